This is an optimization exercise on Yosys and OpenROAD, whose aim is small area, a short achievable clock period and few clock cycles, not a production implementation.
Only simulation tests tie the RTL to the original design; equivalence was not proved.
The runs stand in the order in which they began. Some may have run side by side, so a run need not build on the results above it, and the first need not be the original design.
Some runs may be left out. An edit can pass the tests and still lose a function that they never use.
No activity file was given, so power comes from the tool's default toggle rates.

$ cat flow/run.sh
#!/bin/bash
# synth_recipe.tcl (not shown) runs the flow's synth.tcl, then flattens the netlist and writes it again
# the make line also repeats each setting of config.mk as NAME=value (left out here)
make -C /OpenROAD-flow-scripts/flow DESIGN_CONFIG=/design/flow/config.mk WORK_HOME=/design/flow/orfs CLKGATE_MAP_FILE= SYNTH_SCRIPT=/design/flow/synth_recipe.tcl finish
$ cat flow/config.mk
export PLATFORM = sky130hd
export DESIGN_NAME = ysyx_23060203
export DESIGN_NICKNAME = ysyx_23060203
export VERILOG_FILES = /design/flow/design.v
export SDC_FILE = /design/flow/constraint.sdc
export NUM_CORES = 4
export LEC_CHECK = 0
export CAP_MARGIN = 20
export CORE_MARGIN = 2
export CORE_UTILIZATION = 40
export SLEW_MARGIN = 20
$ cat flow/constraint.sdc
create_clock -name core_clock -period 12.0 [get_ports {clock}]
set_input_delay 2.4000 -clock core_clock [delete_from_list [all_inputs] [get_ports {clock}]]
set_output_delay 2.4000 -clock core_clock [all_outputs]
set_load 0.01 [all_outputs]
$ cat flow/design.v
localparam ALU_ADD = 3'b000;
localparam ALU_SHL = 3'b001;
localparam ALU_LTS = 3'b010;
localparam ALU_LTU = 3'b011;
localparam ALU_XOR = 3'b100;
localparam ALU_SHR = 3'b101;
localparam ALU_OR  = 3'b110;
localparam ALU_AND = 3'b111;
localparam BR_BEQ  = 3'b000;
localparam BR_BNE  = 3'b001;
localparam BR_BLT  = 3'b100;
localparam BR_BGE  = 3'b101;
localparam BR_BLTU = 3'b110;
localparam BR_BGEU = 3'b111;
localparam OP_LUI    = 5'b01101;
localparam OP_AUIPC  = 5'b00101;
localparam OP_JAL    = 5'b11011;
localparam OP_JALR   = 5'b11001;
localparam OP_BRANCH = 5'b11000;
localparam OP_LOAD   = 5'b00000;
localparam OP_STORE  = 5'b01000;
localparam OP_RI     = 5'b00100;
localparam OP_RR     = 5'b01100;
localparam OP_SYS    = 5'b11100;
localparam OP_FENCEI = 5'b00011;
localparam logic [11:0] CSR_MSTATUS  = 12'h300;
localparam logic [11:0] CSR_MTVEC    = 12'h305;
localparam logic [11:0] CSR_MEPC     = 12'h341;
localparam logic [11:0] CSR_MCAUSE   = 12'h342;
localparam logic [11:0] CSR_SATP     = 12'h180;
localparam logic [11:0] CSR_MSCRATCH = 12'h340;
localparam logic [11:0] CSR_MVENDORID = 12'hf11;
localparam logic [11:0] CSR_MARCHID   = 12'hf12;
localparam logic [2:0] CSRF_RW  = 3'b001;
localparam logic [2:0] CSRF_RS  = 3'b010;
localparam logic [2:0] CSRF_RC  = 3'b011;
localparam logic [2:0] CSRF_RWI = 3'b101;
localparam logic [2:0] CSRF_RSI = 3'b110;
localparam logic [2:0] CSRF_RCI = 3'b111;
module ysyx_23060203_CLINT (
  input clock, reset,
  output reg mtip,
  input mtip_clear,
  output logic read_arready,
  input [31:0] read_araddr,
  output logic read_rvalid,
  output logic [1:0] read_rresp,
  output logic [31:0] read_rdata,
  output logic read_rlast,
  output logic [3:0] read_rid
);
  reg [63:0] mtime;
  always @(posedge clock)
  if (reset) begin
    mtime <= 0;
    mtip <= 0;
  end else begin
    mtime <= mtime + 1;
    if (&mtime[15:0]) begin
      mtip <= 1;
    end else if (mtip_clear) begin
      mtip <= 0;
    end
  end
  assign read_arready = 1;
  assign read_rvalid = 1;
  assign read_rresp = 0;
  assign read_rdata = read_araddr[2] ? mtime[63:32] : mtime[31:0];
  assign read_rlast = 1;
  assign read_rid = 0;
endmodule
module ysyx_23060203_MemArb (
  input clock, reset,
  output logic ifu_r_arready,
  input ifu_r_arvalid,
  input [31:0] ifu_r_araddr,
  input [3:0] ifu_r_arid,
  input [7:0] ifu_r_arlen,
  input [2:0] ifu_r_arsize,
  input [1:0] ifu_r_arburst,
  input ifu_r_rready,
  output logic ifu_r_rvalid,
  output logic [1:0] ifu_r_rresp,
  output logic [31:0] ifu_r_rdata,
  output logic ifu_r_rlast,
  output logic [3:0] ifu_r_rid,
  output logic lsu_r_arready,
  input lsu_r_arvalid,
  input [31:0] lsu_r_araddr,
  input [3:0] lsu_r_arid,
  input [7:0] lsu_r_arlen,
  input [2:0] lsu_r_arsize,
  input [1:0] lsu_r_arburst,
  input lsu_r_rready,
  output logic lsu_r_rvalid,
  output logic [1:0] lsu_r_rresp,
  output logic [31:0] lsu_r_rdata,
  output logic lsu_r_rlast,
  output logic [3:0] lsu_r_rid,
  output logic mmu_r_arready,
  input mmu_r_arvalid,
  input [31:0] mmu_r_araddr,
  input [3:0] mmu_r_arid,
  input [7:0] mmu_r_arlen,
  input [2:0] mmu_r_arsize,
  input [1:0] mmu_r_arburst,
  input mmu_r_rready,
  output logic mmu_r_rvalid,
  output logic [1:0] mmu_r_rresp,
  output logic [31:0] mmu_r_rdata,
  output logic mmu_r_rlast,
  output logic [3:0] mmu_r_rid,
  input ram_r_arready,
  output logic ram_r_arvalid,
  output logic [31:0] ram_r_araddr,
  output logic [3:0] ram_r_arid,
  output logic [7:0] ram_r_arlen,
  output logic [2:0] ram_r_arsize,
  output logic [1:0] ram_r_arburst,
  output logic ram_r_rready,
  input ram_r_rvalid,
  input [1:0] ram_r_rresp,
  input [31:0] ram_r_rdata,
  input ram_r_rlast,
  input [3:0] ram_r_rid
);
  typedef enum logic [1:0] {
    ST_IDLE,
    ST_IFU,
    ST_LSU,
    ST_MMU
  } state_t;
  wire st_idle = state == ST_IDLE;
  wire st_ifu = state == ST_IFU;
  wire st_lsu = state == ST_LSU;
  wire st_mmu = state == ST_MMU;
  state_t state, state_next;
  always @(posedge clock) begin
    if (reset) begin
      state <= ST_IDLE;
    end else begin
      state <= state_next;
    end
  end
  wire rhs = ram_r_rready & ram_r_rvalid & ram_r_rlast;
  always_comb begin
    state_next = state;
    if (st_idle) begin
      if (mmu_r_arvalid) begin
        state_next = ST_MMU;
      end else if (ifu_r_arvalid) begin
        state_next = ST_IFU;
      end else if (lsu_r_arvalid) begin
        state_next = ST_LSU;
      end
    end else begin
      if (rhs) begin
        state_next = ST_IDLE;
      end
    end
  end
  always_comb begin
    if (st_ifu) begin
      ram_r_arvalid = ifu_r_arvalid;
      ram_r_araddr = ifu_r_araddr;
      ram_r_arid = ifu_r_arid;
      ram_r_arlen = ifu_r_arlen;
      ram_r_arsize = ifu_r_arsize;
      ram_r_arburst = ifu_r_arburst;
      ram_r_rready = ifu_r_rready;
    end else if (st_lsu) begin
      ram_r_arvalid = lsu_r_arvalid;
      ram_r_araddr = lsu_r_araddr;
      ram_r_arid = lsu_r_arid;
      ram_r_arlen = lsu_r_arlen;
      ram_r_arsize = lsu_r_arsize;
      ram_r_arburst = lsu_r_arburst;
      ram_r_rready = lsu_r_rready;
    end else if (st_mmu) begin
      ram_r_arvalid = mmu_r_arvalid;
      ram_r_araddr = mmu_r_araddr;
      ram_r_arid = mmu_r_arid;
      ram_r_arlen = mmu_r_arlen;
      ram_r_arsize = mmu_r_arsize;
      ram_r_arburst = mmu_r_arburst;
      ram_r_rready = mmu_r_rready;
    end else begin
      ram_r_arvalid = 0;
      ram_r_araddr = 0;
      ram_r_arid = 0;
      ram_r_arlen = 0;
      ram_r_arsize = 0;
      ram_r_arburst = 0;
      ram_r_rready = 0;
    end
  end
  always_comb begin
    if (st_ifu) begin
      ifu_r_arready = ram_r_arready;
      ifu_r_rvalid = ram_r_rvalid;
      ifu_r_rresp = ram_r_rresp;
      ifu_r_rdata = ram_r_rdata;
      ifu_r_rlast = ram_r_rlast;
      ifu_r_rid = ram_r_rid;
    end else begin
      ifu_r_arready = 0;
      ifu_r_rvalid = 0;
      ifu_r_rresp = 0;
      ifu_r_rdata = 0;
      ifu_r_rlast = 0;
      ifu_r_rid = 0;
    end
    if (st_lsu) begin
      lsu_r_arready = ram_r_arready;
      lsu_r_rvalid = ram_r_rvalid;
      lsu_r_rresp = ram_r_rresp;
      lsu_r_rdata = ram_r_rdata;
      lsu_r_rlast = ram_r_rlast;
      lsu_r_rid = ram_r_rid;
    end else begin
      lsu_r_arready = 0;
      lsu_r_rvalid = 0;
      lsu_r_rresp = 0;
      lsu_r_rdata = 0;
      lsu_r_rlast = 0;
      lsu_r_rid = 0;
    end
    if (st_mmu) begin
      mmu_r_arready = ram_r_arready;
      mmu_r_rvalid = ram_r_rvalid;
      mmu_r_rresp = ram_r_rresp;
      mmu_r_rdata = ram_r_rdata;
      mmu_r_rlast = ram_r_rlast;
      mmu_r_rid = ram_r_rid;
    end else begin
      mmu_r_arready = 0;
      mmu_r_rvalid = 0;
      mmu_r_rresp = 0;
      mmu_r_rdata = 0;
      mmu_r_rlast = 0;
      mmu_r_rid = 0;
    end
  end
endmodule
module ysyx_23060203_XBar (
  input clock, reset,
  output logic read_arready,
  input read_arvalid,
  input [31:0] read_araddr,
  input [3:0] read_arid,
  input [7:0] read_arlen,
  input [2:0] read_arsize,
  input [1:0] read_arburst,
  input read_rready,
  output logic read_rvalid,
  output logic [1:0] read_rresp,
  output logic [31:0] read_rdata,
  output logic read_rlast,
  output logic [3:0] read_rid,
  input soc_r_arready,
  output logic soc_r_arvalid,
  output logic [31:0] soc_r_araddr,
  output logic [3:0] soc_r_arid,
  output logic [7:0] soc_r_arlen,
  output logic [2:0] soc_r_arsize,
  output logic [1:0] soc_r_arburst,
  output logic soc_r_rready,
  input soc_r_rvalid,
  input [1:0] soc_r_rresp,
  input [31:0] soc_r_rdata,
  input soc_r_rlast,
  input [3:0] soc_r_rid,
  input clint_r_arready,
  output logic clint_r_arvalid,
  output logic [31:0] clint_r_araddr,
  output logic [3:0] clint_r_arid,
  output logic [7:0] clint_r_arlen,
  output logic [2:0] clint_r_arsize,
  output logic [1:0] clint_r_arburst,
  output logic clint_r_rready,
  input clint_r_rvalid,
  input [1:0] clint_r_rresp,
  input [31:0] clint_r_rdata,
  input clint_r_rlast,
  input [3:0] clint_r_rid
);
  typedef enum logic [2:0] {
    ST_IDLE  = 3'b001,
    ST_SOC   = 3'b010,
    ST_CLINT = 3'b100
  } state_t;
  wire st_idle  = state[0];
  wire st_soc   = state[1];
  wire st_clint = state[2];
  state_t state, state_next;
  always @(posedge clock) begin
    if (reset) begin
      state <= ST_IDLE;
    end else begin
      state <= state_next;
    end
  end
  wire req_clint;
    assign req_clint = (read_araddr[31:16] == 16'h0200);
  always_comb begin
    state_next = state;
    if (st_idle) begin
      if (read_arready & read_arvalid) begin
        if (req_clint) begin
          state_next = ST_CLINT;
        end else begin
          state_next = ST_SOC;
        end
      end
    end else begin
      if (read_rready & read_rvalid & read_rlast) begin
        state_next = ST_IDLE;
      end
    end
  end
  assign read_arready = st_idle & (req_clint ? clint_r_arready : soc_r_arready);
  assign clint_r_arvalid = st_idle & req_clint & read_arvalid;
  assign clint_r_araddr = read_araddr;
  assign clint_r_arid = read_arid;
  assign clint_r_arlen = read_arlen;
  assign clint_r_arsize = read_arsize;
  assign clint_r_arburst = read_arburst;
  assign soc_r_arvalid = st_idle & ~req_clint & read_arvalid;
  assign soc_r_araddr = read_araddr;
  assign soc_r_arid = read_arid;
  assign soc_r_arlen = read_arlen;
  assign soc_r_arsize = read_arsize;
  assign soc_r_arburst = read_arburst;
  assign clint_r_rready = st_clint & read_rready;
  assign soc_r_rready = st_soc & read_rready;
  assign read_rvalid = (st_clint & clint_r_rvalid) | (st_soc & soc_r_rvalid);
  always_comb begin
    if (st_clint) begin
      read_rresp = clint_r_rresp;
      read_rdata = clint_r_rdata;
      read_rlast = clint_r_rlast;
      read_rid = clint_r_rid;
    end else begin
      read_rresp = soc_r_rresp;
      read_rdata = soc_r_rdata;
      read_rlast = soc_r_rlast;
      read_rid = soc_r_rid;
    end
  end
endmodule
module ysyx_23060203_ALU (
  input [31:0] alu_a,
  input [31:0] alu_b,
  input [2:0] funct,
  input sw,
  output reg [31:0] val
);
localparam ALU_ADD = 3'b000;
localparam ALU_SHL = 3'b001;
localparam ALU_LTS = 3'b010;
localparam ALU_LTU = 3'b011;
localparam ALU_XOR = 3'b100;
localparam ALU_SHR = 3'b101;
localparam ALU_OR  = 3'b110;
localparam ALU_AND = 3'b111;
localparam BR_BEQ  = 3'b000;
localparam BR_BNE  = 3'b001;
localparam BR_BLT  = 3'b100;
localparam BR_BGE  = 3'b101;
localparam BR_BLTU = 3'b110;
localparam BR_BGEU = 3'b111;
localparam OP_LUI    = 5'b01101;
localparam OP_AUIPC  = 5'b00101;
localparam OP_JAL    = 5'b11011;
localparam OP_JALR   = 5'b11001;
localparam OP_BRANCH = 5'b11000;
localparam OP_LOAD   = 5'b00000;
localparam OP_STORE  = 5'b01000;
localparam OP_RI     = 5'b00100;
localparam OP_RR     = 5'b01100;
localparam OP_SYS    = 5'b11100;
localparam OP_FENCEI = 5'b00011;
localparam logic [11:0] CSR_MSTATUS  = 12'h300;
localparam logic [11:0] CSR_MTVEC    = 12'h305;
localparam logic [11:0] CSR_MEPC     = 12'h341;
localparam logic [11:0] CSR_MCAUSE   = 12'h342;
localparam logic [11:0] CSR_SATP     = 12'h180;
localparam logic [11:0] CSR_MSCRATCH = 12'h340;
localparam logic [11:0] CSR_MVENDORID = 12'hf11;
localparam logic [11:0] CSR_MARCHID   = 12'hf12;
localparam logic [2:0] CSRF_RW  = 3'b001;
localparam logic [2:0] CSRF_RS  = 3'b010;
localparam logic [2:0] CSRF_RC  = 3'b011;
localparam logic [2:0] CSRF_RWI = 3'b101;
localparam logic [2:0] CSRF_RSI = 3'b110;
localparam logic [2:0] CSRF_RCI = 3'b111;
  wire sub = sw | (funct == ALU_LTS) | (funct == ALU_LTU);
  wire [31:0] a = alu_a;
  wire [31:0] b = alu_b ^ {32{sub}};
  reg [31:0] e;
  reg cf;  
  wire sf = e[31];  
  wire of = (a[31] == b[31]) & (sf ^ a[31]);  
  wire [4:0] shift = alu_b[4:0];
  wire signed [31:0] sra = $signed(a) >>> $signed(shift);
  wire [31:0] srl = a >> shift;
  wire [31:0] shr = sw ? sra : srl;
  always_comb begin
    cf = 0;
    case (funct)
      ALU_ADD, ALU_LTS, ALU_LTU:
        {cf, e} = a + b + {31'b0, sub};  
      ALU_SHL: e = a << shift;
      ALU_XOR: e = a ^ b;
      ALU_SHR: e = shr;
      ALU_OR : e = a | b;
      ALU_AND: e = a & b;
      default: e = 32'b0;
    endcase
  end
  always_comb begin
    case (funct)
      ALU_LTS: val = {31'b0, sf ^ of};
      ALU_LTU: val = {31'b0, ~cf};
      default: val = e;
    endcase
  end
endmodule
module ysyx_23060203_DIV (
  input clock, reset,
  input flush,
  output in_ready,
  input in_valid,
  input in_sign,
  input [31:0] in_a, in_b,
  input out_ready,
  output out_valid,
  output [31:0] out_quot,
  output [31:0] out_rem
);
  parameter ST_HOLD = 6'b111111;
  parameter ST_IDLE = 6'd32;
  reg [5:0] state, state_next;
  wire st_hold = state == ST_HOLD;
  wire st_idle = state == ST_IDLE;
  reg [63:0] a, a_next;
  reg [31:0] b, b_next;
  reg qs, qs_next;
  reg rs, rs_next;
  reg [31:0] q, q_next;
  wire [32:0] rem = a[63:31] - {1'b0, b};
  always @(posedge clock) begin
    if (reset) begin
      state <= ST_IDLE;
    end else begin
      state <= state_next;
      a <= a_next;
      b <= b_next;
      qs <= qs_next;
      rs <= rs_next;
      q <= q_next;
    end
  end
  wire in_as = in_a[31] & in_sign;
  wire in_bs = in_b[31] & in_sign;
  always_comb begin
    state_next = state;
    a_next = a;
    b_next = b;
    qs_next = qs;
    rs_next = rs;
    q_next = q;
    if (in_ready & in_valid) begin
      state_next = 6'd31;
      a_next = {32'b0, ({32{in_as}} ^ in_a) + {31'b0, in_as}};
      b_next = ({32{in_bs}} ^ in_b) + {31'b0, in_bs};
      qs_next = (in_a[31] ^ in_b[31]) & in_sign & (|in_b);
      rs_next = in_a[31] & in_sign;
    end
    if (st_idle) begin
      if (in_valid) ;
    end else if (st_hold) begin
      if (flush | out_ready) begin
        if (in_valid) begin
          ;
        end else begin
          state_next = ST_IDLE;
        end
      end
    end else begin
      if (flush) begin
        if (in_valid) begin
          ;
        end else begin
          state_next = ST_IDLE;
        end
      end else begin
        state_next = state - 1;
        a_next = rem[32] ? {a[62:0], 1'b0} : {rem[31:0], a[30:0], 1'b0};
        q_next = {q[30:0], ~rem[32]};
      end
    end
  end
  assign in_ready = st_idle | flush | (out_ready & st_hold);
  assign out_valid = st_hold & ~flush;
  assign out_quot = ({32{qs}} ^ q) + {31'b0, qs};
  assign out_rem  = ({32{rs}} ^ a[63:32]) + {31'b0, rs};
endmodule
module ysyx_23060203_MUL_radix_4 (
  input clock, reset,
  input flush,
  output in_ready,
  input in_valid,
  input [1:0] in_sign,
  input [31:0] in_a, in_b,
  input out_ready,
  output out_valid,
  output [63:0] out_prod
);
  reg [5:0] state, state_next;
  wire st_idle = state == 0;
  wire st_hold = state == 6'd34;
  reg [33:0] a, a_next;
  reg [33:0] b, b_next;
  wire [67:0] s = {a, 34'b0};
  wire [67:0] ds = {s[66:0], 1'b0};
  wire [67:0] ms = {~a + 1, 34'b0};
  wire [67:0] mds = {ms[66:0], 1'b0};
  reg [67:0] prod, prod_next;
  reg [67:0] prod_next_add;
  always_comb begin
    case ({b[state+1], b[state], b[state-1]})
      3'b001, 3'b010 : prod_next_add = s;
      3'b011         : prod_next_add = ds;
      3'b100         : prod_next_add = mds;
      3'b101, 3'b110 : prod_next_add = ms;
      default        : prod_next_add = 0;
    endcase
  end
  wire [67:0] prod_next_uns = prod + prod_next_add;
  always @(posedge clock) begin
    if (reset) begin
      state <= 0;
    end else begin
      state <= state_next;
      prod <= prod_next;
      a <= a_next;
      b <= b_next;
    end
  end
  wire [33:0] in_sa = {{2{in_sign[1] & in_a[31]}}, in_a};
  wire [67:0] in_s = {in_sa, 34'b0};
  wire [67:0] in_ms = {~in_sa + 1, 34'b0};
  always_comb begin
    state_next = state;
    prod_next = prod;
    a_next = a;
    b_next = b;
    if (in_ready & in_valid) begin
      state_next = 6'd2;
      case (in_b[1:0])
        2'b01: prod_next = {{2{in_s[67]}}, in_s[67:2]};
        2'b10: prod_next = {in_ms[67], in_ms[67:1]};
        2'b11: prod_next = {{2{in_ms[67]}}, in_ms[67:2]};
        default: prod_next = 0;
      endcase
      a_next = in_sa;
      b_next = {{2{in_sign[0] & in_b[31]}}, in_b};
    end
    if (st_idle) begin
      if (in_valid) ;
    end else if (st_hold) begin
      if (flush | out_ready) begin
        if (in_valid) begin
          ;  
        end else begin
          state_next = 0;
        end
      end
    end else begin
      if (flush) begin
        if (in_valid) begin
          ;  
        end else begin
          state_next = 0;
        end
      end else begin
        state_next = state + 6'd2;
        prod_next = {{2{prod_next_uns[67]}}, prod_next_uns[67:2]};
      end
    end
  end
  assign in_ready = st_idle | flush | (out_ready & st_hold);
  assign out_valid = st_hold & ~flush;
  assign out_prod = prod[63:0];
endmodule
module ysyx_23060203_LSU (
  input clock, reset,
  input mem_r_arready,
  output logic mem_r_arvalid,
  output logic [31:0] mem_r_araddr,
  output logic [3:0] mem_r_arid,
  output logic [7:0] mem_r_arlen,
  output logic [2:0] mem_r_arsize,
  output logic [1:0] mem_r_arburst,
  output logic mem_r_rready,
  input mem_r_rvalid,
  input [31:0] mem_r_rdata,
  output logic mem_w_awvalid,
  input mem_w_awready,
  output logic [31:0] mem_w_awaddr,
  output logic [3:0] mem_w_awid,
  output logic [7:0] mem_w_awlen,
  output logic [2:0] mem_w_awsize,
  output logic [1:0] mem_w_awburst,
  input mem_w_wready,
  output logic mem_w_wvalid,
  output logic [31:0] mem_w_wdata,
  output logic [3:0] mem_w_wstrb,
  output logic mem_w_wlast,
  output logic mem_w_bready,
  input mem_w_bvalid,
  output mmu_valid,
  output [31:0] mmu_vaddr,
  input mmu_hit,
  input [31:0] mmu_paddr,
  output in_ready,
  input in_valid,
  input [3:0] ls,
  input [31:0] alu_val,
  input [31:0] val_c,
  input out_ready,
  output out_valid,
  output [31:0] out_rdata
);
  typedef enum logic [3:0] {
    ST_IDLE,
    ST_HOLD,
    ST_MMU,
    ST_LOAD_REQ,
    ST_LOAD_RESP,
    ST_STORE_REQ,
    ST_STORE_ADDR,
    ST_STORE_DATA,
    ST_STORE_RESP
  } state_t;
  state_t state, state_next;
  wire st_idle = state == ST_IDLE;
  wire st_hold = state == ST_HOLD;
  wire st_mmu  = state == ST_MMU;
  reg [31:0] addr, addr_next;
  reg [31:0] load_val, load_val_next;
  always @(posedge clock) begin
    if (reset) begin
      state <= ST_IDLE;
    end else begin
      state <= state_next;
      addr <= addr_next;
      load_val <= load_val_next;
    end
  end
  assign in_ready = st_idle | (st_hold & out_ready);
  always_comb begin
    state_next = state;
    addr_next = addr;
    load_val_next = load_val;
    if (in_valid & in_ready) begin
      addr_next = alu_val;
      state_next = ST_MMU;
    end
    case (state)
      ST_IDLE: begin
        if (in_valid) ;  
      end
      ST_HOLD: begin
        if (out_ready) begin
          if (in_valid) begin
            ;  
          end else begin
            state_next = ST_IDLE;
          end
        end
      end
      ST_MMU: begin
        if (mmu_hit) begin
          addr_next = mmu_paddr;
          if (ls[3]) begin
            state_next = ST_LOAD_REQ;
          end else begin
            state_next = ST_STORE_REQ;
          end
        end
      end
      ST_LOAD_REQ: begin
        if (mem_r_arready) begin
          state_next = ST_LOAD_RESP;
        end
      end
      ST_LOAD_RESP: begin
        if (mem_r_rvalid) begin
          load_val_next = mem_rdata;
          state_next = ST_HOLD;
        end
      end
      ST_STORE_REQ: begin
        if (mem_w_awready & mem_w_wready) begin
          state_next = ST_STORE_RESP;
        end else if (mem_w_awready) begin
          state_next = ST_STORE_DATA;
        end else if (mem_w_wready) begin
          state_next = ST_STORE_ADDR;
        end
      end
      ST_STORE_ADDR: begin
        if (mem_w_awready) begin
          state_next = ST_STORE_RESP;
        end
      end
      ST_STORE_DATA: begin
        if (mem_w_wready) begin
          state_next = ST_STORE_RESP;
        end
      end
      ST_STORE_RESP: begin
        if (mem_w_bvalid) begin
          state_next = ST_HOLD;
        end
      end
      default: ;
    endcase
  end
  assign mmu_valid = st_mmu;
  assign mmu_vaddr = addr;
  assign out_valid = st_hold;
  assign mem_r_arvalid = state == ST_LOAD_REQ;
  assign mem_r_araddr = addr;
  assign mem_r_arid = 4'b0;
  assign mem_r_arlen = 8'b0;
  assign mem_r_arsize = {1'b0, ls[1:0]};
  assign mem_r_arburst = 2'b0;
  assign mem_r_rready = state == ST_LOAD_RESP;
  wire [31:0] mem_rdata_raw = mem_r_rdata >> {addr[1:0], 3'b0};
  reg [31:0] mem_rdata;
  always_comb begin
    case (ls[1:0])
      2'b00: mem_rdata = {{24{mem_rdata_raw[7]  & ls[2]}}, mem_rdata_raw[7:0] };
      2'b01: mem_rdata = {{16{mem_rdata_raw[15] & ls[2]}}, mem_rdata_raw[15:0]};
      default: mem_rdata = mem_rdata_raw[31:0];
    endcase
  end
  assign out_rdata = load_val;
  wire st_store_req = state == ST_STORE_REQ;
  wire st_store_addr = state == ST_STORE_ADDR;
  wire st_store_data = state == ST_STORE_DATA;
  assign mem_w_awvalid = st_store_req | st_store_addr;
  assign mem_w_awaddr = addr;
  assign mem_w_awid = 4'b0;
  assign mem_w_awlen = 8'b0;
  assign mem_w_awsize = {1'b0, ls[1:0]};
  assign mem_w_awburst = 2'b0;
  wire [31:0] mem_wdata = val_c << {addr[1:0], 3'b0};
  reg [3:0] mem_wstrb_raw;
  always_comb begin
    case (ls[1:0])
      2'b00: mem_wstrb_raw = 4'b0001;
      2'b01: mem_wstrb_raw = 4'b0011;
      2'b10: mem_wstrb_raw = 4'b1111;
      default: mem_wstrb_raw = 4'b0000;
    endcase
  end
  wire [3:0] mem_wstrb = mem_wstrb_raw << addr[1:0];
  assign mem_w_wvalid = st_store_req | st_store_data;
  assign mem_w_wdata = mem_wdata;
  assign mem_w_wstrb = mem_wstrb;
  assign mem_w_wlast = 1'b1;
  assign mem_w_bready = state == ST_STORE_RESP;
endmodule
module ysyx_23060203_EXU (
  input clock, reset,
  input flush,
  output [4:0] exu_rd,
  output [31:0] exu_rd_val,
  output mmu_valid,
  output [31:0] mmu_vaddr,
  input mmu_hit,
  input [31:0] mmu_paddr,
  input mem_r_arready,
  output logic mem_r_arvalid,
  output logic [31:0] mem_r_araddr,
  output logic [3:0] mem_r_arid,
  output logic [7:0] mem_r_arlen,
  output logic [2:0] mem_r_arsize,
  output logic [1:0] mem_r_arburst,
  output logic mem_r_rready,
  input mem_r_rvalid,
  input [31:0] mem_r_rdata,
  output logic mem_w_awvalid,
  input mem_w_awready,
  output logic [31:0] mem_w_awaddr,
  output logic [3:0] mem_w_awid,
  output logic [7:0] mem_w_awlen,
  output logic [2:0] mem_w_awsize,
  output logic [1:0] mem_w_awburst,
  input mem_w_wready,
  output logic mem_w_wvalid,
  output logic [31:0] mem_w_wdata,
  output logic [3:0] mem_w_wstrb,
  output logic mem_w_wlast,
  output logic mem_w_bready,
  input mem_w_bvalid,
  output in_ready,
  input in_valid,
  input [31:0] in_pc,
  input [31:0] in_dnpc,
  input [31:0] in_val_a,
  input [31:0] in_val_b,
  input [31:0] in_val_c,
  input [ 2:0] in_alu_funct,
  input        in_alu_sw,
  input        in_mul,
  input [ 4:0] in_rd,
  input        in_rd_src,
  input [ 3:0] in_ls,
  input        in_zicsr,
  input        in_csr_src,
  input        in_exc,
  input        in_ret,
  input        in_fencei,
  input out_ready,
  output out_valid,
  output [31:0] out_pc,
  output [31:0] out_dnpc,
  output [4:0] out_gpr_waddr,
  output [31:0] out_gpr_wdata,
  output out_zicsr,
  output [11:0] out_csr_waddr,
  output [31:0] out_csr_wdata,
  output out_exc,
  output out_ret,
  output out_fencei
);
  reg valid;
  reg [31:0] pc;
  reg [31:0] dnpc;
  reg [31:0] val_a, val_b, val_c;
  reg [ 2:0] alu_funct;
  reg        alu_sw;
  reg        mul;
  reg [ 4:0] rd;
  reg        rd_src;
  reg [ 3:0] ls;
  reg        zicsr;
  reg        csr_src;
  reg        exc;
  reg        ret;
  reg        fencei;
  always @(posedge clock)
  if (reset) begin
    valid <= 0;
  end else begin
    if (flush) begin
      valid <= 0;
    end if (in_ready & in_valid) begin
      valid <= 1;
      pc <= in_pc;
      dnpc <= in_dnpc;
      val_a <= in_val_a;
      val_b <= in_val_b;
      val_c <= in_val_c;
      alu_funct <= in_alu_funct;
      alu_sw <= in_alu_sw;
      mul <= in_mul;
      rd <= in_rd;
      rd_src <= in_rd_src;
      ls <= in_ls;
      zicsr <= in_zicsr;
      csr_src <= in_csr_src;
      exc <= in_exc;
      ret <= in_ret;
      fencei <= in_fencei;
    end else if (out_ready & out_valid) begin
      valid <= 0;
    end
  end
  assign in_ready = ~valid | (out_ready & out_valid);
  assign out_valid = ~flush & valid & exec_out_valid;
  assign out_pc = pc;
  assign out_dnpc = dnpc;
  reg exec_en_r, exec_en_r_next;
  always @(posedge clock)
  if (reset) begin
    exec_en_r <= 0;
  end else begin
    exec_en_r <= exec_en_r_next;
  end
  always_comb begin
    exec_en_r_next = exec_en_r;
    if (flush) exec_en_r_next = 0;
    else if (in_ready & in_valid) exec_en_r_next = 1;
    else if (exec_en_r) begin
      if (lsu_en) begin
        if (lsu_in_ready) exec_en_r_next = 0;
      end else if (mul_en) begin
        if (mul_in_ready) exec_en_r_next = 0;
      end else if (div_en) begin
        if (div_in_ready) exec_en_r_next = 0;
      end
    end
  end
  wire exec_en = ~flush & exec_en_r;
  reg exec_out_valid;
  always_comb begin
    if (exec_en_r) begin
      exec_out_valid = ~(|ls | mul);
    end else begin
      exec_out_valid =
        (lsu_en & lsu_out_valid) |
        (mul_en & mul_out_valid) |
        (div_en & div_out_valid) ;
    end
  end
  wire [31:0] alu_val;
  ysyx_23060203_ALU ALU (
    .alu_a(val_a), .alu_b(val_b),
    .funct(alu_funct), .sw(alu_sw),
    .val(alu_val)
  );
  wire lsu_en = |ls;
  wire lsu_in_ready, lsu_out_valid;
  wire [31:0] lsu_val;
  ysyx_23060203_LSU LSU (
    .clock(clock), .reset(reset),
    .mem_r_arready(mem_r_arready), .mem_r_arvalid(mem_r_arvalid), .mem_r_araddr(mem_r_araddr), .mem_r_arid(mem_r_arid), .mem_r_arlen(mem_r_arlen), .mem_r_arsize(mem_r_arsize), .mem_r_arburst(mem_r_arburst), .mem_r_rready(mem_r_rready), .mem_r_rvalid(mem_r_rvalid), .mem_r_rdata(mem_r_rdata), .mem_w_awvalid(mem_w_awvalid), .mem_w_awready(mem_w_awready), .mem_w_awaddr(mem_w_awaddr), .mem_w_awid(mem_w_awid), .mem_w_awlen(mem_w_awlen), .mem_w_awsize(mem_w_awsize), .mem_w_awburst(mem_w_awburst), .mem_w_wready(mem_w_wready), .mem_w_wvalid(mem_w_wvalid), .mem_w_wdata(mem_w_wdata), .mem_w_wstrb(mem_w_wstrb), .mem_w_wlast(mem_w_wlast), .mem_w_bready(mem_w_bready), .mem_w_bvalid(mem_w_bvalid),
    .mmu_valid(mmu_valid), .mmu_vaddr(mmu_vaddr),
    .mmu_hit(mmu_hit), .mmu_paddr(mmu_paddr),
    .in_ready(lsu_in_ready), .in_valid(exec_en & lsu_en),
    .ls(ls), .alu_val(alu_val), .val_c(val_c),
    .out_ready(out_ready), .out_valid(lsu_out_valid),
    .out_rdata(lsu_val)
  );
  wire mul_en = mul & ~alu_funct[2];
  wire [1:0] mul_sign = {^alu_funct[1:0], ~alu_funct[1] & alu_funct[0]};
  wire mul_in_ready, mul_out_valid;
  wire [63:0] mul_prod;
  wire [31:0] mul_val = (|alu_funct[1:0]) ? mul_prod[63:32] : mul_prod[31:0];
  ysyx_23060203_MUL_radix_4 MUL (
    .clock(clock), .reset(reset), .flush(0),
    .in_ready(mul_in_ready), .in_valid(exec_en & mul_en),
    .in_sign(mul_sign), .in_a(val_a), .in_b(val_b),
    .out_ready(out_ready), .out_valid(mul_out_valid),
    .out_prod(mul_prod)
  );
  wire div_en = mul & alu_funct[2];
  wire div_sign = ~alu_funct[0];
  wire div_in_ready, div_out_valid;
  wire [31:0] div_quot, div_rem;
  wire [31:0] div_val = alu_funct[1] ? div_rem : div_quot;
  ysyx_23060203_DIV DIV (
    .clock(clock), .reset(reset), .flush(0),
    .in_ready(div_in_ready), .in_valid(exec_en & div_en),
    .in_sign(div_sign), .in_a(val_a), .in_b(val_b),
    .out_ready(out_ready), .out_valid(div_out_valid),
    .out_quot(div_quot), .out_rem(div_rem)
  );
  assign out_gpr_waddr = rd;
  assign out_gpr_wdata =
    ls[3] ? lsu_val :
    rd_src ? val_a :
    mul ? (alu_funct[2] ? div_val : mul_val) :
    alu_val;
  assign exu_rd = rd & {5{valid}};
  assign exu_rd_val =
    ls[3] ? lsu_val :
    mul ? (alu_funct[2] ? div_val : mul_val) :
    alu_val;
  assign out_zicsr = zicsr;
  assign out_csr_waddr = val_c[11:0];
  assign out_csr_wdata = csr_src ? val_b : alu_val;
  assign out_exc = exc;
  assign out_ret = ret;
  assign out_fencei = fencei;
endmodule
module ysyx_23060203_BRU (
  input [31:0] src1, src2,
  input [2:0] funct,
  output jump_en
);
  wire [31:0] a = src1;
  wire [31:0] b = ~src2;
  wire cf;
  wire [31:0] e;
  assign {cf, e} = a + b + 1;
  wire sf = e[31];
  wire of = (a[31] == b[31]) & (sf ^ a[31]);
  wire lts = sf ^ of;
  wire ltu = ~cf;
  wire eq = ~(|(src1 ^ src2));
  wire t = funct[2] ? (
    funct[1] ? ltu : lts
  ) : eq;
  assign jump_en = t ^ funct[0];
endmodule
module ysyx_23060203_IDU (
  input clock, reset,
  input flush,
  output [4:0] rs1,
  input [31:0] src1,
  output [4:0] rs2,
  input [31:0] src2,
  output [11:0] csr_raddr,
  input [31:0] csr_rdata,
  input [4:0] exu_rd,
  input [31:0] exu_rd_val,
  output jump_flush,
  output [31:0] jump_dnpc,
  output in_ready,
  input in_valid,
  input [31:0] in_pc,
  input [31:0] in_inst,
  input out_ready,
  output out_valid,
  output     [31:0] out_pc,
  output     [31:0] out_dnpc,
  output reg [31:0] out_val_a,
  output reg [31:0] out_val_b,
  output reg [31:0] out_val_c,
  output reg [ 2:0] out_alu_funct,
  output reg        out_alu_sw,
  output            out_mul,
  output reg [ 4:0] out_rd,
  output            out_rd_src,
  output reg [ 3:0] out_ls,
  output            out_zicsr,
  output            out_csr_src,
  output            out_exc,
  output            out_ret,
  output            out_fencei
);
localparam ALU_ADD = 3'b000;
localparam ALU_SHL = 3'b001;
localparam ALU_LTS = 3'b010;
localparam ALU_LTU = 3'b011;
localparam ALU_XOR = 3'b100;
localparam ALU_SHR = 3'b101;
localparam ALU_OR  = 3'b110;
localparam ALU_AND = 3'b111;
localparam BR_BEQ  = 3'b000;
localparam BR_BNE  = 3'b001;
localparam BR_BLT  = 3'b100;
localparam BR_BGE  = 3'b101;
localparam BR_BLTU = 3'b110;
localparam BR_BGEU = 3'b111;
localparam OP_LUI    = 5'b01101;
localparam OP_AUIPC  = 5'b00101;
localparam OP_JAL    = 5'b11011;
localparam OP_JALR   = 5'b11001;
localparam OP_BRANCH = 5'b11000;
localparam OP_LOAD   = 5'b00000;
localparam OP_STORE  = 5'b01000;
localparam OP_RI     = 5'b00100;
localparam OP_RR     = 5'b01100;
localparam OP_SYS    = 5'b11100;
localparam OP_FENCEI = 5'b00011;
localparam logic [11:0] CSR_MSTATUS  = 12'h300;
localparam logic [11:0] CSR_MTVEC    = 12'h305;
localparam logic [11:0] CSR_MEPC     = 12'h341;
localparam logic [11:0] CSR_MCAUSE   = 12'h342;
localparam logic [11:0] CSR_SATP     = 12'h180;
localparam logic [11:0] CSR_MSCRATCH = 12'h340;
localparam logic [11:0] CSR_MVENDORID = 12'hf11;
localparam logic [11:0] CSR_MARCHID   = 12'hf12;
localparam logic [2:0] CSRF_RW  = 3'b001;
localparam logic [2:0] CSRF_RS  = 3'b010;
localparam logic [2:0] CSRF_RC  = 3'b011;
localparam logic [2:0] CSRF_RWI = 3'b101;
localparam logic [2:0] CSRF_RSI = 3'b110;
localparam logic [2:0] CSRF_RCI = 3'b111;
  reg valid;
  reg [31:0] pc, inst;
  reg jump_flush_en;
  always @(posedge clock)
  if (reset) begin
    valid <= 0;
  end else begin
    if (flush) begin
      valid <= 0;
    end else if (in_valid & in_ready) begin
      valid <= 1;
      pc <= in_pc;
      inst <= in_inst;
      jump_flush_en <= 1;
    end else begin
      if (out_valid & out_ready) begin
        valid <= 0;
      end else if (jump_flush) begin
        jump_flush_en <= 0;
      end
    end
  end
  assign in_ready = ~valid | (out_ready & ~gpr_raw);
  assign out_valid = valid & ~flush & ~gpr_raw;
  assign out_pc = pc;
  wire [4:0] opcode = inst[6:2];
  wire [2:0] funct3 = inst[14:12];
  wire [6:0] funct7 = inst[31:25];
  wire [11:0] funct12 = inst[31:20];
  wire [31:0] imm_i, imm_s, imm_b, imm_u, imm_j, imm_z;
  assign imm_i = {{20{inst[31]}}, inst[31:20]};
  assign imm_s = {{20{inst[31]}}, inst[31:25], inst[11:7]};
  assign imm_b = {{20{inst[31]}}, inst[7], inst[30:25], inst[11:8], 1'b0};
  assign imm_u = {inst[31:12], 12'b0};
  assign imm_j = {{12{inst[31]}}, inst[19:12], inst[20], inst[30:21], 1'b0};
  assign imm_z = {27'b0, inst[19:15]};
  assign rs1 = inst[19:15];
  assign rs2 = inst[24:20];
  wire [4:0] rd = inst[11:7];
  wire rs1_raw = (|rs1) & (rs1 == exu_rd);
  wire rs2_raw = (|rs2) & (rs2 == exu_rd);
  wire gpr_raw = (opcode[4:1] == 4'b1100) & (rs1_raw | (rs2_raw & ~opcode[0]));
  wire [31:0] src1_fw = ((exu_rd == rs1) & (|rs1)) ? exu_rd_val : src1;
  wire [31:0] src2_fw = ((exu_rd == rs2) & (|rs2)) ? exu_rd_val : src2;
  wire sys = opcode == OP_SYS;
  wire zicsr = |funct3;
  wire ecall  = funct12[1:0] == 2'b00;
  wire ebreak = funct12[1:0] == 2'b01;
  wire mret   = funct12[1:0] == 2'b10;
  wire [11:0] csr = inst[31:20];
  assign csr_raddr = csr;
  reg [2:0] sys_alu_funct;
  always_comb begin
    case (funct3)
      CSRF_RS, CSRF_RSI: sys_alu_funct = ALU_OR;
      CSRF_RC, CSRF_RCI: sys_alu_funct = ALU_AND;
      default          : sys_alu_funct = ALU_ADD;
    endcase
  end
  wire br_jump_en;
  ysyx_23060203_BRU BRU (
    .src1(src1), .src2(src2), .funct(funct3),
    .jump_en(br_jump_en)
  );
  wire jump_pred_fail = (opcode[4:1] == 4'b1100) & (opcode[0] | (br_jump_en ^ inst[31]));
  assign jump_flush = valid & ~gpr_raw & jump_pred_fail & jump_flush_en;
  wire [31:0] dnpc_a = (opcode == OP_JALR) ? src1 : pc;
  reg [31:0] jump_dnpc_b;
  always_comb begin
    case (opcode)
      OP_JALR: jump_dnpc_b = imm_i;
      default: jump_dnpc_b = inst[31] ? 32'h4 : imm_b;
    endcase
  end
  wire [31:0] jump_dnpc_c = dnpc_a + jump_dnpc_b;
  assign jump_dnpc = {jump_dnpc_c[31:1], 1'b0};
  reg [31:0] out_dnpc_b;
  always_comb begin
    case (opcode)
      OP_JAL    : out_dnpc_b = imm_j;
      OP_JALR   : out_dnpc_b = imm_i;
      OP_BRANCH : out_dnpc_b = br_jump_en ? imm_b : 32'h4;
      default   : out_dnpc_b = 32'h4;
    endcase
  end
  wire [31:0] out_dnpc_c = dnpc_a + out_dnpc_b;
  assign out_dnpc = {out_dnpc_c[31:1], 1'b0};
  always_comb begin
    case (opcode)
      OP_LUI                    : out_val_a = 0;
      OP_AUIPC, OP_JAL, OP_JALR : out_val_a = pc;
      OP_SYS                    : out_val_a = csr_rdata;
      default                   : out_val_a = src1_fw;
    endcase
    case (opcode)
      OP_LUI, OP_AUIPC : out_val_b = imm_u;
      OP_LOAD, OP_RI   : out_val_b = imm_i;
      OP_STORE         : out_val_b = imm_s;
      OP_RR            : out_val_b = src2_fw;
      OP_SYS           : out_val_b = funct3[2] ? imm_z : src1_fw;
      default          : out_val_b = 32'h4;
    endcase
    case (opcode)
      OP_SYS   : out_val_c = {20'h0, csr};
      default  : out_val_c = src2_fw;
    endcase
  end
  always_comb begin
    case (opcode)
      OP_RI, OP_RR : out_alu_funct = funct3;
      OP_SYS       : out_alu_funct = sys_alu_funct;
      default      : out_alu_funct = ALU_ADD;
    endcase
  end
  always_comb begin
    case (opcode)
      OP_RR   : out_alu_sw = funct7[5];
      OP_RI   : out_alu_sw = (funct3 == ALU_SHR) & funct7[5];
      OP_SYS  : out_alu_sw = &funct3[1:0];
      default : out_alu_sw = 1'b0;
    endcase
  end
  assign out_mul = (opcode == OP_RR) & funct7[0];
  always_comb begin
    case (opcode)
      OP_BRANCH, OP_STORE : out_rd = 5'b0;
      default             : out_rd = rd;
    endcase
  end
  assign out_rd_src = sys;
  always_comb begin
    case (opcode)
      OP_LOAD  : out_ls = {1'b1, ~funct3[2], funct3[1:0]};
      OP_STORE : out_ls = {2'b01, funct3[1:0]};
      default  : out_ls = 4'b0;
    endcase
  end
  assign out_zicsr = sys & zicsr;
  assign out_csr_src = (funct3[1:0] == 2'b01);
  assign out_exc = sys & ~zicsr & (ecall | ebreak);
  assign out_ret = sys & ~zicsr & (mret | ebreak);
  assign out_fencei = opcode == OP_FENCEI;
endmodule
module ysyx_23060203_ICache (
  input clock, reset,
  input flush_icache,
  input [31:0] addr,
  output hit,
  output [31:0] inst,
  output mmu_valid,
  output [31:0] mmu_vaddr,
  input mmu_hit,
  input [31:0] mmu_paddr,
  input mem_r_arready,
  output logic mem_r_arvalid,
  output logic [31:0] mem_r_araddr,
  output logic [3:0] mem_r_arid,
  output logic [7:0] mem_r_arlen,
  output logic [2:0] mem_r_arsize,
  output logic [1:0] mem_r_arburst,
  output logic mem_r_rready,
  input mem_r_rvalid,
  input [31:0] mem_r_rdata,
  input mem_r_rlast
);
  parameter OFFSET_W = 4;  
  parameter INDEX_W  = 2;  
  parameter TAG_W    = 32 - OFFSET_W - INDEX_W;  
  parameter SET_N = 1 << INDEX_W;  
  parameter BLOCK_W = (1 << OFFSET_W) << 3;  
  parameter BLOCK_SZ = (1 << OFFSET_W) >> 2;  
  reg line_valid [SET_N];
  reg [TAG_W-1:0] line_tag [SET_N];
  reg [31:0] line_data [SET_N][BLOCK_SZ];
  wire [TAG_W-1:0] tag = addr[31:OFFSET_W+INDEX_W];
  wire [INDEX_W-1:0] index = addr[OFFSET_W+INDEX_W-1:OFFSET_W];
  wire [(OFFSET_W-2)-1:0] off = addr[OFFSET_W-1:2];
  wire [(OFFSET_W-2)-1:0] off_next = off + 1;
  assign hit = line_valid[index] & (line_tag[index] == tag);
  assign inst = line_data[index][off];
  typedef enum logic [1:0] {
    ST_IDLE,
    ST_MMU,
    ST_REQ,
    ST_RESP
  } state_t;
  wire st_idle = state == ST_IDLE;
  wire st_mmu  = state == ST_MMU;
  wire st_req  = state == ST_REQ;
  wire st_resp = state == ST_RESP;
  state_t state, state_next;
  reg [31:0] paddr, paddr_next;
  always @(posedge clock) begin
    if (reset) begin
      state <= ST_IDLE;
    end else begin
      state <= state_next;
      paddr <= paddr_next;
    end
  end
  always_comb begin
    state_next = state;
    paddr_next = paddr;
    case (state)
      ST_IDLE: begin
        if (~hit) begin
          state_next = ST_MMU;
        end
      end
      ST_MMU: begin
        if (mmu_hit) begin
          state_next = ST_REQ;
          paddr_next = mmu_paddr;
        end
      end
      ST_REQ: begin
        if (mem_r_arready) begin
          state_next = ST_RESP;
        end
      end
      ST_RESP: begin
        if (mem_r_rready & mem_r_rvalid & mem_r_rlast) begin
          state_next = ST_IDLE;
        end
      end
      default: ;
    endcase
  end
  assign mmu_valid = st_mmu;
  assign mmu_vaddr = {tag, index, off_next, 2'b00};
  assign mem_r_arvalid = st_req;
  assign mem_r_araddr = paddr;
  assign mem_r_arid = 0;
  assign mem_r_arlen = BLOCK_SZ - 1;
  assign mem_r_arsize = 3'b010;
  assign mem_r_arburst = (BLOCK_SZ == 1) ? 2'b00 : 2'b10;
  assign mem_r_rready = st_resp;
  reg [(OFFSET_W-2)-1:0] off_r, off_r_next;
  always @(posedge clock) begin
    if (reset) begin
      off_r <= 0;
    end else begin
      off_r <= off_r_next;
    end
  end
  always_comb begin
    off_r_next = off_r;
    if (mem_r_arready & mem_r_arvalid) begin
      off_r_next = off_next;
    end
    if (mem_r_rready & mem_r_rvalid) begin
      off_r_next = off_r + 1;
    end
  end
  integer i;
  always @(posedge clock) if (reset) begin
    for (i = 0; i < SET_N; i = i + 1) begin
      line_valid[i] <= 0;
    end
  end else begin
    if (flush_icache) begin
      for (i = 0; i < SET_N; i = i + 1) begin
        if (mem_r_rready & mem_r_rvalid & mem_r_rlast & (i[INDEX_W-1:0] == index)) ;
        else line_valid[i] <= 0;
      end
    end
    if (mem_r_rready & mem_r_rvalid) begin
      line_data[index][off_r] <= mem_r_rdata;
      if (mem_r_rlast) begin
        line_valid[index] <= 1;
        line_tag[index] <= tag;
      end
    end
  end
endmodule
module ysyx_23060203_IFU (
  input clock, reset,
  input mem_r_arready,
  output logic mem_r_arvalid,
  output logic [31:0] mem_r_araddr,
  output logic [3:0] mem_r_arid,
  output logic [7:0] mem_r_arlen,
  output logic [2:0] mem_r_arsize,
  output logic [1:0] mem_r_arburst,
  output logic mem_r_rready,
  input mem_r_rvalid,
  input [31:0] mem_r_rdata,
  input mem_r_rlast,
  input jump_flush,
  input [31:0] jump_dnpc,
  input cs_flush,
  input [31:0] cs_dnpc,
  input flush_icache,
  output mmu_valid,
  output [31:0] mmu_vaddr,
  input mmu_hit,
  input [31:0] mmu_paddr,
  input out_ready,
  output out_valid,
  output reg [31:0] out_pc,
  output reg [31:0] out_inst
);
  reg [31:0] fetch_pc;
  wire hit;
  wire [31:0] cache_inst;
  ysyx_23060203_ICache ICache (
    .clock(clock), .reset(reset),
    .flush_icache(flush_icache),
    .addr(fetch_pc), .hit(hit), .inst(cache_inst),
    .mmu_valid(mmu_valid), .mmu_vaddr(mmu_vaddr),
    .mmu_hit(mmu_hit), .mmu_paddr(mmu_paddr),
    .mem_r_arready(mem_r_arready), .mem_r_arvalid(mem_r_arvalid), .mem_r_araddr(mem_r_araddr), .mem_r_arid(mem_r_arid), .mem_r_arlen(mem_r_arlen), .mem_r_arsize(mem_r_arsize), .mem_r_arburst(mem_r_arburst), .mem_r_rready(mem_r_rready), .mem_r_rvalid(mem_r_rvalid), .mem_r_rdata(mem_r_rdata), .mem_r_rlast(mem_r_rlast)
  );
  wire [31:0] imm_b =
    {{20{cache_inst[31]}}, cache_inst[7], cache_inst[30:25], cache_inst[11:8], 1'b0};
  wire [31:0] imm_j =
    {{12{cache_inst[31]}}, cache_inst[19:12], cache_inst[20], cache_inst[30:21], 1'b0};
  reg [31:0] pc_incr;
  always_comb begin
    case (cache_inst[6:2])
      5'b11000: pc_incr = cache_inst[31] ? imm_b : 32'h4;
      5'b11011: pc_incr = imm_j;
      5'b11100: pc_incr = 0;  
      default : pc_incr = 32'h4;
    endcase
  end
  wire [31:0] fetch_pc_pred = fetch_pc + pc_incr;
  wire flush = jump_flush | cs_flush;
  wire [31:0] dnpc = cs_flush ? cs_dnpc : jump_dnpc;
  reg flush_r;
  wire flush_w = flush | flush_r;
  wire flush_r_next = flush_w & ~hit;
  reg [31:0] dnpc_r;
  wire [31:0] dnpc_r_next = (flush & ~hit) ? dnpc : dnpc_r;
  assign out_valid = out_valid_r & ~flush;
  reg out_valid_r, out_valid_r_next;
  wire out_step_en = ~out_valid_r | out_ready;
  wire [31:0] out_pc_next   = (~flush_w & hit & out_step_en) ? fetch_pc   : out_pc;
  wire [31:0] out_inst_next = (~flush_w & hit & out_step_en) ? cache_inst : out_inst;
  always_comb begin
    out_valid_r_next = out_valid_r;
    if (flush) begin
      out_valid_r_next = 0;
    end else if (~flush_r) begin
      if (out_valid_r) begin
        if (out_ready) begin
          if (hit) out_valid_r_next = 1;
          else out_valid_r_next = 0;
        end
      end else begin
        if (hit) out_valid_r_next = 1;
      end
    end
  end
  reg [31:0] fetch_pc_next;
  always_comb begin  
    fetch_pc_next = fetch_pc;
    if (flush_r) begin
      if (hit) begin
        fetch_pc_next = dnpc_r;
      end
    end else if (out_valid_r) begin
      if (out_ready) begin
        if (hit) begin
          fetch_pc_next = fetch_pc_pred;
        end
      end
    end else begin
      if (hit) begin
        fetch_pc_next = fetch_pc_pred;
      end
    end
    if (flush) begin
      if (hit) begin
        fetch_pc_next = dnpc;
      end
    end
  end
  always @(posedge clock) begin
    if (reset) begin
      out_valid_r <= 0;
      flush_r <= 0;
        fetch_pc <= 32'h30000000;
    end else begin
      out_valid_r <= out_valid_r_next;
      out_pc <= out_pc_next;
      out_inst <= out_inst_next;
      fetch_pc <= fetch_pc_next;
      flush_r <= flush_r_next;
      dnpc_r <= dnpc_r_next;
    end
  end
endmodule
module ysyx_23060203_GPR (
  input clock, reset,
  input wen,  
  input [4:0] waddr,  
  input [31:0] wdata,  
  input [4:0] raddr1,  
  output [31:0] rdata1,  
  input [4:0] raddr2,  
  output [31:0] rdata2  
);
  parameter NR_REG = 32;
  reg [31:0] r [1:NR_REG-1];
  always @(posedge clock) begin
    if (wen & (|waddr)) begin
      r[waddr] <= wdata;
    end
  end
  assign rdata1 = (|raddr1) ? r[raddr1] : 0;
  assign rdata2 = (|raddr2) ? r[raddr2] : 0;
endmodule
module ysyx_23060203_MMU (
  input clock, reset,
  input flush,
  input [31:0] csr_satp,
  input mem_r_arready,
  output logic mem_r_arvalid,
  output logic [31:0] mem_r_araddr,
  output logic [3:0] mem_r_arid,
  output logic [7:0] mem_r_arlen,
  output logic [2:0] mem_r_arsize,
  output logic [1:0] mem_r_arburst,
  output logic mem_r_rready,
  input mem_r_rvalid,
  input [31:0] mem_r_rdata,
  input ifu_valid,
  input [31:0] ifu_vaddr,
  output reg ifu_hit,
  output [31:0] ifu_paddr,
  input lsu_valid,
  input [31:0] lsu_vaddr,
  output reg lsu_hit,
  output [31:0] lsu_paddr
);
  wire [19:0] ifu_vpn = ifu_vaddr[31:12];
  reg [19:0] ifu_ppn;
  assign ifu_paddr = {ifu_ppn, ifu_vaddr[11:0]};
  wire [19:0] lsu_vpn = lsu_vaddr[31:12];
  reg [19:0] lsu_ppn;
  assign lsu_paddr = {lsu_ppn, lsu_vaddr[11:0]};
  parameter integer LINE_W = 4;
  localparam integer LINE_N = 1 << LINE_W;
  reg line_valid [LINE_N];
  reg [19:0] line_vpn [LINE_N];
  reg [19:0] line_ppn [LINE_N];
  reg [LINE_W-1:0] line_rand;  
  reg [LINE_W-1:0] line_evit;
  always @(posedge clock) begin
    line_rand <= line_rand + 1;
  end
  always_comb begin
    line_evit = line_rand;
    for (integer i = 0; i < LINE_N; i = i + 1) begin
      if (~line_valid[i]) begin
        line_evit = i[LINE_W-1:0];
      end
    end
  end
  always_comb begin
    if (csr_satp[31]) begin  
      ifu_hit = 0;
      ifu_ppn = 0;
      lsu_hit = 0;
      lsu_ppn = 0;
      for (integer i = 0; i < LINE_N; i = i + 1) begin
        if (line_valid[i]) begin
          if (line_vpn[i] == ifu_vpn) begin
            ifu_hit = 1;
            ifu_ppn = line_ppn[i];
          end
          if (line_vpn[i] == lsu_vpn) begin
            lsu_hit = 1;
            lsu_ppn = line_ppn[i];
          end
        end
      end
    end else begin  
      ifu_hit = 1;
      ifu_ppn = ifu_vpn;
      lsu_hit = 1;
      lsu_ppn = lsu_vpn;
    end
  end
  always @(posedge clock) if (reset) begin
    for (integer i = 0; i < LINE_N; i = i + 1) begin
      line_valid[i] <= 0;
    end
  end else begin
    if (st_resp & mem_r_rvalid & ~ptw_lv) begin
      line_valid[line_evit] <= 1;
      line_vpn[line_evit] <= ptw_dev ? lsu_vpn : ifu_vpn;
      line_ppn[line_evit] <= mem_r_rdata[29:10];
    end
    if (flush) begin
      for (integer i = 0; i < LINE_N; i = i + 1) begin
        line_valid[i] <= 0;
      end
    end
  end
  typedef enum logic [2:0] {
    ST_IDLE = 3'b001,
    ST_REQ  = 3'b010,
    ST_RESP = 3'b100
  } state_t;
  wire st_idle = state[0];
  wire st_req  = state[1];
  wire st_resp = state[2];
  state_t state, state_next;
  reg ptw_dev, ptw_dev_next;
  reg ptw_lv, ptw_lv_next;
  reg [31:0] ptw_raddr, ptw_raddr_next;
  always @(posedge clock)
  if (reset) begin
    state <= ST_IDLE;
  end else begin
    state <= state_next;
    ptw_dev <= ptw_dev_next;
    ptw_lv <= ptw_lv_next;
    ptw_raddr <= ptw_raddr_next;
  end
  always_comb begin
    state_next = state;
    ptw_dev_next = ptw_dev;
    ptw_lv_next = ptw_lv;
    ptw_raddr_next = ptw_raddr;
    case (1'b1)
      state[0]: begin  
        if (lsu_valid & ~lsu_hit) begin
          state_next = ST_REQ;
          ptw_dev_next = 1;  
          ptw_lv_next = 1;
          ptw_raddr_next = {csr_satp[19:0], lsu_vpn[19:10], 2'b0};
        end else if (ifu_valid & ~ifu_hit) begin
          state_next = ST_REQ;
          ptw_dev_next = 0;  
          ptw_lv_next = 1;
          ptw_raddr_next = {csr_satp[19:0], ifu_vpn[19:10], 2'b0};
        end
      end
      state[1]: begin  
        if (mem_r_arready) begin
          state_next = ST_RESP;
        end
      end
      state[2]: begin  
        if (mem_r_rvalid) begin
          if (ptw_lv) begin
            state_next = ST_REQ;
            ptw_lv_next = 0;
            ptw_raddr_next = {mem_r_rdata[29:10], ptw_dev ? lsu_vpn[9:0] : ifu_vpn[9:0], 2'b0};
          end else begin
            state_next = ST_IDLE;
          end
        end
      end
      default: ;
    endcase
  end
  assign mem_r_arvalid = st_req;
  assign mem_r_araddr = ptw_raddr;
  assign mem_r_arid = 0;
  assign mem_r_arlen = 0;  
  assign mem_r_arsize = 3'b010;
  assign mem_r_arburst = 0;
  assign mem_r_rready = st_resp;
endmodule
module ysyx_23060203_WBU (
  input clock, reset,
  output gpr_wen,  
  output [4:0] gpr_waddr,  
  output [31:0] gpr_wdata,  
  input [11:0] csr_raddr,  
  output reg [31:0] csr_rdata,  
  output cs_flush,
  output reg [31:0] cs_dnpc,
  output flush_icache,
  output [31:0] csr_satp,
  output flush_tlb,
  input clint_mtip,
  output clint_mtip_clear,
  output in_ready,
  input in_valid,
  input [31:0] in_pc,
  input [31:0] in_dnpc,
  input [4:0] in_gpr_waddr,
  input [31:0] in_gpr_wdata,
  input in_zicsr,
  input [11:0] in_csr_waddr,
  input [31:0] in_csr_wdata,
  input in_exc,
  input in_ret,
  input in_fencei
);
localparam ALU_ADD = 3'b000;
localparam ALU_SHL = 3'b001;
localparam ALU_LTS = 3'b010;
localparam ALU_LTU = 3'b011;
localparam ALU_XOR = 3'b100;
localparam ALU_SHR = 3'b101;
localparam ALU_OR  = 3'b110;
localparam ALU_AND = 3'b111;
localparam BR_BEQ  = 3'b000;
localparam BR_BNE  = 3'b001;
localparam BR_BLT  = 3'b100;
localparam BR_BGE  = 3'b101;
localparam BR_BLTU = 3'b110;
localparam BR_BGEU = 3'b111;
localparam OP_LUI    = 5'b01101;
localparam OP_AUIPC  = 5'b00101;
localparam OP_JAL    = 5'b11011;
localparam OP_JALR   = 5'b11001;
localparam OP_BRANCH = 5'b11000;
localparam OP_LOAD   = 5'b00000;
localparam OP_STORE  = 5'b01000;
localparam OP_RI     = 5'b00100;
localparam OP_RR     = 5'b01100;
localparam OP_SYS    = 5'b11100;
localparam OP_FENCEI = 5'b00011;
localparam logic [11:0] CSR_MSTATUS  = 12'h300;
localparam logic [11:0] CSR_MTVEC    = 12'h305;
localparam logic [11:0] CSR_MEPC     = 12'h341;
localparam logic [11:0] CSR_MCAUSE   = 12'h342;
localparam logic [11:0] CSR_SATP     = 12'h180;
localparam logic [11:0] CSR_MSCRATCH = 12'h340;
localparam logic [11:0] CSR_MVENDORID = 12'hf11;
localparam logic [11:0] CSR_MARCHID   = 12'hf12;
localparam logic [2:0] CSRF_RW  = 3'b001;
localparam logic [2:0] CSRF_RS  = 3'b010;
localparam logic [2:0] CSRF_RC  = 3'b011;
localparam logic [2:0] CSRF_RWI = 3'b101;
localparam logic [2:0] CSRF_RSI = 3'b110;
localparam logic [2:0] CSRF_RCI = 3'b111;
  assign in_ready = 1;
  assign gpr_wen = in_valid;
  assign gpr_waddr = in_gpr_waddr;
  assign gpr_wdata = in_gpr_wdata;
  wire mstatus_mie = mstatus[3];
  wire timer_intr_pending = mstatus_mie & clint_mtip;
  reg valid;
  reg [31:0] pc;
  reg zicsr, exc, ret, fencei, intr;
  reg vmas_sw;
  always @(posedge clock)
  if (reset) begin
    valid <= 0;
  end else begin
    if (in_valid) begin
      valid <= 1;
      pc <= in_pc;
      zicsr <= in_zicsr;
      exc <= in_exc;
      ret <= in_ret;
      fencei <= in_fencei;
      vmas_sw <= in_csr_waddr == CSR_SATP;
    end else begin
      valid <= 0;
    end
  end
  assign cs_flush = valid & (zicsr | exc | ret | fencei | intr);
  assign flush_icache = valid & (fencei | vmas_sw);
  assign flush_tlb = valid & vmas_sw;
  assign clint_mtip_clear = valid & intr;
  always_comb begin
    case (1'b1)
      exc, intr : cs_dnpc = mtvec;
      ret       : cs_dnpc = mepc;
      default   : cs_dnpc = pc + 4;
    endcase
  end
  reg [31:0] mstatus, mtvec, mepc, mcause, satp, mscratch;
  assign csr_satp = satp;
  wire [31:0] exc_mstatus = {mstatus[31:8], mstatus[3], mstatus[6:4], 1'b0, mstatus[2:0]};
  wire [31:0] ret_mstatus = {mstatus[31:8], 1'b1, mstatus[6:4], mstatus[7], mstatus[2:0]};
  always @(posedge clock)
  if (reset) begin
    mstatus <= 32'h1800;
    satp <= 0;
    intr <= 0;
  end else begin
    if (in_valid) begin
      if (in_exc) begin
        mepc <= in_pc;
        mcause <= 32'd11;
        mstatus <= exc_mstatus;
        intr <= 0;
      end else if (in_ret) begin
        mstatus <= ret_mstatus;
        intr <= 0;
      end else if (in_zicsr) begin
        case (in_csr_waddr)
          CSR_MSTATUS  : mstatus  <= in_csr_wdata;
          CSR_MTVEC    : mtvec    <= in_csr_wdata;
          CSR_MEPC     : mepc     <= in_csr_wdata;
          CSR_MCAUSE   : mcause   <= in_csr_wdata;
          CSR_SATP     : satp     <= in_csr_wdata;
          CSR_MSCRATCH : mscratch <= in_csr_wdata;
          default: ;
        endcase
        intr <= 0;
      end else if (timer_intr_pending) begin
        mepc <= in_dnpc;
        mcause <= 32'h80000007;
        mstatus <= exc_mstatus;
        intr <= 1;
      end else begin
        intr <= 0;
      end
    end
  end
  always_comb begin
    case (csr_raddr)
      CSR_MSTATUS  : csr_rdata = mstatus;
      CSR_MTVEC    : csr_rdata = mtvec;
      CSR_MEPC     : csr_rdata = mepc;
      CSR_MCAUSE   : csr_rdata = mcause;
      CSR_SATP     : csr_rdata = satp;
      CSR_MSCRATCH : csr_rdata = mscratch;
      CSR_MVENDORID : csr_rdata = 32'h79737978;
      CSR_MARCHID   : csr_rdata = 32'h015fdeeb;
      default: csr_rdata = 32'b0;
    endcase
  end
endmodule
module ysyx_23060203_CPU (
  input clock, reset,
  input io_out_arready,
  output logic io_out_arvalid,
  output logic [31:0] io_out_araddr,
  output logic [3:0] io_out_arid,
  output logic [7:0] io_out_arlen,
  output logic [2:0] io_out_arsize,
  output logic [1:0] io_out_arburst,
  output logic io_out_rready,
  input io_out_rvalid,
  input [1:0] io_out_rresp,
  input [31:0] io_out_rdata,
  input io_out_rlast,
  input [3:0] io_out_rid,
  output logic io_out_awvalid,
  input io_out_awready,
  output logic [31:0] io_out_awaddr,
  output logic [3:0] io_out_awid,
  output logic [7:0] io_out_awlen,
  output logic [2:0] io_out_awsize,
  output logic [1:0] io_out_awburst,
  input io_out_wready,
  output logic io_out_wvalid,
  output logic [31:0] io_out_wdata,
  output logic [3:0] io_out_wstrb,
  output logic io_out_wlast,
  output logic io_out_bready,
  input io_out_bvalid,
  input [1:0] io_out_bresp
);
  wire [31:0] gpr_rdata1, gpr_rdata2;
  ysyx_23060203_GPR GPR (
    .clock(clock), .reset(reset),
    .raddr1(gpr_raddr1), .rdata1(gpr_rdata1),
    .raddr2(gpr_raddr2), .rdata2(gpr_rdata2),
    .wen(gpr_wen), .waddr(gpr_waddr), .wdata(gpr_wdata)
  );
  wire ifu_out_valid;
  wire [31:0] ifu_out_pc;
  wire [31:0] ifu_out_inst;
  wire ifu_mem_r_arready;
  wire ifu_mem_r_arvalid;
  wire [31:0] ifu_mem_r_araddr;
  wire [3:0] ifu_mem_r_arid;
  wire [7:0] ifu_mem_r_arlen;
  wire [2:0] ifu_mem_r_arsize;
  wire [1:0] ifu_mem_r_arburst;
  wire ifu_mem_r_rready;
  wire ifu_mem_r_rvalid;
  wire [1:0] ifu_mem_r_rresp;
  wire [31:0] ifu_mem_r_rdata;
  wire ifu_mem_r_rlast;
  wire [3:0] ifu_mem_r_rid;
  wire ifu_mem_r_awvalid;
  wire ifu_mem_r_awready;
  wire [31:0] ifu_mem_r_awaddr;
  wire [3:0] ifu_mem_r_awid;
  wire [7:0] ifu_mem_r_awlen;
  wire [2:0] ifu_mem_r_awsize;
  wire [1:0] ifu_mem_r_awburst;
  wire ifu_mem_r_wready;
  wire ifu_mem_r_wvalid;
  wire [31:0] ifu_mem_r_wdata;
  wire [3:0] ifu_mem_r_wstrb;
  wire ifu_mem_r_wlast;
  wire ifu_mem_r_bready;
  wire ifu_mem_r_bvalid;
  wire [1:0] ifu_mem_r_bresp;
  wire [3:0] ifu_mem_r_bid;
  wire ifu_mmu_valid;
  wire [31:0] ifu_mmu_vaddr;
  ysyx_23060203_IFU IFU (
    .clock(clock), .reset(reset),
    .mem_r_arready(ifu_mem_r_arready), .mem_r_arvalid(ifu_mem_r_arvalid), .mem_r_araddr(ifu_mem_r_araddr), .mem_r_arid(ifu_mem_r_arid), .mem_r_arlen(ifu_mem_r_arlen), .mem_r_arsize(ifu_mem_r_arsize), .mem_r_arburst(ifu_mem_r_arburst), .mem_r_rready(ifu_mem_r_rready), .mem_r_rvalid(ifu_mem_r_rvalid), .mem_r_rdata(ifu_mem_r_rdata), .mem_r_rlast(ifu_mem_r_rlast),
    .jump_flush(jump_flush), .jump_dnpc(jump_dnpc),
    .cs_flush(cs_flush), .cs_dnpc(cs_dnpc),
    .flush_icache(flush_icache),
    .mmu_valid(ifu_mmu_valid), .mmu_vaddr(ifu_mmu_vaddr),
    .mmu_hit(ifu_mmu_hit), .mmu_paddr(ifu_mmu_paddr),
    .out_ready(idu_in_ready),
    .out_valid(ifu_out_valid),
    .out_pc(ifu_out_pc),
    .out_inst(ifu_out_inst)
  );
  wire [4:0] gpr_raddr1, gpr_raddr2;
  wire [11:0] csr_raddr;
  wire jump_flush;
  wire [31:0] jump_dnpc;
  wire idu_in_ready;
  wire idu_out_valid;
  wire [31:0] idu_out_pc;
  wire [31:0] idu_out_dnpc;
  wire [31:0] idu_out_val_a;
  wire [31:0] idu_out_val_b;
  wire [31:0] idu_out_val_c;
  wire        idu_out_alu_src;
  wire [2:0]  idu_out_alu_funct;
  wire        idu_out_alu_sw;
  wire        idu_out_mul;
  wire [4:0]  idu_out_rd;
  wire        idu_out_rd_src;
  wire [3:0]  idu_out_ls;
  wire idu_out_zicsr;
  wire idu_out_csr_src;
  wire idu_out_exc;
  wire idu_out_ret;
  wire idu_out_fencei;
  ysyx_23060203_IDU IDU (
    .clock(clock), .reset(reset),
    .flush(cs_flush),
    .rs1(gpr_raddr1), .src1(gpr_rdata1),
    .rs2(gpr_raddr2), .src2(gpr_rdata2),
    .csr_raddr(csr_raddr), .csr_rdata(csr_rdata),
    .exu_rd(exu_rd), .exu_rd_val(exu_rd_val),
    .jump_flush(jump_flush), .jump_dnpc(jump_dnpc),
    .in_ready(idu_in_ready),
    .in_valid(ifu_out_valid),
    .in_pc(ifu_out_pc),
    .in_inst(ifu_out_inst),
    .out_ready(exu_in_ready),
    .out_valid(idu_out_valid),
    .out_pc(idu_out_pc),
    .out_dnpc(idu_out_dnpc),
    .out_val_a(idu_out_val_a),
    .out_val_b(idu_out_val_b),
    .out_val_c(idu_out_val_c),
    .out_alu_funct(idu_out_alu_funct),
    .out_alu_sw(idu_out_alu_sw),
    .out_mul(idu_out_mul),
    .out_rd(idu_out_rd),
    .out_rd_src(idu_out_rd_src),
    .out_ls(idu_out_ls),
    .out_zicsr(idu_out_zicsr),
    .out_csr_src(idu_out_csr_src),
    .out_exc(idu_out_exc),
    .out_ret(idu_out_ret),
    .out_fencei(idu_out_fencei)
  );
  wire [4:0] exu_rd;
  wire [31:0] exu_rd_val;
  wire lsu_mmu_valid;
  wire [31:0] lsu_mmu_vaddr;
  wire lsu_mem_r_arready;
  wire lsu_mem_r_arvalid;
  wire [31:0] lsu_mem_r_araddr;
  wire [3:0] lsu_mem_r_arid;
  wire [7:0] lsu_mem_r_arlen;
  wire [2:0] lsu_mem_r_arsize;
  wire [1:0] lsu_mem_r_arburst;
  wire lsu_mem_r_rready;
  wire lsu_mem_r_rvalid;
  wire [1:0] lsu_mem_r_rresp;
  wire [31:0] lsu_mem_r_rdata;
  wire lsu_mem_r_rlast;
  wire [3:0] lsu_mem_r_rid;
  wire lsu_mem_r_awvalid;
  wire lsu_mem_r_awready;
  wire [31:0] lsu_mem_r_awaddr;
  wire [3:0] lsu_mem_r_awid;
  wire [7:0] lsu_mem_r_awlen;
  wire [2:0] lsu_mem_r_awsize;
  wire [1:0] lsu_mem_r_awburst;
  wire lsu_mem_r_wready;
  wire lsu_mem_r_wvalid;
  wire [31:0] lsu_mem_r_wdata;
  wire [3:0] lsu_mem_r_wstrb;
  wire lsu_mem_r_wlast;
  wire lsu_mem_r_bready;
  wire lsu_mem_r_bvalid;
  wire [1:0] lsu_mem_r_bresp;
  wire [3:0] lsu_mem_r_bid;
  wire exu_in_ready;
  wire exu_out_valid;
  wire [31:0] exu_out_pc;
  wire [31:0] exu_out_dnpc;
  wire [4:0] exu_out_gpr_waddr;
  wire [31:0] exu_out_gpr_wdata;
  wire exu_out_zicsr;
  wire [11:0] exu_out_csr_waddr;
  wire [31:0] exu_out_csr_wdata;
  wire exu_out_exc;
  wire exu_out_ret;
  wire exu_out_fencei;
  ysyx_23060203_EXU EXU (
    .clock(clock), .reset(reset),
    .flush(cs_flush),
    .exu_rd(exu_rd), .exu_rd_val(exu_rd_val),
    .mmu_valid(lsu_mmu_valid), .mmu_vaddr(lsu_mmu_vaddr),
    .mmu_hit(lsu_mmu_hit), .mmu_paddr(lsu_mmu_paddr),
    .mem_r_arready(lsu_mem_r_arready), .mem_r_arvalid(lsu_mem_r_arvalid), .mem_r_araddr(lsu_mem_r_araddr), .mem_r_arid(lsu_mem_r_arid), .mem_r_arlen(lsu_mem_r_arlen), .mem_r_arsize(lsu_mem_r_arsize), .mem_r_arburst(lsu_mem_r_arburst), .mem_r_rready(lsu_mem_r_rready), .mem_r_rvalid(lsu_mem_r_rvalid), .mem_r_rdata(lsu_mem_r_rdata),
    .mem_w_awvalid(io_out_awvalid), .mem_w_awready(io_out_awready), .mem_w_awaddr(io_out_awaddr), .mem_w_awid(io_out_awid), .mem_w_awlen(io_out_awlen), .mem_w_awsize(io_out_awsize), .mem_w_awburst(io_out_awburst), .mem_w_wready(io_out_wready), .mem_w_wvalid(io_out_wvalid), .mem_w_wdata(io_out_wdata), .mem_w_wstrb(io_out_wstrb), .mem_w_wlast(io_out_wlast), .mem_w_bready(io_out_bready), .mem_w_bvalid(io_out_bvalid),
    .in_ready(exu_in_ready),
    .in_valid(idu_out_valid),
    .in_pc(idu_out_pc),
    .in_dnpc(idu_out_dnpc),
    .in_val_a(idu_out_val_a),
    .in_val_b(idu_out_val_b),
    .in_val_c(idu_out_val_c),
    .in_alu_funct(idu_out_alu_funct),
    .in_alu_sw(idu_out_alu_sw),
    .in_mul(idu_out_mul),
    .in_rd(idu_out_rd),
    .in_rd_src(idu_out_rd_src),
    .in_ls(idu_out_ls),
    .in_zicsr(idu_out_zicsr),
    .in_csr_src(idu_out_csr_src),
    .in_exc(idu_out_exc),
    .in_ret(idu_out_ret),
    .in_fencei(idu_out_fencei),
    .out_ready(wbu_in_ready),
    .out_valid(exu_out_valid),
    .out_pc(exu_out_pc),
    .out_dnpc(exu_out_dnpc),
    .out_gpr_waddr(exu_out_gpr_waddr),
    .out_gpr_wdata(exu_out_gpr_wdata),
    .out_zicsr(exu_out_zicsr),
    .out_csr_waddr(exu_out_csr_waddr),
    .out_csr_wdata(exu_out_csr_wdata),
    .out_exc(exu_out_exc),
    .out_ret(exu_out_ret),
    .out_fencei(exu_out_fencei)
  );
  wire gpr_wen;
  wire [4:0] gpr_waddr;
  wire [31:0] gpr_wdata;
  wire [31:0] csr_rdata;
  wire cs_flush;
  wire [31:0] cs_dnpc;
  wire flush_icache;
  wire [31:0] csr_satp;
  wire flush_tlb;
  wire clint_mtip_clear;
  wire wbu_in_ready;
  ysyx_23060203_WBU WBU(
    .clock(clock), .reset(reset),
    .gpr_wen(gpr_wen), .gpr_waddr(gpr_waddr), .gpr_wdata(gpr_wdata),
    .csr_raddr(csr_raddr), .csr_rdata(csr_rdata),
    .cs_flush(cs_flush), .cs_dnpc(cs_dnpc),
    .flush_icache(flush_icache),
    .csr_satp(csr_satp), .flush_tlb(flush_tlb),
    .clint_mtip(clint_mtip), .clint_mtip_clear(clint_mtip_clear),
    .in_ready(wbu_in_ready),
    .in_valid(exu_out_valid),
    .in_pc(exu_out_pc),
    .in_dnpc(exu_out_dnpc),
    .in_gpr_waddr(exu_out_gpr_waddr),
    .in_gpr_wdata(exu_out_gpr_wdata),
    .in_zicsr(exu_out_zicsr),
    .in_csr_waddr(exu_out_csr_waddr),
    .in_csr_wdata(exu_out_csr_wdata),
    .in_exc(exu_out_exc),
    .in_ret(exu_out_ret),
    .in_fencei(exu_out_fencei)
  );
  wire mmu_mem_r_arready;
  wire mmu_mem_r_arvalid;
  wire [31:0] mmu_mem_r_araddr;
  wire [3:0] mmu_mem_r_arid;
  wire [7:0] mmu_mem_r_arlen;
  wire [2:0] mmu_mem_r_arsize;
  wire [1:0] mmu_mem_r_arburst;
  wire mmu_mem_r_rready;
  wire mmu_mem_r_rvalid;
  wire [1:0] mmu_mem_r_rresp;
  wire [31:0] mmu_mem_r_rdata;
  wire mmu_mem_r_rlast;
  wire [3:0] mmu_mem_r_rid;
  wire mmu_mem_r_awvalid;
  wire mmu_mem_r_awready;
  wire [31:0] mmu_mem_r_awaddr;
  wire [3:0] mmu_mem_r_awid;
  wire [7:0] mmu_mem_r_awlen;
  wire [2:0] mmu_mem_r_awsize;
  wire [1:0] mmu_mem_r_awburst;
  wire mmu_mem_r_wready;
  wire mmu_mem_r_wvalid;
  wire [31:0] mmu_mem_r_wdata;
  wire [3:0] mmu_mem_r_wstrb;
  wire mmu_mem_r_wlast;
  wire mmu_mem_r_bready;
  wire mmu_mem_r_bvalid;
  wire [1:0] mmu_mem_r_bresp;
  wire [3:0] mmu_mem_r_bid;
  wire ifu_mmu_hit;
  wire [31:0] ifu_mmu_paddr;
  wire lsu_mmu_hit;
  wire [31:0] lsu_mmu_paddr;
  ysyx_23060203_MMU MMU(
    .clock(clock), .reset(reset),
    .flush(flush_tlb),
    .csr_satp(csr_satp),
    .mem_r_arready(mmu_mem_r_arready), .mem_r_arvalid(mmu_mem_r_arvalid), .mem_r_araddr(mmu_mem_r_araddr), .mem_r_arid(mmu_mem_r_arid), .mem_r_arlen(mmu_mem_r_arlen), .mem_r_arsize(mmu_mem_r_arsize), .mem_r_arburst(mmu_mem_r_arburst), .mem_r_rready(mmu_mem_r_rready), .mem_r_rvalid(mmu_mem_r_rvalid), .mem_r_rdata(mmu_mem_r_rdata),
    .ifu_valid(ifu_mmu_valid), .ifu_vaddr(ifu_mmu_vaddr),
    .ifu_hit(ifu_mmu_hit), .ifu_paddr(ifu_mmu_paddr),
    .lsu_valid(lsu_mmu_valid), .lsu_vaddr(lsu_mmu_vaddr),
    .lsu_hit(lsu_mmu_hit), .lsu_paddr(lsu_mmu_paddr)
  );
  wire mem_r_arready;
  wire mem_r_arvalid;
  wire [31:0] mem_r_araddr;
  wire [3:0] mem_r_arid;
  wire [7:0] mem_r_arlen;
  wire [2:0] mem_r_arsize;
  wire [1:0] mem_r_arburst;
  wire mem_r_rready;
  wire mem_r_rvalid;
  wire [1:0] mem_r_rresp;
  wire [31:0] mem_r_rdata;
  wire mem_r_rlast;
  wire [3:0] mem_r_rid;
  wire mem_r_awvalid;
  wire mem_r_awready;
  wire [31:0] mem_r_awaddr;
  wire [3:0] mem_r_awid;
  wire [7:0] mem_r_awlen;
  wire [2:0] mem_r_awsize;
  wire [1:0] mem_r_awburst;
  wire mem_r_wready;
  wire mem_r_wvalid;
  wire [31:0] mem_r_wdata;
  wire [3:0] mem_r_wstrb;
  wire mem_r_wlast;
  wire mem_r_bready;
  wire mem_r_bvalid;
  wire [1:0] mem_r_bresp;
  wire [3:0] mem_r_bid;
  ysyx_23060203_MemArb MemArb (
    .clock(clock), .reset(reset),
    .ifu_r_arready(ifu_mem_r_arready), .ifu_r_arvalid(ifu_mem_r_arvalid), .ifu_r_araddr(ifu_mem_r_araddr), .ifu_r_arid(ifu_mem_r_arid), .ifu_r_arlen(ifu_mem_r_arlen), .ifu_r_arsize(ifu_mem_r_arsize), .ifu_r_arburst(ifu_mem_r_arburst), .ifu_r_rready(ifu_mem_r_rready), .ifu_r_rvalid(ifu_mem_r_rvalid), .ifu_r_rresp(ifu_mem_r_rresp), .ifu_r_rdata(ifu_mem_r_rdata), .ifu_r_rlast(ifu_mem_r_rlast), .ifu_r_rid(ifu_mem_r_rid), .lsu_r_arready(lsu_mem_r_arready), .lsu_r_arvalid(lsu_mem_r_arvalid), .lsu_r_araddr(lsu_mem_r_araddr), .lsu_r_arid(lsu_mem_r_arid), .lsu_r_arlen(lsu_mem_r_arlen), .lsu_r_arsize(lsu_mem_r_arsize), .lsu_r_arburst(lsu_mem_r_arburst), .lsu_r_rready(lsu_mem_r_rready), .lsu_r_rvalid(lsu_mem_r_rvalid), .lsu_r_rresp(lsu_mem_r_rresp), .lsu_r_rdata(lsu_mem_r_rdata), .lsu_r_rlast(lsu_mem_r_rlast), .lsu_r_rid(lsu_mem_r_rid), .mmu_r_arready(mmu_mem_r_arready), .mmu_r_arvalid(mmu_mem_r_arvalid), .mmu_r_araddr(mmu_mem_r_araddr), .mmu_r_arid(mmu_mem_r_arid), .mmu_r_arlen(mmu_mem_r_arlen), .mmu_r_arsize(mmu_mem_r_arsize), .mmu_r_arburst(mmu_mem_r_arburst), .mmu_r_rready(mmu_mem_r_rready), .mmu_r_rvalid(mmu_mem_r_rvalid), .mmu_r_rresp(mmu_mem_r_rresp), .mmu_r_rdata(mmu_mem_r_rdata), .mmu_r_rlast(mmu_mem_r_rlast), .mmu_r_rid(mmu_mem_r_rid),
    .ram_r_arready(mem_r_arready), .ram_r_arvalid(mem_r_arvalid), .ram_r_araddr(mem_r_araddr), .ram_r_arid(mem_r_arid), .ram_r_arlen(mem_r_arlen), .ram_r_arsize(mem_r_arsize), .ram_r_arburst(mem_r_arburst), .ram_r_rready(mem_r_rready), .ram_r_rvalid(mem_r_rvalid), .ram_r_rresp(mem_r_rresp), .ram_r_rdata(mem_r_rdata), .ram_r_rlast(mem_r_rlast), .ram_r_rid(mem_r_rid)
  );
  wire clint_r_arready;
  wire clint_r_arvalid;
  wire [31:0] clint_r_araddr;
  wire [3:0] clint_r_arid;
  wire [7:0] clint_r_arlen;
  wire [2:0] clint_r_arsize;
  wire [1:0] clint_r_arburst;
  wire clint_r_rready;
  wire clint_r_rvalid;
  wire [1:0] clint_r_rresp;
  wire [31:0] clint_r_rdata;
  wire clint_r_rlast;
  wire [3:0] clint_r_rid;
  wire clint_r_awvalid;
  wire clint_r_awready;
  wire [31:0] clint_r_awaddr;
  wire [3:0] clint_r_awid;
  wire [7:0] clint_r_awlen;
  wire [2:0] clint_r_awsize;
  wire [1:0] clint_r_awburst;
  wire clint_r_wready;
  wire clint_r_wvalid;
  wire [31:0] clint_r_wdata;
  wire [3:0] clint_r_wstrb;
  wire clint_r_wlast;
  wire clint_r_bready;
  wire clint_r_bvalid;
  wire [1:0] clint_r_bresp;
  wire [3:0] clint_r_bid;
  ysyx_23060203_XBar Xbar (
    .clock(clock), .reset(reset),
    .read_arready(mem_r_arready), .read_arvalid(mem_r_arvalid), .read_araddr(mem_r_araddr), .read_arid(mem_r_arid), .read_arlen(mem_r_arlen), .read_arsize(mem_r_arsize), .read_arburst(mem_r_arburst), .read_rready(mem_r_rready), .read_rvalid(mem_r_rvalid), .read_rresp(mem_r_rresp), .read_rdata(mem_r_rdata), .read_rlast(mem_r_rlast), .read_rid(mem_r_rid),
    .soc_r_arready(io_out_arready), .soc_r_arvalid(io_out_arvalid), .soc_r_araddr(io_out_araddr), .soc_r_arid(io_out_arid), .soc_r_arlen(io_out_arlen), .soc_r_arsize(io_out_arsize), .soc_r_arburst(io_out_arburst), .soc_r_rready(io_out_rready), .soc_r_rvalid(io_out_rvalid), .soc_r_rresp(io_out_rresp), .soc_r_rdata(io_out_rdata), .soc_r_rlast(io_out_rlast), .soc_r_rid(io_out_rid), .clint_r_arready(clint_r_arready), .clint_r_arvalid(clint_r_arvalid), .clint_r_araddr(clint_r_araddr), .clint_r_arid(clint_r_arid), .clint_r_arlen(clint_r_arlen), .clint_r_arsize(clint_r_arsize), .clint_r_arburst(clint_r_arburst), .clint_r_rready(clint_r_rready), .clint_r_rvalid(clint_r_rvalid), .clint_r_rresp(clint_r_rresp), .clint_r_rdata(clint_r_rdata), .clint_r_rlast(clint_r_rlast), .clint_r_rid(clint_r_rid)
  );
  wire clint_mtip;
  ysyx_23060203_CLINT CLINT (
    .clock(clock), .reset(reset),
    .mtip(clint_mtip), .mtip_clear(clint_mtip_clear),
    .read_arready(clint_r_arready), .read_araddr(clint_r_araddr), .read_rvalid(clint_r_rvalid), .read_rresp(clint_r_rresp), .read_rdata(clint_r_rdata), .read_rlast(clint_r_rlast), .read_rid(clint_r_rid)
  );
endmodule
module ysyx_23060203 (
  input clock, reset,
  input io_interrupt,
  input         io_master_awready,
  output        io_master_awvalid,
  output [31:0] io_master_awaddr,
  output [3:0]  io_master_awid,
  output [7:0]  io_master_awlen,
  output [2:0]  io_master_awsize,
  output [1:0]  io_master_awburst,
  input         io_master_wready,
  output        io_master_wvalid,
  output [31:0] io_master_wdata,
  output [3:0]  io_master_wstrb,
  output        io_master_wlast,
  output        io_master_bready,
  input         io_master_bvalid,
  input  [1:0]  io_master_bresp,
  input  [3:0]  io_master_bid,
  input         io_master_arready,
  output        io_master_arvalid,
  output [31:0] io_master_araddr,
  output [3:0]  io_master_arid,
  output [7:0]  io_master_arlen,
  output [2:0]  io_master_arsize,
  output [1:0]  io_master_arburst,
  output        io_master_rready,
  input         io_master_rvalid,
  input  [1:0]  io_master_rresp,
  input  [31:0] io_master_rdata,
  input         io_master_rlast,
  input  [3:0]  io_master_rid,
  output        io_slave_awready,
  input         io_slave_awvalid,
  input  [31:0] io_slave_awaddr,
  input  [3:0]  io_slave_awid,
  input  [7:0]  io_slave_awlen,
  input  [2:0]  io_slave_awsize,
  input  [1:0]  io_slave_awburst,
  output        io_slave_wready,
  input         io_slave_wvalid,
  input  [31:0] io_slave_wdata,
  input  [3:0]  io_slave_wstrb,
  input         io_slave_wlast,
  input         io_slave_bready,
  output        io_slave_bvalid,
  output [1:0]  io_slave_bresp,
  output [3:0]  io_slave_bid,
  output        io_slave_arready,
  input         io_slave_arvalid,
  input  [31:0] io_slave_araddr,
  input  [3:0]  io_slave_arid,
  input  [7:0]  io_slave_arlen,
  input  [2:0]  io_slave_arsize,
  input  [1:0]  io_slave_arburst,
  input         io_slave_rready,
  output        io_slave_rvalid,
  output [1:0]  io_slave_rresp,
  output [31:0] io_slave_rdata,
  output        io_slave_rlast,
  output [3:0]  io_slave_rid
);
  assign io_slave_awready = 0;
  assign io_slave_wready  = 0;
  assign io_slave_bvalid  = 0;
  assign io_slave_bresp   = 0;
  assign io_slave_bid     = 0;
  assign io_slave_arready = 0;
  assign io_slave_rvalid  = 0;
  assign io_slave_rresp   = 0;
  assign io_slave_rdata   = 0;
  assign io_slave_rlast   = 0;
  assign io_slave_rid     = 0;
  ysyx_23060203_CPU NPC_CPU (
    .clock(clock), .reset(reset),
    .io_out_arready(io_master_arready),
    .io_out_arvalid(io_master_arvalid),
    .io_out_araddr(io_master_araddr),
    .io_out_arid(io_master_arid),
    .io_out_arlen(io_master_arlen),
    .io_out_arsize(io_master_arsize),
    .io_out_arburst(io_master_arburst),
    .io_out_rready(io_master_rready),
    .io_out_rvalid(io_master_rvalid),
    .io_out_rresp(io_master_rresp),
    .io_out_rdata(io_master_rdata),
    .io_out_rlast(io_master_rlast),
    .io_out_rid(io_master_rid),
    .io_out_awvalid(io_master_awvalid),
    .io_out_awready(io_master_awready),
    .io_out_awaddr(io_master_awaddr),
    .io_out_awid(io_master_awid),
    .io_out_awlen(io_master_awlen),
    .io_out_awsize(io_master_awsize),
    .io_out_awburst(io_master_awburst),
    .io_out_wready(io_master_wready),
    .io_out_wvalid(io_master_wvalid),
    .io_out_wdata(io_master_wdata),
    .io_out_wstrb(io_master_wstrb),
    .io_out_wlast(io_master_wlast),
    .io_out_bready(io_master_bready),
    .io_out_bvalid(io_master_bvalid),
    .io_out_bresp(io_master_bresp)
  );
endmodule
==> impl_metrics.ini, run 1 <==
[route]
routed_via_density = 6.35
detail-route-antenna-nets = 0
wirelength_um = 683000
wire_per_inst_um = 32.8
drc = 0
dr_total_vias = 132000
detail_route.iter0.violations = 19300
first_pass_iters = 8

[placement]
globalplace.congestion = 0.974
post-dp-hpwl_um = 461000
numPortBuffers = 151
dp_cells = 20100

[die]
rows = 246
pin_count = 383
initial_core_util = 0.402
die_h_um = 676
dieWidth_um = 676
core_sq_um = 449000
dieArea_sq_um = 457000

[cts]
cts_setup_buffers = 0
cts.clk_slew.worst_paths_ps = 60
ctsHtreeMaxLevel = 5
hold_buffers = 0
clock-root-buffer = clkbuf_16
clock-sinks = 3337
insertion_delay_ps = 1010
clk_path_buf_depth = 4
cts_tree = yes
cts_made_buffers = 367
ctsResizeCount = 0

[synthesis]
syn_avg_cell_area_sq_um = 12.4
synth_edf_count = 3107
synthFlopType = edfxtp_1
synth_cell_types = 107
syn-cell-area_sq_um = 181000
yosysWarnings = 16
netlist_instances = 14500
yosysSeqAreaShare = 0.542
synth-seq-cells = 3337
async_reset_ff_frac = 0

[sta]
fmax_ghz = 0.100
drv_slew = 0
fin_crit_sh = 0.831
fin_skew_ps = 108
hold_viol = 0
min_period_ps = 9970
rsz0062_at_grt = no
worstMarginPinSlew_ps = 1360
setup_violations = 0
tns_ps = 0
slew_headroom = 0.0808

[setup_path]
critPathRequiredTime_ps = 12710
worst-setup-path-type = flop to flop
start_kind = flop
cpMaxStageDelayCell = dfxtp_4
worstPathArrival_ps = 10680
rrSetupSlack_ps = 2030
cp_max_fo = 35
end_kind = flop
critPathMaxStageDelay_ps = 930
cp_common_cell = o21ai_0
r2r_cells = 32

[cells_and_area]
drive_above_1_share = 0.162
nets = 15000
finalNonFillerCells = 20800
syn2layout_area_growth_pct = 12.3

[outcome]
status = finished clean

[pwr]
ir_worst_vdd_uv = 116
power_density_nw_per_um2 = 139
leakage_nw = 67.2

[global_routing]
antenna_found_initial = 29
grt_pass1_wl_um = 945000
grt_max_degree = 160
gr-total-overflow = 0
grt_pass1_vias = 123000
grt_usage = 0.290

[flow_run]
drv_cap = 0

[min_path]
holdPathStages = 0
min_path_type = flop to flop
## critical path, delay by kind of cell, from the launching register on
kind            cells  cell delay (ps)
simple gates        3              500
fa+ha+maj           2              820
flops               1              930
compound gates     20             4610
buf+inv             2              710
xor+xnor            1              140
mux                 4             1890
## layout by cell type (no fill, tap or decap), types with 310 or more instances in the layout
| master | n |
|---|---|
| nor2_1 | 1143 |
| o21ai_0 | 685 |
| nand3_1 | 335 |
| buf_4 | 508 |
| clkbuf_16 | 373 |
| xor2_1 | 449 |
| mux4_2 | 842 |
| inv_1 | 310 |
| a21oi_1 | 769 |
| nand2_1 | 980 |
| edfxtp_1 | 3107 |
| xnor2_1 | 769 |
| mux2i_1 | 368 |
## flip-flops by register name, indices dropped and copies added (netlist names), 33 cells and up, named ones only
register and flops:
NPC_CPU.CLINT.mtime 64, NPC_CPU.EXU.DIV.a 64, NPC_CPU.EXU.MUL.a 33, NPC_CPU.EXU.MUL.b 33, NPC_CPU.EXU.MUL.prod 68, NPC_CPU.GPR.r 992
NPC_CPU.IFU.ICache.line_data 480, NPC_CPU.IFU.ICache.line_tag 104, NPC_CPU.MMU.line_ppn 320, NPC_CPU.MMU.line_vpn 320
## metal layers
| metal | routed length [um] | vias up | track usage |
|---|---|---|---|
| met5 | 13 | - | 0 |
| met3 | 75400 | 1488 | 0.0616 |
| met2 | 295000 | 7925 | 0.428 |
| li1 | - | 55800 | - |
| met1 | 269000 | 66800 | 0.401 |
| met4 | 44000 | 2 | 0.156 |
## through the flow
stage / area [sq um] / hold WS (ps) / worst slack (ps) / power [mW] / utilization
floorplan: 181000 / 380 / 1090 / 15.6 / -
global placement: 190000 / 394 / 2270 / 16.6 / 0.423
detailed placement: 190000 / 405 / 2380 / 16.6 / 0.423
CTS: 203000 / 390 / 2270 / 28.3 / 0.451
global route: 203000 / 408 / 1610 / 29.1 / 0.451
finish: 203000 / 377 / 2030 / 28.3 / 0.451
## cells in the mapped netlist, drive strengths merged, types with 29 or more instances
cell type,count,share of area
edfxtp,3107,0.52
nor2,1223,0.025
nand2,982,0.020
mux4,842,0.10
a21oi,778,0.022
xnor2,769,0.037
o21ai,756,0.021
clkbuf,670,0.014
xor2,450,0.022
buf,445,0.012
mux2i,369,0.020
nand3,338,0.0094
inv,313,0.0065
ha,296,0.021
nor3,233,0.0065
dfxtp,230,0.025
nand4,216,0.0075
nor4,162,0.0060
a21o,161,0.0067
a22oi,146,0.0061
mux2,144,0.0090
a211oi,140,0.0058
a31oi,121,0.0042
o211ai,109,0.0045
a221oi,102,0.0050
nand2b,99,0.0034
nor2b,93,0.0032
and3,91,0.0032
o31ai,91,0.0038
or3,87,0.0030
and2,74,0.0026
o21a,65,0.0027
o22ai,61,0.0021
a221o,60,0.0033
o311ai,51,0.0025
a22o,48,0.0023
o221ai,43,0.0021
a211o,33,0.0016
nand3b,32,0.0013
or2,31,0.0011
and4,29,0.0014
nor3b,29,0.0012
## area by class of cell
cell class / count / area [sq um]
clock inverters: 230 / 2720
diodes: 11 / 27.5
fillers: 40200 / 247000
clock buffers: 450 / 9720
inverters: 330 / 1240
well taps: 5952 / 7450
repair buffers: 675 / 5650
flip-flops and latches: 3337 / 98000
multi-input cells: 9819 / 78000
## path summary, 6_finish.rpt
check                              start                    to
setup / recovery                    flop  NPC_CPU.EXU.dnpc[30]
hold / removal    NPC_CPU.IFU.out_pc[22]    NPC_CPU.IDU.pc[22]
setup reg to reg                    flop  NPC_CPU.EXU.dnpc[30]
hold reg to reg   NPC_CPU.IFU.out_pc[22]    NPC_CPU.IDU.pc[22]
## where the power goes
part	internal [mW]	switching (mW)	total [mW]
sequential	13.0	0.331	13.4
combinational	1.13	1.93	3.07
clock	6.84	4.99	11.8
## cell families (layout without fill, tap and decap cells)
| family | count (synthesis) | after routing | share of synthesized area |
|---|---|---|---|
| AND/OR/NAND/NOR | 3834 | 3834 | 0.101 |
| flip-flops | 3337 | 3337 | 0.542 |
| AO/OA/AOI/OAI | 3031 | 3031 | 0.109 |
| buffers and inverters | 1445 | 1685 | 0.0331 |
| multiplexers | 1355 | 1355 | 0.134 |
| XOR/XNOR | 1219 | 1219 | 0.0591 |
| adder cells (fa/ha/maj) | 302 | 302 | 0.0212 |
| other | 2 | 89 | 0.0000416 |
Testbench counts, summed over its fixed seeds: cycles 62,571.
--- run 2: outline of the changes from run 1 ---
flow/design.v: 2280 -> 2380 lines; modules unchanged: 3
  ysyx_23060203_MemArb: edited, 173 -> 184 lines
  ysyx_23060203_XBar: edited, 106 -> 107 lines
  ysyx_23060203_ALU: edited, 78 -> 78 lines
  ysyx_23060203_DIV: edited, 80 -> 99 lines
  ysyx_23060203_MUL_radix_4: edited, 88 -> 69 lines
  ysyx_23060203_LSU: edited, 181 -> 230 lines
  ysyx_23060203_EXU: edited, 205 -> 243 lines, not shown
  ysyx_23060203_IDU: edited, 218 -> 202 lines
  ysyx_23060203_ICache: edited, 132 -> 167 lines
  ysyx_23060203_IFU: edited, 118 -> 84 lines
  ysyx_23060203_GPR: edited, 20 -> 20 lines
  ysyx_23060203_MMU: edited, 155 -> 157 lines
  ysyx_23060203_WBU: edited, 157 -> 157 lines
  ysyx_23060203_CPU: edited, 373 -> 387 lines, shown in part
==> module ysyx_23060203_MemArb, changes in run 2 <==
@@ -1,4 +1,9 @@
 module ysyx_23060203_MemArb (
   input clock, reset,
+  input wbuf_busy,
+  input wbuf_busy_next,
+  input ifu_r_arvalid_next,
+  input lsu_r_arvalid_next,
+  input mmu_r_arvalid_next,
   output logic ifu_r_arready,
   input ifu_r_arvalid,
@@ -28,5 +33,5 @@
   output logic [3:0] lsu_r_rid,
   output logic mmu_r_arready,
-  input mmu_r_arvalid,
+  input mmu_r_arvalid_raw,
   input [31:0] mmu_r_araddr,
   input [3:0] mmu_r_arid,
@@ -41,4 +46,5 @@
   output logic [3:0] mmu_r_rid,
   input ram_r_arready,
+  output ram_r_clint,
   output logic ram_r_arvalid,
   output logic [31:0] ram_r_araddr,
@@ -72,17 +78,22 @@
     end
   end
+  wire mmu_r_arvalid = mmu_r_arvalid_raw;
+  wire g_mmu = st_mmu;
+  wire g_lsu = st_lsu;
+  wire g_ifu = st_ifu;
+  assign ram_r_clint = (g_ifu & (ifu_r_araddr[31:16] == 16'h0200)) |
+                       (g_lsu & (lsu_r_araddr[31:16] == 16'h0200)) |
+                       (g_mmu & (mmu_r_araddr[31:16] == 16'h0200));
   wire rhs = ram_r_rready & ram_r_rvalid & ram_r_rlast;
   always_comb begin
     state_next = state;
-    if (st_idle) begin
-      if (mmu_r_arvalid) begin
+    if (st_idle | rhs) begin
+      if (mmu_r_arvalid_next & ~wbuf_busy_next) begin
         state_next = ST_MMU;
-      end else if (ifu_r_arvalid) begin
+      end else if (lsu_r_arvalid_next) begin
+        state_next = ST_LSU;
+      end else if (ifu_r_arvalid_next) begin
         state_next = ST_IFU;
-      end else if (lsu_r_arvalid) begin
-        state_next = ST_LSU;
-      end
-    end else begin
-      if (rhs) begin
+      end else begin
         state_next = ST_IDLE;
       end
@@ -90,5 +101,5 @@
   end
   always_comb begin
-    if (st_ifu) begin
+    if (g_ifu) begin
       ram_r_arvalid = ifu_r_arvalid;
       ram_r_araddr = ifu_r_araddr;
@@ -98,5 +109,5 @@
       ram_r_arburst = ifu_r_arburst;
       ram_r_rready = ifu_r_rready;
-    end else if (st_lsu) begin
+    end else if (g_lsu) begin
       ram_r_arvalid = lsu_r_arvalid;
       ram_r_araddr = lsu_r_araddr;
@@ -106,5 +117,5 @@
       ram_r_arburst = lsu_r_arburst;
       ram_r_rready = lsu_r_rready;
-    end else if (st_mmu) begin
+    end else if (g_mmu) begin
       ram_r_arvalid = mmu_r_arvalid;
       ram_r_araddr = mmu_r_araddr;
@@ -125,5 +136,5 @@
   end
   always_comb begin
-    if (st_ifu) begin
+    if (g_ifu) begin
       ifu_r_arready = ram_r_arready;
       ifu_r_rvalid = ram_r_rvalid;
@@ -140,5 +151,5 @@
       ifu_r_rid = 0;
     end
-    if (st_lsu) begin
+    if (g_lsu) begin
       lsu_r_arready = ram_r_arready;
       lsu_r_rvalid = ram_r_rvalid;
@@ -155,5 +166,5 @@
       lsu_r_rid = 0;
     end
-    if (st_mmu) begin
+    if (g_mmu) begin
       mmu_r_arready = ram_r_arready;
       mmu_r_rvalid = ram_r_rvalid;
==> module ysyx_23060203_XBar, changes in run 2 <==
@@ -3,4 +3,5 @@
   output logic read_arready,
   input read_arvalid,
+  input read_clint,
   input [31:0] read_araddr,
   input [3:0] read_arid,
@@ -58,5 +59,5 @@
   end
   wire req_clint;
-    assign req_clint = (read_araddr[31:16] == 16'h0200);
+  assign req_clint = read_clint;
   always_comb begin
     state_next = state;
==> module ysyx_23060203_ALU, changes in run 2 <==
@@ -4,4 +4,5 @@
   input [2:0] funct,
   input sw,
+  input sub,    
   output reg [31:0] val
 );
@@ -45,5 +46,4 @@
 localparam logic [2:0] CSRF_RSI = 3'b110;
 localparam logic [2:0] CSRF_RCI = 3'b111;
-  wire sub = sw | (funct == ALU_LTS) | (funct == ALU_LTU);
   wire [31:0] a = alu_a;
   wire [31:0] b = alu_b ^ {32{sub}};
@@ -60,5 +60,5 @@
     case (funct)
       ALU_ADD, ALU_LTS, ALU_LTU:
-        {cf, e} = a + b + {31'b0, sub};  
+        {cf, e} = a + b + {31'b0, sub}; 
       ALU_SHL: e = a << shift;
       ALU_XOR: e = a ^ b;
==> module ysyx_23060203_DIV as of run 2 <==
module ysyx_23060203_DIV (
  input clock, reset,
  input flush,
  output in_ready,
  input in_valid,
  input in_sign,
  input in_rem,      
  input [31:0] in_a, in_b,
  input out_ready,
  output out_valid,
  output [31:0] out_val
);
  parameter ST_HOLD = 6'b111111;
  parameter ST_IDLE = 6'd32;
  parameter ST_NORM = 6'd33;
  parameter ST_SHIFT = 6'd34;
  reg [5:0] state, state_next;
  wire st_hold = state == ST_HOLD;
  wire st_idle = state == ST_IDLE;
  wire st_norm = state == ST_NORM;
  wire st_shift = state == ST_SHIFT;
  reg [5:0] sh_r;
  reg [63:0] a, a_next;
  reg [31:0] b, b_next;
  reg qs, qs_next;
  reg rs, rs_next;
  reg sel_rem, sel_rem_next;
  wire [32:0] rem = a[63:31] - {1'b0, b};
  function automatic [5:0] clz32(input [31:0] v);
    integer i;
    reg found;
    clz32 = 6'd32;
    found = 0;
    for (i = 31; i >= 0; i = i - 1) begin
      if (v[i] & ~found) begin
        clz32 = 6'(31 - i);
        found = 1;
      end
    end
  endfunction
  wire [5:0] clz_a = clz32(a[31:0]);
  wire [5:0] clz_b = clz32(b);
  wire       b_zero = ~(|b);
  wire [5:0] sh_b = 6'd31 - clz_b;
  wire [5:0] sh = b_zero ? 6'd0 : ((clz_a > sh_b) ? clz_a : sh_b);
  wire [63:0] a_norm = {32'b0, a[31:0]} << sh_r;
  always @(posedge clock) if (st_norm) sh_r <= sh;
  always @(posedge clock) begin
    if (reset) begin
      state <= ST_IDLE;
    end else begin
      state <= state_next;
      a <= a_next;
      b <= b_next;
      qs <= qs_next;
      rs <= rs_next;
      sel_rem <= sel_rem_next;
    end
  end
  wire in_as = in_a[31] & in_sign;
  wire in_bs = in_b[31] & in_sign;
  always_comb begin
    state_next = state;
    a_next = a;
    b_next = b;
    qs_next = qs;
    rs_next = rs;
    sel_rem_next = sel_rem;
    if (in_ready & in_valid) begin
      state_next = ST_NORM;
      a_next = {32'b0, ({32{in_as}} ^ in_a) + {31'b0, in_as}};
      b_next = ({32{in_bs}} ^ in_b) + {31'b0, in_bs};
      qs_next = (in_a[31] ^ in_b[31]) & in_sign & (|in_b);
      rs_next = in_a[31] & in_sign;
      sel_rem_next = in_rem;
    end else if (st_idle) begin
      ;
    end else if (st_hold) begin
      if (flush | out_ready) begin
        state_next = ST_IDLE;
      end
    end else if (flush) begin
      state_next = ST_IDLE;
    end else if (st_norm) begin
      state_next = ST_SHIFT;
    end else if (st_shift) begin
      a_next = a_norm;
      state_next = 6'd31 - sh_r;  
    end else begin
      state_next = state - 1;
      a_next = rem[32] ? {a[62:0], 1'b0} : {rem[31:0], a[30:0], 1'b1};
    end
  end
  assign in_ready = st_idle | flush | (out_ready & st_hold);
  assign out_valid = st_hold & ~flush;
  wire [31:0] res = sel_rem ? a[63:32] : a[31:0];
  wire neg = sel_rem ? rs : qs;
  assign out_val = ({32{neg}} ^ res) + {31'b0, neg};
endmodule
==> module ysyx_23060203_MUL_radix_4 as of run 2 <==
module ysyx_23060203_MUL_radix_4 (
  input clock, reset,
  input flush,
  output in_ready,
  input in_valid,
  input [1:0] in_sign,
  input [31:0] in_a, in_b,
  input out_ready,
  output out_valid,
  output [63:0] out_prod
);
  localparam [3:0] ST_IDLE = 4'd0;
  localparam [3:0] ST_HOLD = 4'd10;
  reg [3:0] state;
  wire st_idle = state == ST_IDLE;
  wire st_hold = state == ST_HOLD;
  wire st_busy = ~st_idle & ~st_hold;
  reg [33:0] a;       
  reg [37:0] hi;      
  reg [35:0] lb;      
  reg        prev;    
  function automatic [37:0] booth(input [2:0] bits, input [33:0] m);
    reg [37:0] m1;
    reg [37:0] sel;
    begin
      m1 = {{4{m[33]}}, m};
      case (bits)
        3'b001, 3'b010, 3'b101, 3'b110: sel = m1;
        3'b011, 3'b100:                 sel = m1 << 1;
        default:                        sel = 38'b0;
      endcase
      booth = (bits[2] & ~(&bits)) ? ~sel : sel;
    end
  endfunction
  wire [2:0] d0 = {lb[1], lb[0], prev};
  wire [2:0] d1 = {lb[3], lb[2], lb[1]};
  wire neg0 = d0[2] & ~(&d0);
  wire neg1 = d1[2] & ~(&d1);
  wire [37:0] pp0 = booth(d0, a);
  wire [37:0] pp1 = booth(d1, a);
  wire [37:0] sum = hi + pp0 + {pp1[35:0], 2'b00} + {35'b0, neg1, 1'b0, neg0};
  always @(posedge clock) begin
    if (reset) begin
      state <= ST_IDLE;
    end else if (in_ready & in_valid) begin
      state <= 4'd1;
    end else if (st_hold) begin
      if (flush | out_ready) state <= ST_IDLE;
    end else if (st_busy) begin
      if (flush) state <= ST_IDLE;
      else state <= state + 4'd1;
    end
  end
  always @(posedge clock) begin
    if (in_ready & in_valid) begin
      a <= {{2{in_sign[1] & in_a[31]}}, in_a};
      lb <= {{4{in_sign[0] & in_b[31]}}, in_b};
      hi <= 38'b0;
      prev <= 1'b0;
    end else if (st_busy) begin
      hi <= {{4{sum[37]}}, sum[37:4]};
      lb <= {sum[3:0], lb[35:4]};
      prev <= lb[3];
    end
  end
  assign in_ready = st_idle | flush | (out_ready & st_hold);
  assign out_valid = st_hold & ~flush;
  assign out_prod = {hi[27:0], lb};
endmodule
==> module ysyx_23060203_LSU as of run 2 <==
module ysyx_23060203_LSU (
  input clock, reset,
  input mem_r_arready,
  output logic mem_r_arvalid,
  output mem_r_arvalid_next,
  output logic [31:0] mem_r_araddr,
  output logic [3:0] mem_r_arid,
  output logic [7:0] mem_r_arlen,
  output logic [2:0] mem_r_arsize,
  output logic [1:0] mem_r_arburst,
  output logic mem_r_rready,
  input mem_r_rvalid,
  input [31:0] mem_r_rdata,
  output logic mem_w_awvalid,
  input mem_w_awready,
  output logic [31:0] mem_w_awaddr,
  output logic [3:0] mem_w_awid,
  output logic [7:0] mem_w_awlen,
  output logic [2:0] mem_w_awsize,
  output logic [1:0] mem_w_awburst,
  input mem_w_wready,
  output logic mem_w_wvalid,
  output logic [31:0] mem_w_wdata,
  output logic [3:0] mem_w_wstrb,
  output logic mem_w_wlast,
  output logic mem_w_bready,
  input mem_w_bvalid,
  output mmu_valid,
  output [31:0] mmu_vaddr,
  input mmu_hit,
  input [31:0] mmu_paddr,
  input vm_on,
  output wbuf_busy,
  output wbuf_busy_next,
  output store_fast,
  output in_ready,
  input in_valid,
  input [3:0] ls,
  input [31:0] alu_val,
  input [31:0] val_c,
  input out_ready,
  output out_valid,
  output [31:0] out_rdata
);
  typedef enum logic [2:0] {
    ST_IDLE,
    ST_HOLD,
    ST_MMU,
    ST_LOAD_REQ,
    ST_LOAD_RESP,
    ST_STORE_WAIT
  } state_t;
  state_t state, state_next;
  wire st_idle = state == ST_IDLE;
  wire st_hold = state == ST_HOLD;
  wire st_mmu  = state == ST_MMU;
  reg [31:0] addr, addr_next;
  reg [31:0] load_val, load_val_next;
  parameter WB_W = 2;
  localparam WB_N = 1 << WB_W;
  reg             wb_v    [WB_N];
  reg [31:0]      wb_a    [WB_N];
  reg [31:0]      wb_d    [WB_N];
  reg [3:0]       wb_s    [WB_N];
  reg [1:0]       wb_z    [WB_N];
  reg             wb_aw_done, wb_w_done;
  wire wb_valid = wb_v[0];
  wire wb_full  = wb_v[WB_N-1];
  wire aw_hs = mem_w_awvalid & mem_w_awready;
  wire w_hs  = mem_w_wvalid & mem_w_wready;
  wire wb_done = wb_valid & (wb_aw_done | aw_hs) & (wb_w_done | w_hs);
  assign wbuf_busy = wb_valid;
  assign store_fast = st_idle & ~vm_on & ~wb_full;
  wire is_store = ~ls[3];
  function automatic [31:0] st_data(input [31:0] d, input [1:0] a);
    st_data = d << {a, 3'b0};
  endfunction
  function automatic [3:0] st_strb(input [1:0] sz, input [1:0] a);
    reg [3:0] raw;
    case (sz)
      2'b00: raw = 4'b0001;
      2'b01: raw = 4'b0011;
      2'b10: raw = 4'b1111;
      default: raw = 4'b0000;
    endcase
    st_strb = raw << a;
  endfunction
  wire accept = in_valid & in_ready;
  wire wb_push_fast = accept & is_store & store_fast;
  wire wb_push_slow = (state == ST_STORE_WAIT) & ~wb_full;
  wire wb_push = wb_push_fast | wb_push_slow;
  wire [31:0] wb_src_addr = wb_push_fast ? alu_val : addr;
  reg ld_conflict;
  reg ld_conflict_next;
  always_comb begin
    ld_conflict_next = 0;
    for (integer i = 0; i < WB_N; i = i + 1) begin
      if (wb_v[i] & ~(wb_done & (i == 0)) & (wb_a[i][11:2] == addr_next[11:2]))
        ld_conflict_next = 1;
    end
  end
  always @(posedge clock) ld_conflict <= ld_conflict_next;
  reg [WB_N-1:0] wb_v_sh, wb_push_at;
  always_comb begin
    for (integer i = 0; i < WB_N; i = i + 1) begin
      wb_v_sh[i] = wb_done ? ((i == WB_N-1) ? 1'b0 : wb_v[(i == WB_N-1) ? i : i+1]) : wb_v[i];
    end
    for (integer i = 0; i < WB_N; i = i + 1) begin
      wb_push_at[i] = wb_push & ~wb_v_sh[i] & ((i == 0) ? 1'b1 : wb_v_sh[(i == 0) ? 0 : i-1]);
    end
  end
  assign wbuf_busy_next = |(wb_v_sh | wb_push_at);
  wire [31:0] wb_new_d = st_data(val_c, wb_src_addr[1:0]);
  wire [3:0]  wb_new_s = st_strb(ls[1:0], wb_src_addr[1:0]);
  always @(posedge clock) begin
    if (reset) begin
      for (integer i = 0; i < WB_N; i = i + 1) wb_v[i] <= 0;
      wb_aw_done <= 0;
      wb_w_done <= 0;
    end else begin
      for (integer i = 0; i < WB_N; i = i + 1) wb_v[i] <= wb_v_sh[i] | wb_push_at[i];
      if (wb_done) begin
        wb_aw_done <= 0;
        wb_w_done <= 0;
      end else begin
        if (aw_hs) wb_aw_done <= 1;
        if (w_hs) wb_w_done <= 1;
      end
    end
  end
  always @(posedge clock) begin
    for (integer i = 0; i < WB_N; i = i + 1) begin
      if (wb_push_at[i]) begin
        wb_a[i] <= wb_src_addr;
        wb_d[i] <= wb_new_d;
        wb_s[i] <= wb_new_s;
        wb_z[i] <= ls[1:0];
      end else if (wb_done & (i != WB_N-1)) begin
        wb_a[i] <= wb_a[(i == WB_N-1) ? i : i+1];
        wb_d[i] <= wb_d[(i == WB_N-1) ? i : i+1];
        wb_s[i] <= wb_s[(i == WB_N-1) ? i : i+1];
        wb_z[i] <= wb_z[(i == WB_N-1) ? i : i+1];
      end
    end
  end
  always @(posedge clock) begin
    if (reset) begin
      state <= ST_IDLE;
    end else begin
      state <= state_next;
      addr <= addr_next;
      load_val <= load_val_next;
    end
  end
  assign in_ready = st_idle | (st_hold & out_ready);
  always_comb begin
    state_next = state;
    addr_next = addr;
    load_val_next = load_val;
    case (state)
      ST_HOLD: begin
        if (out_ready) state_next = ST_IDLE;
      end
      ST_MMU: begin
        if (mmu_hit) begin
          addr_next = mmu_paddr;
          if (ls[3]) begin
            state_next = ST_LOAD_REQ;
          end else begin
            state_next = ST_STORE_WAIT;
          end
        end
      end
      ST_LOAD_REQ: begin
        if (mem_r_arvalid & mem_r_arready) begin
          state_next = ST_LOAD_RESP;
        end
      end
      ST_LOAD_RESP: begin
        if (mem_r_rvalid) begin
          load_val_next = mem_rdata;
          state_next = ST_HOLD;
        end
      end
      ST_STORE_WAIT: begin
        if (~wb_full) state_next = ST_HOLD;
      end
      default: ;
    endcase
    if (accept) begin
      addr_next = alu_val;
      if (vm_on) state_next = ST_MMU;
      else if (ls[3]) state_next = ST_LOAD_REQ;
      else if (wb_full) state_next = ST_STORE_WAIT;
      else state_next = ST_IDLE;
    end
  end
  assign mmu_valid = st_mmu;
  assign mmu_vaddr = addr;
  assign out_valid = st_hold;
  assign mem_r_arvalid = (state == ST_LOAD_REQ) & ~ld_conflict;
  assign mem_r_arvalid_next = (state_next == ST_LOAD_REQ) & ~ld_conflict_next;
  assign mem_r_araddr = addr;
  assign mem_r_arid = 4'b0;
  assign mem_r_arlen = 8'b0;
  assign mem_r_arsize = {1'b0, ls[1:0]};
  assign mem_r_arburst = 2'b0;
  assign mem_r_rready = state == ST_LOAD_RESP;
  wire [31:0] mem_rdata_raw = mem_r_rdata >> {addr[1:0], 3'b0};
  reg [31:0] mem_rdata;
  always_comb begin
    case (ls[1:0])
      2'b00: mem_rdata = {{24{mem_rdata_raw[7]  & ls[2]}}, mem_rdata_raw[7:0] };
      2'b01: mem_rdata = {{16{mem_rdata_raw[15] & ls[2]}}, mem_rdata_raw[15:0]};
      default: mem_rdata = mem_rdata_raw[31:0];
    endcase
  end
  assign out_rdata = load_val;
  assign mem_w_awvalid = wb_valid & ~wb_aw_done;
  assign mem_w_awaddr = wb_a[0];
  assign mem_w_awid = 4'b0;
  assign mem_w_awlen = 8'b0;
  assign mem_w_awsize = {1'b0, wb_z[0]};
  assign mem_w_awburst = 2'b0;
  assign mem_w_wvalid = wb_valid & ~wb_w_done;
  assign mem_w_wdata = wb_d[0];
  assign mem_w_wstrb = wb_s[0];
  assign mem_w_wlast = 1'b1;
  assign mem_w_bready = 1'b1;
endmodule
==> module ysyx_23060203_IDU, changes in run 2 <==
@@ -10,6 +10,4 @@
   input [4:0] exu_rd,
   input [31:0] exu_rd_val,
-  output jump_flush,
-  output [31:0] jump_dnpc,
   output in_ready,
   input in_valid,
@@ -20,4 +18,8 @@
   output     [31:0] out_pc,
   output     [31:0] out_dnpc,
+  output     [31:0] out_alt,
+  output            out_br,
+  output            out_jalr,
+  output            out_pred,
   output reg [31:0] out_val_a,
   output reg [31:0] out_val_b,
@@ -25,4 +27,5 @@
   output reg [ 2:0] out_alu_funct,
   output reg        out_alu_sw,
+  output            out_alu_sub,
   output            out_mul,
   output reg [ 4:0] out_rd,
@@ -76,5 +79,4 @@
   reg valid;
   reg [31:0] pc, inst;
-  reg jump_flush_en;
   always @(posedge clock)
   if (reset) begin
@@ -85,17 +87,18 @@
     end else if (in_valid & in_ready) begin
       valid <= 1;
-      pc <= in_pc;
-      inst <= in_inst;
-      jump_flush_en <= 1;
     end else begin
       if (out_valid & out_ready) begin
         valid <= 0;
-      end else if (jump_flush) begin
-        jump_flush_en <= 0;
       end
     end
   end
-  assign in_ready = ~valid | (out_ready & ~gpr_raw);
-  assign out_valid = valid & ~flush & ~gpr_raw;
+  assign in_ready = ~valid | out_ready;
+  always @(posedge clock) begin
+    if (in_ready) begin
+      pc <= in_pc;
+      inst <= in_inst;
+    end
+  end
+  assign out_valid = valid & ~flush;
   assign out_pc = pc;
   wire [4:0] opcode = inst[6:2];
@@ -113,7 +116,4 @@
   assign rs2 = inst[24:20];
   wire [4:0] rd = inst[11:7];
-  wire rs1_raw = (|rs1) & (rs1 == exu_rd);
-  wire rs2_raw = (|rs2) & (rs2 == exu_rd);
-  wire gpr_raw = (opcode[4:1] == 4'b1100) & (rs1_raw | (rs2_raw & ~opcode[0]));
   wire [31:0] src1_fw = ((exu_rd == rs1) & (|rs1)) ? exu_rd_val : src1;
   wire [31:0] src2_fw = ((exu_rd == rs2) & (|rs2)) ? exu_rd_val : src2;
@@ -133,36 +133,18 @@
     endcase
   end
-  wire br_jump_en;
-  ysyx_23060203_BRU BRU (
-    .src1(src1), .src2(src2), .funct(funct3),
-    .jump_en(br_jump_en)
-  );
-  wire jump_pred_fail = (opcode[4:1] == 4'b1100) & (opcode[0] | (br_jump_en ^ inst[31]));
-  assign jump_flush = valid & ~gpr_raw & jump_pred_fail & jump_flush_en;
-  wire [31:0] dnpc_a = (opcode == OP_JALR) ? src1 : pc;
-  reg [31:0] jump_dnpc_b;
-  always_comb begin
-    case (opcode)
-      OP_JALR: jump_dnpc_b = imm_i;
-      default: jump_dnpc_b = inst[31] ? 32'h4 : imm_b;
-    endcase
-  end
-  wire [31:0] jump_dnpc_c = dnpc_a + jump_dnpc_b;
-  assign jump_dnpc = {jump_dnpc_c[31:1], 1'b0};
-  reg [31:0] out_dnpc_b;
-  always_comb begin
-    case (opcode)
-      OP_JAL    : out_dnpc_b = imm_j;
-      OP_JALR   : out_dnpc_b = imm_i;
-      OP_BRANCH : out_dnpc_b = br_jump_en ? imm_b : 32'h4;
-      default   : out_dnpc_b = 32'h4;
-    endcase
-  end
-  wire [31:0] out_dnpc_c = dnpc_a + out_dnpc_b;
-  assign out_dnpc = {out_dnpc_c[31:1], 1'b0};
+  wire is_jal = opcode == OP_JAL;
+  wire is_br = opcode == OP_BRANCH;
+  wire [31:0] tgt_j = pc + imm_j;
+  wire [31:0] tgt_b = pc + imm_b;
+  wire [31:0] pc_plus4 = pc + 32'h4;
+  assign out_dnpc = is_jal ? tgt_j : ((is_br & inst[31]) ? tgt_b : pc_plus4);
+  assign out_alt = inst[31] ? pc_plus4 : tgt_b;
+  assign out_br = is_br;
+  assign out_jalr = opcode == OP_JALR;
+  assign out_pred = inst[31];
   always_comb begin
     case (opcode)
       OP_LUI                    : out_val_a = 0;
-      OP_AUIPC, OP_JAL, OP_JALR : out_val_a = pc;
+      OP_AUIPC, OP_JAL          : out_val_a = pc;
       OP_SYS                    : out_val_a = csr_rdata;
       default                   : out_val_a = src1_fw;
@@ -170,5 +152,5 @@
     case (opcode)
       OP_LUI, OP_AUIPC : out_val_b = imm_u;
-      OP_LOAD, OP_RI   : out_val_b = imm_i;
+      OP_LOAD, OP_RI, OP_JALR : out_val_b = imm_i;
       OP_STORE         : out_val_b = imm_s;
       OP_RR            : out_val_b = src2_fw;
@@ -185,4 +167,5 @@
       OP_RI, OP_RR : out_alu_funct = funct3;
       OP_SYS       : out_alu_funct = sys_alu_funct;
+      OP_BRANCH    : out_alu_funct = funct3;  
       default      : out_alu_funct = ALU_ADD;
     endcase
@@ -196,4 +179,5 @@
     endcase
   end
+  assign out_alu_sub = out_alu_sw | (out_alu_funct == ALU_LTS) | (out_alu_funct == ALU_LTU);
   assign out_mul = (opcode == OP_RR) & funct7[0];
   always_comb begin
==> module ysyx_23060203_ICache as of run 2 <==
module ysyx_23060203_ICache (
  input clock, reset,
  input flush_icache,
  input vm_on,
  input [31:0] addr,
  output hit,
  output [31:0] inst,
  output mmu_valid,
  output [31:0] mmu_vaddr,
  input mmu_hit,
  input [31:0] mmu_paddr,
  input mem_r_arready,
  output logic mem_r_arvalid,
  output mem_r_arvalid_next,
  output logic [31:0] mem_r_araddr,
  output logic [3:0] mem_r_arid,
  output logic [7:0] mem_r_arlen,
  output logic [2:0] mem_r_arsize,
  output logic [1:0] mem_r_arburst,
  output logic mem_r_rready,
  input mem_r_rvalid,
  input [31:0] mem_r_rdata,
  input mem_r_rlast
);
  parameter OFFSET_W = 4;  
  parameter INDEX_W  = 2;  
  parameter TAG_W    = 32 - OFFSET_W - INDEX_W; 
  parameter SET_N = 1 << INDEX_W; 
  parameter BLOCK_SZ = (1 << OFFSET_W) >> 2;  
  reg line_valid [SET_N];
  reg [BLOCK_SZ-1:0] line_wvalid [SET_N];  
  reg [TAG_W-1:0] line_tag [SET_N];
  reg [31:0] line_data [SET_N][BLOCK_SZ];
  wire [TAG_W-1:0] tag = addr[31:OFFSET_W+INDEX_W];
  wire [INDEX_W-1:0] index = addr[OFFSET_W+INDEX_W-1:OFFSET_W];
  wire [(OFFSET_W-2)-1:0] off = addr[OFFSET_W-1:2];
  wire tag_hit = line_valid[index] & (line_tag[index] == tag);
  assign hit = tag_hit & line_wvalid[index][off];
  assign inst = line_data[index][off];
  wire [31-OFFSET_W:0] pf_line = addr[31:OFFSET_W] + 1'b1;
  wire [TAG_W-1:0] pf_tag = pf_line[31-OFFSET_W:INDEX_W];
  wire [INDEX_W-1:0] pf_index = pf_line[INDEX_W-1:0];
  wire pf_present = line_valid[pf_index] & (line_tag[pf_index] == pf_tag);
  wire pf_want = hit & ~pf_present & ~(&addr[11:OFFSET_W]);
  typedef enum logic [1:0] {
    ST_IDLE,
    ST_MMU,
    ST_REQ,
    ST_RESP
  } state_t;
  wire st_idle = state == ST_IDLE;
  wire st_mmu  = state == ST_MMU;
  wire st_req  = state == ST_REQ;
  wire st_resp = state == ST_RESP;
  state_t state, state_next;
  reg [31:0] paddr, paddr_next;            
  reg [TAG_W-1:0] rf_tag, rf_tag_next;     
  reg [INDEX_W-1:0] rf_index, rf_index_next;
  reg [(OFFSET_W-2)-1:0] rf_off, rf_off_next;  
  wire beat = mem_r_rready & mem_r_rvalid;
  wire last_beat = beat & mem_r_rlast;
  always @(posedge clock) begin
    if (reset) begin
      state <= ST_IDLE;
    end else begin
      state <= state_next;
      paddr <= paddr_next;
      rf_tag <= rf_tag_next;
      rf_index <= rf_index_next;
      rf_off <= rf_off_next;
    end
  end
  always_comb begin
    state_next = state;
    paddr_next = paddr;
    rf_tag_next = rf_tag;
    rf_index_next = rf_index;
    rf_off_next = rf_off;
    case (state)
      ST_IDLE: begin
        if (~hit) begin
          rf_tag_next = tag;
          rf_index_next = index;
          rf_off_next = off;
          if (vm_on) begin
            state_next = ST_MMU;
          end else begin
            state_next = ST_REQ;
            paddr_next = {addr[31:2], 2'b00};
          end
        end else if (pf_want) begin
          rf_tag_next = pf_tag;
          rf_index_next = pf_index;
          rf_off_next = 0;
          if (vm_on) begin
            state_next = ST_MMU;
          end else begin
            state_next = ST_REQ;
            paddr_next = {pf_line, {OFFSET_W{1'b0}}};
          end
        end
      end
      ST_MMU: begin
        if (mmu_hit) begin
          state_next = ST_REQ;
          paddr_next = {mmu_paddr[31:2], 2'b00};
        end
      end
      ST_REQ: begin
        if (mem_r_arready) begin
          state_next = ST_RESP;
        end
      end
      ST_RESP: begin
        if (last_beat) begin
          state_next = ST_IDLE;
        end
      end
      default: ;
    endcase
  end
  assign mmu_valid = st_mmu;
  assign mmu_vaddr = {rf_tag, rf_index, rf_off, 2'b00};
  assign mem_r_arvalid = st_req;
  assign mem_r_arvalid_next = state_next == ST_REQ;
  assign mem_r_araddr = paddr;
  assign mem_r_arid = 0;
  assign mem_r_arlen = BLOCK_SZ - 1;
  assign mem_r_arsize = 3'b010;
  assign mem_r_arburst = 2'b10;  
  assign mem_r_rready = st_resp;
  reg [(OFFSET_W-2)-1:0] off_r;
  always @(posedge clock) begin
    if (reset) begin
      off_r <= 0;
    end else if (st_req) begin
      off_r <= paddr[OFFSET_W-1:2];
    end else if (beat) begin
      off_r <= off_r + 1;
    end
  end
  always @(posedge clock) begin
    if (beat) begin
      line_data[rf_index][off_r] <= mem_r_rdata;
    end
  end
  integer i;
  always @(posedge clock) if (reset) begin
    for (i = 0; i < SET_N; i = i + 1) begin
      line_valid[i] <= 0;
    end
  end else begin
    if (st_req & mem_r_arready) begin
      line_valid[rf_index] <= 1;
      line_tag[rf_index] <= rf_tag;
      line_wvalid[rf_index] <= 0;
    end
    if (beat) begin
      line_wvalid[rf_index][off_r] <= 1;
    end
    if (flush_icache) begin
      for (i = 0; i < SET_N; i = i + 1) begin
        line_valid[i] <= 0;
      end
    end
  end
endmodule
==> module ysyx_23060203_IFU as of run 2 <==
module ysyx_23060203_IFU (
  input clock, reset,
  input mem_r_arready,
  output logic mem_r_arvalid,
  output mem_r_arvalid_next,
  output logic [31:0] mem_r_araddr,
  output logic [3:0] mem_r_arid,
  output logic [7:0] mem_r_arlen,
  output logic [2:0] mem_r_arsize,
  output logic [1:0] mem_r_arburst,
  output logic mem_r_rready,
  input mem_r_rvalid,
  input [31:0] mem_r_rdata,
  input mem_r_rlast,
  input jump_flush,
  input [31:0] jump_dnpc,
  input cs_flush,
  input [31:0] cs_dnpc,
  input flush_icache,
  input vm_on,
  output mmu_valid,
  output [31:0] mmu_vaddr,
  input mmu_hit,
  input [31:0] mmu_paddr,
  input out_ready,
  output out_valid,
  output reg [31:0] out_pc,
  output reg [31:0] out_inst
);
  reg [31:0] fetch_pc;
  wire hit;
  wire [31:0] cache_inst;
  ysyx_23060203_ICache ICache (
    .clock(clock), .reset(reset),
    .flush_icache(flush_icache), .vm_on(vm_on),
    .addr(fetch_pc), .hit(hit), .inst(cache_inst),
    .mmu_valid(mmu_valid), .mmu_vaddr(mmu_vaddr),
    .mmu_hit(mmu_hit), .mmu_paddr(mmu_paddr),
    .mem_r_arready(mem_r_arready), .mem_r_arvalid(mem_r_arvalid), .mem_r_arvalid_next(mem_r_arvalid_next), .mem_r_araddr(mem_r_araddr), .mem_r_arid(mem_r_arid), .mem_r_arlen(mem_r_arlen), .mem_r_arsize(mem_r_arsize), .mem_r_arburst(mem_r_arburst), .mem_r_rready(mem_r_rready), .mem_r_rvalid(mem_r_rvalid), .mem_r_rdata(mem_r_rdata), .mem_r_rlast(mem_r_rlast)
  );
  wire [31:0] o_imm_b =
    {{20{out_inst[31]}}, out_inst[7], out_inst[30:25], out_inst[11:8], 1'b0};
  wire [31:0] o_imm_j =
    {{12{out_inst[31]}}, out_inst[19:12], out_inst[20], out_inst[30:21], 1'b0};
  wire o_jal = out_inst[6:2] == 5'b11011;
  wire o_br  = out_inst[6:2] == 5'b11000;
  wire o_sys = out_inst[6:2] == 5'b11100;
  wire o_taken = o_jal | (o_br & out_inst[31]);
  wire [31:0] pred_tgt = out_pc + (o_jal ? o_imm_j : o_imm_b);
  reg out_new;    
  reg sys_hold;
  wire redirect = out_new & o_taken;
  wire block = (out_new & o_sys) | sys_hold;
  wire flush = jump_flush | cs_flush;
  wire [31:0] dnpc = cs_flush ? cs_dnpc : jump_dnpc;
  assign out_valid = out_valid_r & ~flush;
  reg out_valid_r;
  wire out_step_en = ~out_valid_r | out_ready;
  wire fetch_ok = hit & ~redirect & ~block;
  wire step = fetch_ok & out_step_en;
  wire out_valid_r_next = flush ? 1'b0 : (out_step_en ? fetch_ok : out_valid_r);
  wire [31:0] fetch_pc_next = flush ? dnpc :
                              redirect ? pred_tgt :
                              step ? {fetch_pc[31:2] + 1'b1, fetch_pc[1:0]} : fetch_pc;
  always @(posedge clock) begin
    if (reset) begin
      out_valid_r <= 0;
      out_new <= 0;
      sys_hold <= 0;
      fetch_pc <= 32'h30000000;
    end else begin
      out_valid_r <= out_valid_r_next;
      out_new <= ~flush & step;
      sys_hold <= ~flush & (sys_hold | (out_new & o_sys));
      fetch_pc <= fetch_pc_next;
    end
  end
  always @(posedge clock) begin
    if (~flush & step) begin
      out_pc <= fetch_pc;
      out_inst <= cache_inst;
    end
  end
endmodule
==> module ysyx_23060203_GPR as of run 2 <==
module ysyx_23060203_GPR (
  input clock, reset,
  input wen, 
  input [4:0] waddr, 
  input [31:0] wdata, 
  input [4:0] raddr1, 
  output [31:0] rdata1, 
  input [4:0] raddr2, 
  output [31:0] rdata2 
);
  parameter NR_REG = 32;
  reg [31:0] r [1:NR_REG-1];
  always @(posedge clock) begin
    if (wen & (|waddr)) begin
      r[waddr] <= wdata;
    end
  end
  assign rdata1 = (|raddr1) ? r[raddr1] : 0;
  assign rdata2 = (|raddr2) ? r[raddr2] : 0;
endmodule
==> module ysyx_23060203_MMU, changes in run 2 <==
@@ -5,4 +5,5 @@
   input mem_r_arready,
   output logic mem_r_arvalid,
+  output mem_r_arvalid_next,
   output logic [31:0] mem_r_araddr,
   output logic [3:0] mem_r_arid,
@@ -28,10 +29,10 @@
   reg [19:0] lsu_ppn;
   assign lsu_paddr = {lsu_ppn, lsu_vaddr[11:0]};
-  parameter integer LINE_W = 4;
+  parameter integer LINE_W = 1;
   localparam integer LINE_N = 1 << LINE_W;
   reg line_valid [LINE_N];
   reg [19:0] line_vpn [LINE_N];
   reg [19:0] line_ppn [LINE_N];
-  reg [LINE_W-1:0] line_rand;  
+  reg [LINE_W-1:0] line_rand; 
   reg [LINE_W-1:0] line_evit;
   always @(posedge clock) begin
@@ -147,4 +148,5 @@
   end
   assign mem_r_arvalid = st_req;
+  assign mem_r_arvalid_next = state_next[1];
   assign mem_r_araddr = ptw_raddr;
   assign mem_r_arid = 0;
==> module ysyx_23060203_WBU, changes in run 2 <==
@@ -1,9 +1,9 @@
 module ysyx_23060203_WBU (
   input clock, reset,
-  output gpr_wen,  
-  output [4:0] gpr_waddr,  
-  output [31:0] gpr_wdata,  
-  input [11:0] csr_raddr,  
-  output reg [31:0] csr_rdata,  
+  output gpr_wen, 
+  output [4:0] gpr_waddr, 
+  output [31:0] gpr_wdata, 
+  input [11:0] csr_raddr, 
+  output reg [31:0] csr_rdata, 
   output cs_flush,
   output reg [31:0] cs_dnpc,
==> module ysyx_23060203_CPU, changes in run 2, first 32 of 109 lines <==
@@ -73,8 +73,9 @@
   ysyx_23060203_IFU IFU (
     .clock(clock), .reset(reset),
-    .mem_r_arready(ifu_mem_r_arready), .mem_r_arvalid(ifu_mem_r_arvalid), .mem_r_araddr(ifu_mem_r_araddr), .mem_r_arid(ifu_mem_r_arid), .mem_r_arlen(ifu_mem_r_arlen), .mem_r_arsize(ifu_mem_r_arsize), .mem_r_arburst(ifu_mem_r_arburst), .mem_r_rready(ifu_mem_r_rready), .mem_r_rvalid(ifu_mem_r_rvalid), .mem_r_rdata(ifu_mem_r_rdata), .mem_r_rlast(ifu_mem_r_rlast),
+    .mem_r_arready(ifu_mem_r_arready), .mem_r_arvalid(ifu_mem_r_arvalid), .mem_r_arvalid_next(ifu_mem_r_arvalid_next), .mem_r_araddr(ifu_mem_r_araddr), .mem_r_arid(ifu_mem_r_arid), .mem_r_arlen(ifu_mem_r_arlen), .mem_r_arsize(ifu_mem_r_arsize), .mem_r_arburst(ifu_mem_r_arburst), .mem_r_rready(ifu_mem_r_rready), .mem_r_rvalid(ifu_mem_r_rvalid), .mem_r_rdata(ifu_mem_r_rdata), .mem_r_rlast(ifu_mem_r_rlast),
     .jump_flush(jump_flush), .jump_dnpc(jump_dnpc),
     .cs_flush(cs_flush), .cs_dnpc(cs_dnpc),
     .flush_icache(flush_icache),
+    .vm_on(csr_satp[31]),
     .mmu_valid(ifu_mmu_valid), .mmu_vaddr(ifu_mmu_vaddr),
     .mmu_hit(ifu_mmu_hit), .mmu_paddr(ifu_mmu_paddr),
@@ -92,4 +93,6 @@
   wire [31:0] idu_out_pc;
   wire [31:0] idu_out_dnpc;
+  wire [31:0] idu_out_alt;
+  wire idu_out_br, idu_out_jalr, idu_out_pred;
   wire [31:0] idu_out_val_a;
   wire [31:0] idu_out_val_b;
@@ -98,4 +101,5 @@
   wire [2:0]  idu_out_alu_funct;
   wire        idu_out_alu_sw;
+  wire        idu_out_alu_sub;
   wire        idu_out_mul;
   wire [4:0]  idu_out_rd;
@@ -109,10 +113,9 @@
   ysyx_23060203_IDU IDU (
     .clock(clock), .reset(reset),
-    .flush(cs_flush),
+    .flush(cs_flush | jump_flush),
     .rs1(gpr_raddr1), .src1(gpr_rdata1),
     .rs2(gpr_raddr2), .src2(gpr_rdata2),
     .csr_raddr(csr_raddr), .csr_rdata(csr_rdata),
--- a/flow/config.mk
+++ b/flow/config.mk
@@ -9,3 +9,4 @@
 export CORE_MARGIN = 2
 export CORE_UTILIZATION = 40
+export SETUP_SLACK_MARGIN = 5
 export SLEW_MARGIN = 20
==> run 2 against run 1 <==
Critical path depth down 21. Via count fell by 5.7%. Global-route usage increased by 0.89 points. Design area down 7.6%. Sequential share of layout area fell by 0.92 points.
==> impl_metrics.ini, run 2 <==
[sta]
fin_crit_sh = 0.542
drv_slew = 0
slew_headroom = 0.145
setup_violations = 0
fin_skew_ps = 64.5
hold_viol = 0
fmax_ghz = 0.154
rsz0062_at_grt = no
timing.final.ws_setup_ps = 5490
min_period_ps = 6510
tns_ps = 0
worstMarginPinSlew_ps = 1270

[global_routing]
grt_max_degree = 143
grt_use_met3 = 0.0754
grt_pass1_vias = 116000
grt_pass1_wl_um = 907000
grt_busiest_layer = met2
gr-total-overflow = 0
grt_use_met2 = 0.441
gr-usage-met1 = 0.403
grt_usage = 0.299
antenna_found_initial = 42

[die]
rows = 238
die_h_um = 652
dieWidth_um = 652
dieArea_sq_um = 426000
initial_core_util = 0.401
pin_count = 383
core_sq_um = 419000

[cts]
cts.clk_slew.worst_paths_ps = 60
cts_made_buffers = 338
ctsResizeCount = 0
hold_buffers = 0
clock-root-buffer = clkbuf_16
clk_path_buf_depth = 4
insertion_delay_ps = 1030
cts_tree = yes
clock-sinks = 3040
ctsHtreeMaxLevel = 5
cts_setup_buffers = 0

[setup_path]
worstPathArrival_ps = 7220
start_kind = flop
critPathRequiredTime_ps = 12720
r2r_cells = 11
crit_path_end = NPC_CPU.GPR.r[25][15]
worst-setup-path-type = flop to flop
reg2reg_from = NPC_CPU.EXU.val_b[1]
worstSetupStartpoint = NPC_CPU.EXU.val_b[1]
end_kind = flop
rr_endpoint = NPC_CPU.GPR.r[25][15]
cp_max_fo = 56
rrSetupSlack_ps = 5490

[cells_and_area]
largest_reg_flops = 992
syn2layout_area_growth_pct = 11.5
top_regs = NPC_CPU.GPR.r: 992 flops, NPC_CPU.IFU.ICache.line_data: 480 flops
n_fill_cell = 38100
final_common_cell = edfxtp_1
top_register = NPC_CPU.GPR.r
drive_above_1_share = 0.156
nets = 14200
final_cell_mix = edfxtp_1, nand2_1, nor2_1
finalInstanceArea_sq_um = 187000
finalNonFillerCells = 19400

[placement]
dpl-instance-area_sq_um = 176000
numPortBuffers = 149
post-dp-hpwl_um = 450000
dp_cells = 18800
globalplace.congestion = 1.04
place_ws_ps = 5810

[pwr]
power_density_nw_per_um2 = 157
ir_worst_vdd_uv = 362
leakage_nw = 64.0
total_power_mw = 29.4

[route]
wirelength_um = 656000
detail-route-antenna-nets = 0
routed_via_density = 6.40
wire_per_inst_um = 33.8
dr_total_vias = 124000
drc = 0
detail_route.iter0.violations = 18100
first_pass_iters = 12

[synthesis]
synth_area_leaders = edfxtp_1, mux4_2, dfxtp_1
syn-cell-area_sq_um = 168000
yosysWarnings = 21
netlist.area_leader.share = 0.497
synth-seq-cells = 3040
synth_cell_types = 112
async_reset_ff_frac = 0
synth.most_common_cell = edfxtp_1
synth_edf_count = 2785
syn_avg_cell_area_sq_um = 12.2
synthFlopType = edfxtp_1
synth.cells.most_frequent = edfxtp_1, nor2_1, nand2_1, mux4_2, a21oi_1
yosysSeqAreaShare = 0.528
synth.largest_area_cell = edfxtp_1
netlist_instances = 13700

[min_path]
holdPathStages = 1
min_path_type = flop to flop

[outcome]
status = finished clean

[flow_run]
drv_cap = 0
run 2: cell types whose count changed after synthesis, sizes merged, moves of 85 or more:
cell,before,now
xor2,450,277
buf,445,348
nor2,1223,1133
nand4,216,119
inv,313,398
nand2,982,1108
xnor2,769,505
edfxtp,3107,2785
a211oi,140,241
nand3,338,237
run 2: worst min-delay path by stage:
stage                                        to             startpoint  slack [ps]
after floorplan           NPC_CPU.MMU.line_rand  NPC_CPU.MMU.line_rand         350
after global placement    NPC_CPU.MMU.line_rand  NPC_CPU.MMU.line_rand         360
after detailed placement  NPC_CPU.MMU.line_rand  NPC_CPU.MMU.line_rand         360
after CTS                 NPC_CPU.MMU.line_rand  NPC_CPU.MMU.line_rand         380
after global routing      NPC_CPU.MMU.line_rand  NPC_CPU.MMU.line_rand         400
final                     NPC_CPU.MMU.line_rand  NPC_CPU.MMU.line_rand         380
run 2: logic make-up (layout without fill, tap and decap cells):
group | after synthesis | after routing | synth area share
buffers and inverters | 1489 | 1573 | 0.0366
xor gates and xnor gates | 785 | 785 | 0.0411
DFF | 3040 | 3040 | 0.528
muxes | 1447 | 1447 | 0.150
adders and majority gates | 387 | 387 | 0.0306
other | 2 | 101 | 0.0000447
and+or+nand+nor | 3421 | 3421 | 0.0926
AOI/OAI and AO/OA | 3164 | 3164 | 0.121
run 2: layout make-up:
cell class | count | area, sq um | area share
diodes | 22 | 55.1 | 0.000294
clock buffers | 422 | 9010 | 0.0481
clock inverters | 197 | 1940 | 0.0103
inverters | 401 | 1510 | 0.00803
multi-input cells | 9283 | 74500 | 0.398
flip-flops and latches | 3040 | 88800 | 0.474
well taps | 5520 | 6910 | 0.0369
repair buffers | 553 | 4680 | 0.0250
run 2: stage by stage:
stage / utilization / hold WS, ps
2_1_floorplan: - / 353
3_3_place_gp: 0.420 / 363
3_5_place_dp: 0.420 / 365
4_1_cts: 0.446 / 380
5_1_grt: 0.447 / 396
6_report: 0.447 / 378
run 2: per-layer routing:
layer  share of wire  vias up
li1                -    52400
met1            0.39    63000
met2            0.43     7532
met3            0.11     1525
met4           0.065       24
met5         0.00025        -
run 2: worst max-delay path: stages (launching register included):
cell       delay (ps)
edfxtp_1          620
buf_4             580
buf_4             800
mux4_2            630
mux2_2            330
a221oi_1          640
nand3_1           160
nor2_1           1000
a2111oi_2         430
a211oi_1          570
o31ai_4           210
buf_6             230
run 2: power breakdown:
part	leakage, nW	switching, mW	internal, mW	total [mW]
clock network	5.32	4.56	5.89	10.4
logic	30.9	3.87	2.76	6.63
registers	27.8	0.455	11.9	12.3
Testbench counts for the RTL of run 2, summed over its fixed seeds: cycles 33,230.
==> run 3, diff against run 2 <==
--- a/flow/design.v
+++ b/flow/design.v
@@ -77,4 +77,7 @@
   input lsu_r_arvalid_next,
   input mmu_r_arvalid_next,
+  input [31:0] ifu_r_araddr_next,
+  input [31:0] lsu_r_araddr_next,
+  input [31:0] mmu_r_araddr_next,
   output logic ifu_r_arready,
   input ifu_r_arvalid,
@@ -153,8 +156,29 @@
   wire g_lsu = st_lsu;
   wire g_ifu = st_ifu;
-  assign ram_r_clint = (g_ifu & (ifu_r_araddr[31:16] == 16'h0200)) |
-                       (g_lsu & (lsu_r_araddr[31:16] == 16'h0200)) |
-                       (g_mmu & (mmu_r_araddr[31:16] == 16'h0200));
   wire rhs = ram_r_rready & ram_r_rvalid & ram_r_rlast;
+  reg [31:0] ar_addr;
+  reg [7:0]  ar_len;
+  reg [2:0]  ar_size;
+  reg [1:0]  ar_burst;
+  reg        ar_clint;
+  assign ram_r_clint = ar_clint;
+  always @(posedge clock) begin
+    if (st_idle | rhs) begin
+      case (state_next)
+        ST_MMU: begin
+          ar_addr <= mmu_r_araddr_next; ar_len <= mmu_r_arlen; ar_size <= mmu_r_arsize; ar_burst <= mmu_r_arburst;
+          ar_clint <= mmu_r_araddr_next[31:16] == 16'h0200;
+        end
+        ST_LSU: begin
+          ar_addr <= lsu_r_araddr_next; ar_len <= lsu_r_arlen; ar_size <= lsu_r_arsize; ar_burst <= lsu_r_arburst;
+          ar_clint <= lsu_r_araddr_next[31:16] == 16'h0200;
+        end
+        default: begin
+          ar_addr <= ifu_r_araddr_next; ar_len <= ifu_r_arlen; ar_size <= ifu_r_arsize; ar_burst <= ifu_r_arburst;
+          ar_clint <= ifu_r_araddr_next[31:16] == 16'h0200;
+        end
+      endcase
+    end
+  end
   always_comb begin
     state_next = state;
@@ -171,36 +195,21 @@
     end
   end
+  assign ram_r_araddr = ar_addr;
+  assign ram_r_arid = 4'b0;
+  assign ram_r_arlen = ar_len;
+  assign ram_r_arsize = ar_size;
+  assign ram_r_arburst = ar_burst;
   always_comb begin
     if (g_ifu) begin
       ram_r_arvalid = ifu_r_arvalid;
-      ram_r_araddr = ifu_r_araddr;
-      ram_r_arid = ifu_r_arid;
-      ram_r_arlen = ifu_r_arlen;
-      ram_r_arsize = ifu_r_arsize;
-      ram_r_arburst = ifu_r_arburst;
       ram_r_rready = ifu_r_rready;
     end else if (g_lsu) begin
       ram_r_arvalid = lsu_r_arvalid;
-      ram_r_araddr = lsu_r_araddr;
-      ram_r_arid = lsu_r_arid;
-      ram_r_arlen = lsu_r_arlen;
-      ram_r_arsize = lsu_r_arsize;
-      ram_r_arburst = lsu_r_arburst;
       ram_r_rready = lsu_r_rready;
     end else if (g_mmu) begin
       ram_r_arvalid = mmu_r_arvalid;
-      ram_r_araddr = mmu_r_araddr;
-      ram_r_arid = mmu_r_arid;
-      ram_r_arlen = mmu_r_arlen;
-      ram_r_arsize = mmu_r_arsize;
-      ram_r_arburst = mmu_r_arburst;
       ram_r_rready = mmu_r_rready;
     end else begin
       ram_r_arvalid = 0;
-      ram_r_araddr = 0;
-      ram_r_arid = 0;
-      ram_r_arlen = 0;
-      ram_r_arsize = 0;
-      ram_r_arburst = 0;
       ram_r_rready = 0;
     end
@@ -466,5 +475,10 @@
   reg rs, rs_next;
   reg sel_rem, sel_rem_next;
-  wire [32:0] rem = a[63:31] - {1'b0, b};
+  reg [33:0] b3;    
+  wire [33:0] r = a[63:30];
+  wire [34:0] d1 = {1'b0, r} - {3'b0, b};
+  wire [34:0] d2 = {1'b0, r} - {2'b0, b, 1'b0};
+  wire [34:0] d3 = {1'b0, r} - {1'b0, b3};
+  always @(posedge clock) if (st_norm) b3 <= {2'b0, b} + {1'b0, b, 1'b0};
   function automatic [5:0] clz32(input [31:0] v);
     integer i;
@@ -485,5 +499,5 @@
   wire [5:0] sh = b_zero ? 6'd0 : ((clz_a > sh_b) ? clz_a : sh_b);
   wire [63:0] a_norm = {32'b0, a[31:0]} << sh_r;
-  always @(posedge clock) if (st_norm) sh_r <= sh;
+  always @(posedge clock) if (st_norm) sh_r <= {sh[5:1], 1'b0};  
   always @(posedge clock) begin
     if (reset) begin
@@ -526,8 +540,11 @@
     end else if (st_shift) begin
       a_next = a_norm;
-      state_next = 6'd31 - sh_r;  
+      state_next = 6'd15 - {1'b0, sh_r[5:1]};  
     end else begin
       state_next = state - 1;
-      a_next = rem[32] ? {a[62:0], 1'b0} : {rem[31:0], a[30:0], 1'b1};
+      if (~d3[34])      a_next = {d3[31:0], a[29:0], 2'b11};
+      else if (~d2[34]) a_next = {d2[31:0], a[29:0], 2'b10};
+      else if (~d1[34]) a_next = {d1[31:0], a[29:0], 2'b01};
+      else              a_next = {r[31:0],  a[29:0], 2'b00};
     end
   end
@@ -558,25 +575,26 @@
   reg [37:0] hi;      
   reg [35:0] lb;      
-  reg        prev;    
-  function automatic [37:0] booth(input [2:0] bits, input [33:0] m);
+  function automatic [2:0] bdec(input [2:0] bits);
+    reg one, two, neg;
+    begin
+      one = bits[1] ^ bits[0];
+      two = (bits == 3'b011) | (bits == 3'b100);
+      neg = bits[2] & ~(&bits);
+      bdec = {neg, two, one};
+    end
+  endfunction
+  function automatic [37:0] bsel(input [2:0] d, input [33:0] m);
     reg [37:0] m1;
     reg [37:0] sel;
     begin
       m1 = {{4{m[33]}}, m};
-      case (bits)
-        3'b001, 3'b010, 3'b101, 3'b110: sel = m1;
-        3'b011, 3'b100:                 sel = m1 << 1;
-        default:                        sel = 38'b0;
-      endcase
-      booth = (bits[2] & ~(&bits)) ? ~sel : sel;
+      sel = ({38{d[0]}} & m1) | ({38{d[1]}} & (m1 << 1));
+      bsel = d[2] ? ~sel : sel;
     end
   endfunction
-  wire [2:0] d0 = {lb[1], lb[0], prev};
-  wire [2:0] d1 = {lb[3], lb[2], lb[1]};
-  wire neg0 = d0[2] & ~(&d0);
-  wire neg1 = d1[2] & ~(&d1);
-  wire [37:0] pp0 = booth(d0, a);
-  wire [37:0] pp1 = booth(d1, a);
-  wire [37:0] sum = hi + pp0 + {pp1[35:0], 2'b00} + {35'b0, neg1, 1'b0, neg0};
+  reg [2:0] dd0, dd1;
+  wire [37:0] pp0 = bsel(dd0, a);
+  wire [37:0] pp1 = bsel(dd1, a);
+  wire [37:0] sum = hi + pp0 + {pp1[35:0], 2'b00} + {35'b0, dd1[2], 1'b0, dd0[2]};
   always @(posedge clock) begin
     if (reset) begin
@@ -596,9 +614,11 @@
       lb <= {{4{in_sign[0] & in_b[31]}}, in_b};
       hi <= 38'b0;
-      prev <= 1'b0;
+      dd0 <= bdec({in_b[1:0], 1'b0});
+      dd1 <= bdec(in_b[3:1]);
     end else if (st_busy) begin
       hi <= {{4{sum[37]}}, sum[37:4]};
       lb <= {sum[3:0], lb[35:4]};
-      prev <= lb[3];
+      dd0 <= bdec(lb[5:3]);
+      dd1 <= bdec(lb[7:5]);
     end
   end
@@ -612,4 +632,5 @@
   output logic mem_r_arvalid,
   output mem_r_arvalid_next,
+  output [31:0] mem_r_araddr_next,
   output logic [31:0] mem_r_araddr,
   output logic [3:0] mem_r_arid,
@@ -809,4 +830,5 @@
   assign mem_r_arvalid = (state == ST_LOAD_REQ) & ~ld_conflict;
   assign mem_r_arvalid_next = (state_next == ST_LOAD_REQ) & ~ld_conflict_next;
+  assign mem_r_araddr_next = addr_next;
   assign mem_r_araddr = addr;
   assign mem_r_arid = 4'b0;
@@ -854,4 +876,5 @@
   output logic mem_r_arvalid,
   output mem_r_arvalid_next,
+  output [31:0] mem_r_araddr_next,
   output logic [31:0] mem_r_araddr,
   output logic [3:0] mem_r_arid,
@@ -1028,5 +1051,5 @@
   ysyx_23060203_LSU LSU (
     .clock(clock), .reset(reset),
-    .mem_r_arready(mem_r_arready), .mem_r_arvalid(mem_r_arvalid), .mem_r_arvalid_next(mem_r_arvalid_next), .mem_r_araddr(mem_r_araddr), .mem_r_arid(mem_r_arid), .mem_r_arlen(mem_r_arlen), .mem_r_arsize(mem_r_arsize), .mem_r_arburst(mem_r_arburst), .mem_r_rready(mem_r_rready), .mem_r_rvalid(mem_r_rvalid), .mem_r_rdata(mem_r_rdata), .mem_w_awvalid(mem_w_awvalid), .mem_w_awready(mem_w_awready), .mem_w_awaddr(mem_w_awaddr), .mem_w_awid(mem_w_awid), .mem_w_awlen(mem_w_awlen), .mem_w_awsize(mem_w_awsize), .mem_w_awburst(mem_w_awburst), .mem_w_wready(mem_w_wready), .mem_w_wvalid(mem_w_wvalid), .mem_w_wdata(mem_w_wdata), .mem_w_wstrb(mem_w_wstrb), .mem_w_wlast(mem_w_wlast), .mem_w_bready(mem_w_bready), .mem_w_bvalid(mem_w_bvalid),
+    .mem_r_arready(mem_r_arready), .mem_r_arvalid(mem_r_arvalid), .mem_r_arvalid_next(mem_r_arvalid_next), .mem_r_araddr_next(mem_r_araddr_next), .mem_r_araddr(mem_r_araddr), .mem_r_arid(mem_r_arid), .mem_r_arlen(mem_r_arlen), .mem_r_arsize(mem_r_arsize), .mem_r_arburst(mem_r_arburst), .mem_r_rready(mem_r_rready), .mem_r_rvalid(mem_r_rvalid), .mem_r_rdata(mem_r_rdata), .mem_w_awvalid(mem_w_awvalid), .mem_w_awready(mem_w_awready), .mem_w_awaddr(mem_w_awaddr), .mem_w_awid(mem_w_awid), .mem_w_awlen(mem_w_awlen), .mem_w_awsize(mem_w_awsize), .mem_w_awburst(mem_w_awburst), .mem_w_wready(mem_w_wready), .mem_w_wvalid(mem_w_wvalid), .mem_w_wdata(mem_w_wdata), .mem_w_wstrb(mem_w_wstrb), .mem_w_wlast(mem_w_wlast), .mem_w_bready(mem_w_bready), .mem_w_bvalid(mem_w_bvalid),
     .mmu_valid(mmu_valid), .mmu_vaddr(mmu_vaddr),
     .mmu_hit(mmu_hit), .mmu_paddr(mmu_paddr),
@@ -1061,16 +1084,18 @@
   );
   assign out_gpr_waddr = rd;
-  assign out_gpr_wdata =
+  wire use_alu = ~ls[3] & ~rd_src & ~jalr & ~mul;
+  wire [31:0] other_val =
     ls[3] ? lsu_val :
     rd_src ? val_a :
     jalr ? dnpc :
-    mul ? (alu_funct[2] ? div_val : mul_val) :
-    alu_val;
+    (alu_funct[2] ? div_val : mul_val);
+  assign out_gpr_wdata = use_alu ? alu_val : other_val;
   assign exu_rd = rd & {5{valid}};
-  assign exu_rd_val =
+  wire use_alu_fw = ~ls[3] & ~jalr & ~mul;
+  wire [31:0] other_fw =
     ls[3] ? lsu_val :
     jalr ? dnpc :
-    mul ? (alu_funct[2] ? div_val : mul_val) :
-    alu_val;
+    (alu_funct[2] ? div_val : mul_val);
+  assign exu_rd_val = use_alu_fw ? alu_val : other_fw;
   assign out_zicsr = zicsr;
   assign out_csr_waddr = val_c[11:0];
@@ -1217,6 +1242,4 @@
   assign rs2 = inst[24:20];
   wire [4:0] rd = inst[11:7];
-  wire [31:0] src1_fw = ((exu_rd == rs1) & (|rs1)) ? exu_rd_val : src1;
-  wire [31:0] src2_fw = ((exu_rd == rs2) & (|rs2)) ? exu_rd_val : src2;
   wire sys = opcode == OP_SYS;
   wire zicsr = |funct3;
@@ -1244,23 +1267,33 @@
   assign out_jalr = opcode == OP_JALR;
   assign out_pred = inst[31];
+  wire fw1 = (exu_rd == rs1) & (|rs1);
+  wire fw2 = (exu_rd == rs2) & (|rs2);
+  reg [31:0] val_a_rf, val_b_rf, val_c_rf;
+  reg sel_a_fw, sel_b_fw, sel_c_fw;
   always_comb begin
+    sel_a_fw = 0;
     case (opcode)
-      OP_LUI                    : out_val_a = 0;
-      OP_AUIPC, OP_JAL          : out_val_a = pc;
-      OP_SYS                    : out_val_a = csr_rdata;
-      default                   : out_val_a = src1_fw;
+      OP_LUI                    : val_a_rf = 0;
+      OP_AUIPC, OP_JAL          : val_a_rf = pc;
+      OP_SYS                    : val_a_rf = csr_rdata;
+      default                   : begin val_a_rf = src1; sel_a_fw = fw1; end
     endcase
+    sel_b_fw = 0;
     case (opcode)
-      OP_LUI, OP_AUIPC : out_val_b = imm_u;
-      OP_LOAD, OP_RI, OP_JALR : out_val_b = imm_i;
-      OP_STORE         : out_val_b = imm_s;
-      OP_RR            : out_val_b = src2_fw;
-      OP_SYS           : out_val_b = funct3[2] ? imm_z : src1_fw;
-      default          : out_val_b = 32'h4;
+      OP_LUI, OP_AUIPC : val_b_rf = imm_u;
+      OP_LOAD, OP_RI, OP_JALR : val_b_rf = imm_i;
+      OP_STORE         : val_b_rf = imm_s;
+      OP_RR            : begin val_b_rf = src2; sel_b_fw = fw2; end
+      OP_SYS           : begin val_b_rf = funct3[2] ? imm_z : src1; sel_b_fw = ~funct3[2] & fw1; end
+      default          : val_b_rf = 32'h4;
     endcase
+    sel_c_fw = 0;
     case (opcode)
-      OP_SYS   : out_val_c = {20'h0, csr};
-      default  : out_val_c = src2_fw;
+      OP_SYS   : val_c_rf = {20'h0, csr};
+      default  : begin val_c_rf = src2; sel_c_fw = fw2; end
     endcase
+    out_val_a = sel_a_fw ? exu_rd_val : val_a_rf;
+    out_val_b = sel_b_fw ? exu_rd_val : val_b_rf;
+    out_val_c = sel_c_fw ? exu_rd_val : val_c_rf;
   end
   always_comb begin
@@ -1316,4 +1349,5 @@
   output logic mem_r_arvalid,
   output mem_r_arvalid_next,
+  output [31:0] mem_r_araddr_next,
   output logic [31:0] mem_r_araddr,
   output logic [3:0] mem_r_arid,
@@ -1427,4 +1461,5 @@
   assign mem_r_arvalid = st_req;
   assign mem_r_arvalid_next = state_next == ST_REQ;
+  assign mem_r_araddr_next = paddr_next;
   assign mem_r_araddr = paddr;
   assign mem_r_arid = 0;
@@ -1474,4 +1509,5 @@
   output logic mem_r_arvalid,
   output mem_r_arvalid_next,
+  output [31:0] mem_r_araddr_next,
   output logic [31:0] mem_r_araddr,
   output logic [3:0] mem_r_arid,
@@ -1507,5 +1543,5 @@
     .mmu_valid(mmu_valid), .mmu_vaddr(mmu_vaddr),
     .mmu_hit(mmu_hit), .mmu_paddr(mmu_paddr),
-    .mem_r_arready(mem_r_arready), .mem_r_arvalid(mem_r_arvalid), .mem_r_arvalid_next(mem_r_arvalid_next), .mem_r_araddr(mem_r_araddr), .mem_r_arid(mem_r_arid), .mem_r_arlen(mem_r_arlen), .mem_r_arsize(mem_r_arsize), .mem_r_arburst(mem_r_arburst), .mem_r_rready(mem_r_rready), .mem_r_rvalid(mem_r_rvalid), .mem_r_rdata(mem_r_rdata), .mem_r_rlast(mem_r_rlast)
+    .mem_r_arready(mem_r_arready), .mem_r_arvalid(mem_r_arvalid), .mem_r_arvalid_next(mem_r_arvalid_next), .mem_r_araddr_next(mem_r_araddr_next), .mem_r_araddr(mem_r_araddr), .mem_r_arid(mem_r_arid), .mem_r_arlen(mem_r_arlen), .mem_r_arsize(mem_r_arsize), .mem_r_arburst(mem_r_arburst), .mem_r_rready(mem_r_rready), .mem_r_rvalid(mem_r_rvalid), .mem_r_rdata(mem_r_rdata), .mem_r_rlast(mem_r_rlast)
   );
   wire [31:0] o_imm_b =
@@ -1580,4 +1616,5 @@
   output logic mem_r_arvalid,
   output mem_r_arvalid_next,
+  output [31:0] mem_r_araddr_next,
   output logic [31:0] mem_r_araddr,
   output logic [3:0] mem_r_arid,
@@ -1723,4 +1760,5 @@
   assign mem_r_arvalid = st_req;
   assign mem_r_arvalid_next = state_next[1];
+  assign mem_r_araddr_next = ptw_raddr_next;
   assign mem_r_araddr = ptw_raddr;
   assign mem_r_arid = 0;
@@ -1961,5 +1999,5 @@
   ysyx_23060203_IFU IFU (
     .clock(clock), .reset(reset),
-    .mem_r_arready(ifu_mem_r_arready), .mem_r_arvalid(ifu_mem_r_arvalid), .mem_r_arvalid_next(ifu_mem_r_arvalid_next), .mem_r_araddr(ifu_mem_r_araddr), .mem_r_arid(ifu_mem_r_arid), .mem_r_arlen(ifu_mem_r_arlen), .mem_r_arsize(ifu_mem_r_arsize), .mem_r_arburst(ifu_mem_r_arburst), .mem_r_rready(ifu_mem_r_rready), .mem_r_rvalid(ifu_mem_r_rvalid), .mem_r_rdata(ifu_mem_r_rdata), .mem_r_rlast(ifu_mem_r_rlast),
+    .mem_r_arready(ifu_mem_r_arready), .mem_r_arvalid(ifu_mem_r_arvalid), .mem_r_arvalid_next(ifu_mem_r_arvalid_next), .mem_r_araddr_next(ifu_mem_r_araddr_next), .mem_r_araddr(ifu_mem_r_araddr), .mem_r_arid(ifu_mem_r_arid), .mem_r_arlen(ifu_mem_r_arlen), .mem_r_arsize(ifu_mem_r_arsize), .mem_r_arburst(ifu_mem_r_arburst), .mem_r_rready(ifu_mem_r_rready), .mem_r_rvalid(ifu_mem_r_rvalid), .mem_r_rdata(ifu_mem_r_rdata), .mem_r_rlast(ifu_mem_r_rlast),
     .jump_flush(jump_flush), .jump_dnpc(jump_dnpc),
     .cs_flush(cs_flush), .cs_dnpc(cs_dnpc),
@@ -2033,4 +2071,5 @@
   wire wbuf_busy, wbuf_busy_next;
   wire ifu_mem_r_arvalid_next, lsu_mem_r_arvalid_next, mmu_mem_r_arvalid_next;
+  wire [31:0] ifu_mem_r_araddr_next, lsu_mem_r_araddr_next, mmu_mem_r_araddr_next;
   wire [4:0] exu_rd;
   wire [31:0] exu_rd_val;
@@ -2086,5 +2125,5 @@
     .mmu_hit(lsu_mmu_hit), .mmu_paddr(lsu_mmu_paddr),
     .vm_on(csr_satp[31]), .wbuf_busy(wbuf_busy), .wbuf_busy_next(wbuf_busy_next),
-    .mem_r_arready(lsu_mem_r_arready), .mem_r_arvalid(lsu_mem_r_arvalid), .mem_r_arvalid_next(lsu_mem_r_arvalid_next), .mem_r_araddr(lsu_mem_r_araddr), .mem_r_arid(lsu_mem_r_arid), .mem_r_arlen(lsu_mem_r_arlen), .mem_r_arsize(lsu_mem_r_arsize), .mem_r_arburst(lsu_mem_r_arburst), .mem_r_rready(lsu_mem_r_rready), .mem_r_rvalid(lsu_mem_r_rvalid), .mem_r_rdata(lsu_mem_r_rdata),
+    .mem_r_arready(lsu_mem_r_arready), .mem_r_arvalid(lsu_mem_r_arvalid), .mem_r_arvalid_next(lsu_mem_r_arvalid_next), .mem_r_araddr_next(lsu_mem_r_araddr_next), .mem_r_araddr(lsu_mem_r_araddr), .mem_r_arid(lsu_mem_r_arid), .mem_r_arlen(lsu_mem_r_arlen), .mem_r_arsize(lsu_mem_r_arsize), .mem_r_arburst(lsu_mem_r_arburst), .mem_r_rready(lsu_mem_r_rready), .mem_r_rvalid(lsu_mem_r_rvalid), .mem_r_rdata(lsu_mem_r_rdata),
     .mem_w_awvalid(io_out_awvalid), .mem_w_awready(io_out_awready), .mem_w_awaddr(io_out_awaddr), .mem_w_awid(io_out_awid), .mem_w_awlen(io_out_awlen), .mem_w_awsize(io_out_awsize), .mem_w_awburst(io_out_awburst), .mem_w_wready(io_out_wready), .mem_w_wvalid(io_out_wvalid), .mem_w_wdata(io_out_wdata), .mem_w_wstrb(io_out_wstrb), .mem_w_wlast(io_out_wlast), .mem_w_bready(io_out_bready), .mem_w_bvalid(io_out_bvalid),
     .in_ready(exu_in_ready),
@@ -2190,5 +2229,5 @@
     .flush(flush_tlb),
     .csr_satp(csr_satp),
-    .mem_r_arready(mmu_mem_r_arready), .mem_r_arvalid(mmu_mem_r_arvalid), .mem_r_arvalid_next(mmu_mem_r_arvalid_next), .mem_r_araddr(mmu_mem_r_araddr), .mem_r_arid(mmu_mem_r_arid), .mem_r_arlen(mmu_mem_r_arlen), .mem_r_arsize(mmu_mem_r_arsize), .mem_r_arburst(mmu_mem_r_arburst), .mem_r_rready(mmu_mem_r_rready), .mem_r_rvalid(mmu_mem_r_rvalid), .mem_r_rdata(mmu_mem_r_rdata),
+    .mem_r_arready(mmu_mem_r_arready), .mem_r_arvalid(mmu_mem_r_arvalid), .mem_r_arvalid_next(mmu_mem_r_arvalid_next), .mem_r_araddr_next(mmu_mem_r_araddr_next), .mem_r_araddr(mmu_mem_r_araddr), .mem_r_arid(mmu_mem_r_arid), .mem_r_arlen(mmu_mem_r_arlen), .mem_r_arsize(mmu_mem_r_arsize), .mem_r_arburst(mmu_mem_r_arburst), .mem_r_rready(mmu_mem_r_rready), .mem_r_rvalid(mmu_mem_r_rvalid), .mem_r_rdata(mmu_mem_r_rdata),
     .ifu_valid(ifu_mmu_valid), .ifu_vaddr(ifu_mmu_vaddr),
     .ifu_hit(ifu_mmu_hit), .ifu_paddr(ifu_mmu_paddr),
@@ -2230,4 +2269,5 @@
     .wbuf_busy(wbuf_busy), .wbuf_busy_next(wbuf_busy_next),
     .ifu_r_arvalid_next(ifu_mem_r_arvalid_next), .lsu_r_arvalid_next(lsu_mem_r_arvalid_next), .mmu_r_arvalid_next(mmu_mem_r_arvalid_next),
+    .ifu_r_araddr_next(ifu_mem_r_araddr_next), .lsu_r_araddr_next(lsu_mem_r_araddr_next), .mmu_r_araddr_next(mmu_mem_r_araddr_next),
     .ifu_r_arready(ifu_mem_r_arready), .ifu_r_arvalid(ifu_mem_r_arvalid), .ifu_r_araddr(ifu_mem_r_araddr), .ifu_r_arid(ifu_mem_r_arid), .ifu_r_arlen(ifu_mem_r_arlen), .ifu_r_arsize(ifu_mem_r_arsize), .ifu_r_arburst(ifu_mem_r_arburst), .ifu_r_rready(ifu_mem_r_rready), .ifu_r_rvalid(ifu_mem_r_rvalid), .ifu_r_rresp(ifu_mem_r_rresp), .ifu_r_rdata(ifu_mem_r_rdata), .ifu_r_rlast(ifu_mem_r_rlast), .ifu_r_rid(ifu_mem_r_rid), .lsu_r_arready(lsu_mem_r_arready), .lsu_r_arvalid(lsu_mem_r_arvalid), .lsu_r_araddr(lsu_mem_r_araddr), .lsu_r_arid(lsu_mem_r_arid), .lsu_r_arlen(lsu_mem_r_arlen), .lsu_r_arsize(lsu_mem_r_arsize), .lsu_r_arburst(lsu_mem_r_arburst), .lsu_r_rready(lsu_mem_r_rready), .lsu_r_rvalid(lsu_mem_r_rvalid), .lsu_r_rresp(lsu_mem_r_rresp), .lsu_r_rdata(lsu_mem_r_rdata), .lsu_r_rlast(lsu_mem_r_rlast), .lsu_r_rid(lsu_mem_r_rid), .mmu_r_arready(mmu_mem_r_arready), .mmu_r_arvalid_raw(mmu_mem_r_arvalid), .mmu_r_araddr(mmu_mem_r_araddr), .mmu_r_arid(mmu_mem_r_arid), .mmu_r_arlen(mmu_mem_r_arlen), .mmu_r_arsize(mmu_mem_r_arsize), .mmu_r_arburst(mmu_mem_r_arburst), .mmu_r_rready(mmu_mem_r_rready), .mmu_r_rvalid(mmu_mem_r_rvalid), .mmu_r_rresp(mmu_mem_r_rresp), .mmu_r_rdata(mmu_mem_r_rdata), .mmu_r_rlast(mmu_mem_r_rlast), .mmu_r_rid(mmu_mem_r_rid),
     .ram_r_arready(mem_r_arready), .ram_r_clint(mem_r_clint), .ram_r_arvalid(mem_r_arvalid), .ram_r_araddr(mem_r_araddr), .ram_r_arid(mem_r_arid), .ram_r_arlen(mem_r_arlen), .ram_r_arsize(mem_r_arsize), .ram_r_arburst(mem_r_arburst), .ram_r_rready(mem_r_rready), .ram_r_rvalid(mem_r_rvalid), .ram_r_rresp(mem_r_rresp), .ram_r_rdata(mem_r_rdata), .ram_r_rlast(mem_r_rlast), .ram_r_rid(mem_r_rid)
==> flow/flow/run.sh (new file) <==
#!/bin/bash
set -euo pipefail
bash standard.sh SETUP_SLACK_MARGIN=7 CORE_UTILIZATION=50 finish > flow_make.log 2>&1
==> flow/standard.sh (new file) <==
#!/bin/bash
# synth_recipe.tcl (not shown) runs the flow's synth.tcl, then flattens the netlist and writes it again
# the make line also repeats each setting of config.mk as NAME=value (left out here)
make -C /OpenROAD-flow-scripts/flow DESIGN_CONFIG=/design/flow/config.mk WORK_HOME=/design/flow/orfs CLKGATE_MAP_FILE= SYNTH_SCRIPT=/design/flow/synth_recipe.tcl "${@:-finish}"
--- a/flow/config.mk
+++ b/flow/config.mk
@@ -9,4 +9,3 @@
 export CORE_MARGIN = 2
 export CORE_UTILIZATION = 40
-export SETUP_SLACK_MARGIN = 5
 export SLEW_MARGIN = 20
removed: flow/run.sh
==> run 3 against run 2 <==
Wire length is 6.8% higher. Clock-buffer cell count is 22 higher. Non-clock buffer count rose by 267. Final cell count up 1.6%. Sequential share of layout area fell by 1.5 points. Critical path type is now primary input to flop. Critical endpoint is now NPC_CPU.MemArb.ar_clint.
==> impl_metrics.ini, run 3 <==
[outcome]
status = finished clean

[sta]
hold_viol = 0
drv_slew = 0
slew_headroom = 0.149
rsz0062_at_grt = yes
min_period_ps = 5440
fmax_ghz = 0.184
fin_crit_sh = 0.453
tns_ps = 0
worstMarginPinSlew_ps = 1260
timing.final.ws_setup_ps = 6560
fin_skew_ps = 61.3
setup_violations = 0

[pwr]
sw_frac_of_total = 0.311
combinationalPowerShare = 0.257
seq_power_share = 0.402
power_density_nw_per_um2 = 160
ir_worst_vdd_uv = 224
power_frac_clock = 0.341
p_sw_mw = 9.89
p_int_mw = 21.9
total_power_mw = 31.7
leakage_nw = 70.2

[setup_path]
end_kind = flop
worst-setup-path-type = primary input to flop
start_kind = primary input
worstPathArrival_ps = 6270
cp_max_fo = 34
crit_path_end = NPC_CPU.MemArb.ar_clint
crit_buf_inv = 2
worstSetupStartpoint = io_master_rvalid
reg2reg_from = NPC_CPU.IFU.fetch_pc[12]
critPathRequiredTime_ps = 12830
path_cells = clkdlybuf4s50_1, a21oi_2, nand2b_4, o21a_1, o21ai_0, nand2_1, a21oi_2, nand3b_1, o41a_1, buf_6, a22o_1, a21o_1, nor4_2, nand4_1, nor4_2, and4b_1
critPathMaxStageDelay_ps = 630
rrSetupSlack_ps = 6590
path_delay_family = compound AO/OA/AOI/OAI gates
r2r_cells = 16
rr_endpoint = NPC_CPU.MemArb.ar_clint
worst-path-stages = 16
cpMaxStageDelayCell = clkdlybuf4s50_1

[cts]
clock-root-buffer = clkbuf_16
cts.clk_slew.worst_paths_ps = 60
insertion_delay_ps = 980
ctsHtreeMaxLevel = 5
cts_made_buffers = 346
cts_tree = yes
clock-sinks = 3118
clk_path_buf_depth = 4

[synthesis]
yosysSeqAreaShare = 0.522
async_reset_ff_frac = 0
synth.cells.most_frequent = edfxtp_1, nor2_1, nand2_1, o21ai_0, a21oi_1
netlist.area_leader.share = 0.493
netlist_instances = 14700
synth-seq-cells = 3118
synth_area_leaders = edfxtp_1, mux4_2, ha_1
yosysWarnings = 21
synth_edf_count = 2864
synth.most_common_cell = edfxtp_1
synth.largest_area_cell = edfxtp_1
synth_cell_types = 102
synthFlopType = edfxtp_1
syn-cell-area_sq_um = 174000
syn_avg_cell_area_sq_um = 11.9

[placement]
place_ws_ps = 4960
globalplace.congestion = 1.03
post-dp-hpwl_um = 477000
dpl-instance-area_sq_um = 182000
numPortBuffers = 149

[route]
wire_per_inst_um = 35.5
detail_route.iter0.violations = 19300
detail-route-antenna-nets = 0
wirelength_um = 701000
first_pass_iters = 9
routed_via_density = 6.77
drc = 0
dr_total_vias = 134000

[global_routing]
grt_max_degree = 139
grt_pass1_vias = 125000
antenna_found_initial = 67
gr-total-overflow = 0
grt_pass1_wl_um = 966000
grt_usage = 0.385

[cells_and_area]
post-route-util = 0.573
top_regs = NPC_CPU.GPR.r: 992 flops, NPC_CPU.IFU.ICache.line_data: 480 flops
largest_reg_flops = 992
final_cell_mix = edfxtp_1, nand2_1, nor2_1
n_fill_cell = 28400
syn2layout_area_growth_pct = 13.9
nets = 15500
top_register = NPC_CPU.GPR.r
final_common_cell = edfxtp_1
finalInstanceArea_sq_um = 199000
drive_above_1_share = 0.177

[die]
die_h_um = 595
rows = 216
dieArea_sq_um = 354000
pin_count = 383
dieWidth_um = 595
initial_core_util = 0.503
core_sq_um = 347000

[min_path]
min_path_type = flop to flop

[flow_run]
drv_cap = 0
-- run 3: cell count changes after synthesis, moves of 89 or more --
| cell | delta |
|---|---|
| nor2_1 | +190 |
| o21ai_0 | +337 |
| buf_2 | -89 |
| a21oi_1 | +95 |
| o21ai_1 | -112 |
| ha_1 | +118 |
| nand2_1 | +182 |
-- run 3: area by class of cell --
class | count | area (sq um) | area share
Timing Repair Buffer | 820 | 7720 | 0.0389
Sequential cell | 3118 | 91200 | 0.459
Clock buffer | 444 | 9160 | 0.0461
Clock inverter | 187 | 2170 | 0.0109
Tap cell | 4578 | 5730 | 0.0288
Inverter | 464 | 1780 | 0.00895
Antenna cell | 46 | 115 | 0.000580
Multi-Input combinational cell | 10100 | 80800 | 0.407
Timing Repair inverter | 1 | 5.00 | 0.0000252
-- run 3: worst min-delay path by stage --
stage | from | endpoint | cells past startpoint
final | NPC_CPU.MMU.line_rand | NPC_CPU.MMU.line_rand | 1
after global routing | NPC_CPU.MMU.line_rand | NPC_CPU.MMU.line_rand | 1
after CTS | NPC_CPU.MMU.line_rand | NPC_CPU.MMU.line_rand | 1
after detailed placement | NPC_CPU.MMU.line_rand | NPC_CPU.MMU.line_rand | 1
after global placement | NPC_CPU.MMU.line_rand | NPC_CPU.MMU.line_rand | 1
after floorplan | NPC_CPU.MMU.line_rand | NPC_CPU.MMU.line_rand | 1
-- run 3: metal layers --
| layer | vias up | track usage | routed length, um |
|---|---|---|---|
| met5 | - | 0 | 474 |
| met4 | 50 | 0.202 | 43100 |
| met3 | 1629 | 0.110 | 87000 |
| met2 | 8652 | 0.556 | 299000 |
| met1 | 67300 | 0.526 | 271000 |
| li1 | 56100 | - | - |
-- run 3: logic make-up (layout without fill, tap and decap cells) --
| group | count (synthesis) | after routing | synth area share |
|---|---|---|---|
| simple gates | 3831 | 3831 | 0.0980 |
| compound gates | 3406 | 3412 | 0.122 |
| flops | 3118 | 3118 | 0.522 |
| buf+inv | 1518 | 1916 | 0.0349 |
| mux | 1422 | 1422 | 0.141 |
| xor+xnor | 844 | 844 | 0.0426 |
| fa+ha+maj | 509 | 509 | 0.0384 |
| other cells | 2 | 125 | 0.0000431 |
-- run 3: worst reg2reg max path, delay by kind of cell (launching register included) --
kind	cells	cell delay [ps]
flops	1	320
simple gates	11	3370
buf+inv	1	310
compound gates	4	1280
-- run 3: power by group through the flow --
stage	combinational (mW)	clock, mW	sequential (mW)
3_5_place_dp	6.83	0	13.0
5_1_grt	8.86	11.3	12.8
6_report	8.14	10.8	12.8
3_3_place_gp	6.74	0	13.0
4_1_cts	7.48	10.9	12.8
2_1_floorplan	5.10	0	12.7
-- run 3: repair_timing --
action                      CTS  global route
gates cloned                 15             7
gates resized for setup     363           258
pin swaps                    77           131
setup endpoints to repair  1562           803
setup buffers               110           108
hold buffers                  0             0
-- run 3: metrics by stage --
step / std cells / hold slack, ps
2_1_floorplan: 14700 / 353
3_3_place_gp: 18800 / 362
3_5_place_dp: 18800 / 365
4_1_cts: 19600 / 380
5_1_grt: 19700 / 394
6_report: 19800 / 380
Testbench counts for the RTL of run 3, summed over its fixed seeds: cycles 31,743.
==> run 4, diff against run 3 <==
--- a/flow/design.v
+++ b/flow/design.v
@@ -77,7 +77,4 @@
   input lsu_r_arvalid_next,
   input mmu_r_arvalid_next,
-  input [31:0] ifu_r_araddr_next,
-  input [31:0] lsu_r_araddr_next,
-  input [31:0] mmu_r_araddr_next,
   output logic ifu_r_arready,
   input ifu_r_arvalid,
@@ -156,29 +153,8 @@
   wire g_lsu = st_lsu;
   wire g_ifu = st_ifu;
+  assign ram_r_clint = (g_ifu & (ifu_r_araddr[31:16] == 16'h0200)) |
+                       (g_lsu & (lsu_r_araddr[31:16] == 16'h0200)) |
+                       (g_mmu & (mmu_r_araddr[31:16] == 16'h0200));
   wire rhs = ram_r_rready & ram_r_rvalid & ram_r_rlast;
-  reg [31:0] ar_addr;
-  reg [7:0]  ar_len;
-  reg [2:0]  ar_size;
-  reg [1:0]  ar_burst;
-  reg        ar_clint;
-  assign ram_r_clint = ar_clint;
-  always @(posedge clock) begin
-    if (st_idle | rhs) begin
-      case (state_next)
-        ST_MMU: begin
-          ar_addr <= mmu_r_araddr_next; ar_len <= mmu_r_arlen; ar_size <= mmu_r_arsize; ar_burst <= mmu_r_arburst;
-          ar_clint <= mmu_r_araddr_next[31:16] == 16'h0200;
-        end
-        ST_LSU: begin
-          ar_addr <= lsu_r_araddr_next; ar_len <= lsu_r_arlen; ar_size <= lsu_r_arsize; ar_burst <= lsu_r_arburst;
-          ar_clint <= lsu_r_araddr_next[31:16] == 16'h0200;
-        end
-        default: begin
-          ar_addr <= ifu_r_araddr_next; ar_len <= ifu_r_arlen; ar_size <= ifu_r_arsize; ar_burst <= ifu_r_arburst;
-          ar_clint <= ifu_r_araddr_next[31:16] == 16'h0200;
-        end
-      endcase
-    end
-  end
   always_comb begin
     state_next = state;
@@ -195,21 +171,36 @@
     end
   end
-  assign ram_r_araddr = ar_addr;
-  assign ram_r_arid = 4'b0;
-  assign ram_r_arlen = ar_len;
-  assign ram_r_arsize = ar_size;
-  assign ram_r_arburst = ar_burst;
   always_comb begin
     if (g_ifu) begin
       ram_r_arvalid = ifu_r_arvalid;
+      ram_r_araddr = ifu_r_araddr;
+      ram_r_arid = ifu_r_arid;
+      ram_r_arlen = ifu_r_arlen;
+      ram_r_arsize = ifu_r_arsize;
+      ram_r_arburst = ifu_r_arburst;
       ram_r_rready = ifu_r_rready;
     end else if (g_lsu) begin
       ram_r_arvalid = lsu_r_arvalid;
+      ram_r_araddr = lsu_r_araddr;
+      ram_r_arid = lsu_r_arid;
+      ram_r_arlen = lsu_r_arlen;
+      ram_r_arsize = lsu_r_arsize;
+      ram_r_arburst = lsu_r_arburst;
       ram_r_rready = lsu_r_rready;
     end else if (g_mmu) begin
       ram_r_arvalid = mmu_r_arvalid;
+      ram_r_araddr = mmu_r_araddr;
+      ram_r_arid = mmu_r_arid;
+      ram_r_arlen = mmu_r_arlen;
+      ram_r_arsize = mmu_r_arsize;
+      ram_r_arburst = mmu_r_arburst;
       ram_r_rready = mmu_r_rready;
     end else begin
       ram_r_arvalid = 0;
+      ram_r_araddr = 0;
+      ram_r_arid = 0;
+      ram_r_arlen = 0;
+      ram_r_arsize = 0;
+      ram_r_arburst = 0;
       ram_r_rready = 0;
     end
@@ -632,5 +623,4 @@
   output logic mem_r_arvalid,
   output mem_r_arvalid_next,
-  output [31:0] mem_r_araddr_next,
   output logic [31:0] mem_r_araddr,
   output logic [3:0] mem_r_arid,
@@ -830,5 +820,4 @@
   assign mem_r_arvalid = (state == ST_LOAD_REQ) & ~ld_conflict;
   assign mem_r_arvalid_next = (state_next == ST_LOAD_REQ) & ~ld_conflict_next;
-  assign mem_r_araddr_next = addr_next;
   assign mem_r_araddr = addr;
   assign mem_r_arid = 4'b0;
@@ -876,5 +865,4 @@
   output logic mem_r_arvalid,
   output mem_r_arvalid_next,
-  output [31:0] mem_r_araddr_next,
   output logic [31:0] mem_r_araddr,
   output logic [3:0] mem_r_arid,
@@ -1051,5 +1039,5 @@
   ysyx_23060203_LSU LSU (
     .clock(clock), .reset(reset),
-    .mem_r_arready(mem_r_arready), .mem_r_arvalid(mem_r_arvalid), .mem_r_arvalid_next(mem_r_arvalid_next), .mem_r_araddr_next(mem_r_araddr_next), .mem_r_araddr(mem_r_araddr), .mem_r_arid(mem_r_arid), .mem_r_arlen(mem_r_arlen), .mem_r_arsize(mem_r_arsize), .mem_r_arburst(mem_r_arburst), .mem_r_rready(mem_r_rready), .mem_r_rvalid(mem_r_rvalid), .mem_r_rdata(mem_r_rdata), .mem_w_awvalid(mem_w_awvalid), .mem_w_awready(mem_w_awready), .mem_w_awaddr(mem_w_awaddr), .mem_w_awid(mem_w_awid), .mem_w_awlen(mem_w_awlen), .mem_w_awsize(mem_w_awsize), .mem_w_awburst(mem_w_awburst), .mem_w_wready(mem_w_wready), .mem_w_wvalid(mem_w_wvalid), .mem_w_wdata(mem_w_wdata), .mem_w_wstrb(mem_w_wstrb), .mem_w_wlast(mem_w_wlast), .mem_w_bready(mem_w_bready), .mem_w_bvalid(mem_w_bvalid),
+    .mem_r_arready(mem_r_arready), .mem_r_arvalid(mem_r_arvalid), .mem_r_arvalid_next(mem_r_arvalid_next), .mem_r_araddr(mem_r_araddr), .mem_r_arid(mem_r_arid), .mem_r_arlen(mem_r_arlen), .mem_r_arsize(mem_r_arsize), .mem_r_arburst(mem_r_arburst), .mem_r_rready(mem_r_rready), .mem_r_rvalid(mem_r_rvalid), .mem_r_rdata(mem_r_rdata), .mem_w_awvalid(mem_w_awvalid), .mem_w_awready(mem_w_awready), .mem_w_awaddr(mem_w_awaddr), .mem_w_awid(mem_w_awid), .mem_w_awlen(mem_w_awlen), .mem_w_awsize(mem_w_awsize), .mem_w_awburst(mem_w_awburst), .mem_w_wready(mem_w_wready), .mem_w_wvalid(mem_w_wvalid), .mem_w_wdata(mem_w_wdata), .mem_w_wstrb(mem_w_wstrb), .mem_w_wlast(mem_w_wlast), .mem_w_bready(mem_w_bready), .mem_w_bvalid(mem_w_bvalid),
     .mmu_valid(mmu_valid), .mmu_vaddr(mmu_vaddr),
     .mmu_hit(mmu_hit), .mmu_paddr(mmu_paddr),
@@ -1349,5 +1337,4 @@
   output logic mem_r_arvalid,
   output mem_r_arvalid_next,
-  output [31:0] mem_r_araddr_next,
   output logic [31:0] mem_r_araddr,
   output logic [3:0] mem_r_arid,
@@ -1461,5 +1448,4 @@
   assign mem_r_arvalid = st_req;
   assign mem_r_arvalid_next = state_next == ST_REQ;
-  assign mem_r_araddr_next = paddr_next;
   assign mem_r_araddr = paddr;
   assign mem_r_arid = 0;
@@ -1509,5 +1495,4 @@
   output logic mem_r_arvalid,
   output mem_r_arvalid_next,
-  output [31:0] mem_r_araddr_next,
   output logic [31:0] mem_r_araddr,
   output logic [3:0] mem_r_arid,
@@ -1543,5 +1528,5 @@
     .mmu_valid(mmu_valid), .mmu_vaddr(mmu_vaddr),
     .mmu_hit(mmu_hit), .mmu_paddr(mmu_paddr),
-    .mem_r_arready(mem_r_arready), .mem_r_arvalid(mem_r_arvalid), .mem_r_arvalid_next(mem_r_arvalid_next), .mem_r_araddr_next(mem_r_araddr_next), .mem_r_araddr(mem_r_araddr), .mem_r_arid(mem_r_arid), .mem_r_arlen(mem_r_arlen), .mem_r_arsize(mem_r_arsize), .mem_r_arburst(mem_r_arburst), .mem_r_rready(mem_r_rready), .mem_r_rvalid(mem_r_rvalid), .mem_r_rdata(mem_r_rdata), .mem_r_rlast(mem_r_rlast)
+    .mem_r_arready(mem_r_arready), .mem_r_arvalid(mem_r_arvalid), .mem_r_arvalid_next(mem_r_arvalid_next), .mem_r_araddr(mem_r_araddr), .mem_r_arid(mem_r_arid), .mem_r_arlen(mem_r_arlen), .mem_r_arsize(mem_r_arsize), .mem_r_arburst(mem_r_arburst), .mem_r_rready(mem_r_rready), .mem_r_rvalid(mem_r_rvalid), .mem_r_rdata(mem_r_rdata), .mem_r_rlast(mem_r_rlast)
   );
   wire [31:0] o_imm_b =
@@ -1616,5 +1601,4 @@
   output logic mem_r_arvalid,
   output mem_r_arvalid_next,
-  output [31:0] mem_r_araddr_next,
   output logic [31:0] mem_r_araddr,
   output logic [3:0] mem_r_arid,
@@ -1760,5 +1744,4 @@
   assign mem_r_arvalid = st_req;
   assign mem_r_arvalid_next = state_next[1];
-  assign mem_r_araddr_next = ptw_raddr_next;
   assign mem_r_araddr = ptw_raddr;
   assign mem_r_arid = 0;
@@ -1999,5 +1982,5 @@
   ysyx_23060203_IFU IFU (
     .clock(clock), .reset(reset),
-    .mem_r_arready(ifu_mem_r_arready), .mem_r_arvalid(ifu_mem_r_arvalid), .mem_r_arvalid_next(ifu_mem_r_arvalid_next), .mem_r_araddr_next(ifu_mem_r_araddr_next), .mem_r_araddr(ifu_mem_r_araddr), .mem_r_arid(ifu_mem_r_arid), .mem_r_arlen(ifu_mem_r_arlen), .mem_r_arsize(ifu_mem_r_arsize), .mem_r_arburst(ifu_mem_r_arburst), .mem_r_rready(ifu_mem_r_rready), .mem_r_rvalid(ifu_mem_r_rvalid), .mem_r_rdata(ifu_mem_r_rdata), .mem_r_rlast(ifu_mem_r_rlast),
+    .mem_r_arready(ifu_mem_r_arready), .mem_r_arvalid(ifu_mem_r_arvalid), .mem_r_arvalid_next(ifu_mem_r_arvalid_next), .mem_r_araddr(ifu_mem_r_araddr), .mem_r_arid(ifu_mem_r_arid), .mem_r_arlen(ifu_mem_r_arlen), .mem_r_arsize(ifu_mem_r_arsize), .mem_r_arburst(ifu_mem_r_arburst), .mem_r_rready(ifu_mem_r_rready), .mem_r_rvalid(ifu_mem_r_rvalid), .mem_r_rdata(ifu_mem_r_rdata), .mem_r_rlast(ifu_mem_r_rlast),
     .jump_flush(jump_flush), .jump_dnpc(jump_dnpc),
     .cs_flush(cs_flush), .cs_dnpc(cs_dnpc),
@@ -2071,5 +2054,4 @@
   wire wbuf_busy, wbuf_busy_next;
   wire ifu_mem_r_arvalid_next, lsu_mem_r_arvalid_next, mmu_mem_r_arvalid_next;
-  wire [31:0] ifu_mem_r_araddr_next, lsu_mem_r_araddr_next, mmu_mem_r_araddr_next;
   wire [4:0] exu_rd;
   wire [31:0] exu_rd_val;
@@ -2125,5 +2107,5 @@
     .mmu_hit(lsu_mmu_hit), .mmu_paddr(lsu_mmu_paddr),
     .vm_on(csr_satp[31]), .wbuf_busy(wbuf_busy), .wbuf_busy_next(wbuf_busy_next),
-    .mem_r_arready(lsu_mem_r_arready), .mem_r_arvalid(lsu_mem_r_arvalid), .mem_r_arvalid_next(lsu_mem_r_arvalid_next), .mem_r_araddr_next(lsu_mem_r_araddr_next), .mem_r_araddr(lsu_mem_r_araddr), .mem_r_arid(lsu_mem_r_arid), .mem_r_arlen(lsu_mem_r_arlen), .mem_r_arsize(lsu_mem_r_arsize), .mem_r_arburst(lsu_mem_r_arburst), .mem_r_rready(lsu_mem_r_rready), .mem_r_rvalid(lsu_mem_r_rvalid), .mem_r_rdata(lsu_mem_r_rdata),
+    .mem_r_arready(lsu_mem_r_arready), .mem_r_arvalid(lsu_mem_r_arvalid), .mem_r_arvalid_next(lsu_mem_r_arvalid_next), .mem_r_araddr(lsu_mem_r_araddr), .mem_r_arid(lsu_mem_r_arid), .mem_r_arlen(lsu_mem_r_arlen), .mem_r_arsize(lsu_mem_r_arsize), .mem_r_arburst(lsu_mem_r_arburst), .mem_r_rready(lsu_mem_r_rready), .mem_r_rvalid(lsu_mem_r_rvalid), .mem_r_rdata(lsu_mem_r_rdata),
     .mem_w_awvalid(io_out_awvalid), .mem_w_awready(io_out_awready), .mem_w_awaddr(io_out_awaddr), .mem_w_awid(io_out_awid), .mem_w_awlen(io_out_awlen), .mem_w_awsize(io_out_awsize), .mem_w_awburst(io_out_awburst), .mem_w_wready(io_out_wready), .mem_w_wvalid(io_out_wvalid), .mem_w_wdata(io_out_wdata), .mem_w_wstrb(io_out_wstrb), .mem_w_wlast(io_out_wlast), .mem_w_bready(io_out_bready), .mem_w_bvalid(io_out_bvalid),
     .in_ready(exu_in_ready),
@@ -2229,5 +2211,5 @@
     .flush(flush_tlb),
     .csr_satp(csr_satp),
-    .mem_r_arready(mmu_mem_r_arready), .mem_r_arvalid(mmu_mem_r_arvalid), .mem_r_arvalid_next(mmu_mem_r_arvalid_next), .mem_r_araddr_next(mmu_mem_r_araddr_next), .mem_r_araddr(mmu_mem_r_araddr), .mem_r_arid(mmu_mem_r_arid), .mem_r_arlen(mmu_mem_r_arlen), .mem_r_arsize(mmu_mem_r_arsize), .mem_r_arburst(mmu_mem_r_arburst), .mem_r_rready(mmu_mem_r_rready), .mem_r_rvalid(mmu_mem_r_rvalid), .mem_r_rdata(mmu_mem_r_rdata),
+    .mem_r_arready(mmu_mem_r_arready), .mem_r_arvalid(mmu_mem_r_arvalid), .mem_r_arvalid_next(mmu_mem_r_arvalid_next), .mem_r_araddr(mmu_mem_r_araddr), .mem_r_arid(mmu_mem_r_arid), .mem_r_arlen(mmu_mem_r_arlen), .mem_r_arsize(mmu_mem_r_arsize), .mem_r_arburst(mmu_mem_r_arburst), .mem_r_rready(mmu_mem_r_rready), .mem_r_rvalid(mmu_mem_r_rvalid), .mem_r_rdata(mmu_mem_r_rdata),
     .ifu_valid(ifu_mmu_valid), .ifu_vaddr(ifu_mmu_vaddr),
     .ifu_hit(ifu_mmu_hit), .ifu_paddr(ifu_mmu_paddr),
@@ -2269,5 +2251,4 @@
     .wbuf_busy(wbuf_busy), .wbuf_busy_next(wbuf_busy_next),
     .ifu_r_arvalid_next(ifu_mem_r_arvalid_next), .lsu_r_arvalid_next(lsu_mem_r_arvalid_next), .mmu_r_arvalid_next(mmu_mem_r_arvalid_next),
-    .ifu_r_araddr_next(ifu_mem_r_araddr_next), .lsu_r_araddr_next(lsu_mem_r_araddr_next), .mmu_r_araddr_next(mmu_mem_r_araddr_next),
     .ifu_r_arready(ifu_mem_r_arready), .ifu_r_arvalid(ifu_mem_r_arvalid), .ifu_r_araddr(ifu_mem_r_araddr), .ifu_r_arid(ifu_mem_r_arid), .ifu_r_arlen(ifu_mem_r_arlen), .ifu_r_arsize(ifu_mem_r_arsize), .ifu_r_arburst(ifu_mem_r_arburst), .ifu_r_rready(ifu_mem_r_rready), .ifu_r_rvalid(ifu_mem_r_rvalid), .ifu_r_rresp(ifu_mem_r_rresp), .ifu_r_rdata(ifu_mem_r_rdata), .ifu_r_rlast(ifu_mem_r_rlast), .ifu_r_rid(ifu_mem_r_rid), .lsu_r_arready(lsu_mem_r_arready), .lsu_r_arvalid(lsu_mem_r_arvalid), .lsu_r_araddr(lsu_mem_r_araddr), .lsu_r_arid(lsu_mem_r_arid), .lsu_r_arlen(lsu_mem_r_arlen), .lsu_r_arsize(lsu_mem_r_arsize), .lsu_r_arburst(lsu_mem_r_arburst), .lsu_r_rready(lsu_mem_r_rready), .lsu_r_rvalid(lsu_mem_r_rvalid), .lsu_r_rresp(lsu_mem_r_rresp), .lsu_r_rdata(lsu_mem_r_rdata), .lsu_r_rlast(lsu_mem_r_rlast), .lsu_r_rid(lsu_mem_r_rid), .mmu_r_arready(mmu_mem_r_arready), .mmu_r_arvalid_raw(mmu_mem_r_arvalid), .mmu_r_araddr(mmu_mem_r_araddr), .mmu_r_arid(mmu_mem_r_arid), .mmu_r_arlen(mmu_mem_r_arlen), .mmu_r_arsize(mmu_mem_r_arsize), .mmu_r_arburst(mmu_mem_r_arburst), .mmu_r_rready(mmu_mem_r_rready), .mmu_r_rvalid(mmu_mem_r_rvalid), .mmu_r_rresp(mmu_mem_r_rresp), .mmu_r_rdata(mmu_mem_r_rdata), .mmu_r_rlast(mmu_mem_r_rlast), .mmu_r_rid(mmu_mem_r_rid),
     .ram_r_arready(mem_r_arready), .ram_r_clint(mem_r_clint), .ram_r_arvalid(mem_r_arvalid), .ram_r_araddr(mem_r_araddr), .ram_r_arid(mem_r_arid), .ram_r_arlen(mem_r_arlen), .ram_r_arsize(mem_r_arsize), .ram_r_arburst(mem_r_arburst), .ram_r_rready(mem_r_rready), .ram_r_rvalid(mem_r_rvalid), .ram_r_rresp(mem_r_rresp), .ram_r_rdata(mem_r_rdata), .ram_r_rlast(mem_r_rlast), .ram_r_rid(mem_r_rid)
==> run 4 against run 3 <==
Non-clock buffer count fell by 120. Sequential share of layout area up 0.44 points. Final cell count is 2.1% lower. Area after synthesis down 1.0%. Power shrank 4.9%. Hold slack improved by 2.4 ps. Clock skew rose by 3.3 ps. Global-route usage down 0.055 points. First-iteration DRC count rose by 3.1%. Synthesized cell count decreased by 1.6%. Critical path depth fell by 2. Register-to-register slack better by 150 ps. Largest power group unchanged.
==> impl_metrics.ini, run 4 <==
[cells_and_area]
final_cell_mix = edfxtp_1, nand2_1, nor2_1
finalInstanceArea_sq_um = 194000
drive_above_1_share = 0.166
final_common_cell = edfxtp_1
syn2layout_area_growth_pct = 12.4
top_register = NPC_CPU.GPR.r
nets = 15200
largest_reg_flops = 992
top_regs = NPC_CPU.GPR.r: 992 flops, NPC_CPU.IFU.ICache.line_data: 480 flops
n_fill_cell = 28300

[global_routing]
grt_max_degree = 127
gr-total-overflow = 0
grt_pass1_vias = 123000
antenna_found_initial = 57
grt_pass1_wl_um = 948000
grt_usage = 0.384

[route]
first_pass_iters = 11
detail_route.iter0.violations = 19900
wirelength_um = 688000
detail-route-antenna-nets = 0
wire_per_inst_um = 35.6
drc = 0
routed_via_density = 6.76
dr_total_vias = 131000

[synthesis]
netlist.area_leader.share = 0.491
synth_compound_area_frac = 0.126
synth_area_leaders = edfxtp_1, mux4_2, ha_1
netlist_instances = 14400
synth_edf_count = 2824
synth-seq-cells = 3078
synthFlopType = edfxtp_1
async_reset_ff_frac = 0
synthXorXnorAreaFrac = 0.0445
synth_cell_types = 103
synth.cells.most_frequent = edfxtp_1, nor2_1, nand2_1, a21oi_1, o21ai_0
yosysWarnings = 21
syn-cell-area_sq_um = 173000
muxShareOfSynthArea = 0.141
synthSimpleGateAreaFrac = 0.0939
yosysSeqAreaShare = 0.521
synth.most_common_cell = edfxtp_1
syn_avg_cell_area_sq_um = 12.0
synth_top_family_by_area = multiplexers
synth-adder-area-share = 0.0387
synth.largest_area_cell = edfxtp_1

[sta]
fmax_ghz = 0.190
timing.final.ws_setup_ps = 6740
slew_headroom = 0.0979
min_period_ps = 5260
fin_skew_ps = 64.5
hold_viol = 0
tns_ps = 0
rsz0062_at_grt = yes
setup_violations = 0
fin_crit_sh = 0.438
worstMarginPinSlew_ps = 1350
drv_slew = 0

[pwr]
leakage_nw = 68.3
ir_worst_vdd_uv = 165
power_density_nw_per_um2 = 156

[setup_path]
worstPathArrival_ps = 5910
worst-setup-path-type = flop to flop
cp_max_fo = 31
r2r_cells = 14
end_kind = flop
critPathRequiredTime_ps = 12650
rr_endpoint = NPC_CPU.EXU.val_c[3]
start_kind = flop
rrSetupSlack_ps = 6740
reg2reg_from = NPC_CPU.EXU.alu_funct[1]
worstSetupStartpoint = NPC_CPU.EXU.alu_funct[1]

[min_path]
holdPathStages = 1
min_path_type = flop to flop
holdCritStartpoint = NPC_CPU.MMU.line_rand
worstHoldEndpoint = NPC_CPU.MMU.line_rand

[die]
core_sq_um = 343000
die_h_um = 592
dieWidth_um = 592
initial_core_util = 0.503
rows = 215
pin_count = 383
dieArea_sq_um = 350000

[cts]
cts_tree = yes
clock-sinks = 3078
hold_buffers = 0
cts.clk_slew.worst_paths_ps = 70
insertion_delay_ps = 990
ctsHtreeMaxLevel = 5
clk_path_buf_depth = 4
cts_made_buffers = 344
clock-root-buffer = clkbuf_16

[placement]
place_ws_ps = 5780
dpl-instance-area_sq_um = 180000
post-dp-hpwl_um = 468000
globalplace.congestion = 1.06
numPortBuffers = 149

[flow_run]
drv_cap = 0

[outcome]
status = finished clean
## run 4: cell types whose count changed in the layout (fill, tap and decap cells not counted), moves of 71 or more
cell     previous run  this run
buf_4             568       477
nor2_1           1238      1167
a22oi_1           214       138
mux2i_1           499       409
nand2_1          1270      1194
o21ai_0           959       834
## run 4: cell families after synthesis
| kind of cell | Yosys count |
|---|---|
| and+or+nand+nor | 3630 |
| other | 2 |
| xor gates and xnor gates | 873 |
| adders and majority gates | 508 |
| buffers and inverters | 1548 |
| DFF | 3078 |
| muxes | 1376 |
| AOI/OAI and AO/OA | 3406 |
## run 4: metrics by stage
| step | power, mW | instances | hold slack (ps) | utilization |
|---|---|---|---|---|
| 2_1_floorplan | 17.2 | 14500 | 353 | - |
| 3_3_place_gp | 19.1 | 18600 | 362 | 0.524 |
| 3_5_place_dp | 19.2 | 18600 | 364 | 0.524 |
| 4_1_cts | 30.0 | 19200 | 382 | 0.561 |
| 5_1_grt | 31.3 | 19300 | 396 | 0.565 |
| 6_report | 30.2 | 19300 | 383 | 0.566 |
## run 4: how the worst max path moves through the flow
stage | endpoint | slack, ps | cells after the start
after global routing | NPC_CPU.EXU.val_c[3] | 6950 | 14
after CTS | io_master_arvalid | 6760 | 5
after detailed placement | NPC_CPU.GPR.r[27][13] | 5780 | 11
final | NPC_CPU.EXU.val_c[3] | 6740 | 14
after floorplan | NPC_CPU.EXU.LSU.wb_a[0][0] | 6580 | 5
after global placement | NPC_CPU.GPR.r[22][0] | 5650 | 16
## run 4: power by group
part / switching, mW / leakage (nW) / total [mW] / internal [mW]
registers: 0.562 / 28.1 / 12.6 / 12.0
clock network: 4.60 / 5.53 / 10.8 / 6.23
logic: 4.09 / 34.7 / 6.78 / 2.68
## run 4: area by class of cell
| class | instances | area (sq um) | area share |
|---|---|---|---|
| clock inverters | 200 | 2230 | 0.0115 |
| well taps | 4557 | 5700 | 0.0294 |
| diodes | 28 | 70.1 | 0.000361 |
| flip-flops and latches | 3078 | 89900 | 0.463 |
| multi-input cells | 9882 | 78900 | 0.406 |
| repair buffers | 700 | 6290 | 0.0324 |
| clock buffers | 428 | 9160 | 0.0472 |
| inverters | 474 | 1810 | 0.00932 |
## run 4: timing repair
item                        CTS  global route
setup endpoints to repair  1333          1146
pin swaps                    10            20
gates resized for setup     215           149
setup buffers                31            78
gates cloned                 12             8
## run 4: critical path, stage by stage (launching register included)
cell,delay (ps)
edfxtp_1,330
buf_4,340
clkinvlp_4,460
ha_1,370
buf_4,220
nor2_2,140
buf_4,470
a21oi_1,90
o211ai_1,160
o211a_1,190
a221o_1,480
mux2i_1,160
o21ai_0,480
mux2i_1,140
o21ai_1,780
## run 4: per-layer routing
metal / global-route usage / vias up / part of all wire
met5: 0.00392 / - / 0.00087
met4: 0.194 / 36 / 0.060
met3: 0.123 / 1615 / 0.13
met2: 0.555 / 8426 / 0.43
met1: 0.520 / 65800 / 0.38
li1: - / 55000 / -
Testbench counts for the RTL of run 4, summed over its fixed seeds: cycles 31,743.

-- what the ideal ports hide --
Ports are ideal in the flow. The routed layouts listed here were re-timed in OpenROAD. Step 1, drivers: a clkbuf_16 drives clock and a buf_2 each remaining input, both assumed. Step 2 adds t to the input delays and takes it off the output delays; t is the mean of the earliest and latest rising clock arrival at the registers after step 1. Input paths then give back, and output paths get back, about the clock's delay inside the block. Three values: ideal, step 1, step 2; two values: the first two.
run | shift t [ns] | slack for setup (ns) | hold slack, ns | clock arrival spread, ns | slew at the worst register clock pin (ns)
run 1 | 1.067 | 2.028 / 2.028 / 2.028 | 0.377 / 0.377 / 0.377 | 0.109 / 0.109 | 0.07 / 0.07
run 2 | 1.101 | 5.491 / 5.491 / 5.491 | 0.378 / 0.378 / 0.378 | 0.069 / 0.069 | 0.08 / 0.08
run 3 | 1.065 | 6.563 / 6.591 / 5.587 | 0.380 / 0.380 / 0.380 | 0.065 / 0.065 | 0.07 / 0.07
run 4 | 1.063 | 6.740 / 6.740 / 6.173 | 0.383 / 0.383 / 0.383 | 0.071 / 0.070 | 0.07 / 0.07
After both steps every run listed still meets setup and hold. The setup slack of run 3, which loses most, moves by +0.028 ns with the drivers and by -0.976 ns with both steps.
